This design comes from an exercise in tuning for small area, a short achievable clock period and few clock cycles per item on the open sky130 flow, not from production work. In this exercise RTL edits were held to simulation tests only and were not proved equivalent to the original. The runs stand in the order in which they began. Some may have run side by side, so a run need not build on the results above it, and the first need not be the original design. Not every run is shown, and edits may drop behaviour that the tests do not exercise.

## flow/run.sh

```bash
#!/bin/bash
# synth_recipe.tcl (not shown) runs the flow's synth.tcl, then flattens the netlist and writes it again
# the make line also repeats each setting of config.mk as NAME=value (left out here)
make -C /OpenROAD-flow-scripts/flow DESIGN_CONFIG=/design/flow/config.mk WORK_HOME=/design/flow/orfs CLKGATE_MAP_FILE= SYNTH_SCRIPT=/design/flow/synth_recipe.tcl finish
```

## flow/config.mk

```make
export PLATFORM = sky130hd
export DESIGN_NAME = dot_product_accel
export DESIGN_NICKNAME = dot_product_accel
export VERILOG_FILES = /design/flow/design.v
export SDC_FILE = /design/flow/constraint.sdc
export NUM_CORES = 4
export LEC_CHECK = 0
export CAP_MARGIN = 20
export CORE_MARGIN = 2
export CORE_UTILIZATION = 40
export SLEW_MARGIN = 20
```

## flow/constraint.sdc

```tcl
create_clock -name core_clock -period 10.5 [get_ports {clk}]
set_input_delay 2.1000 -clock core_clock [delete_from_list [all_inputs] [get_ports {clk}]]
set_output_delay 2.1000 -clock core_clock [all_outputs]
set_load 0.01 [all_outputs]
```

## flow/design.v

```verilog
`timescale 1ns/1ps
module dot_product_accel (
    input  logic                 clk,
    input  logic                 rst,           
    input  logic                 start,         
    output logic                 done,          
    input  logic signed [31:0]   a0,
    input  logic signed [31:0]   a1,
    input  logic signed [31:0]   a2,
    input  logic signed [31:0]   a3,
    input  logic signed [31:0]   a4,
    input  logic signed [31:0]   a5,
    input  logic signed [31:0]   a6,
    input  logic signed [31:0]   a7,
    input  logic signed [31:0]   b0,
    input  logic signed [31:0]   b1,
    input  logic signed [31:0]   b2,
    input  logic signed [31:0]   b3,
    input  logic signed [31:0]   b4,
    input  logic signed [31:0]   b5,
    input  logic signed [31:0]   b6,
    input  logic signed [31:0]   b7,
    output logic signed [63:0]   result
);
    typedef enum logic [1:0] {
        S_IDLE = 2'b00,
        S_RUN  = 2'b01,
        S_DONE = 2'b10
    } state_t;
    state_t state, state_n;
    logic signed [31:0] A [0:7];
    logic signed [31:0] B [0:7];
    logic [3:0]               idx;       
    logic [3:0]               idx_n;
    logic signed [63:0]       acc;       
    logic signed [63:0]       acc_n;
    logic signed [63:0]       prod;      
    always_ff @(posedge clk) begin
        if (rst) begin
            A[0] <= '0; A[1] <= '0; A[2] <= '0; A[3] <= '0;
            A[4] <= '0; A[5] <= '0; A[6] <= '0; A[7] <= '0;
            B[0] <= '0; B[1] <= '0; B[2] <= '0; B[3] <= '0;
            B[4] <= '0; B[5] <= '0; B[6] <= '0; B[7] <= '0;
        end else if (start && (state != S_RUN)) begin
            A[0] <= a0; A[1] <= a1; A[2] <= a2; A[3] <= a3;
            A[4] <= a4; A[5] <= a5; A[6] <= a6; A[7] <= a7;
            B[0] <= b0; B[1] <= b1; B[2] <= b2; B[3] <= b3;
            B[4] <= b4; B[5] <= b5; B[6] <= b6; B[7] <= b7;
        end
    end
    always_comb begin
        prod = $signed(A[idx]) * $signed(B[idx]);
    end
    always_comb begin
        state_n = state;
        idx_n   = idx;
        acc_n   = acc;
    case (state)
            S_IDLE: begin
                if (start) begin
                    idx_n = 4'd0;
                    acc_n = 64'sd0;
                    state_n = S_RUN;
                end
            end
            S_RUN: begin
                acc_n = acc + prod;  
                if (idx == 4'd7) begin
                    state_n = S_DONE;
                end else begin
                    idx_n = idx + 4'd1;
                end
            end
            S_DONE: begin
                if (start) begin
                    idx_n = 4'd0;
                    acc_n = 64'sd0;
                    state_n = S_RUN;
                end
            end
            default: begin
                state_n = S_IDLE;
            end
        endcase
    end
    always_ff @(posedge clk) begin
        if (rst) begin
            state  <= S_IDLE;
            idx    <= '0;
            acc    <= '0;
            result <= '0;
            done   <= 1'b0;
        end else begin
            state <= state_n;
            idx   <= idx_n;
            acc   <= acc_n;
            if (state == S_RUN && state_n == S_DONE) begin
                result <= acc_n;  
            end
            case (state_n)
                S_IDLE: done <= 1'b0;
                S_RUN:  done <= 1'b0;
                S_DONE: done <= 1'b1;
                default: done <= 1'b0;
            endcase
        end
    end
endmodule
```

==> results of run 1 <==
==> what timing repair did <==
| action | 4_1_cts | 5_1_grt |
|---|---|---|
| gates resized for setup | 0 | 24 |
| endpoints found under the setup margin | 0 | 24 |
| setup buffers | 0 | 6 |
==> sequential cells by signal, summed over array words and instances (netlist names) <==
name and count:
A 256, B 256, acc 64, done 1, idx 4, result 64
state 2
==> path summary, 6_finish.rpt <==
path	end	cells after the start
setup / recovery	result[63]	33
hold / removal	acc[49]	2
setup reg to reg	result[63]	33
hold reg to reg	acc[49]	2
==> layout by cell type (no fill, tap or decap), types with 10 or more instances in the layout <==
cell             count
buf_12              23
nand4_1             66
clkbuf_8            15
nand3_1             14
nor2_1             520
xor2_1              25
nand2b_1            29
a211oi_1            27
ha_1               220
dfxtp_1            646
fa_1              1209
diode_2             22
bufinv_16           12
a22oi_1            100
nor3_1              12
a41oi_2             11
o21ai_0             32
a22o_1              22
nor2b_1             17
and2_1              49
a31oi_1             16
o21bai_1            16
inv_1             1321
clkinv_2            10
a21o_1              51
buf_4              208
xnor2_1             54
o21a_1              42
a21oi_1            611
a222oi_1            64
clkdlybuf4s50_1    578
o21ai_2             13
mux2_2              56
clkbuf_16           76
nand2_1           1715
o21ai_1             40
==> final cells by class <==
class	count	area share
Antenna cell	22	0.000715
Clock buffer	100	0.0278
Clock inverter	37	0.00867
Inverter	1323	0.0646
Multi-Input combinational cell	5161	0.592
Sequential cell	647	0.168
Tap cell	2160	0.0351
Timing Repair Buffer	812	0.102
==> worst register-to-register path, delay by kind of cell, from the launching register on <==
family | cells | cell delay (ns)
simple gates | 7 | 1.55
fa+ha+maj | 10 | 5.01
compound gates | 7 | 1.85
xor+xnor | 1 | 0.14
flops | 1 | 0.43
buf+inv | 8 | 1.10
==> cells by family (layout without fill, tap and decap cells) <==
group,after synthesis,in the layout
compound gates,1122,1122
xor+xnor,79,79
fa+ha+maj,1434,1434
buf+inv,1794,2272
flops,647,647
mux,57,57
other cells,0,22
simple gates,2469,2469
==> stage by stage <==
stage,setup WS (ns),instance area [um2],util,std cells
global route,-0.0128,76900,0.478,10261
global placement,0.354,73900,0.459,10096
detailed placement,0.332,73900,0.459,10096
CTS,0.266,76700,0.477,10233
finish,0.276,76900,0.478,10262
floorplan,0.297,65000,-,7602
==> metal layers <==
| metal | up-vias | routed length [um] |
|---|---|---|
| met4 | 14 | 10200 |
| met5 | - | 87 |
| li1 | 24128 | - |
| met1 | 27564 | 104000 |
| met2 | 2367 | 108000 |
| met3 | 405 | 22200 |
==> metrics.md, run 1 <==
| Metric | Value |
|---|---|
| Post-synth top cells | 1,718 x nand2_1, 1,323 x inv_1, 1,210 x fa_1 |
| Main area contributors after synthesis | fa_1 37%, dfxtp_1 20%, nand2_1 9.9%, inv_1 7.6%, a21oi_1 4.7% |
| Post-synth top area share | 0.373 |
| Root buffer cell | clkbuf_16 |
| # IOs | 580 |
| Share of layout cells above drive strength 1 | 0.0630 |
| Worst Path Buf+Inv | 8 |
| H-tree depth | 3 |
| DR iter-0 viols | 5,430 |
| Final #Nets | 9,970 |
| Most numerous cell in the Yosys netlist | nand2_1 |
| Critical setup path kind | reg2reg |
| RR Startpoint | idx[1] |
| Post-synth cell types | 88 |
| Worst hold margin | 0.448 ns |
| Final HPWL DP | 199,000 um |
| Total track usage | 0.297 |
| Grt ovf | 0 |
| Core Area | 161,000 um2 |
| Fraction of the mapped netlist area in compound gates | 0.108 |
| Worst Skew | 0.0717 ns |
| Post-Syn Area | 65,000 um2 |
| Outcome | timing/DRC/antenna clean |
| Die Span X | 407 um |
| CP endpoint kind | flop |
| Crit-path slowest cell | fa_1 |
| Worst EP required | 11.05 ns |
| Type of origin of the critical path | flop |
| Maximum root-to-sink buffer count | 3 |
| Post-synth EDFFs | 0 |
| Slew Viols, Final | 0 |
| CP most frequent cell | fa_1 |
| XOR/XNOR Fraction of Synth Area | 0.0107 |
| Area leader, netlist | fa_1 |
| CP max stage delay | 0.67 ns |
| Register Area | 13,000 um2 |
| Clock Pin Slew Worst Setup and Hold Paths | 0.06 ns |
| Inserted Clock Buffers | 76 |
| Met1 GRT Util | 0.417 |
| Filler cells | 15,639 |
| Worst R2R Setup Slack | 0.28 ns |
| Setup violations, final | 0 |
| Post-Route WL | 244,000 um |
| Via count | 54,478 |
| Fin crit share | 0.974 |
| Die height | 407 um |
| Slew headroom | 0.297 |
| Synth Net Count | 9,551 |
| Final hold viol count | 0 |
| Min Tclk post-route | 10.22 ns |
| Global routing's busiest layer | met2 |
| Fmax | 97.8 MHz |
| CTS tree | built |
| Simple-gate portion of the synthesized area | 0.152 |
| Adder-Cell Fraction of Synth Area | 0.416 |
| Worst-Margin Slew | 1.05 ns |
| Post-Synthesis Cells | 7,602 |
| Syn avg cell area | 8.54 um2 |
| Initial Util | 0.404 |
| DRC Markers | 0 |
| Max-Cap Viols | 0 |
| Multi-input gate area | 45,600 um2 |
| Routed Antenna Nets | 0 |
| Die area | 166,000 um2 |
| Via density | 5.31 |
| First-pass detailed-route iteration total | 9 |
| Clk Latency, worst-skew pair | 0.71 ns |
| Yosys reg bits | 647 |
| First-pass GRT wire length | 363,000 um |
| Vias in the first global route | 55,854 |
| # hold bufs at CTS | 0 |
| Clock Sink Count | 647 |
| Met2 GRT Util | 0.454 |
| Setup TNS | 0 ns |
| Synth Flop Type | dfxtp_1 |
| Crit path DAT | 10.78 ns |
| Sequential-to-total area share from yosys stat | 0.199 |
| Syn. warnings | 3 |
| Initial antenna violation count | 28 |
| RSZ-0062 raised after global routing | yes |
| Cell family with most CP delay | adder cells |
| CP startpoint | idx[1] |
| Layout area overhead | 18.5% |
| Combinational family with the most area after synthesis | adder cells |
| GPL Wtd Cong | 0.969 |
| Met3 usage | 0.0589 |
| Hold Path Class | reg2reg |
| Largest net degree at the start of global routing | 207 |
| Post-DR wirelength/cell | 23.8 um |
| Worst hold path startpoint | acc[49] |
| Max FO, Critical Path | 14 |
| I/O Buffers | 579 |
| Ys async rst share | 0 |
| Mux cell area share after synthesis | 0.00986 |
| Num rows | 147 |
Testbench counts, summed over its fixed seeds: cycles 14,400, items 1,600.
Power of run 1 is not shown: default switching activity piles up to over one toggle a cycle in this logic, so the estimate is an artifact.
==> run 2: too many edits to list; what changed since run 1 <==
flow/design.v: 108 -> 1870 lines; modules unchanged: 0
  dot_product_accel: edited, 107 -> 1869 lines, shown in part
==> module dot_product_accel, changes in run 2, first 48 of 1937 lines <==
@@ -2,5 +2,5 @@
     input  logic                 clk,
-    input  logic                 rst,           
-    input  logic                 start,         
-    output logic                 done,          
+    input  logic                 rst,
+    input  logic                 start,
+    output logic                 done,
     input  logic signed [31:0]   a0,
@@ -23,85 +23,1847 @@
 );
-    typedef enum logic [1:0] {
-        S_IDLE = 2'b00,
-        S_RUN  = 2'b01,
-        S_DONE = 2'b10
-    } state_t;
-    state_t state, state_n;
-    logic signed [31:0] A [0:7];
-    logic signed [31:0] B [0:7];
-    logic [3:0]               idx;       
-    logic [3:0]               idx_n;
-    logic signed [63:0]       acc;       
-    logic signed [63:0]       acc_n;
-    logic signed [63:0]       prod;      
-    always_ff @(posedge clk) begin
-        if (rst) begin
-            A[0] <= '0; A[1] <= '0; A[2] <= '0; A[3] <= '0;
-            A[4] <= '0; A[5] <= '0; A[6] <= '0; A[7] <= '0;
-            B[0] <= '0; B[1] <= '0; B[2] <= '0; B[3] <= '0;
-            B[4] <= '0; B[5] <= '0; B[6] <= '0; B[7] <= '0;
-        end else if (start && (state != S_RUN)) begin
-            A[0] <= a0; A[1] <= a1; A[2] <= a2; A[3] <= a3;
-            A[4] <= a4; A[5] <= a5; A[6] <= a6; A[7] <= a7;
-            B[0] <= b0; B[1] <= b1; B[2] <= b2; B[3] <= b3;
-            B[4] <= b4; B[5] <= b5; B[6] <= b6; B[7] <= b7;
-        end
+  logic [31:0] ra [0:7];
+  logic [31:0] rb [0:7];
+  logic [63:0] acc_s, acc_c;
+  logic [3:0]  cnt;
+  logic        busy;
+  always_ff @(posedge clk) begin
+    if (start) begin
+      ra[0] <= a0; rb[0] <= b0;
+      ra[1] <= a1; rb[1] <= b1;
+      ra[2] <= a2; rb[2] <= b2;
+      ra[3] <= a3; rb[3] <= b3;
+      ra[4] <= a4; rb[4] <= b4;
==> metrics.md, run 2 <==
| Metric | Value |
|---|---|
| Maximum root-to-sink buffer count | 3 (unchanged) |
| Min Tclk post-route | 6.95 ns (-3.27 ns) |
| Main area contributors after synthesis | dfxtp_1 27%, fa_1 23%, mux2_2 11%, a22oi_1 7.4%, xor2_1 6.1% |
| Cell family with most CP delay | compound AO/OA/AOI/OAI gates |
| Share of layout cells above drive strength 1 | 0.142 (+0.0791) |
| Root buffer cell | clkbuf_16 |
| Most frequent cells in the layout | 631 x dfxtp_1, 619 x inv_1, 578 x clkdlybuf4s50_1 |
| Num rows | 126 (-14%) |
| CP endpoint kind | primary output |
| Routed Antenna Nets | 0 (unchanged) |
| Post-synth cell types | 64 (-27%) |
| Post-synth EDFFs | 0 (unchanged) |
| Post-synth top area share | 0.273 (-0.0997) |
| Fin crit share | 0.662 (-0.311) |
| Type of origin of the critical path | flop |
| Final #Nets | 6,139 (-38%) |
| Simple-gate portion of the synthesized area | 0.0595 (-0.0923) |
| Design Area, Final | 57,000 um2 (-26%) |
| Worst Path Buf+Inv | 2 (-6) |
| Post-DR wirelength/cell | 24.4 um (+2.6%) |
| Syn. warnings | 3 (unchanged) |
| Max-Cap Viols | 0 (unchanged) |
| Core Area | 118,000 um2 (-27%) |
| Hold Path End | rb[3][21] |
| GPL Wtd Cong | 0.899 (-7.2%) |
| Clock Sink Count | 645 (-0.31%) |
| Post-cts resize count | 0 (unchanged) |
| Post-CTS setup buffer count | 0 (unchanged) |
| Hold Path Class | reg2reg |
| DRC Markers | 0 (unchanged) |
| First-pass GRT wire length | 238,000 um (-34%) |
| Via density | 5.34 (+0.55%) |
| Post-Route WL | 160,000 um (-35%) |
| Vias in the first global route | 36,532 (-35%) |
| Ys async rst share | 0 (unchanged) |
| Fraction of the mapped netlist area in compound gates | 0.110 (+0.00186) |
| Worst R2R Setup Slack | 4.89 ns (+4.61 ns) |
| First-pass detailed-route iteration total | 6 (-3) |
| Register Area | 12,900 um2 (-0.20%) |
| H-tree depth | 3 (unchanged) |
| Setup violations, final | 0 (unchanged) |
| Synth Net Count | 5,793 (-39%) |
| Clock Pin Slew Worst Setup and Hold Paths | 0.06 ns (about the same) |
| Worst-Margin Slew | 1.11 ns (+0.0600 ns) |
| Final hold viol count | 0 (unchanged) |
| Multi-input gate area | 30,800 um2 (-32%) |
| Layout area overhead | 20.6% |
| Die area | 121,000 um2 (-27%) |
| Die Span X | 348 um (-15%) |
| CTS tree | built |
| CP most frequent cell | o21ai_1 |
| Total track usage | 0.262 (-0.0353) |
| Mux cell area share after synthesis | 0.109 (+0.0995) |
| Inserted Clock Buffers | 73 (-3.9%) |
| Post-Synthesis Cells | 4,605 (-39%) |
| RSZ-0062 raised after global routing | no |
| Yosys reg bits | 645 (-0.31%) |
| Max FO, Critical Path | 4 (-10) |
| Most numerous cell in the Yosys netlist | dfxtp_1 |
| Combinational family with the most area after synthesis | adder cells |
| Final HPWL DP | 115,000 um (-42%) |
| Outcome | timing/DRC/antenna clean |
| Largest net degree at the start of global routing | 154 (-26%) |
| Worst EP required | 8.40 ns (-2.65 ns) |
| CP max stage delay | 0.55 ns (-0.12 ns) |
| Crit path DAT | 4.85 ns (-5.93 ns) |
| Area leader, netlist | dfxtp_1 |
| Syn avg cell area | 10.3 um2 (+20%) |
| Crit-path slowest cell | clkdlybuf4s50_1 |
| Critical setup path kind | reg2out |
| Clk Latency, worst-skew pair | 0.67 ns (-0.04 ns) |
| RR Startpoint | rb[0][3] |
| Final core utilization | 0.484 (+0.00631) |
| DP Area | 54,300 um2 (-27%) |
| # IOs | 580 (unchanged) |
| CP Cell Sequence | ha_1 > inv_1 > fa_1 > nand2b_1 > a21oi_2 > o21ai_1 > a211oi_2 > a31oi_1 > o21ai_1 > nand2_1 > o31ai_1 > xor2_1 > clkdlybuf4s50_1 |
| Die height | 348 um (-15%) |
| Worst hold margin | 0.445 ns (-0.00310 ns) |
| R2r endpoint | acc_c[30] |
| Worst hold path startpoint | rb[4][21] |
| Grt ovf | 0 (unchanged) |
| Slew headroom | 0.262 (-0.0353) |
| Initial antenna violation count | 19 (-32%) |
| Sequential-to-total area share from yosys stat | 0.273 (+0.0739) |
| Filler cells | 10,925 (-30%) |
| Slew Viols, Final | 0 (unchanged) |
| DR iter-0 viols | 2,925 (-46%) |
| Initial Util | 0.402 (-0.00183) |
| Adder-Cell Fraction of Synth Area | 0.264 (-0.152) |
| Post-synth top cells | 645 x dfxtp_1, 619 x inv_1, 542 x fa_1 |
| Fmax | 144 MHz (+47%) |
| # hold bufs at CTS | 0 (unchanged) |
| Most common cell after layout, fill and taps aside | dfxtp_1 |
| XOR/XNOR Fraction of Synth Area | 0.104 (+0.0935) |
| Worst Skew | 0.0380 ns (-0.0337 ns) |
| Worst hold path depth | 1 (-1) |
| I/O Buffers | 579 (unchanged) |
| Synth Flop Type | dfxtp_1 |
| Setup TNS | 0 ns (unchanged) |
| R2R cell count | 15 (-55%) |
| Post-Syn Area | 47,300 um2 (-27%) |
| Via count | 34,947 (-36%) |
| Biggest regs | ra (256), rb (256), acc_s (64) |
==> run 2: worst max path at each step <==
stage / slack, ns / endpoint / cells after the start / startpoint
floorplan: 5.43 / acc_c[29] / 17 / rb[0][3]
global placement: 4.25 / result[63] / 13 / acc_s[1]
detailed placement: 4.26 / result[63] / 13 / acc_s[1]
CTS: 3.53 / result[63] / 13 / acc_c[1]
global route: 3.33 / result[63] / 13 / acc_c[1]
finish: 3.55 / result[61] / 13 / acc_c[1]
==> run 2: area by class of cell <==
class,instances,share of cell area
Antenna cell,2,0.0000878
Timing Repair Buffer,646,0.111
Multi-Input combinational cell,2965,0.541
Inverter,620,0.0408
Clock inverter,39,0.0110
Sequential cell,645,0.227
Clock buffer,94,0.0356
Tap cell,1536,0.0337
==> run 2: stage by stage <==
| stage | setup slack, ns | instances |
|---|---|---|
| final | 3.55 | 6547 |
| after global routing | 3.33 | 6546 |
| after CTS | 3.53 | 6545 |
| after detailed placement | 4.26 | 6412 |
| after global placement | 4.25 | 6412 |
| after floorplan | 5.43 | 4605 |
==> run 2: logic make-up (layout without fill, tap and decap cells) <==
group | Yosys count | in the layout
AOI/OAI and AO/OA | 739 | 739
muxes | 460 | 460
buffers and inverters | 995 | 1399
other | 0 | 2
DFF | 645 | 645
and+or+nand+nor | 531 | 531
adders and majority gates | 673 | 673
xor gates and xnor gates | 562 | 562
==> run 2: per-layer routing <==
layer | GRT usage | wire length (um) | vias to the layer above
met5 | 0 | 114 | -
met4 | 0.0776 | 4730 | 18
met3 | 0.0726 | 15400 | 349
met2 | 0.437 | 76300 | 1772
met1 | 0.329 | 63100 | 17172
li1 | - | - | 15636
Testbench counts for the RTL of run 2, summed over its fixed seeds: cycles 14,400, items 1,600.
Power of run 2 is not shown: the default activity estimate is doubtful for this run.
## Run 3: large edit since run 2, in outline
flow/design.v: 1870 -> 1871 lines; modules unchanged: 0
  dot_product_accel: edited, 1869 -> 1861 lines, shown in part
  dotp_fa: new, 5 lines
  dotp_ha: new, 4 lines
==> module dot_product_accel as of run 3, first 55 of 1861 lines <==
module dot_product_accel (
    input  logic                 clk,
    input  logic                 rst,
    input  logic                 start,
    output logic                 done,
    input  logic signed [31:0]   a0,
    input  logic signed [31:0]   a1,
    input  logic signed [31:0]   a2,
    input  logic signed [31:0]   a3,
    input  logic signed [31:0]   a4,
    input  logic signed [31:0]   a5,
    input  logic signed [31:0]   a6,
    input  logic signed [31:0]   a7,
    input  logic signed [31:0]   b0,
    input  logic signed [31:0]   b1,
    input  logic signed [31:0]   b2,
    input  logic signed [31:0]   b3,
    input  logic signed [31:0]   b4,
    input  logic signed [31:0]   b5,
    input  logic signed [31:0]   b6,
    input  logic signed [31:0]   b7,
    output logic signed [63:0]   result
);
  logic [31:0] ra [0:7];
  logic [31:0] rb [0:7];
  logic [63:0] acc_s, acc_c;
  logic [3:0]  cnt;
  logic        busy;
  logic [63:0] res_q;
  always_ff @(posedge clk) begin
    if (start) begin
      ra[0] <= a0; rb[0] <= b0;
      ra[1] <= a1; rb[1] <= b1;
      ra[2] <= a2; rb[2] <= b2;
      ra[3] <= a3; rb[3] <= b3;
      ra[4] <= a4; rb[4] <= b4;
      ra[5] <= a5; rb[5] <= b5;
      ra[6] <= a6; rb[6] <= b6;
      ra[7] <= a7; rb[7] <= b7;
    end else begin
      ra[0] <= ra[1]; rb[0] <= rb[1];
      ra[1] <= ra[2]; rb[1] <= rb[2];
      ra[2] <= ra[3]; rb[2] <= rb[3];
      ra[3] <= ra[4]; rb[3] <= rb[4];
      ra[4] <= ra[5]; rb[4] <= rb[5];
      ra[5] <= ra[6]; rb[5] <= rb[6];
      ra[6] <= ra[7]; rb[6] <= rb[7];
      ra[7] <= '0; rb[7] <= '0;
    end
  end
  logic [15:0] e_one [0:0];
  logic [15:0] e_two [0:0];
  logic [15:0] e_neg [0:0];
  always_ff @(posedge clk) begin
    if (start) begin
==> module dotp_fa as of run 3 <==
module dotp_fa (input logic a, input logic b, input logic c,
                output logic s, output logic co);
  assign s  = a ^ b ^ c;
  assign co = (a & b) | (a & c) | (b & c);
endmodule
==> module dotp_ha as of run 3 <==
module dotp_ha (input logic a, input logic b, output logic s, output logic co);
  assign s  = a ^ b;
  assign co = a & b;
endmodule
--- a/flow/config.mk
+++ b/flow/config.mk
@@ -11 +11,2 @@
 export SLEW_MARGIN = 20
+export SYNTH_HIERARCHICAL = 1
==> metrics.md, run 3 <==
| Metric | Value |
|---|---|
| GPL Wtd Cong | 0.880 (-2.2%) |
| Post-Route WL | 157,000 um (-1.8%) |
| Inserted Clock Buffers | 79 (+8.2%) |
| Via count | 33,857 (-3.1%) |
| DRC Markers | 0 (unchanged) |
| Setup violations, final | 0 (unchanged) |
| Outcome | timing/DRC/antenna clean |
| Worst hold path depth | 1 (unchanged) |
| Min Tclk post-route | 4.97 ns (-1.98 ns) |
| Clock Sink Count | 725 (+12%) |
| Max-Cap Viols | 0 (unchanged) |
| Final #Nets | 5,700 (-7.2%) |
| Slew headroom | 0.203 (-0.0591) |
| Setup TNS | 0 ns (unchanged) |
| Hold Path Class | reg2reg |
| Maximum root-to-sink buffer count | 3 (unchanged) |
| CP endpoint kind | flop |
| Via density | 5.55 (+4.0%) |
| CTS tree | built |
| Worst hold path startpoint | rb[4][22] |
| Layout area overhead | 20.3% |
| Vias in the first global route | 35,727 (-2.2%) |
| Num rows | 126 (unchanged) |
| CP startpoint | ra[0][14] |
| Most common cell after layout, fill and taps aside | dfxtp_1 |
| Final HPWL DP | 108,000 um (-5.4%) |
| Critical setup path kind | reg2reg |
| Hold Path End | rb[3][22] |
| Most frequent cells in the layout | 613 x dfxtp_1, 578 x clkdlybuf4s50_1, 548 x fa_1 |
| Total track usage | 0.255 (-0.00715) |
| Post-Synthesis Cells | 4,139 (-10%) |
| Final hold viol count | 0 (unchanged) |
| Biggest regs | ra (256), rb (224) |
| Worst Skew | 0.0269 ns (-0.0112 ns) |
| Die Span X | 350 um (+0.54%) |
| Grt ovf | 0 (unchanged) |
| Share of layout cells above drive strength 1 | 0.153 (+0.0110) |
| Synth Flop Type | dfxtp_1 |
| Core Area | 118,000 um2 (+0.54%) |
| Most numerous cell in the Yosys netlist | dfxtp_1 |
| Largest net degree at the start of global routing | 154 (unchanged) |
| Post-synth top cells | 661 x dfxtp_1, 548 x fa_1, 543 x xnor2_1 |
| # IOs | 580 (unchanged) |
| Post-cts resize count | 0 (unchanged) |
| Max FO, Critical Path | 32 (+28) |
| Ys async rst share | 0 (unchanged) |
| Yosys reg bits | 725 (+12%) |
| Routed Antenna Nets | 0 (unchanged) |
| Post-CTS setup buffer count | 0 (unchanged) |
| Post-synth top area share | 0.277 (+0.00376) |
| # hold bufs at CTS | 0 (unchanged) |
| Largest register FFs | 256 |
| Sequential-to-total area share from yosys stat | 0.317 (+0.0440) |
| Worst R2R Setup Slack | 5.53 ns (+0.64 ns) |
| Post-Syn Area | 47,800 um2 (+1.1%) |
| Die height | 350 um (+0.54%) |
| Crit path DAT | 5.49 ns (+0.64 ns) |
| Post-synth EDFFs | 64 (+64) |
| Syn. warnings | 17 (+14) |
| Initial antenna violation count | 33 (+14) |
| Final core utilization | 0.486 (+0.00146) |
| Slew Viols, Final | 0 (unchanged) |
| RR Startpoint | ra[0][14] |
| Post-DR wirelength/cell | 25.7 um (+5.4%) |
| R2r endpoint | acc_c[32] |
| Worst-Margin Slew | 1.20 ns (+0.0886 ns) |
| H-tree depth | 3 (unchanged) |
| Post-synth cell types | 65 (+1.6%) |
| Fin crit share | 0.474 (-0.189) |
| First-pass GRT wire length | 233,000 um (-2.3%) |
| Worst EP required | 11.01 ns (+2.61 ns) |
| Main area contributors after synthesis | dfxtp_1 28%, fa_1 23%, mux2_2 10%, xnor2_1 10%, a22oi_1 7.8% |
| Root buffer cell | clkbuf_16 |
| RSZ-0062 raised after global routing | no |
| Clock Pin Slew Worst Setup and Hold Paths | 0.06 ns (about the same) |
| Syn avg cell area | 11.5 um2 (+12%) |
| Synth Net Count | 5,352 (-7.6%) |
| Largest reg by FF count | ra |
| Fmax | 201 MHz (+40%) |
| Worst hold margin | 0.439 ns (-0.00659 ns) |
| Area leader, netlist | dfxtp_1 |
| Die area | 122,000 um2 (+1.1%) |
| Clk Latency, worst-skew pair | 0.68 ns (about the same) |
| Type of origin of the critical path | flop |
| First-pass detailed-route iteration total | 6 (unchanged) |
| Initial Util | 0.404 (+0.00221) |
| I/O Buffers | 579 (unchanged) |
| R2R cell count | 9 (-6) |
| DR iter-0 viols | 3,234 (+11%) |
[run 3: cell count changes after synthesis, moves of 26 or more]
cell / previous run / this run
inv_1: 619 / 76
xor2_1: 331 / 49
edfxtp_1: 0 / 64
nand2b_1: 44 / 2
xnor2_1: 231 / 543
nand3_1: 36 / 9
a22oi_1: 463 / 496
a21oi_1: 75 / 102
buf_1: 25 / 51
o21ai_0: 72 / 46
[run 3: layer usage]
layer  up-vias  part of all wire  track usage
met5         -            0.0015            0
met1     16784              0.39        0.314
li1      14951                 -            -
met4        38             0.032       0.0874
met2      1719              0.46        0.414
met3       365              0.11       0.0879
[run 3: per-stage QoR]
stage	worst slack, ns	cells	area [um2]
after floorplan	6.17	4139	47800
after global placement	5.63	5942	54600
after detailed placement	5.62	5942	54600
after CTS	5.64	6086	57400
after global routing	5.42	6095	57400
final	5.53	6099	57500
[run 3: cell type report]
class | count | area (um2)
fill | 10725 | 60800
multi-input combinational | 2961 | 30900
sequential | 725 | 15200
timing repair buffer | 644 | 6300
clock buffer | 122 | 2450
tap | 1536 | 1920
clock inverter | 22 | 320
inverter | 76 | 285
antenna | 13 | 32.5
[run 3: worst max path at each step]
stage,to,cells past startpoint
6_report,acc_c[32],9
5_1_grt,acc_c[27],9
4_1_cts,acc_c[32],9
3_5_place_dp,rb[6][26],4
3_3_place_gp,rb[5][13],4
2_1_floorplan,acc_c[25],10
[run 3: worst max-delay path, cell delays in order (launching register included)]
cell and delay [ns]:
dfxtp_2 1.10, a22oi_1 0.25, xnor2_1 0.21, fa_1 0.62, fa_1 0.49, fa_1 0.53
fa_1 0.41, fa_1 0.59, fa_1 0.42, nor2b_1 0.13
[run 3: logic make-up (layout without fill, tap and decap cells)]
family          count (synthesis)  count (layout)  synth area share
compound gates                767             767             0.116
buf+inv                       453             864            0.0356
simple gates                  471             471            0.0516
xor+xnor                      592             592             0.109
flops                         725             725             0.317
mux                           433             433             0.102
fa+ha+maj                     698             698             0.269
other cells                     0              13                 0
[run 3: Yosys stat by module (local to each module, per instance)]
module | copies in the design | cells inside | flip-flops and latches
dot_product_accel | 1 | 3548 | 725
dotp_fa | 547 | 1 | 0
dotp_ha | 44 | 1 | 0
Testbench counts for the RTL of run 3, summed over its fixed seeds: cycles 16,000, items 1,600.
Power of run 3 is not shown: the default activity estimate is doubtful for this run.
==> run 4, diff against run 3 <==
--- a/flow/design.v
+++ b/flow/design.v
@@ -29,3 +29,2 @@
   logic        busy;
-  logic [63:0] res_q;
   always_ff @(posedge clk) begin
@@ -1852,3 +1851,3 @@
       cnt <= cnt + 4'd1;
-      if (cnt == 4'd8) begin
+      if (cnt == 4'd7) begin
         busy <= 1'b0;
@@ -1858,5 +1857,3 @@
   end
-  always_ff @(posedge clk)
-    if (busy && cnt == 4'd8) res_q <= acc_s + acc_c;
-  assign result = res_q;
+  assign result = acc_s + acc_c;
 endmodule
--- a/flow/config.mk
+++ b/flow/config.mk
@@ -10,2 +10,3 @@
 export CORE_UTILIZATION = 40
+export SETUP_SLACK_MARGIN = 5
 export SLEW_MARGIN = 20
==> metrics.md, run 4 <==
| Metric | Value |
|---|---|
| Via density | 5.56 (about the same) |
| Die height | 343 um (-1.9%) |
| Setup violations, final | 0 (unchanged) |
| First-pass GRT wire length | 232,000 um (-0.21%) |
| Worst hold margin | 0.446 ns (+0.00774 ns) |
| Layout area overhead | 23.4% |
| First-pass detailed-route iteration total | 7 (+1) |
| Die area | 118,000 um2 (-3.8%) |
| Slew Viols, Final | 0 (unchanged) |
| Clock Pin Slew Worst Setup and Hold Paths | 0.06 ns (about the same) |
| RSZ-0062 raised after global routing | yes |
| Ys async rst share | 0 (unchanged) |
| Worst EP required | 8.40 ns (-2.61 ns) |
| Worst hold path startpoint | ra[7][23] |
| Inserted Clock Buffers | 76 (-3.8%) |
| Hold Path Class | reg2reg |
| Final hold viol count | 0 (unchanged) |
| Share of layout cells above drive strength 1 | 0.199 (+0.0462) |
| Num rows | 124 (-1.6%) |
| Die Span X | 343 um (-1.9%) |
| CTS tree | built |
| Type of origin of the critical path | flop |
| Most frequent cells in the layout | 584 x dfxtp_1, 547 x fa_1, 530 x clkdlybuf4s50_1 |
| Syn avg cell area | 11.2 um2 (-3.2%) |
| Main area contributors after synthesis | dfxtp_1 29%, fa_1 24%, mux2_2 11%, xnor2_1 10%, a22oi_1 8.1% |
| Post-synth top area share | 0.288 (+0.0111) |
| Max FO, Critical Path | 6 (-81%) |
| RR Startpoint | ra[0][16] |
| DRC Markers | 0 (unchanged) |
| Initial Util | 0.402 (-0.00176) |
| Largest register FFs | 256 (unchanged) |
| Outcome | timing/DRC/antenna clean |
| Final #Nets | 5,723 (+0.40%) |
| Post-Layout Cell Count | 6,085 (-0.23%) |
| Most numerous cell in the Yosys netlist | dfxtp_1 |
| Largest net degree at the start of global routing | 198 (+29%) |
| Post-Synthesis Cells | 4,110 (-0.70%) |
| R2r endpoint | acc_c[26] |
| Post-Route WL | 157,000 um (about the same) |
| Worst hold path depth | 1 (unchanged) |
| Hold Path End | ra[6][23] |
| Syn. warnings | 17 (unchanged) |
| Worst Skew | 0.0338 ns (+0.00689 ns) |
| Post-Syn Area | 45,900 um2 (-3.8%) |
| Post-DR wirelength/cell | 25.8 um (+0.27%) |
| Final HPWL DP | 110,000 um (+1.2%) |
| Sequential-to-total area share from yosys stat | 0.288 (-0.0292) |
| Clk Latency, worst-skew pair | 0.66 ns (-0.02 ns) |
| Yosys reg bits | 661 (-8.8%) |
| Setup TNS | 0 ns (unchanged) |
| Largest reg by FF count | ra |
| Grt ovf | 0 (unchanged) |
| Post-synth cell types | 64 (-1.5%) |
| Initial antenna violation count | 19 (-42%) |
| R2R cell count | 9 (unchanged) |
| Max-Cap Viols | 0 (unchanged) |
| # IOs | 580 (unchanged) |
| Synth Flop Type | dfxtp_1 |
| Post-synth top cells | 661 x dfxtp_1, 548 x fa_1, 541 x xnor2_1 |
| Inst Count DP | 5,886 (-0.94%) |
| Crit path DAT | 3.78 ns (-1.71 ns) |
| GPL Wtd Cong | 0.874 (-0.69%) |
| Synth Net Count | 5,322 (-0.56%) |
| Slew headroom | 0.215 (+0.0119) |
| Area leader, netlist | dfxtp_1 |
| Min Tclk post-route | 5.88 ns (+0.911 ns) |
| Total track usage | 0.263 (+0.00822) |
| Fin crit share | 0.560 (+0.0868) |
| Worst R2R Setup Slack | 5.56 ns (+0.03 ns) |
| Vias in the first global route | 35,456 (-0.76%) |
| Clock Sink Count | 661 (-8.8%) |
| Root buffer cell | clkbuf_16 |
| H-tree depth | 3 (unchanged) |
| Via count | 33,808 (-0.14%) |
| Biggest regs | ra (256), rb (224), acc_s (64) |
| DR iter-0 viols | 3,208 (-0.80%) |
| Maximum root-to-sink buffer count | 3 (unchanged) |
| CP endpoint kind | primary output |
| Fmax | 170 MHz (-15%) |
| Most common cell after layout, fill and taps aside | dfxtp_1 |
| Post-synth EDFFs | 0 (-100%) |
| Core Area | 114,000 um2 (-3.4%) |
| I/O Buffers | 579 (unchanged) |
| Worst-Margin Slew | 1.18 ns (-0.0179 ns) |
| Critical setup path kind | reg2out |
| Routed Antenna Nets | 0 (unchanged) |
[run 4: changes by cell type after synthesis, sizes merged, moves of 9 or more]
cell and delta:
a21o -14, buf +10, clkbuf -11, edfxtp -64, nand2 +14, or3 +9
[run 4: metrics by stage]
step | util | worst slack [ns] | instance area, um2
2_1_floorplan | - | 5.62 | 45900
3_3_place_gp | 0.462 | 3.92 | 52700
3_5_place_dp | 0.462 | 3.89 | 52700
4_1_cts | 0.493 | 4.63 | 56300
5_1_grt | 0.496 | 4.49 | 56700
6_report | 0.496 | 4.62 | 56700
[run 4: cell type report]
class	count	area, um2
Antenna cell	5	12.5
Clock buffer	105	2150
Clock inverter	30	403
Fill cell	10388	57500
Inverter	70	263
Multi-Input combinational cell	3003	31900
Sequential cell	661	13300
Tap cell	1512	1890
Timing Repair Buffer	699	6680
[run 4: timing repair]
action / 4_1_cts / 5_1_grt
gates resized for setup: 290 / 91
pin swaps: 62 / 48
setup endpoints to repair: 53 / 40
buffers inserted: 39 / 20
hold buffers: 0 / 0
[run 4: modules after synthesis (local to each module, per instance)]
| module | flip-flops and latches | times used | cell area, um2 |
|---|---|---|---|
| dotp_ha | 0 | 44 | 12.5 |
| dot_product_accel | 661 | 1 | 34400 |
| dotp_fa | 0 | 547 | 20.0 |
[run 4: worst max-delay path by stage]
stage                     startpoint          to  depth (start not counted)
final                      acc_s[31]  result[52]                         11
after global routing       acc_s[31]  result[54]                         11
after CTS                   acc_c[1]  result[61]                         15
after detailed placement    acc_s[1]  result[57]                         13
after global placement      acc_s[1]  result[57]                         13
after floorplan             acc_s[1]  result[57]                         11
[run 4: critical path, cell delays in order, from the launching register on]
cell,delay [ns]
dfxtp_1,0.33
ha_1,0.49
and3_1,0.30
and2_1,0.22
nand2_1,0.18
nor2_4,0.28
or4b_4,0.59
a21boi_4,0.22
buf_6,0.12
nand2b_4,0.11
xor2_1,0.14
buf_2,0.15
[run 4: kinds of logic (layout without fill, tap and decap cells)]
| logic type | count (synthesis) | count (layout) | share of synthesized area |
|---|---|---|---|
| AO/OA/AOI/OAI | 769 | 769 | 0.118 |
| XOR/XNOR | 589 | 589 | 0.112 |
| adder cells (fa/ha/maj) | 697 | 697 | 0.279 |
| buffers and inverters | 446 | 904 | 0.0370 |
| flip-flops | 661 | 661 | 0.288 |
| multiplexers | 433 | 433 | 0.106 |
| other | 0 | 5 | 0 |
| AND/OR/NAND/NOR | 515 | 515 | 0.0591 |
[run 4: metal layers]
layer  up-vias  wire length [um]  GRT usage
li1      14914                 -          -
met1     16780             62600      0.333
met2      1728             71400      0.416
met3       356             17500     0.0945
met4        30              5070     0.0871
met5         -               175          0
Testbench counts for the RTL of run 4, summed over its fixed seeds: cycles 14,400, items 1,600.
Power of run 4 is not shown: the default activity estimate is doubtful for this run.
==> run 5: too many edits to list; what changed since run 4 <==
flow/design.v: 1868 -> 1867 lines; modules unchanged: 2
  dot_product_accel: edited, 1858 -> 1857 lines, shown in part
==> module dot_product_accel, changes in run 5, first 34 of 1696 lines <==
@@ -24,9 +24,11 @@
   logic [31:0] ra [0:7];
-  logic [31:0] rb [0:7];
+  logic [31:0] rb [1:7];
+  logic [15:0] e_one, e_two, e_neg;
   logic [63:0] acc_s, acc_c;
   logic [3:0]  cnt;
-  logic        busy;
+  logic        busy, first;
+  logic [63:0] res_q;
   always_ff @(posedge clk) begin
     if (start) begin
-      ra[0] <= a0; rb[0] <= b0;
+      ra[0] <= a0;
       ra[1] <= a1; rb[1] <= b1;
@@ -39,3 +41,3 @@
     end else begin
-      ra[0] <= ra[1]; rb[0] <= rb[1];
+      ra[0] <= ra[1];
       ra[1] <= ra[2]; rb[1] <= rb[2];
@@ -49,570 +51,569 @@
   end
-  logic [15:0] e_one [0:0];
-  logic [15:0] e_two [0:0];
-  logic [15:0] e_neg [0:0];
   always_ff @(posedge clk) begin
     if (start) begin
-      e_one[0][0] <= b0[0] ^ 1'b0; e_two[0][0] <= (b0[1] & ~b0[0] & ~1'b0) | (~b0[1] & b0[0] & 1'b0); e_neg[0][0] <= b0[1] & ~(b0[0] & 1'b0);
-      e_one[0][1] <= b0[2] ^ b0[1]; e_two[0][1] <= (b0[3] & ~b0[2] & ~b0[1]) | (~b0[3] & b0[2] & b0[1]); e_neg[0][1] <= b0[3] & ~(b0[2] & b0[1]);
-      e_one[0][2] <= b0[4] ^ b0[3]; e_two[0][2] <= (b0[5] & ~b0[4] & ~b0[3]) | (~b0[5] & b0[4] & b0[3]); e_neg[0][2] <= b0[5] & ~(b0[4] & b0[3]);
-      e_one[0][3] <= b0[6] ^ b0[5]; e_two[0][3] <= (b0[7] & ~b0[6] & ~b0[5]) | (~b0[7] & b0[6] & b0[5]); e_neg[0][3] <= b0[7] & ~(b0[6] & b0[5]);
-      e_one[0][4] <= b0[8] ^ b0[7]; e_two[0][4] <= (b0[9] & ~b0[8] & ~b0[7]) | (~b0[9] & b0[8] & b0[7]); e_neg[0][4] <= b0[9] & ~(b0[8] & b0[7]);
-      e_one[0][5] <= b0[10] ^ b0[9]; e_two[0][5] <= (b0[11] & ~b0[10] & ~b0[9]) | (~b0[11] & b0[10] & b0[9]); e_neg[0][5] <= b0[11] & ~(b0[10] & b0[9]);
-      e_one[0][6] <= b0[12] ^ b0[11]; e_two[0][6] <= (b0[13] & ~b0[12] & ~b0[11]) | (~b0[13] & b0[12] & b0[11]); e_neg[0][6] <= b0[13] & ~(b0[12] & b0[11]);
removed: flow/run.sh
==> flow/flow/run.sh (new file) <==
#!/bin/bash
# Own layout flow: the standard ORFS flow (standard.sh, unchanged
# synthesis), with buf_1 port buffers and timing repair aimed at a tighter
# setup target than the clock period. The constraints are the standard flow's.
# Each tool's output goes to standard_flow.log and ORFS's own logs.
export BUFFER_PORTS_ARGS="-buffer_cell sky130_fd_sc_hd__buf_1"
export SETUP_SLACK_MARGIN=${SETUP_MARGIN_OVERRIDE:-6.5}
bash standard.sh > standard_flow.log 2>&1
==> flow/standard.sh (new file) <==
#!/bin/bash
# synth_recipe.tcl (not shown) runs the flow's synth.tcl, then flattens the netlist and writes it again
# the make line also repeats each setting of config.mk as NAME=value (left out here)
make -C /OpenROAD-flow-scripts/flow DESIGN_CONFIG=/design/flow/config.mk WORK_HOME=/design/flow/orfs CLKGATE_MAP_FILE= SYNTH_SCRIPT=/design/flow/synth_recipe.tcl "${@:-finish}"
--- a/flow/config.mk
+++ b/flow/config.mk
@@ -10,3 +10,2 @@
 export CORE_UTILIZATION = 40
-export SETUP_SLACK_MARGIN = 5
 export SLEW_MARGIN = 20
==> metrics.md, run 5 <==
| Metric | Value |
|---|---|
| Crit path DAT | 4.64 ns (+0.86 ns) |
| Post-Synthesis Cells | 4,171 (+1.5%) |
| Synth Flop Type | dfxtp_1 |
| Final HPWL DP | 108,000 um (-1.4%) |
| Max-Cap Viols | 0 (unchanged) |
| Critical setup path kind | reg2reg |
| Core Area | 118,000 um2 (+3.7%) |
| Worst hold margin | 0.447 ns (+0.000347 ns) |
| R2r endpoint | acc_c[29] |
| Worst-Margin Slew | 1.05 ns (-0.129 ns) |
| Type of origin of the critical path | flop |
| # hold bufs at CTS | 0 (unchanged) |
| Post-Syn Area | 47,900 um2 (+4.3%) |
| Biggest regs | ra (256), rb (224) |
| Most frequent cells in the layout | 586 x dfxtp_1, 578 x buf_1, 512 x xnor2_1 |
| Routed Antenna Nets | 0 (unchanged) |
| Share of layout cells above drive strength 1 | 0.247 (+0.0473) |
| R2R cell count | 9 (unchanged) |
| Worst hold path startpoint | rb[1][0] |
| RSZ-0062 raised after global routing | yes |
| Sequential-to-total area share from yosys stat | 0.317 (+0.0290) |
| Setup ws final | 6.39 ns (+1.78 ns) |
| DRC Markers | 0 (unchanged) |
| Post-synth EDFFs | 64 (+64) |
| H-tree depth | 3 (unchanged) |
| Syn avg cell area | 11.5 um2 (+2.8%) |
| DP Worst Slack | 5.89 ns (+2.00 ns) |
| Min Tclk post-route | 4.11 ns (-1.78 ns) |
| Largest reg by FF count | ra |
| Maximum root-to-sink buffer count | 3 (unchanged) |
| Most numerous cell in the Yosys netlist | dfxtp_1 |
| Via density | 5.72 (+3.0%) |
| Yosys reg bits | 727 (+10%) |
| Die Span X | 350 um (+2.1%) |
| Max FO, Critical Path | 16 (+10) |
| First-pass detailed-route iteration total | 10 (+3) |
| Via count | 36,616 (+8.3%) |
| Ys async rst share | 0 (unchanged) |
| Most common cell after layout, fill and taps aside | dfxtp_1 |
| Root buffer cell | clkbuf_16 |
| Clk Latency, worst-skew pair | 0.69 ns (+0.03 ns) |
| Inserted Clock Buffers | 80 (+5.3%) |
| Post-Route WL | 178,000 um (+13%) |
| First-pass GRT wire length | 255,000 um (+9.7%) |
| CTS tree | built |
| Setup violations, final | 0 (unchanged) |
| GPL Wtd Cong | 0.897 (+2.7%) |
| Worst hold path depth | 1 (unchanged) |
| DR iter-0 viols | 4,406 (+37%) |
| Initial antenna violation count | 10 (-9) |
| Post-DR wirelength/cell | 27.8 um (+7.7%) |
| Largest net degree at the start of global routing | 160 (-19%) |
| Area leader, netlist | dfxtp_1 |
| Final #Nets | 5,937 (+3.7%) |
| Slew headroom | 0.301 (+0.0860) |
| Initial Util | 0.405 (+0.00250) |
| Largest register FFs | 256 (unchanged) |
| Clock Pin Slew Worst Setup and Hold Paths | 0.06 ns (about the same) |
| RR Startpoint | ra[0][14] |
| Layout area overhead | 23.5% (about the same) |
| Final hold viol count | 0 (unchanged) |
| Outcome | timing/DRC/antenna clean |
| Fmax | 244 MHz (+43%) |
| Hold Path End | e_two[0] |
| Num rows | 126 (+1.6%) |
| Main area contributors after synthesis | dfxtp_1 28%, fa_1 23%, mux2_2 10%, xnor2_1 9.9%, a22oi_1 7.8% |
| Synth Net Count | 5,385 (+1.2%) |
| Fin crit share | 0.391 (-0.169) |
| Post-synth top cells | 663 x dfxtp_1, 548 x fa_1, 539 x xnor2_1 |
| # IOs | 580 (unchanged) |
| Clock Sink Count | 727 (+10%) |
| Hold Path Class | reg2reg |
| Worst EP required | 11.03 ns (+2.63 ns) |
| Setup TNS | 0 ns (unchanged) |
| Worst R2R Setup Slack | 6.39 ns (+0.83 ns) |
| Total track usage | 0.283 (+0.0202) |
| Grt ovf | 0 (unchanged) |
| Worst Skew | 0.0465 ns (+0.0128 ns) |
| CP endpoint kind | flop |
| Syn. warnings | 9 (-8) |
| I/O Buffers | 579 (unchanged) |
| Vias in the first global route | 37,850 (+6.8%) |
| Slew Viols, Final | 0 (unchanged) |
| Die area | 123,000 um2 (+4.3%) |
| Post-synth top area share | 0.277 (-0.0111) |
| Final core utilization | 0.500 (+0.00329) |
| Post-synth cell types | 62 (-3.1%) |
| Die height | 350 um (+2.1%) |
[run 5: cell types whose count changed in the layout (fill, tap and decap cells not counted), moves of 87 or more]
cell,before,now
buf_1,0,578
clkdlybuf4s50_1,530,0
fa_1,547,403
fa_2,1,145
buf_12,5,92
[run 5: worst max-delay path by stage]
stage               slack (ns)  depth (start not counted)         to       from
CTS                       6.40                          9  acc_c[41]  ra[0][29]
detailed placement        5.89                          8  acc_c[29]  ra[0][12]
global placement          5.90                          8  acc_c[29]  ra[0][12]
finish                    6.39                          9  acc_c[29]  ra[0][14]
global route              6.34                          9  acc_c[33]  ra[0][28]
floorplan                 6.50                         10  acc_c[25]   e_one[3]
[run 5: kinds of logic after synthesis]
logic type / Yosys count / synth area share
AO/OA/AOI/OAI: 786 / 0.116
multiplexers: 433 / 0.102
adder cells (fa/ha/maj): 699 / 0.268
AND/OR/NAND/NOR: 494 / 0.0537
buffers and inverters: 439 / 0.0344
flip-flops: 727 / 0.317
XOR/XNOR: 593 / 0.108
[run 5: repair_timing]
item,CTS,global route
gates resized for setup,335,166
setup endpoints to repair,82,76
buffers inserted,151,32
gates cloned,29,5
pin swaps,108,133
[run 5: critical path: stages, from the launching register on]
cell     delay, ns
dfxtp_4       0.41
buf_12        0.20
a22oi_1       0.10
xnor2_1       0.26
fa_1          0.52
fa_1          0.50
fa_2          0.53
fa_2          0.44
fa_2          0.56
fa_1          0.40
[run 5: per-layer routing]
| layer | up-vias | part of all wire | global-route usage |
|---|---|---|---|
| met4 | 7 | 0.055 | 0.127 |
| met5 | - | 0.00068 | 0 |
| met2 | 2496 | 0.44 | 0.433 |
| met3 | 636 | 0.14 | 0.120 |
| met1 | 17924 | 0.37 | 0.346 |
| li1 | 15553 | - | - |
[run 5: cell type report]
cell class / instances / area [um2]
clock inverters: 29 / 414
repair buffers: 851 / 6620
inverters: 58 / 218
fillers: 10576 / 59200
well taps: 1600 / 2000
multi-input cells: 3005 / 32100
diodes: 10 / 25.0
clock buffers: 117 / 2350
flip-flops and latches: 727 / 15400
[run 5: per-module statistics from Yosys, one instance, submodules excluded]
module / cells / times used / area, um2 / flip-flops and latches
dot_product_accel: 3580 / 1 / 36400 / 727
dotp_fa: 1 / 547 / 20.0 / 0
dotp_ha: 1 / 44 / 12.5 / 0
[run 5: metrics by stage]
step,instance area [um2],instances
floorplan,48000,4171
global placement,51200,6024
detailed placement,51200,6024
CTS,58000,6350
global route,59200,6393
finish,59200,6397
Testbench counts for the RTL of run 5, summed over its fixed seeds: cycles 16,000, items 1,600.
Power of run 5 is not shown: the default activity estimate is doubtful for this run.
==> run 6, diff against run 5 <==
--- a/flow/design.v
+++ b/flow/design.v
@@ -1855,3 +1855,3 @@
   always_ff @(posedge clk)
-    if (busy && cnt == 4'd8) res_q <= acc_s + acc_c;
+    res_q <= acc_s + acc_c;
   assign result = res_q;
--- a/flow/config.mk
+++ b/flow/config.mk
@@ -9,3 +9,3 @@
 export CORE_MARGIN = 2
-export CORE_UTILIZATION = 40
+export CORE_UTILIZATION = 65
 export SLEW_MARGIN = 20
==> metrics.md, run 6 <==
| Metric | Value |
|---|---|
| Outcome | timing/DRC/antenna clean |
| Synth Flop Type | dfxtp_1 |
| Maximum root-to-sink buffer count | 3 (unchanged) |
| Via count | 37,689 (+2.9%) |
| First-pass GRT wire length | 234,000 um (-8.1%) |
| Worst Skew | 0.0332 ns (-0.0134 ns) |
| Final HPWL DP | 106,000 um (-1.9%) |
| Largest register FFs | 256 (unchanged) |
| Post-synth top area share | 0.309 (+0.0322) |
| Largest reg by FF count | ra |
| Worst hold path depth | 1 (unchanged) |
| Min Tclk post-route | 4.18 ns (+0.0752 ns) |
| Die height | 273 um (-22%) |
| Clock Pin Slew Worst Setup and Hold Paths | 0.06 ns (about the same) |
| Clock Sink Count | 727 (unchanged) |
| Setup ws final | 6.32 ns (-0.0752 ns) |
| Worst R2R Setup Slack | 6.32 ns (-0.08 ns) |
| Setup violations, final | 0 (unchanged) |
| Root buffer cell | clkbuf_16 |
| Slew headroom | 0.397 (+0.0959) |
| Crit path DAT | 4.72 ns (+0.08 ns) |
| CP endpoint kind | flop |
| Design Area, Final | 57,200 um2 (-3.4%) |
| First-pass detailed-route iteration total | 15 (+5) |
| R2r endpoint | acc_c[31] |
| Synth Net Count | 5,332 (-0.98%) |
| Fin crit share | 0.398 (+0.00716) |
| Post-Synthesis Cells | 4,118 (-1.3%) |
| Ys async rst share | 0 (unchanged) |
| Initial antenna violation count | 41 (+31) |
| DP Area | 49,700 um2 (-2.9%) |
| Sequential-to-total area share from yosys stat | 0.309 (-0.00793) |
| Core Area | 71,600 um2 (-40%) |
| Total track usage | 0.421 (+0.138) |
| Die Span X | 273 um (-22%) |
| Max-Cap Viols | 0 (unchanged) |
| Final hold viol count | 0 (unchanged) |
| Die area | 74,600 um2 (-39%) |
| Largest net degree at the start of global routing | 122 (-24%) |
| CTS tree | built |
| Fmax | 239 MHz (-1.8%) |
| CP Cell Sequence | buf_12 > buf_12 > a22oi_2 > xnor2_2 > fa_1 > fa_2 > fa_2 > fa_2 > fa_2 > fa_1 |
| # IOs | 580 (unchanged) |
| I/O Buffers | 579 (unchanged) |
| RR Startpoint | ra[0][13] |
| Post-synth top cells | 727 x dfxtp_1, 548 x fa_1, 541 x xnor2_1 |
| Vias in the first global route | 36,959 (-2.4%) |
| CP max stage delay | 0.59 ns (+0.03 ns) |
| DRC Markers | 0 (unchanged) |
| Setup TNS | 0 ns (unchanged) |
| Crit-path slowest cell | fa_2 |
| Clk Latency, worst-skew pair | 0.69 ns (about the same) |
| DP Worst Slack | 5.89 ns (-0.00251 ns) |
| RSZ-0062 raised after global routing | yes |
| # hold bufs at CTS | 0 (unchanged) |
| Biggest regs | ra (256), rb (224) |
| Worst-Margin Slew | 0.895 ns (-0.153 ns) |
| Yosys reg bits | 727 (unchanged) |
| Post-Layout Cell Count | 5,679 (-11%) |
| Layout area overhead | 21.4% |
| R2R cell count | 10 (+1) |
| GPL Wtd Cong | 0.963 (+7.3%) |
| Post-synth EDFFs | 0 (-100%) |
| Max FO, Critical Path | 14 (-2) |
| Slew Viols, Final | 0 (unchanged) |
| Main area contributors after synthesis | dfxtp_1 31%, fa_1 23%, mux2_2 10%, xnor2_1 10%, a22oi_1 7.9% |
| Num rows | 98 (-22%) |
| DR iter-0 viols | 5,337 (+21%) |
| Inserted Clock Buffers | 76 (-5.0%) |
| Critical setup path kind | reg2reg |
| Post-Route WL | 176,000 um (-0.76%) |
| Post-synth cell types | 67 (+8.1%) |
| Worst hold path startpoint | rb[5][11] |
| Most numerous cell in the Yosys netlist | dfxtp_1 |
| Syn avg cell area | 11.4 um2 (-0.50%) |
| Grt ovf | 0 (unchanged) |
| Hold Path End | rb[4][11] |
| Area leader, netlist | dfxtp_1 |
| Routed Antenna Nets | 0 (unchanged) |
| Final #Nets | 5,855 (-1.4%) |
| CP most frequent cell | fa_2 |
| Most frequent cells in the layout | 652 x dfxtp_1, 578 x buf_1, 508 x xnor2_1 |
| Via density | 6.64 (+16%) |
| Hold Path Class | reg2reg |
| Inst Count DP | 5,360 (-11%) |
| Post-DR wirelength/cell | 31.0 um (+12%) |
| Share of layout cells above drive strength 1 | 0.245 (-0.00219) |
| H-tree depth | 3 (unchanged) |
| Initial Util | 0.657 (+0.253) |
| Post-Syn Area | 47,100 um2 (-1.8%) |
| Worst EP required | 11.04 ns (about the same) |
| Syn. warnings | 9 (unchanged) |
| Type of origin of the critical path | flop |
| Most common cell after layout, fill and taps aside | dfxtp_1 |
run 6: changes by cell type after synthesis, moves of 6 or more:
cell / change
dfxtp_1: +64
nor2_1: -17
nor3_1: -8
clkbuf_1: -12
edfxtp_1: -64
o21ai_0: -7
a21o_1: -7
o21bai_1: -6
run 6: cells by family (layout without fill, tap and decap cells):
logic type / Yosys count / count (layout) / synth area share
AOI/OAI and AO/OA: 766 / 766 / 0.116
xor gates and xnor gates: 594 / 594 / 0.111
adders and majority gates: 699 / 699 / 0.273
buffers and inverters: 423 / 1008 / 0.0337
DFF: 727 / 727 / 0.309
muxes: 433 / 433 / 0.104
other: 0 / 26 / 0
and+or+nand+nor: 476 / 476 / 0.0534
run 6: modules after synthesis, one instance, submodules excluded:
module / flip-flops and latches / cells
dotp_ha: 0 / 1
dotp_fa: 0 / 1
dot_product_accel: 727 / 3527
run 6: how the worst max path moves through the flow:
stage	start	end	slack (ns)	cells past startpoint
after global placement	start	ra[2][10]	5.87	4
after floorplan	e_one[3]	acc_c[25]	6.50	10
final	ra[0][13]	acc_c[31]	6.32	10
after global routing	e_one[3]	acc_c[37]	6.28	9
after detailed placement	start	ra[6][31]	5.89	4
after CTS	ra[0][19]	acc_c[28]	6.46	9
run 6: final cells by class:
| cell class | count | area, um2 |
|---|---|---|
| clock inverter | 33 | 472 |
| fill | 4327 | 14500 |
| inverter | 57 | 214 |
| clock buffer | 107 | 2190 |
| tap | 950 | 1190 |
| sequential | 727 | 14800 |
| antenna | 26 | 65.1 |
| multi-input combinational | 2968 | 32100 |
| timing repair buffer | 811 | 6180 |
run 6: per-layer routing:
layer,global-route usage,routed length [um],vias up
met5,0.00642,529,-
met1,0.516,59700,18143
met3,0.174,26200,1154
li1,-,-,15250
met4,0.188,14500,30
met2,0.652,75300,3112
run 6: critical path: cells and delay by family (launching register included):
family	cells	cell delay, ns
compound gates	1	0.25
fa+ha+maj	6	2.90
flops	1	0.35
buf+inv	2	0.29
xor+xnor	1	0.21
run 6: repair_timing:
| action | CTS | global route |
|---|---|---|
| endpoints found under the setup margin | 68 | 134 |
| endpoints found under the hold margin | 0 | 0 |
| pin swaps | 30 | 191 |
| resized for setup | 249 | 342 |
| cloned | 23 | 33 |
| buffers inserted | 20 | 76 |
run 6: metrics by stage:
stage	util	hold WS, ns
5_1_grt	0.798	0.440
3_3_place_gp	0.694	0.435
4_1_cts	0.758	0.434
2_1_floorplan	-	0.408
3_5_place_dp	0.694	0.440
6_report	0.798	0.436
Testbench counts for the RTL of run 6, summed over its fixed seeds: cycles 16,000, items 1,600.
Power of run 6 is not shown: the default activity estimate is doubtful for this run.
==> run 7, diff against run 6 <==
--- a/flow/config.mk
+++ b/flow/config.mk
@@ -10,2 +10,4 @@
 export CORE_UTILIZATION = 65
+export CTS_BUF_LIST = sky130_fd_sc_hd__clkbuf_4 sky130_fd_sc_hd__clkbuf_8
+export CTS_CLUSTER_SIZE = 24
 export SLEW_MARGIN = 20
==> metrics.md, run 7 <==
| Metric | Value |
|---|---|
| Area leader, netlist | dfxtp_1 |
| Grt ovf | 0 (unchanged) |
| Largest reg by FF count | ra |
| Clock Pin Slew Worst Setup and Hold Paths | 0.07 ns (about the same) |
| DRC Markers | 0 (unchanged) |
| Yosys reg bits | 727 (unchanged) |
| Post-DR wirelength/cell | 29.4 um (-5.2%) |
| Fin crit share | 0.395 (-0.00276) |
| Main area contributors after synthesis | dfxtp_1 31%, fa_1 23%, mux2_2 10%, xnor2_1 10%, a22oi_1 7.9% |
| Worst-Margin Slew | 1.11 ns (+0.220 ns) |
| Post-Layout Cell Count | 5,696 (+0.30%) |
| Synth Flop Type | dfxtp_1 |
| Outcome | timing/DRC/antenna clean |
| Worst hold path depth | 1 (unchanged) |
| CP most frequent cell | fa_1 |
| Post-Route WL | 168,000 um (-4.9%) |
| Post-synth cell types | 67 (unchanged) |
| Hold Path End | rb[4][28] |
| Post-synth top area share | 0.309 (unchanged) |
| Final HPWL DP | 106,000 um (unchanged) |
| Vias in the first global route | 37,093 (+0.36%) |
| First-pass detailed-route iteration total | 13 (-2) |
| Final hold viol count | 0 (unchanged) |
| Worst hold margin | 0.425 ns (-0.0116 ns) |
| Worst R2R Setup Slack | 6.35 ns (+0.03 ns) |
| Post-synth EDFFs | 0 (unchanged) |
| Sequential-to-total area share from yosys stat | 0.309 (unchanged) |
| RSZ-0062 raised after global routing | yes |
| Die area | 74,600 um2 (unchanged) |
| Min Tclk post-route | 4.15 ns (-0.0290 ns) |
| Share of layout cells above drive strength 1 | 0.226 (-0.0181) |
| Worst EP required | 11.14 ns (+0.10 ns) |
| Via count | 36,709 (-2.6%) |
| I/O Buffers | 579 (unchanged) |
| Initial Util | 0.657 (unchanged) |
| CP max stage delay | 0.63 ns (+0.04 ns) |
| # hold bufs at CTS | 0 (unchanged) |
| Crit-path slowest cell | fa_1 |
| Core Area | 71,600 um2 (unchanged) |
| Crit path DAT | 4.80 ns (+0.08 ns) |
| R2r endpoint | acc_c[33] |
| Inst Count DP | 5,360 (unchanged) |
| Largest register FFs | 256 (unchanged) |
| Slew headroom | 0.257 (-0.140) |
| Synth Net Count | 5,332 (unchanged) |
| Post-synth top cells | 727 x dfxtp_1, 548 x fa_1, 541 x xnor2_1 |
| Syn. warnings | 9 (unchanged) |
| Clock Sink Count | 727 (unchanged) |
| Max FO, Critical Path | 16 (+2) |
| Largest net degree at the start of global routing | 122 (unchanged) |
| CTS tree | built |
| Max-Cap Viols | 0 (unchanged) |
| Clk Latency, worst-skew pair | 0.82 ns (+0.13 ns) |
| Most numerous cell in the Yosys netlist | dfxtp_1 |
| R2R cell count | 9 (-1) |
| Routed Antenna Nets | 0 (unchanged) |
| CP endpoint kind | flop |
| GPL Wtd Cong | 0.963 (unchanged) |
| Most frequent cells in the layout | 655 x dfxtp_1, 578 x buf_1, 526 x xnor2_1 |
| Inserted Clock Buffers | 115 (+51%) |
| Via density | 6.44 (-2.9%) |
| Final #Nets | 5,850 (-0.085%) |
| Ys async rst share | 0 (unchanged) |
| Root buffer cell | clkbuf_8 |
| H-tree depth | 3 (unchanged) |
| Setup TNS | 0 ns (unchanged) |
| Worst Skew | 0.0803 ns (+0.0471 ns) |
| Post-Synthesis Cells | 4,118 (unchanged) |
| CP Cell Sequence | buf_12 > a22oi_1 > xnor2_1 > fa_1 > fa_1 > fa_2 > fa_1 > fa_2 > fa_1 |
| First-pass GRT wire length | 236,000 um (+0.93%) |
| Fmax | 241 MHz (+0.70%) |
| Post-Syn Area | 47,100 um2 (unchanged) |
| Biggest regs | ra (256), rb (224) |
| Die Span X | 273 um (unchanged) |
| Filler cells | 4,619 (+6.7%) |
| Maximum root-to-sink buffer count | 3 (unchanged) |
| Final core utilization | 0.783 (-0.0152) |
| Syn avg cell area | 11.4 um2 (unchanged) |
| Critical setup path kind | reg2reg |
| Worst hold path startpoint | rb[5][28] |
| DR iter-0 viols | 4,607 (-14%) |
| Hold Path Class | reg2reg |
| Initial antenna violation count | 37 (-9.8%) |
| Total track usage | 0.425 (+0.00415) |
| Most common cell after layout, fill and taps aside | dfxtp_1 |
| Num rows | 98 (unchanged) |
| # IOs | 580 (unchanged) |
| RR Startpoint | ra[0][15] |
| Die height | 273 um (unchanged) |
| Setup violations, final | 0 (unchanged) |
| Type of origin of the critical path | flop |
| Layout area overhead | 19.1% |
| Slew Viols, Final | 0 (unchanged) |
-- run 7: cell counts after synthesis --
No cell type changed its count.
-- run 7: what timing repair did --
action,4_1_cts,5_1_grt
gates cloned,28,21
gates resized for setup,268,184
buffers inserted,34,26
endpoints found under the setup margin,67,73
pin swaps,46,101
-- run 7: metal layers --
layer	track usage	vias up	part of all wire
li1	-	15246	-
met4	0.190	20	0.071
met1	0.525	17735	0.35
met3	0.175	893	0.15
met5	0	-	0.0013
met2	0.655	2815	0.43
-- run 7: worst max path at each step --
stage / startpoint / to / slack, ns / depth (start not counted)
after global placement: start / ra[2][10] / 5.87 / 4
after CTS: ra[0][19] / acc_c[28] / 6.46 / 9
after global routing: ra[0][25] / acc_c[29] / 6.31 / 9
after floorplan: e_one[3] / acc_c[25] / 6.50 / 10
after detailed placement: start / ra[6][31] / 5.89 / 4
final: ra[0][15] / acc_c[33] / 6.35 / 9
-- run 7: Yosys stat by module, one instance, submodules excluded --
module	cells inside	copies in the design	flops+latches	cell area, um2
dot_product_accel	3527	1	727	35600
dotp_fa	1	547	0	20.0
dotp_ha	1	44	0	12.5
-- run 7: cells by family (layout without fill, tap and decap cells) --
group,count (synthesis),in the layout,share of synthesized area
simple gates,476,476,0.0534
fa+ha+maj,699,699,0.273
compound gates,766,766,0.116
flops,727,727,0.309
other cells,0,25,0
xor+xnor,594,594,0.111
mux,433,433,0.104
buf+inv,423,1026,0.0337
-- run 7: stage by stage --
| step | setup slack [ns] | area (um2) |
|---|---|---|
| 5_1_grt | 6.31 | 56000 |
| 6_report | 6.35 | 56100 |
| 3_3_place_gp | 5.87 | 49700 |
| 4_1_cts | 6.46 | 54500 |
| 2_1_floorplan | 6.50 | 47100 |
| 3_5_place_dp | 5.89 | 49700 |
-- run 7: area by class of cell --
| cell class | count | area [um2] | area share |
|---|---|---|---|
| multi-input combinational | 2968 | 31600 | 0.564 |
| sequential | 727 | 14700 | 0.263 |
| timing repair buffer | 767 | 5670 | 0.101 |
| clock buffer | 176 | 2170 | 0.0387 |
| tap | 950 | 1190 | 0.0212 |
| clock inverter | 26 | 419 | 0.00748 |
| inverter | 57 | 214 | 0.00382 |
| antenna | 25 | 62.6 | 0.00112 |
-- run 7: critical path, delay by kind of cell, from the launching register on --
kind	cells	cell delay, ns
fa+ha+maj	6	2.98
buf+inv	1	0.17
xor+xnor	1	0.16
flops	1	0.38
compound gates	1	0.31
Power of run 7 is not shown: the default activity estimate is doubtful for this run.
--- run 8: outline of the changes from run 7 ---
flow/design.v: 1867 -> 1462 lines; modules unchanged: 2
  dot_product_accel: edited, 1857 -> 1452 lines, shown in part
==> module dot_product_accel, changes in run 8, first 14 of 2786 lines <==
@@ -51,2 +51,24 @@
   end
+  logic [10:0] e_x1, e_x2, e_x3, e_x4, e_ng;
+  logic [33:0] t3;
+  wire  [31:0] nxt_a = start ? a0 : ra[1];
+  wire  [31:0] nxt_b = start ? b0 : rb[1];
+  wire  [33:0] in_ax = {{2{a0[31]}}, a0};
+  wire  [33:0] ch_ax = {{2{ra[1][31]}}, ra[1]};
+  wire  [33:0] in_t3 = in_ax + {in_ax[32:0], 1'b0};
+  wire  [33:0] ch_t3 = ch_ax + {ch_ax[32:0], 1'b0};
+  always_ff @(posedge clk) begin
+    t3 <= start ? in_t3 : ch_t3;
+    e_x1[0] <= ~(nxt_b[1] ^ nxt_b[2]) & ((nxt_b[0] ^ nxt_b[2]) ^ (1'b0 ^ nxt_b[2])); e_x2[0] <= (~(nxt_b[1] ^ nxt_b[2]) & (nxt_b[0] ^ nxt_b[2]) & (1'b0 ^ nxt_b[2])) | ((nxt_b[1] ^ nxt_b[2]) & ~(nxt_b[0] ^ nxt_b[2]) & ~(1'b0 ^ nxt_b[2])); e_x3[0] <= (nxt_b[1] ^ nxt_b[2]) & ((nxt_b[0] ^ nxt_b[2]) ^ (1'b0 ^ nxt_b[2])); e_x4[0] <= (nxt_b[1] ^ nxt_b[2]) & (nxt_b[0] ^ nxt_b[2]) & (1'b0 ^ nxt_b[2]); e_ng[0] <= nxt_b[2] & ((nxt_b[1] ^ nxt_b[2]) | (nxt_b[0] ^ nxt_b[2]) | (1'b0 ^ nxt_b[2]));
+    e_x1[1] <= ~(nxt_b[4] ^ nxt_b[5]) & ((nxt_b[3] ^ nxt_b[5]) ^ (nxt_b[2] ^ nxt_b[5])); e_x2[1] <= (~(nxt_b[4] ^ nxt_b[5]) & (nxt_b[3] ^ nxt_b[5]) & (nxt_b[2] ^ nxt_b[5])) | ((nxt_b[4] ^ nxt_b[5]) & ~(nxt_b[3] ^ nxt_b[5]) & ~(nxt_b[2] ^ nxt_b[5])); e_x3[1] <= (nxt_b[4] ^ nxt_b[5]) & ((nxt_b[3] ^ nxt_b[5]) ^ (nxt_b[2] ^ nxt_b[5])); e_x4[1] <= (nxt_b[4] ^ nxt_b[5]) & (nxt_b[3] ^ nxt_b[5]) & (nxt_b[2] ^ nxt_b[5]); e_ng[1] <= nxt_b[5] & ((nxt_b[4] ^ nxt_b[5]) | (nxt_b[3] ^ nxt_b[5]) | (nxt_b[2] ^ nxt_b[5]));
==> metrics.md, run 8 <==
| Metric | Value |
|---|---|
| DR iter-0 viols | 5,534 (+20%) |
| Yosys reg bits | 764 (+5.1%) |
| CP endpoint kind | flop |
| Fin crit share | 0.385 (-0.0104) |
| First-pass GRT wire length | 238,000 um (+0.64%) |
| Maximum root-to-sink buffer count | 3 (unchanged) |
| R2R cell count | 8 (-1) |
| Main area contributors after synthesis | dfxtp_1 31%, fa_1 17%, mux2_2 9.7%, xnor2_1 7.8%, a221oi_1 5.5% |
| Die area | 77,300 um2 (+3.7%) |
| Clk Latency, worst-skew pair | 0.86 ns (+0.04 ns) |
| Hold Path Class | reg2reg |
| DP Worst Slack | 5.42 ns (-0.466 ns) |
| Biggest regs | ra (255), rb (224) |
| Post-DR wirelength/cell | 26.9 um (-8.4%) |
| Most frequent cells in the layout | 712 x dfxtp_1, 572 x buf_1, 430 x xnor2_1 |
| Syn. warnings | 9 (unchanged) |
| Largest net degree at the start of global routing | 215 (+76%) |
| Post-Synthesis Cells | 4,516 (+9.7%) |
| Post-Route WL | 161,000 um (-4.2%) |
| Initial Util | 0.656 (-0.00156) |
| Slew headroom | 0.248 (-0.00912) |
| Sequential-to-total area share from yosys stat | 0.313 (+0.00410) |
| Area leader, netlist | dfxtp_1 |
| Synth Flop Type | dfxtp_1 |
| # IOs | 580 (unchanged) |
| Max FO, Critical Path | 10 (-6) |
| Core Area | 74,400 um2 (+4.0%) |
| Vias in the first global route | 39,009 (+5.2%) |
| Setup ws final | 6.46 ns (+0.110 ns) |
| DRC Markers | 0 (unchanged) |
| Layout area overhead | 12.7% |
| Via density | 6.58 (+2.0%) |
| Most common cell after layout, fill and taps aside | dfxtp_1 |
| Post-Layout Cell Count | 5,961 (+4.7%) |
| Post-synth top cells | 764 x dfxtp_1, 434 x xnor2_1, 420 x mux2_2 |
| Initial antenna violation count | 23 (-38%) |
| Setup violations, final | 0 (unchanged) |
| Grt ovf | 0 (unchanged) |
| Synth Net Count | 5,623 (+5.5%) |
| CTS tree | built |
| Post-Syn Area | 48,800 um2 (+3.7%) |
| RSZ-0062 raised after global routing | yes |
| Worst hold path startpoint | rb[5][23] |
| RR Startpoint | t3[6] |
| Clock Sink Count | 764 (+5.1%) |
| First-pass detailed-route iteration total | 12 (-1) |
| Worst Skew | 0.0635 ns (-0.0168 ns) |
| Crit path DAT | 4.73 ns (-0.07 ns) |
| Die height | 278 um (+1.8%) |
| Post-synth top area share | 0.313 (+0.00410) |
| Syn avg cell area | 10.8 um2 (-5.4%) |
| Critical setup path kind | reg2reg |
| Die Span X | 278 um (+1.8%) |
| Most numerous cell in the Yosys netlist | dfxtp_1 |
| Setup TNS | 0 ns (unchanged) |
| Worst EP required | 11.19 ns (+0.05 ns) |
| Slew Viols, Final | 0 (unchanged) |
| Final hold viol count | 0 (unchanged) |
| Largest reg by FF count | ra |
| I/O Buffers | 579 (unchanged) |
| H-tree depth | 4 (+1) |
| Worst R2R Setup Slack | 6.46 ns (+0.11 ns) |
| GPL Wtd Cong | 0.983 (+2.1%) |
| Total track usage | 0.402 (-0.0232) |
| Inserted Clock Buffers | 130 (+13%) |
| R2r endpoint | acc_c[34] |
| Filler cells | 5,260 (+14%) |
| Root buffer cell | clkbuf_8 |
| Post-synth cell types | 76 (+13%) |
| Inst Count DP | 5,696 (+6.3%) |
| Share of layout cells above drive strength 1 | 0.176 (-0.0500) |
| Final HPWL DP | 110,000 um (+3.8%) |
| Outcome | timing/DRC/antenna clean |
| Fmax | 247 MHz (+2.7%) |
| Ys async rst share | 0 (unchanged) |
| # hold bufs at CTS | 0 (unchanged) |
| Max-Cap Viols | 0 (unchanged) |
| Min Tclk post-route | 4.04 ns (-0.110 ns) |
| Post-synth EDFFs | 0 (unchanged) |
| Clock Pin Slew Worst Setup and Hold Paths | 0.06 ns (about the same) |
| Type of origin of the critical path | flop |
| Final #Nets | 5,984 (+2.3%) |
| Largest register FFs | 255 (-0.39%) |
| Num rows | 100 (+2.0%) |
| Routed Antenna Nets | 0 (unchanged) |
| Worst-Margin Slew | 1.13 ns (+0.0137 ns) |
| Crit path capture | acc_c[34] |
| CP startpoint | t3[6] |
| Via count | 39,195 (+6.8%) |
[run 8: cell types whose count changed after synthesis, sizes merged, moves of 37 or more]
cell | previous run | this run
a21o | 31 | 80
a221oi | 0 | 304
a22o | 1 | 300
a22oi | 496 | 42
clkbuf | 320 | 376
dfxtp | 727 | 764
fa | 548 | 403
ha | 151 | 189
o21ai | 60 | 114
xnor2 | 541 | 434
[run 8: worst max-delay path, cell delays in order (launching register included)]
cell and delay (ns):
dfxtp_1 0.80, a22o_1 0.22, a221oi_1 0.05, xnor2_1 0.27
fa_2 0.54, fa_1 0.49, fa_1 0.42, fa_2 0.62
fa_1 0.45
[run 8: worst min path at each step]
| stage | endpoint | slack, ns | cells past startpoint |
|---|---|---|---|
| finish | rb[4][23] | 0.43 | 1 |
| global route | ra[4][18] | 0.44 | 1 |
| CTS | ra[1][16] | 0.43 | 1 |
| detailed placement | rb[6][30] | 0.44 | 1 |
| global placement | ra[3][10] | 0.43 | 1 |
| floorplan | ra[1][31] | 0.43 | 1 |
[run 8: logic make-up after synthesis]
| logic type | Yosys count | share of synthesized area |
|---|---|---|
| AOI/OAI and AO/OA | 1106 | 0.177 |
| DFF | 764 | 0.313 |
| adders and majority gates | 592 | 0.214 |
| and+or+nand+nor | 586 | 0.0624 |
| buffers and inverters | 508 | 0.0393 |
| xor gates and xnor gates | 506 | 0.0908 |
| muxes | 454 | 0.104 |
[run 8: through the flow]
step	util	instance area [um2]	hold slack, ns
after floorplan	-	49000	0.434
after global placement	0.689	51300	0.435
after detailed placement	0.689	51300	0.440
after CTS	0.730	54400	0.428
after global routing	0.739	55000	0.437
final	0.739	55000	0.429
[run 8: repair_timing]
item / CTS / global route
pin swaps: 3 / 25
setup buffers: 2 / 16
setup endpoints to repair: 62 / 70
gates resized for setup: 38 / 104
[run 8: routing by layer]
metal	up-vias	share of wire	track usage
li1	17002	-	-
met4	26	0.052	0.158
met3	794	0.14	0.188
met1	18728	0.38	0.505
met2	2645	0.42	0.599
met5	-	0.0040	0.0175
[run 8: final cells by class]
cell class	instances	area (um2)	share of cell area
Clock buffer	205	2510	0.0457
Inverter	74	278	0.00505
Timing Repair Buffer	663	3070	0.0558
Antenna cell	16	40.0	0.000728
Multi-Input combinational cell	3244	32100	0.583
Tap cell	969	1210	0.0220
Sequential cell	764	15400	0.280
Clock inverter	26	425	0.00773
[run 8: per-module statistics from Yosys, one instance, submodules excluded]
module / flops+latches / cells inside / times used
dot_product_accel: 764 / 4069 / 1
dotp_fa: 0 / 1 / 400
dotp_ha: 0 / 1 / 47
Testbench counts for the RTL of run 8, summed over its fixed seeds: cycles 16,000, items 1,600.
Power of run 8 is not shown: the default activity estimate is doubtful for this run.
==> run 9, diff against run 8 <==
--- a/flow/design.v
+++ b/flow/design.v
@@ -54,2 +54,4 @@
   logic [33:0] t3;
+  logic [33:0] t3_n;
+  logic [31:0] ra0_n;
   wire  [31:0] nxt_a = start ? a0 : ra[1];
@@ -62,2 +64,4 @@
     t3 <= start ? in_t3 : ch_t3;
+    t3_n <= ~(start ? in_t3 : ch_t3);
+    ra0_n <= ~(start ? a0 : ra[1]);
     e_x1[0] <= ~(nxt_b[1] ^ nxt_b[2]) & ((nxt_b[0] ^ nxt_b[2]) ^ (1'b0 ^ nxt_b[2])); e_x2[0] <= (~(nxt_b[1] ^ nxt_b[2]) & (nxt_b[0] ^ nxt_b[2]) & (1'b0 ^ nxt_b[2])) | ((nxt_b[1] ^ nxt_b[2]) & ~(nxt_b[0] ^ nxt_b[2]) & ~(1'b0 ^ nxt_b[2])); e_x3[0] <= (nxt_b[1] ^ nxt_b[2]) & ((nxt_b[0] ^ nxt_b[2]) ^ (1'b0 ^ nxt_b[2])); e_x4[0] <= (nxt_b[1] ^ nxt_b[2]) & (nxt_b[0] ^ nxt_b[2]) & (1'b0 ^ nxt_b[2]); e_ng[0] <= nxt_b[2] & ((nxt_b[1] ^ nxt_b[2]) | (nxt_b[0] ^ nxt_b[2]) | (1'b0 ^ nxt_b[2]));
@@ -323,176 +327,176 @@
   wire n210 = ~(((e_x1[5] & ra[0][31]) | (e_x2[5] & ra[0][31]) | (e_x3[5] & t3[33]) | (e_x4[5] & ra[0][31])) ^ e_ng[5]);
-  wire n211 = ((e_x1[6] & ra[0][0]) | (e_x2[6] & 1'b0) | (e_x3[6] & t3[0]) | (e_x4[6] & 1'b0)) ^ e_ng[6];
-  wire n212 = ((e_x1[6] & ra[0][1]) | (e_x2[6] & ra[0][0]) | (e_x3[6] & t3[1]) | (e_x4[6] & 1'b0)) ^ e_ng[6];
-  wire n213 = ((e_x1[6] & ra[0][2]) | (e_x2[6] & ra[0][1]) | (e_x3[6] & t3[2]) | (e_x4[6] & ra[0][0])) ^ e_ng[6];
-  wire n214 = ((e_x1[6] & ra[0][3]) | (e_x2[6] & ra[0][2]) | (e_x3[6] & t3[3]) | (e_x4[6] & ra[0][1])) ^ e_ng[6];
-  wire n215 = ((e_x1[6] & ra[0][4]) | (e_x2[6] & ra[0][3]) | (e_x3[6] & t3[4]) | (e_x4[6] & ra[0][2])) ^ e_ng[6];
-  wire n216 = ((e_x1[6] & ra[0][5]) | (e_x2[6] & ra[0][4]) | (e_x3[6] & t3[5]) | (e_x4[6] & ra[0][3])) ^ e_ng[6];
-  wire n217 = ((e_x1[6] & ra[0][6]) | (e_x2[6] & ra[0][5]) | (e_x3[6] & t3[6]) | (e_x4[6] & ra[0][4])) ^ e_ng[6];
-  wire n218 = ((e_x1[6] & ra[0][7]) | (e_x2[6] & ra[0][6]) | (e_x3[6] & t3[7]) | (e_x4[6] & ra[0][5])) ^ e_ng[6];
-  wire n219 = ((e_x1[6] & ra[0][8]) | (e_x2[6] & ra[0][7]) | (e_x3[6] & t3[8]) | (e_x4[6] & ra[0][6])) ^ e_ng[6];
-  wire n220 = ((e_x1[6] & ra[0][9]) | (e_x2[6] & ra[0][8]) | (e_x3[6] & t3[9]) | (e_x4[6] & ra[0][7])) ^ e_ng[6];
-  wire n221 = ((e_x1[6] & ra[0][10]) | (e_x2[6] & ra[0][9]) | (e_x3[6] & t3[10]) | (e_x4[6] & ra[0][8])) ^ e_ng[6];
-  wire n222 = ((e_x1[6] & ra[0][11]) | (e_x2[6] & ra[0][10]) | (e_x3[6] & t3[11]) | (e_x4[6] & ra[0][9])) ^ e_ng[6];
-  wire n223 = ((e_x1[6] & ra[0][12]) | (e_x2[6] & ra[0][11]) | (e_x3[6] & t3[12]) | (e_x4[6] & ra[0][10])) ^ e_ng[6];
-  wire n224 = ((e_x1[6] & ra[0][13]) | (e_x2[6] & ra[0][12]) | (e_x3[6] & t3[13]) | (e_x4[6] & ra[0][11])) ^ e_ng[6];
-  wire n225 = ((e_x1[6] & ra[0][14]) | (e_x2[6] & ra[0][13]) | (e_x3[6] & t3[14]) | (e_x4[6] & ra[0][12])) ^ e_ng[6];
-  wire n226 = ((e_x1[6] & ra[0][15]) | (e_x2[6] & ra[0][14]) | (e_x3[6] & t3[15]) | (e_x4[6] & ra[0][13])) ^ e_ng[6];
-  wire n227 = ((e_x1[6] & ra[0][16]) | (e_x2[6] & ra[0][15]) | (e_x3[6] & t3[16]) | (e_x4[6] & ra[0][14])) ^ e_ng[6];
-  wire n228 = ((e_x1[6] & ra[0][17]) | (e_x2[6] & ra[0][16]) | (e_x3[6] & t3[17]) | (e_x4[6] & ra[0][15])) ^ e_ng[6];
-  wire n229 = ((e_x1[6] & ra[0][18]) | (e_x2[6] & ra[0][17]) | (e_x3[6] & t3[18]) | (e_x4[6] & ra[0][16])) ^ e_ng[6];
-  wire n230 = ((e_x1[6] & ra[0][19]) | (e_x2[6] & ra[0][18]) | (e_x3[6] & t3[19]) | (e_x4[6] & ra[0][17])) ^ e_ng[6];
-  wire n231 = ((e_x1[6] & ra[0][20]) | (e_x2[6] & ra[0][19]) | (e_x3[6] & t3[20]) | (e_x4[6] & ra[0][18])) ^ e_ng[6];
-  wire n232 = ((e_x1[6] & ra[0][21]) | (e_x2[6] & ra[0][20]) | (e_x3[6] & t3[21]) | (e_x4[6] & ra[0][19])) ^ e_ng[6];
-  wire n233 = ((e_x1[6] & ra[0][22]) | (e_x2[6] & ra[0][21]) | (e_x3[6] & t3[22]) | (e_x4[6] & ra[0][20])) ^ e_ng[6];
-  wire n234 = ((e_x1[6] & ra[0][23]) | (e_x2[6] & ra[0][22]) | (e_x3[6] & t3[23]) | (e_x4[6] & ra[0][21])) ^ e_ng[6];
-  wire n235 = ((e_x1[6] & ra[0][24]) | (e_x2[6] & ra[0][23]) | (e_x3[6] & t3[24]) | (e_x4[6] & ra[0][22])) ^ e_ng[6];
-  wire n236 = ((e_x1[6] & ra[0][25]) | (e_x2[6] & ra[0][24]) | (e_x3[6] & t3[25]) | (e_x4[6] & ra[0][23])) ^ e_ng[6];
-  wire n237 = ((e_x1[6] & ra[0][26]) | (e_x2[6] & ra[0][25]) | (e_x3[6] & t3[26]) | (e_x4[6] & ra[0][24])) ^ e_ng[6];
-  wire n238 = ((e_x1[6] & ra[0][27]) | (e_x2[6] & ra[0][26]) | (e_x3[6] & t3[27]) | (e_x4[6] & ra[0][25])) ^ e_ng[6];
-  wire n239 = ((e_x1[6] & ra[0][28]) | (e_x2[6] & ra[0][27]) | (e_x3[6] & t3[28]) | (e_x4[6] & ra[0][26])) ^ e_ng[6];
-  wire n240 = ((e_x1[6] & ra[0][29]) | (e_x2[6] & ra[0][28]) | (e_x3[6] & t3[29]) | (e_x4[6] & ra[0][27])) ^ e_ng[6];
-  wire n241 = ((e_x1[6] & ra[0][30]) | (e_x2[6] & ra[0][29]) | (e_x3[6] & t3[30]) | (e_x4[6] & ra[0][28])) ^ e_ng[6];
-  wire n242 = ((e_x1[6] & ra[0][31]) | (e_x2[6] & ra[0][30]) | (e_x3[6] & t3[31]) | (e_x4[6] & ra[0][29])) ^ e_ng[6];
-  wire n243 = ((e_x1[6] & ra[0][31]) | (e_x2[6] & ra[0][31]) | (e_x3[6] & t3[32]) | (e_x4[6] & ra[0][30])) ^ e_ng[6];
-  wire n244 = ((e_x1[6] & ra[0][31]) | (e_x2[6] & ra[0][31]) | (e_x3[6] & t3[33]) | (e_x4[6] & ra[0][31])) ^ e_ng[6];
-  wire n245 = ~(((e_x1[6] & ra[0][31]) | (e_x2[6] & ra[0][31]) | (e_x3[6] & t3[33]) | (e_x4[6] & ra[0][31])) ^ e_ng[6]);
-  wire n246 = ((e_x1[7] & ra[0][0]) | (e_x2[7] & 1'b0) | (e_x3[7] & t3[0]) | (e_x4[7] & 1'b0)) ^ e_ng[7];
-  wire n247 = ((e_x1[7] & ra[0][1]) | (e_x2[7] & ra[0][0]) | (e_x3[7] & t3[1]) | (e_x4[7] & 1'b0)) ^ e_ng[7];
-  wire n248 = ((e_x1[7] & ra[0][2]) | (e_x2[7] & ra[0][1]) | (e_x3[7] & t3[2]) | (e_x4[7] & ra[0][0])) ^ e_ng[7];
-  wire n249 = ((e_x1[7] & ra[0][3]) | (e_x2[7] & ra[0][2]) | (e_x3[7] & t3[3]) | (e_x4[7] & ra[0][1])) ^ e_ng[7];
-  wire n250 = ((e_x1[7] & ra[0][4]) | (e_x2[7] & ra[0][3]) | (e_x3[7] & t3[4]) | (e_x4[7] & ra[0][2])) ^ e_ng[7];
-  wire n251 = ((e_x1[7] & ra[0][5]) | (e_x2[7] & ra[0][4]) | (e_x3[7] & t3[5]) | (e_x4[7] & ra[0][3])) ^ e_ng[7];
-  wire n252 = ((e_x1[7] & ra[0][6]) | (e_x2[7] & ra[0][5]) | (e_x3[7] & t3[6]) | (e_x4[7] & ra[0][4])) ^ e_ng[7];
-  wire n253 = ((e_x1[7] & ra[0][7]) | (e_x2[7] & ra[0][6]) | (e_x3[7] & t3[7]) | (e_x4[7] & ra[0][5])) ^ e_ng[7];
-  wire n254 = ((e_x1[7] & ra[0][8]) | (e_x2[7] & ra[0][7]) | (e_x3[7] & t3[8]) | (e_x4[7] & ra[0][6])) ^ e_ng[7];
-  wire n255 = ((e_x1[7] & ra[0][9]) | (e_x2[7] & ra[0][8]) | (e_x3[7] & t3[9]) | (e_x4[7] & ra[0][7])) ^ e_ng[7];
-  wire n256 = ((e_x1[7] & ra[0][10]) | (e_x2[7] & ra[0][9]) | (e_x3[7] & t3[10]) | (e_x4[7] & ra[0][8])) ^ e_ng[7];
-  wire n257 = ((e_x1[7] & ra[0][11]) | (e_x2[7] & ra[0][10]) | (e_x3[7] & t3[11]) | (e_x4[7] & ra[0][9])) ^ e_ng[7];
-  wire n258 = ((e_x1[7] & ra[0][12]) | (e_x2[7] & ra[0][11]) | (e_x3[7] & t3[12]) | (e_x4[7] & ra[0][10])) ^ e_ng[7];
-  wire n259 = ((e_x1[7] & ra[0][13]) | (e_x2[7] & ra[0][12]) | (e_x3[7] & t3[13]) | (e_x4[7] & ra[0][11])) ^ e_ng[7];
-  wire n260 = ((e_x1[7] & ra[0][14]) | (e_x2[7] & ra[0][13]) | (e_x3[7] & t3[14]) | (e_x4[7] & ra[0][12])) ^ e_ng[7];
-  wire n261 = ((e_x1[7] & ra[0][15]) | (e_x2[7] & ra[0][14]) | (e_x3[7] & t3[15]) | (e_x4[7] & ra[0][13])) ^ e_ng[7];
-  wire n262 = ((e_x1[7] & ra[0][16]) | (e_x2[7] & ra[0][15]) | (e_x3[7] & t3[16]) | (e_x4[7] & ra[0][14])) ^ e_ng[7];
-  wire n263 = ((e_x1[7] & ra[0][17]) | (e_x2[7] & ra[0][16]) | (e_x3[7] & t3[17]) | (e_x4[7] & ra[0][15])) ^ e_ng[7];
-  wire n264 = ((e_x1[7] & ra[0][18]) | (e_x2[7] & ra[0][17]) | (e_x3[7] & t3[18]) | (e_x4[7] & ra[0][16])) ^ e_ng[7];
-  wire n265 = ((e_x1[7] & ra[0][19]) | (e_x2[7] & ra[0][18]) | (e_x3[7] & t3[19]) | (e_x4[7] & ra[0][17])) ^ e_ng[7];
-  wire n266 = ((e_x1[7] & ra[0][20]) | (e_x2[7] & ra[0][19]) | (e_x3[7] & t3[20]) | (e_x4[7] & ra[0][18])) ^ e_ng[7];
-  wire n267 = ((e_x1[7] & ra[0][21]) | (e_x2[7] & ra[0][20]) | (e_x3[7] & t3[21]) | (e_x4[7] & ra[0][19])) ^ e_ng[7];
-  wire n268 = ((e_x1[7] & ra[0][22]) | (e_x2[7] & ra[0][21]) | (e_x3[7] & t3[22]) | (e_x4[7] & ra[0][20])) ^ e_ng[7];
-  wire n269 = ((e_x1[7] & ra[0][23]) | (e_x2[7] & ra[0][22]) | (e_x3[7] & t3[23]) | (e_x4[7] & ra[0][21])) ^ e_ng[7];
-  wire n270 = ((e_x1[7] & ra[0][24]) | (e_x2[7] & ra[0][23]) | (e_x3[7] & t3[24]) | (e_x4[7] & ra[0][22])) ^ e_ng[7];
-  wire n271 = ((e_x1[7] & ra[0][25]) | (e_x2[7] & ra[0][24]) | (e_x3[7] & t3[25]) | (e_x4[7] & ra[0][23])) ^ e_ng[7];
-  wire n272 = ((e_x1[7] & ra[0][26]) | (e_x2[7] & ra[0][25]) | (e_x3[7] & t3[26]) | (e_x4[7] & ra[0][24])) ^ e_ng[7];
-  wire n273 = ((e_x1[7] & ra[0][27]) | (e_x2[7] & ra[0][26]) | (e_x3[7] & t3[27]) | (e_x4[7] & ra[0][25])) ^ e_ng[7];
-  wire n274 = ((e_x1[7] & ra[0][28]) | (e_x2[7] & ra[0][27]) | (e_x3[7] & t3[28]) | (e_x4[7] & ra[0][26])) ^ e_ng[7];
-  wire n275 = ((e_x1[7] & ra[0][29]) | (e_x2[7] & ra[0][28]) | (e_x3[7] & t3[29]) | (e_x4[7] & ra[0][27])) ^ e_ng[7];
-  wire n276 = ((e_x1[7] & ra[0][30]) | (e_x2[7] & ra[0][29]) | (e_x3[7] & t3[30]) | (e_x4[7] & ra[0][28])) ^ e_ng[7];
-  wire n277 = ((e_x1[7] & ra[0][31]) | (e_x2[7] & ra[0][30]) | (e_x3[7] & t3[31]) | (e_x4[7] & ra[0][29])) ^ e_ng[7];
-  wire n278 = ((e_x1[7] & ra[0][31]) | (e_x2[7] & ra[0][31]) | (e_x3[7] & t3[32]) | (e_x4[7] & ra[0][30])) ^ e_ng[7];
-  wire n279 = ((e_x1[7] & ra[0][31]) | (e_x2[7] & ra[0][31]) | (e_x3[7] & t3[33]) | (e_x4[7] & ra[0][31])) ^ e_ng[7];
-  wire n280 = ~(((e_x1[7] & ra[0][31]) | (e_x2[7] & ra[0][31]) | (e_x3[7] & t3[33]) | (e_x4[7] & ra[0][31])) ^ e_ng[7]);
-  wire n281 = ((e_x1[8] & ra[0][0]) | (e_x2[8] & 1'b0) | (e_x3[8] & t3[0]) | (e_x4[8] & 1'b0)) ^ e_ng[8];
-  wire n282 = ((e_x1[8] & ra[0][1]) | (e_x2[8] & ra[0][0]) | (e_x3[8] & t3[1]) | (e_x4[8] & 1'b0)) ^ e_ng[8];
-  wire n283 = ((e_x1[8] & ra[0][2]) | (e_x2[8] & ra[0][1]) | (e_x3[8] & t3[2]) | (e_x4[8] & ra[0][0])) ^ e_ng[8];
-  wire n284 = ((e_x1[8] & ra[0][3]) | (e_x2[8] & ra[0][2]) | (e_x3[8] & t3[3]) | (e_x4[8] & ra[0][1])) ^ e_ng[8];
-  wire n285 = ((e_x1[8] & ra[0][4]) | (e_x2[8] & ra[0][3]) | (e_x3[8] & t3[4]) | (e_x4[8] & ra[0][2])) ^ e_ng[8];
-  wire n286 = ((e_x1[8] & ra[0][5]) | (e_x2[8] & ra[0][4]) | (e_x3[8] & t3[5]) | (e_x4[8] & ra[0][3])) ^ e_ng[8];
-  wire n287 = ((e_x1[8] & ra[0][6]) | (e_x2[8] & ra[0][5]) | (e_x3[8] & t3[6]) | (e_x4[8] & ra[0][4])) ^ e_ng[8];
-  wire n288 = ((e_x1[8] & ra[0][7]) | (e_x2[8] & ra[0][6]) | (e_x3[8] & t3[7]) | (e_x4[8] & ra[0][5])) ^ e_ng[8];
-  wire n289 = ((e_x1[8] & ra[0][8]) | (e_x2[8] & ra[0][7]) | (e_x3[8] & t3[8]) | (e_x4[8] & ra[0][6])) ^ e_ng[8];
-  wire n290 = ((e_x1[8] & ra[0][9]) | (e_x2[8] & ra[0][8]) | (e_x3[8] & t3[9]) | (e_x4[8] & ra[0][7])) ^ e_ng[8];
-  wire n291 = ((e_x1[8] & ra[0][10]) | (e_x2[8] & ra[0][9]) | (e_x3[8] & t3[10]) | (e_x4[8] & ra[0][8])) ^ e_ng[8];
-  wire n292 = ((e_x1[8] & ra[0][11]) | (e_x2[8] & ra[0][10]) | (e_x3[8] & t3[11]) | (e_x4[8] & ra[0][9])) ^ e_ng[8];
-  wire n293 = ((e_x1[8] & ra[0][12]) | (e_x2[8] & ra[0][11]) | (e_x3[8] & t3[12]) | (e_x4[8] & ra[0][10])) ^ e_ng[8];
-  wire n294 = ((e_x1[8] & ra[0][13]) | (e_x2[8] & ra[0][12]) | (e_x3[8] & t3[13]) | (e_x4[8] & ra[0][11])) ^ e_ng[8];
-  wire n295 = ((e_x1[8] & ra[0][14]) | (e_x2[8] & ra[0][13]) | (e_x3[8] & t3[14]) | (e_x4[8] & ra[0][12])) ^ e_ng[8];
-  wire n296 = ((e_x1[8] & ra[0][15]) | (e_x2[8] & ra[0][14]) | (e_x3[8] & t3[15]) | (e_x4[8] & ra[0][13])) ^ e_ng[8];
-  wire n297 = ((e_x1[8] & ra[0][16]) | (e_x2[8] & ra[0][15]) | (e_x3[8] & t3[16]) | (e_x4[8] & ra[0][14])) ^ e_ng[8];
-  wire n298 = ((e_x1[8] & ra[0][17]) | (e_x2[8] & ra[0][16]) | (e_x3[8] & t3[17]) | (e_x4[8] & ra[0][15])) ^ e_ng[8];
-  wire n299 = ((e_x1[8] & ra[0][18]) | (e_x2[8] & ra[0][17]) | (e_x3[8] & t3[18]) | (e_x4[8] & ra[0][16])) ^ e_ng[8];
-  wire n300 = ((e_x1[8] & ra[0][19]) | (e_x2[8] & ra[0][18]) | (e_x3[8] & t3[19]) | (e_x4[8] & ra[0][17])) ^ e_ng[8];
-  wire n301 = ((e_x1[8] & ra[0][20]) | (e_x2[8] & ra[0][19]) | (e_x3[8] & t3[20]) | (e_x4[8] & ra[0][18])) ^ e_ng[8];
-  wire n302 = ((e_x1[8] & ra[0][21]) | (e_x2[8] & ra[0][20]) | (e_x3[8] & t3[21]) | (e_x4[8] & ra[0][19])) ^ e_ng[8];
-  wire n303 = ((e_x1[8] & ra[0][22]) | (e_x2[8] & ra[0][21]) | (e_x3[8] & t3[22]) | (e_x4[8] & ra[0][20])) ^ e_ng[8];
-  wire n304 = ((e_x1[8] & ra[0][23]) | (e_x2[8] & ra[0][22]) | (e_x3[8] & t3[23]) | (e_x4[8] & ra[0][21])) ^ e_ng[8];
-  wire n305 = ((e_x1[8] & ra[0][24]) | (e_x2[8] & ra[0][23]) | (e_x3[8] & t3[24]) | (e_x4[8] & ra[0][22])) ^ e_ng[8];
-  wire n306 = ((e_x1[8] & ra[0][25]) | (e_x2[8] & ra[0][24]) | (e_x3[8] & t3[25]) | (e_x4[8] & ra[0][23])) ^ e_ng[8];
-  wire n307 = ((e_x1[8] & ra[0][26]) | (e_x2[8] & ra[0][25]) | (e_x3[8] & t3[26]) | (e_x4[8] & ra[0][24])) ^ e_ng[8];
-  wire n308 = ((e_x1[8] & ra[0][27]) | (e_x2[8] & ra[0][26]) | (e_x3[8] & t3[27]) | (e_x4[8] & ra[0][25])) ^ e_ng[8];
-  wire n309 = ((e_x1[8] & ra[0][28]) | (e_x2[8] & ra[0][27]) | (e_x3[8] & t3[28]) | (e_x4[8] & ra[0][26])) ^ e_ng[8];
-  wire n310 = ((e_x1[8] & ra[0][29]) | (e_x2[8] & ra[0][28]) | (e_x3[8] & t3[29]) | (e_x4[8] & ra[0][27])) ^ e_ng[8];
-  wire n311 = ((e_x1[8] & ra[0][30]) | (e_x2[8] & ra[0][29]) | (e_x3[8] & t3[30]) | (e_x4[8] & ra[0][28])) ^ e_ng[8];
-  wire n312 = ((e_x1[8] & ra[0][31]) | (e_x2[8] & ra[0][30]) | (e_x3[8] & t3[31]) | (e_x4[8] & ra[0][29])) ^ e_ng[8];
-  wire n313 = ((e_x1[8] & ra[0][31]) | (e_x2[8] & ra[0][31]) | (e_x3[8] & t3[32]) | (e_x4[8] & ra[0][30])) ^ e_ng[8];
-  wire n314 = ((e_x1[8] & ra[0][31]) | (e_x2[8] & ra[0][31]) | (e_x3[8] & t3[33]) | (e_x4[8] & ra[0][31])) ^ e_ng[8];
-  wire n315 = ~(((e_x1[8] & ra[0][31]) | (e_x2[8] & ra[0][31]) | (e_x3[8] & t3[33]) | (e_x4[8] & ra[0][31])) ^ e_ng[8]);
-  wire n316 = ((e_x1[9] & ra[0][0]) | (e_x2[9] & 1'b0) | (e_x3[9] & t3[0]) | (e_x4[9] & 1'b0)) ^ e_ng[9];
-  wire n317 = ((e_x1[9] & ra[0][1]) | (e_x2[9] & ra[0][0]) | (e_x3[9] & t3[1]) | (e_x4[9] & 1'b0)) ^ e_ng[9];
-  wire n318 = ((e_x1[9] & ra[0][2]) | (e_x2[9] & ra[0][1]) | (e_x3[9] & t3[2]) | (e_x4[9] & ra[0][0])) ^ e_ng[9];
-  wire n319 = ((e_x1[9] & ra[0][3]) | (e_x2[9] & ra[0][2]) | (e_x3[9] & t3[3]) | (e_x4[9] & ra[0][1])) ^ e_ng[9];
-  wire n320 = ((e_x1[9] & ra[0][4]) | (e_x2[9] & ra[0][3]) | (e_x3[9] & t3[4]) | (e_x4[9] & ra[0][2])) ^ e_ng[9];
-  wire n321 = ((e_x1[9] & ra[0][5]) | (e_x2[9] & ra[0][4]) | (e_x3[9] & t3[5]) | (e_x4[9] & ra[0][3])) ^ e_ng[9];
-  wire n322 = ((e_x1[9] & ra[0][6]) | (e_x2[9] & ra[0][5]) | (e_x3[9] & t3[6]) | (e_x4[9] & ra[0][4])) ^ e_ng[9];
-  wire n323 = ((e_x1[9] & ra[0][7]) | (e_x2[9] & ra[0][6]) | (e_x3[9] & t3[7]) | (e_x4[9] & ra[0][5])) ^ e_ng[9];
-  wire n324 = ((e_x1[9] & ra[0][8]) | (e_x2[9] & ra[0][7]) | (e_x3[9] & t3[8]) | (e_x4[9] & ra[0][6])) ^ e_ng[9];
-  wire n325 = ((e_x1[9] & ra[0][9]) | (e_x2[9] & ra[0][8]) | (e_x3[9] & t3[9]) | (e_x4[9] & ra[0][7])) ^ e_ng[9];
-  wire n326 = ((e_x1[9] & ra[0][10]) | (e_x2[9] & ra[0][9]) | (e_x3[9] & t3[10]) | (e_x4[9] & ra[0][8])) ^ e_ng[9];
-  wire n327 = ((e_x1[9] & ra[0][11]) | (e_x2[9] & ra[0][10]) | (e_x3[9] & t3[11]) | (e_x4[9] & ra[0][9])) ^ e_ng[9];
-  wire n328 = ((e_x1[9] & ra[0][12]) | (e_x2[9] & ra[0][11]) | (e_x3[9] & t3[12]) | (e_x4[9] & ra[0][10])) ^ e_ng[9];
-  wire n329 = ((e_x1[9] & ra[0][13]) | (e_x2[9] & ra[0][12]) | (e_x3[9] & t3[13]) | (e_x4[9] & ra[0][11])) ^ e_ng[9];
-  wire n330 = ((e_x1[9] & ra[0][14]) | (e_x2[9] & ra[0][13]) | (e_x3[9] & t3[14]) | (e_x4[9] & ra[0][12])) ^ e_ng[9];
-  wire n331 = ((e_x1[9] & ra[0][15]) | (e_x2[9] & ra[0][14]) | (e_x3[9] & t3[15]) | (e_x4[9] & ra[0][13])) ^ e_ng[9];
-  wire n332 = ((e_x1[9] & ra[0][16]) | (e_x2[9] & ra[0][15]) | (e_x3[9] & t3[16]) | (e_x4[9] & ra[0][14])) ^ e_ng[9];
-  wire n333 = ((e_x1[9] & ra[0][17]) | (e_x2[9] & ra[0][16]) | (e_x3[9] & t3[17]) | (e_x4[9] & ra[0][15])) ^ e_ng[9];
-  wire n334 = ((e_x1[9] & ra[0][18]) | (e_x2[9] & ra[0][17]) | (e_x3[9] & t3[18]) | (e_x4[9] & ra[0][16])) ^ e_ng[9];
-  wire n335 = ((e_x1[9] & ra[0][19]) | (e_x2[9] & ra[0][18]) | (e_x3[9] & t3[19]) | (e_x4[9] & ra[0][17])) ^ e_ng[9];
-  wire n336 = ((e_x1[9] & ra[0][20]) | (e_x2[9] & ra[0][19]) | (e_x3[9] & t3[20]) | (e_x4[9] & ra[0][18])) ^ e_ng[9];
-  wire n337 = ((e_x1[9] & ra[0][21]) | (e_x2[9] & ra[0][20]) | (e_x3[9] & t3[21]) | (e_x4[9] & ra[0][19])) ^ e_ng[9];
-  wire n338 = ((e_x1[9] & ra[0][22]) | (e_x2[9] & ra[0][21]) | (e_x3[9] & t3[22]) | (e_x4[9] & ra[0][20])) ^ e_ng[9];
-  wire n339 = ((e_x1[9] & ra[0][23]) | (e_x2[9] & ra[0][22]) | (e_x3[9] & t3[23]) | (e_x4[9] & ra[0][21])) ^ e_ng[9];
-  wire n340 = ((e_x1[9] & ra[0][24]) | (e_x2[9] & ra[0][23]) | (e_x3[9] & t3[24]) | (e_x4[9] & ra[0][22])) ^ e_ng[9];
-  wire n341 = ((e_x1[9] & ra[0][25]) | (e_x2[9] & ra[0][24]) | (e_x3[9] & t3[25]) | (e_x4[9] & ra[0][23])) ^ e_ng[9];
-  wire n342 = ((e_x1[9] & ra[0][26]) | (e_x2[9] & ra[0][25]) | (e_x3[9] & t3[26]) | (e_x4[9] & ra[0][24])) ^ e_ng[9];
-  wire n343 = ((e_x1[9] & ra[0][27]) | (e_x2[9] & ra[0][26]) | (e_x3[9] & t3[27]) | (e_x4[9] & ra[0][25])) ^ e_ng[9];
-  wire n344 = ((e_x1[9] & ra[0][28]) | (e_x2[9] & ra[0][27]) | (e_x3[9] & t3[28]) | (e_x4[9] & ra[0][26])) ^ e_ng[9];
-  wire n345 = ((e_x1[9] & ra[0][29]) | (e_x2[9] & ra[0][28]) | (e_x3[9] & t3[29]) | (e_x4[9] & ra[0][27])) ^ e_ng[9];
-  wire n346 = ((e_x1[9] & ra[0][30]) | (e_x2[9] & ra[0][29]) | (e_x3[9] & t3[30]) | (e_x4[9] & ra[0][28])) ^ e_ng[9];
-  wire n347 = ((e_x1[9] & ra[0][31]) | (e_x2[9] & ra[0][30]) | (e_x3[9] & t3[31]) | (e_x4[9] & ra[0][29])) ^ e_ng[9];
-  wire n348 = ((e_x1[9] & ra[0][31]) | (e_x2[9] & ra[0][31]) | (e_x3[9] & t3[32]) | (e_x4[9] & ra[0][30])) ^ e_ng[9];
-  wire n349 = ((e_x1[9] & ra[0][31]) | (e_x2[9] & ra[0][31]) | (e_x3[9] & t3[33]) | (e_x4[9] & ra[0][31])) ^ e_ng[9];
-  wire n350 = ~(((e_x1[9] & ra[0][31]) | (e_x2[9] & ra[0][31]) | (e_x3[9] & t3[33]) | (e_x4[9] & ra[0][31])) ^ e_ng[9]);
-  wire n351 = ((e_x1[10] & ra[0][0]) | (e_x2[10] & 1'b0) | (e_x3[10] & t3[0]) | (e_x4[10] & 1'b0)) ^ e_ng[10];
-  wire n352 = ((e_x1[10] & ra[0][1]) | (e_x2[10] & ra[0][0]) | (e_x3[10] & t3[1]) | (e_x4[10] & 1'b0)) ^ e_ng[10];
-  wire n353 = ((e_x1[10] & ra[0][2]) | (e_x2[10] & ra[0][1]) | (e_x3[10] & t3[2]) | (e_x4[10] & ra[0][0])) ^ e_ng[10];
-  wire n354 = ((e_x1[10] & ra[0][3]) | (e_x2[10] & ra[0][2]) | (e_x3[10] & t3[3]) | (e_x4[10] & ra[0][1])) ^ e_ng[10];
-  wire n355 = ((e_x1[10] & ra[0][4]) | (e_x2[10] & ra[0][3]) | (e_x3[10] & t3[4]) | (e_x4[10] & ra[0][2])) ^ e_ng[10];
-  wire n356 = ((e_x1[10] & ra[0][5]) | (e_x2[10] & ra[0][4]) | (e_x3[10] & t3[5]) | (e_x4[10] & ra[0][3])) ^ e_ng[10];
-  wire n357 = ((e_x1[10] & ra[0][6]) | (e_x2[10] & ra[0][5]) | (e_x3[10] & t3[6]) | (e_x4[10] & ra[0][4])) ^ e_ng[10];
-  wire n358 = ((e_x1[10] & ra[0][7]) | (e_x2[10] & ra[0][6]) | (e_x3[10] & t3[7]) | (e_x4[10] & ra[0][5])) ^ e_ng[10];
-  wire n359 = ((e_x1[10] & ra[0][8]) | (e_x2[10] & ra[0][7]) | (e_x3[10] & t3[8]) | (e_x4[10] & ra[0][6])) ^ e_ng[10];
-  wire n360 = ((e_x1[10] & ra[0][9]) | (e_x2[10] & ra[0][8]) | (e_x3[10] & t3[9]) | (e_x4[10] & ra[0][7])) ^ e_ng[10];
-  wire n361 = ((e_x1[10] & ra[0][10]) | (e_x2[10] & ra[0][9]) | (e_x3[10] & t3[10]) | (e_x4[10] & ra[0][8])) ^ e_ng[10];
-  wire n362 = ((e_x1[10] & ra[0][11]) | (e_x2[10] & ra[0][10]) | (e_x3[10] & t3[11]) | (e_x4[10] & ra[0][9])) ^ e_ng[10];
-  wire n363 = ((e_x1[10] & ra[0][12]) | (e_x2[10] & ra[0][11]) | (e_x3[10] & t3[12]) | (e_x4[10] & ra[0][10])) ^ e_ng[10];
-  wire n364 = ((e_x1[10] & ra[0][13]) | (e_x2[10] & ra[0][12]) | (e_x3[10] & t3[13]) | (e_x4[10] & ra[0][11])) ^ e_ng[10];
-  wire n365 = ((e_x1[10] & ra[0][14]) | (e_x2[10] & ra[0][13]) | (e_x3[10] & t3[14]) | (e_x4[10] & ra[0][12])) ^ e_ng[10];
-  wire n366 = ((e_x1[10] & ra[0][15]) | (e_x2[10] & ra[0][14]) | (e_x3[10] & t3[15]) | (e_x4[10] & ra[0][13])) ^ e_ng[10];
-  wire n367 = ((e_x1[10] & ra[0][16]) | (e_x2[10] & ra[0][15]) | (e_x3[10] & t3[16]) | (e_x4[10] & ra[0][14])) ^ e_ng[10];
-  wire n368 = ((e_x1[10] & ra[0][17]) | (e_x2[10] & ra[0][16]) | (e_x3[10] & t3[17]) | (e_x4[10] & ra[0][15])) ^ e_ng[10];
-  wire n369 = ((e_x1[10] & ra[0][18]) | (e_x2[10] & ra[0][17]) | (e_x3[10] & t3[18]) | (e_x4[10] & ra[0][16])) ^ e_ng[10];
-  wire n370 = ((e_x1[10] & ra[0][19]) | (e_x2[10] & ra[0][18]) | (e_x3[10] & t3[19]) | (e_x4[10] & ra[0][17])) ^ e_ng[10];
-  wire n371 = ((e_x1[10] & ra[0][20]) | (e_x2[10] & ra[0][19]) | (e_x3[10] & t3[20]) | (e_x4[10] & ra[0][18])) ^ e_ng[10];
-  wire n372 = ((e_x1[10] & ra[0][21]) | (e_x2[10] & ra[0][20]) | (e_x3[10] & t3[21]) | (e_x4[10] & ra[0][19])) ^ e_ng[10];
-  wire n373 = ((e_x1[10] & ra[0][22]) | (e_x2[10] & ra[0][21]) | (e_x3[10] & t3[22]) | (e_x4[10] & ra[0][20])) ^ e_ng[10];
-  wire n374 = ((e_x1[10] & ra[0][23]) | (e_x2[10] & ra[0][22]) | (e_x3[10] & t3[23]) | (e_x4[10] & ra[0][21])) ^ e_ng[10];
-  wire n375 = ((e_x1[10] & ra[0][24]) | (e_x2[10] & ra[0][23]) | (e_x3[10] & t3[24]) | (e_x4[10] & ra[0][22])) ^ e_ng[10];
-  wire n376 = ((e_x1[10] & ra[0][25]) | (e_x2[10] & ra[0][24]) | (e_x3[10] & t3[25]) | (e_x4[10] & ra[0][23])) ^ e_ng[10];
-  wire n377 = ((e_x1[10] & ra[0][26]) | (e_x2[10] & ra[0][25]) | (e_x3[10] & t3[26]) | (e_x4[10] & ra[0][24])) ^ e_ng[10];
-  wire n378 = ((e_x1[10] & ra[0][27]) | (e_x2[10] & ra[0][26]) | (e_x3[10] & t3[27]) | (e_x4[10] & ra[0][25])) ^ e_ng[10];
-  wire n379 = ((e_x1[10] & ra[0][28]) | (e_x2[10] & ra[0][27]) | (e_x3[10] & t3[28]) | (e_x4[10] & ra[0][26])) ^ e_ng[10];
-  wire n380 = ((e_x1[10] & ra[0][29]) | (e_x2[10] & ra[0][28]) | (e_x3[10] & t3[29]) | (e_x4[10] & ra[0][27])) ^ e_ng[10];
-  wire n381 = ((e_x1[10] & ra[0][30]) | (e_x2[10] & ra[0][29]) | (e_x3[10] & t3[30]) | (e_x4[10] & ra[0][28])) ^ e_ng[10];
-  wire n382 = ((e_x1[10] & ra[0][31]) | (e_x2[10] & ra[0][30]) | (e_x3[10] & t3[31]) | (e_x4[10] & ra[0][29])) ^ e_ng[10];
-  wire n383 = ((e_x1[10] & ra[0][31]) | (e_x2[10] & ra[0][31]) | (e_x3[10] & t3[32]) | (e_x4[10] & ra[0][30])) ^ e_ng[10];
-  wire n384 = ((e_x1[10] & ra[0][31]) | (e_x2[10] & ra[0][31]) | (e_x3[10] & t3[33]) | (e_x4[10] & ra[0][31])) ^ e_ng[10];
+  wire n211 = ((e_x1[6] & ~ra0_n[0]) | (e_x2[6] & 1'b0) | (e_x3[6] & ~t3_n[0]) | (e_x4[6] & 1'b0)) ^ e_ng[6];
+  wire n212 = ((e_x1[6] & ~ra0_n[1]) | (e_x2[6] & ~ra0_n[0]) | (e_x3[6] & ~t3_n[1]) | (e_x4[6] & 1'b0)) ^ e_ng[6];
+  wire n213 = ((e_x1[6] & ~ra0_n[2]) | (e_x2[6] & ~ra0_n[1]) | (e_x3[6] & ~t3_n[2]) | (e_x4[6] & ~ra0_n[0])) ^ e_ng[6];
+  wire n214 = ((e_x1[6] & ~ra0_n[3]) | (e_x2[6] & ~ra0_n[2]) | (e_x3[6] & ~t3_n[3]) | (e_x4[6] & ~ra0_n[1])) ^ e_ng[6];
+  wire n215 = ((e_x1[6] & ~ra0_n[4]) | (e_x2[6] & ~ra0_n[3]) | (e_x3[6] & ~t3_n[4]) | (e_x4[6] & ~ra0_n[2])) ^ e_ng[6];
+  wire n216 = ((e_x1[6] & ~ra0_n[5]) | (e_x2[6] & ~ra0_n[4]) | (e_x3[6] & ~t3_n[5]) | (e_x4[6] & ~ra0_n[3])) ^ e_ng[6];
+  wire n217 = ((e_x1[6] & ~ra0_n[6]) | (e_x2[6] & ~ra0_n[5]) | (e_x3[6] & ~t3_n[6]) | (e_x4[6] & ~ra0_n[4])) ^ e_ng[6];
+  wire n218 = ((e_x1[6] & ~ra0_n[7]) | (e_x2[6] & ~ra0_n[6]) | (e_x3[6] & ~t3_n[7]) | (e_x4[6] & ~ra0_n[5])) ^ e_ng[6];
+  wire n219 = ((e_x1[6] & ~ra0_n[8]) | (e_x2[6] & ~ra0_n[7]) | (e_x3[6] & ~t3_n[8]) | (e_x4[6] & ~ra0_n[6])) ^ e_ng[6];
+  wire n220 = ((e_x1[6] & ~ra0_n[9]) | (e_x2[6] & ~ra0_n[8]) | (e_x3[6] & ~t3_n[9]) | (e_x4[6] & ~ra0_n[7])) ^ e_ng[6];
+  wire n221 = ((e_x1[6] & ~ra0_n[10]) | (e_x2[6] & ~ra0_n[9]) | (e_x3[6] & ~t3_n[10]) | (e_x4[6] & ~ra0_n[8])) ^ e_ng[6];
+  wire n222 = ((e_x1[6] & ~ra0_n[11]) | (e_x2[6] & ~ra0_n[10]) | (e_x3[6] & ~t3_n[11]) | (e_x4[6] & ~ra0_n[9])) ^ e_ng[6];
+  wire n223 = ((e_x1[6] & ~ra0_n[12]) | (e_x2[6] & ~ra0_n[11]) | (e_x3[6] & ~t3_n[12]) | (e_x4[6] & ~ra0_n[10])) ^ e_ng[6];
+  wire n224 = ((e_x1[6] & ~ra0_n[13]) | (e_x2[6] & ~ra0_n[12]) | (e_x3[6] & ~t3_n[13]) | (e_x4[6] & ~ra0_n[11])) ^ e_ng[6];
+  wire n225 = ((e_x1[6] & ~ra0_n[14]) | (e_x2[6] & ~ra0_n[13]) | (e_x3[6] & ~t3_n[14]) | (e_x4[6] & ~ra0_n[12])) ^ e_ng[6];
+  wire n226 = ((e_x1[6] & ~ra0_n[15]) | (e_x2[6] & ~ra0_n[14]) | (e_x3[6] & ~t3_n[15]) | (e_x4[6] & ~ra0_n[13])) ^ e_ng[6];
+  wire n227 = ((e_x1[6] & ~ra0_n[16]) | (e_x2[6] & ~ra0_n[15]) | (e_x3[6] & ~t3_n[16]) | (e_x4[6] & ~ra0_n[14])) ^ e_ng[6];
+  wire n228 = ((e_x1[6] & ~ra0_n[17]) | (e_x2[6] & ~ra0_n[16]) | (e_x3[6] & ~t3_n[17]) | (e_x4[6] & ~ra0_n[15])) ^ e_ng[6];
+  wire n229 = ((e_x1[6] & ~ra0_n[18]) | (e_x2[6] & ~ra0_n[17]) | (e_x3[6] & ~t3_n[18]) | (e_x4[6] & ~ra0_n[16])) ^ e_ng[6];
+  wire n230 = ((e_x1[6] & ~ra0_n[19]) | (e_x2[6] & ~ra0_n[18]) | (e_x3[6] & ~t3_n[19]) | (e_x4[6] & ~ra0_n[17])) ^ e_ng[6];
+  wire n231 = ((e_x1[6] & ~ra0_n[20]) | (e_x2[6] & ~ra0_n[19]) | (e_x3[6] & ~t3_n[20]) | (e_x4[6] & ~ra0_n[18])) ^ e_ng[6];
+  wire n232 = ((e_x1[6] & ~ra0_n[21]) | (e_x2[6] & ~ra0_n[20]) | (e_x3[6] & ~t3_n[21]) | (e_x4[6] & ~ra0_n[19])) ^ e_ng[6];
+  wire n233 = ((e_x1[6] & ~ra0_n[22]) | (e_x2[6] & ~ra0_n[21]) | (e_x3[6] & ~t3_n[22]) | (e_x4[6] & ~ra0_n[20])) ^ e_ng[6];
+  wire n234 = ((e_x1[6] & ~ra0_n[23]) | (e_x2[6] & ~ra0_n[22]) | (e_x3[6] & ~t3_n[23]) | (e_x4[6] & ~ra0_n[21])) ^ e_ng[6];
+  wire n235 = ((e_x1[6] & ~ra0_n[24]) | (e_x2[6] & ~ra0_n[23]) | (e_x3[6] & ~t3_n[24]) | (e_x4[6] & ~ra0_n[22])) ^ e_ng[6];
+  wire n236 = ((e_x1[6] & ~ra0_n[25]) | (e_x2[6] & ~ra0_n[24]) | (e_x3[6] & ~t3_n[25]) | (e_x4[6] & ~ra0_n[23])) ^ e_ng[6];
+  wire n237 = ((e_x1[6] & ~ra0_n[26]) | (e_x2[6] & ~ra0_n[25]) | (e_x3[6] & ~t3_n[26]) | (e_x4[6] & ~ra0_n[24])) ^ e_ng[6];
+  wire n238 = ((e_x1[6] & ~ra0_n[27]) | (e_x2[6] & ~ra0_n[26]) | (e_x3[6] & ~t3_n[27]) | (e_x4[6] & ~ra0_n[25])) ^ e_ng[6];
+  wire n239 = ((e_x1[6] & ~ra0_n[28]) | (e_x2[6] & ~ra0_n[27]) | (e_x3[6] & ~t3_n[28]) | (e_x4[6] & ~ra0_n[26])) ^ e_ng[6];
+  wire n240 = ((e_x1[6] & ~ra0_n[29]) | (e_x2[6] & ~ra0_n[28]) | (e_x3[6] & ~t3_n[29]) | (e_x4[6] & ~ra0_n[27])) ^ e_ng[6];
+  wire n241 = ((e_x1[6] & ~ra0_n[30]) | (e_x2[6] & ~ra0_n[29]) | (e_x3[6] & ~t3_n[30]) | (e_x4[6] & ~ra0_n[28])) ^ e_ng[6];
+  wire n242 = ((e_x1[6] & ~ra0_n[31]) | (e_x2[6] & ~ra0_n[30]) | (e_x3[6] & ~t3_n[31]) | (e_x4[6] & ~ra0_n[29])) ^ e_ng[6];
+  wire n243 = ((e_x1[6] & ~ra0_n[31]) | (e_x2[6] & ~ra0_n[31]) | (e_x3[6] & ~t3_n[32]) | (e_x4[6] & ~ra0_n[30])) ^ e_ng[6];
+  wire n244 = ((e_x1[6] & ~ra0_n[31]) | (e_x2[6] & ~ra0_n[31]) | (e_x3[6] & ~t3_n[33]) | (e_x4[6] & ~ra0_n[31])) ^ e_ng[6];
+  wire n245 = ~(((e_x1[6] & ~ra0_n[31]) | (e_x2[6] & ~ra0_n[31]) | (e_x3[6] & ~t3_n[33]) | (e_x4[6] & ~ra0_n[31])) ^ e_ng[6]);
+  wire n246 = ((e_x1[7] & ~ra0_n[0]) | (e_x2[7] & 1'b0) | (e_x3[7] & ~t3_n[0]) | (e_x4[7] & 1'b0)) ^ e_ng[7];
+  wire n247 = ((e_x1[7] & ~ra0_n[1]) | (e_x2[7] & ~ra0_n[0]) | (e_x3[7] & ~t3_n[1]) | (e_x4[7] & 1'b0)) ^ e_ng[7];
+  wire n248 = ((e_x1[7] & ~ra0_n[2]) | (e_x2[7] & ~ra0_n[1]) | (e_x3[7] & ~t3_n[2]) | (e_x4[7] & ~ra0_n[0])) ^ e_ng[7];
+  wire n249 = ((e_x1[7] & ~ra0_n[3]) | (e_x2[7] & ~ra0_n[2]) | (e_x3[7] & ~t3_n[3]) | (e_x4[7] & ~ra0_n[1])) ^ e_ng[7];
+  wire n250 = ((e_x1[7] & ~ra0_n[4]) | (e_x2[7] & ~ra0_n[3]) | (e_x3[7] & ~t3_n[4]) | (e_x4[7] & ~ra0_n[2])) ^ e_ng[7];
+  wire n251 = ((e_x1[7] & ~ra0_n[5]) | (e_x2[7] & ~ra0_n[4]) | (e_x3[7] & ~t3_n[5]) | (e_x4[7] & ~ra0_n[3])) ^ e_ng[7];
+  wire n252 = ((e_x1[7] & ~ra0_n[6]) | (e_x2[7] & ~ra0_n[5]) | (e_x3[7] & ~t3_n[6]) | (e_x4[7] & ~ra0_n[4])) ^ e_ng[7];
+  wire n253 = ((e_x1[7] & ~ra0_n[7]) | (e_x2[7] & ~ra0_n[6]) | (e_x3[7] & ~t3_n[7]) | (e_x4[7] & ~ra0_n[5])) ^ e_ng[7];
+  wire n254 = ((e_x1[7] & ~ra0_n[8]) | (e_x2[7] & ~ra0_n[7]) | (e_x3[7] & ~t3_n[8]) | (e_x4[7] & ~ra0_n[6])) ^ e_ng[7];
+  wire n255 = ((e_x1[7] & ~ra0_n[9]) | (e_x2[7] & ~ra0_n[8]) | (e_x3[7] & ~t3_n[9]) | (e_x4[7] & ~ra0_n[7])) ^ e_ng[7];
+  wire n256 = ((e_x1[7] & ~ra0_n[10]) | (e_x2[7] & ~ra0_n[9]) | (e_x3[7] & ~t3_n[10]) | (e_x4[7] & ~ra0_n[8])) ^ e_ng[7];
+  wire n257 = ((e_x1[7] & ~ra0_n[11]) | (e_x2[7] & ~ra0_n[10]) | (e_x3[7] & ~t3_n[11]) | (e_x4[7] & ~ra0_n[9])) ^ e_ng[7];
+  wire n258 = ((e_x1[7] & ~ra0_n[12]) | (e_x2[7] & ~ra0_n[11]) | (e_x3[7] & ~t3_n[12]) | (e_x4[7] & ~ra0_n[10])) ^ e_ng[7];
+  wire n259 = ((e_x1[7] & ~ra0_n[13]) | (e_x2[7] & ~ra0_n[12]) | (e_x3[7] & ~t3_n[13]) | (e_x4[7] & ~ra0_n[11])) ^ e_ng[7];
+  wire n260 = ((e_x1[7] & ~ra0_n[14]) | (e_x2[7] & ~ra0_n[13]) | (e_x3[7] & ~t3_n[14]) | (e_x4[7] & ~ra0_n[12])) ^ e_ng[7];
+  wire n261 = ((e_x1[7] & ~ra0_n[15]) | (e_x2[7] & ~ra0_n[14]) | (e_x3[7] & ~t3_n[15]) | (e_x4[7] & ~ra0_n[13])) ^ e_ng[7];
+  wire n262 = ((e_x1[7] & ~ra0_n[16]) | (e_x2[7] & ~ra0_n[15]) | (e_x3[7] & ~t3_n[16]) | (e_x4[7] & ~ra0_n[14])) ^ e_ng[7];
+  wire n263 = ((e_x1[7] & ~ra0_n[17]) | (e_x2[7] & ~ra0_n[16]) | (e_x3[7] & ~t3_n[17]) | (e_x4[7] & ~ra0_n[15])) ^ e_ng[7];
+  wire n264 = ((e_x1[7] & ~ra0_n[18]) | (e_x2[7] & ~ra0_n[17]) | (e_x3[7] & ~t3_n[18]) | (e_x4[7] & ~ra0_n[16])) ^ e_ng[7];
+  wire n265 = ((e_x1[7] & ~ra0_n[19]) | (e_x2[7] & ~ra0_n[18]) | (e_x3[7] & ~t3_n[19]) | (e_x4[7] & ~ra0_n[17])) ^ e_ng[7];
+  wire n266 = ((e_x1[7] & ~ra0_n[20]) | (e_x2[7] & ~ra0_n[19]) | (e_x3[7] & ~t3_n[20]) | (e_x4[7] & ~ra0_n[18])) ^ e_ng[7];
+  wire n267 = ((e_x1[7] & ~ra0_n[21]) | (e_x2[7] & ~ra0_n[20]) | (e_x3[7] & ~t3_n[21]) | (e_x4[7] & ~ra0_n[19])) ^ e_ng[7];
+  wire n268 = ((e_x1[7] & ~ra0_n[22]) | (e_x2[7] & ~ra0_n[21]) | (e_x3[7] & ~t3_n[22]) | (e_x4[7] & ~ra0_n[20])) ^ e_ng[7];
+  wire n269 = ((e_x1[7] & ~ra0_n[23]) | (e_x2[7] & ~ra0_n[22]) | (e_x3[7] & ~t3_n[23]) | (e_x4[7] & ~ra0_n[21])) ^ e_ng[7];
+  wire n270 = ((e_x1[7] & ~ra0_n[24]) | (e_x2[7] & ~ra0_n[23]) | (e_x3[7] & ~t3_n[24]) | (e_x4[7] & ~ra0_n[22])) ^ e_ng[7];
+  wire n271 = ((e_x1[7] & ~ra0_n[25]) | (e_x2[7] & ~ra0_n[24]) | (e_x3[7] & ~t3_n[25]) | (e_x4[7] & ~ra0_n[23])) ^ e_ng[7];
+  wire n272 = ((e_x1[7] & ~ra0_n[26]) | (e_x2[7] & ~ra0_n[25]) | (e_x3[7] & ~t3_n[26]) | (e_x4[7] & ~ra0_n[24])) ^ e_ng[7];
+  wire n273 = ((e_x1[7] & ~ra0_n[27]) | (e_x2[7] & ~ra0_n[26]) | (e_x3[7] & ~t3_n[27]) | (e_x4[7] & ~ra0_n[25])) ^ e_ng[7];
+  wire n274 = ((e_x1[7] & ~ra0_n[28]) | (e_x2[7] & ~ra0_n[27]) | (e_x3[7] & ~t3_n[28]) | (e_x4[7] & ~ra0_n[26])) ^ e_ng[7];
+  wire n275 = ((e_x1[7] & ~ra0_n[29]) | (e_x2[7] & ~ra0_n[28]) | (e_x3[7] & ~t3_n[29]) | (e_x4[7] & ~ra0_n[27])) ^ e_ng[7];
+  wire n276 = ((e_x1[7] & ~ra0_n[30]) | (e_x2[7] & ~ra0_n[29]) | (e_x3[7] & ~t3_n[30]) | (e_x4[7] & ~ra0_n[28])) ^ e_ng[7];
+  wire n277 = ((e_x1[7] & ~ra0_n[31]) | (e_x2[7] & ~ra0_n[30]) | (e_x3[7] & ~t3_n[31]) | (e_x4[7] & ~ra0_n[29])) ^ e_ng[7];
+  wire n278 = ((e_x1[7] & ~ra0_n[31]) | (e_x2[7] & ~ra0_n[31]) | (e_x3[7] & ~t3_n[32]) | (e_x4[7] & ~ra0_n[30])) ^ e_ng[7];
+  wire n279 = ((e_x1[7] & ~ra0_n[31]) | (e_x2[7] & ~ra0_n[31]) | (e_x3[7] & ~t3_n[33]) | (e_x4[7] & ~ra0_n[31])) ^ e_ng[7];
+  wire n280 = ~(((e_x1[7] & ~ra0_n[31]) | (e_x2[7] & ~ra0_n[31]) | (e_x3[7] & ~t3_n[33]) | (e_x4[7] & ~ra0_n[31])) ^ e_ng[7]);
+  wire n281 = ((e_x1[8] & ~ra0_n[0]) | (e_x2[8] & 1'b0) | (e_x3[8] & ~t3_n[0]) | (e_x4[8] & 1'b0)) ^ e_ng[8];
+  wire n282 = ((e_x1[8] & ~ra0_n[1]) | (e_x2[8] & ~ra0_n[0]) | (e_x3[8] & ~t3_n[1]) | (e_x4[8] & 1'b0)) ^ e_ng[8];
+  wire n283 = ((e_x1[8] & ~ra0_n[2]) | (e_x2[8] & ~ra0_n[1]) | (e_x3[8] & ~t3_n[2]) | (e_x4[8] & ~ra0_n[0])) ^ e_ng[8];
+  wire n284 = ((e_x1[8] & ~ra0_n[3]) | (e_x2[8] & ~ra0_n[2]) | (e_x3[8] & ~t3_n[3]) | (e_x4[8] & ~ra0_n[1])) ^ e_ng[8];
+  wire n285 = ((e_x1[8] & ~ra0_n[4]) | (e_x2[8] & ~ra0_n[3]) | (e_x3[8] & ~t3_n[4]) | (e_x4[8] & ~ra0_n[2])) ^ e_ng[8];
+  wire n286 = ((e_x1[8] & ~ra0_n[5]) | (e_x2[8] & ~ra0_n[4]) | (e_x3[8] & ~t3_n[5]) | (e_x4[8] & ~ra0_n[3])) ^ e_ng[8];
+  wire n287 = ((e_x1[8] & ~ra0_n[6]) | (e_x2[8] & ~ra0_n[5]) | (e_x3[8] & ~t3_n[6]) | (e_x4[8] & ~ra0_n[4])) ^ e_ng[8];
+  wire n288 = ((e_x1[8] & ~ra0_n[7]) | (e_x2[8] & ~ra0_n[6]) | (e_x3[8] & ~t3_n[7]) | (e_x4[8] & ~ra0_n[5])) ^ e_ng[8];
+  wire n289 = ((e_x1[8] & ~ra0_n[8]) | (e_x2[8] & ~ra0_n[7]) | (e_x3[8] & ~t3_n[8]) | (e_x4[8] & ~ra0_n[6])) ^ e_ng[8];
+  wire n290 = ((e_x1[8] & ~ra0_n[9]) | (e_x2[8] & ~ra0_n[8]) | (e_x3[8] & ~t3_n[9]) | (e_x4[8] & ~ra0_n[7])) ^ e_ng[8];
+  wire n291 = ((e_x1[8] & ~ra0_n[10]) | (e_x2[8] & ~ra0_n[9]) | (e_x3[8] & ~t3_n[10]) | (e_x4[8] & ~ra0_n[8])) ^ e_ng[8];
+  wire n292 = ((e_x1[8] & ~ra0_n[11]) | (e_x2[8] & ~ra0_n[10]) | (e_x3[8] & ~t3_n[11]) | (e_x4[8] & ~ra0_n[9])) ^ e_ng[8];
+  wire n293 = ((e_x1[8] & ~ra0_n[12]) | (e_x2[8] & ~ra0_n[11]) | (e_x3[8] & ~t3_n[12]) | (e_x4[8] & ~ra0_n[10])) ^ e_ng[8];
+  wire n294 = ((e_x1[8] & ~ra0_n[13]) | (e_x2[8] & ~ra0_n[12]) | (e_x3[8] & ~t3_n[13]) | (e_x4[8] & ~ra0_n[11])) ^ e_ng[8];
+  wire n295 = ((e_x1[8] & ~ra0_n[14]) | (e_x2[8] & ~ra0_n[13]) | (e_x3[8] & ~t3_n[14]) | (e_x4[8] & ~ra0_n[12])) ^ e_ng[8];
+  wire n296 = ((e_x1[8] & ~ra0_n[15]) | (e_x2[8] & ~ra0_n[14]) | (e_x3[8] & ~t3_n[15]) | (e_x4[8] & ~ra0_n[13])) ^ e_ng[8];
+  wire n297 = ((e_x1[8] & ~ra0_n[16]) | (e_x2[8] & ~ra0_n[15]) | (e_x3[8] & ~t3_n[16]) | (e_x4[8] & ~ra0_n[14])) ^ e_ng[8];
+  wire n298 = ((e_x1[8] & ~ra0_n[17]) | (e_x2[8] & ~ra0_n[16]) | (e_x3[8] & ~t3_n[17]) | (e_x4[8] & ~ra0_n[15])) ^ e_ng[8];
+  wire n299 = ((e_x1[8] & ~ra0_n[18]) | (e_x2[8] & ~ra0_n[17]) | (e_x3[8] & ~t3_n[18]) | (e_x4[8] & ~ra0_n[16])) ^ e_ng[8];
+  wire n300 = ((e_x1[8] & ~ra0_n[19]) | (e_x2[8] & ~ra0_n[18]) | (e_x3[8] & ~t3_n[19]) | (e_x4[8] & ~ra0_n[17])) ^ e_ng[8];
+  wire n301 = ((e_x1[8] & ~ra0_n[20]) | (e_x2[8] & ~ra0_n[19]) | (e_x3[8] & ~t3_n[20]) | (e_x4[8] & ~ra0_n[18])) ^ e_ng[8];
+  wire n302 = ((e_x1[8] & ~ra0_n[21]) | (e_x2[8] & ~ra0_n[20]) | (e_x3[8] & ~t3_n[21]) | (e_x4[8] & ~ra0_n[19])) ^ e_ng[8];
+  wire n303 = ((e_x1[8] & ~ra0_n[22]) | (e_x2[8] & ~ra0_n[21]) | (e_x3[8] & ~t3_n[22]) | (e_x4[8] & ~ra0_n[20])) ^ e_ng[8];
+  wire n304 = ((e_x1[8] & ~ra0_n[23]) | (e_x2[8] & ~ra0_n[22]) | (e_x3[8] & ~t3_n[23]) | (e_x4[8] & ~ra0_n[21])) ^ e_ng[8];
+  wire n305 = ((e_x1[8] & ~ra0_n[24]) | (e_x2[8] & ~ra0_n[23]) | (e_x3[8] & ~t3_n[24]) | (e_x4[8] & ~ra0_n[22])) ^ e_ng[8];
+  wire n306 = ((e_x1[8] & ~ra0_n[25]) | (e_x2[8] & ~ra0_n[24]) | (e_x3[8] & ~t3_n[25]) | (e_x4[8] & ~ra0_n[23])) ^ e_ng[8];
+  wire n307 = ((e_x1[8] & ~ra0_n[26]) | (e_x2[8] & ~ra0_n[25]) | (e_x3[8] & ~t3_n[26]) | (e_x4[8] & ~ra0_n[24])) ^ e_ng[8];
+  wire n308 = ((e_x1[8] & ~ra0_n[27]) | (e_x2[8] & ~ra0_n[26]) | (e_x3[8] & ~t3_n[27]) | (e_x4[8] & ~ra0_n[25])) ^ e_ng[8];
+  wire n309 = ((e_x1[8] & ~ra0_n[28]) | (e_x2[8] & ~ra0_n[27]) | (e_x3[8] & ~t3_n[28]) | (e_x4[8] & ~ra0_n[26])) ^ e_ng[8];
+  wire n310 = ((e_x1[8] & ~ra0_n[29]) | (e_x2[8] & ~ra0_n[28]) | (e_x3[8] & ~t3_n[29]) | (e_x4[8] & ~ra0_n[27])) ^ e_ng[8];
+  wire n311 = ((e_x1[8] & ~ra0_n[30]) | (e_x2[8] & ~ra0_n[29]) | (e_x3[8] & ~t3_n[30]) | (e_x4[8] & ~ra0_n[28])) ^ e_ng[8];
+  wire n312 = ((e_x1[8] & ~ra0_n[31]) | (e_x2[8] & ~ra0_n[30]) | (e_x3[8] & ~t3_n[31]) | (e_x4[8] & ~ra0_n[29])) ^ e_ng[8];
+  wire n313 = ((e_x1[8] & ~ra0_n[31]) | (e_x2[8] & ~ra0_n[31]) | (e_x3[8] & ~t3_n[32]) | (e_x4[8] & ~ra0_n[30])) ^ e_ng[8];
+  wire n314 = ((e_x1[8] & ~ra0_n[31]) | (e_x2[8] & ~ra0_n[31]) | (e_x3[8] & ~t3_n[33]) | (e_x4[8] & ~ra0_n[31])) ^ e_ng[8];
+  wire n315 = ~(((e_x1[8] & ~ra0_n[31]) | (e_x2[8] & ~ra0_n[31]) | (e_x3[8] & ~t3_n[33]) | (e_x4[8] & ~ra0_n[31])) ^ e_ng[8]);
+  wire n316 = ((e_x1[9] & ~ra0_n[0]) | (e_x2[9] & 1'b0) | (e_x3[9] & ~t3_n[0]) | (e_x4[9] & 1'b0)) ^ e_ng[9];
+  wire n317 = ((e_x1[9] & ~ra0_n[1]) | (e_x2[9] & ~ra0_n[0]) | (e_x3[9] & ~t3_n[1]) | (e_x4[9] & 1'b0)) ^ e_ng[9];
+  wire n318 = ((e_x1[9] & ~ra0_n[2]) | (e_x2[9] & ~ra0_n[1]) | (e_x3[9] & ~t3_n[2]) | (e_x4[9] & ~ra0_n[0])) ^ e_ng[9];
+  wire n319 = ((e_x1[9] & ~ra0_n[3]) | (e_x2[9] & ~ra0_n[2]) | (e_x3[9] & ~t3_n[3]) | (e_x4[9] & ~ra0_n[1])) ^ e_ng[9];
+  wire n320 = ((e_x1[9] & ~ra0_n[4]) | (e_x2[9] & ~ra0_n[3]) | (e_x3[9] & ~t3_n[4]) | (e_x4[9] & ~ra0_n[2])) ^ e_ng[9];
+  wire n321 = ((e_x1[9] & ~ra0_n[5]) | (e_x2[9] & ~ra0_n[4]) | (e_x3[9] & ~t3_n[5]) | (e_x4[9] & ~ra0_n[3])) ^ e_ng[9];
+  wire n322 = ((e_x1[9] & ~ra0_n[6]) | (e_x2[9] & ~ra0_n[5]) | (e_x3[9] & ~t3_n[6]) | (e_x4[9] & ~ra0_n[4])) ^ e_ng[9];
+  wire n323 = ((e_x1[9] & ~ra0_n[7]) | (e_x2[9] & ~ra0_n[6]) | (e_x3[9] & ~t3_n[7]) | (e_x4[9] & ~ra0_n[5])) ^ e_ng[9];
+  wire n324 = ((e_x1[9] & ~ra0_n[8]) | (e_x2[9] & ~ra0_n[7]) | (e_x3[9] & ~t3_n[8]) | (e_x4[9] & ~ra0_n[6])) ^ e_ng[9];
+  wire n325 = ((e_x1[9] & ~ra0_n[9]) | (e_x2[9] & ~ra0_n[8]) | (e_x3[9] & ~t3_n[9]) | (e_x4[9] & ~ra0_n[7])) ^ e_ng[9];
+  wire n326 = ((e_x1[9] & ~ra0_n[10]) | (e_x2[9] & ~ra0_n[9]) | (e_x3[9] & ~t3_n[10]) | (e_x4[9] & ~ra0_n[8])) ^ e_ng[9];
+  wire n327 = ((e_x1[9] & ~ra0_n[11]) | (e_x2[9] & ~ra0_n[10]) | (e_x3[9] & ~t3_n[11]) | (e_x4[9] & ~ra0_n[9])) ^ e_ng[9];
+  wire n328 = ((e_x1[9] & ~ra0_n[12]) | (e_x2[9] & ~ra0_n[11]) | (e_x3[9] & ~t3_n[12]) | (e_x4[9] & ~ra0_n[10])) ^ e_ng[9];
+  wire n329 = ((e_x1[9] & ~ra0_n[13]) | (e_x2[9] & ~ra0_n[12]) | (e_x3[9] & ~t3_n[13]) | (e_x4[9] & ~ra0_n[11])) ^ e_ng[9];
+  wire n330 = ((e_x1[9] & ~ra0_n[14]) | (e_x2[9] & ~ra0_n[13]) | (e_x3[9] & ~t3_n[14]) | (e_x4[9] & ~ra0_n[12])) ^ e_ng[9];
+  wire n331 = ((e_x1[9] & ~ra0_n[15]) | (e_x2[9] & ~ra0_n[14]) | (e_x3[9] & ~t3_n[15]) | (e_x4[9] & ~ra0_n[13])) ^ e_ng[9];
+  wire n332 = ((e_x1[9] & ~ra0_n[16]) | (e_x2[9] & ~ra0_n[15]) | (e_x3[9] & ~t3_n[16]) | (e_x4[9] & ~ra0_n[14])) ^ e_ng[9];
+  wire n333 = ((e_x1[9] & ~ra0_n[17]) | (e_x2[9] & ~ra0_n[16]) | (e_x3[9] & ~t3_n[17]) | (e_x4[9] & ~ra0_n[15])) ^ e_ng[9];
+  wire n334 = ((e_x1[9] & ~ra0_n[18]) | (e_x2[9] & ~ra0_n[17]) | (e_x3[9] & ~t3_n[18]) | (e_x4[9] & ~ra0_n[16])) ^ e_ng[9];
+  wire n335 = ((e_x1[9] & ~ra0_n[19]) | (e_x2[9] & ~ra0_n[18]) | (e_x3[9] & ~t3_n[19]) | (e_x4[9] & ~ra0_n[17])) ^ e_ng[9];
+  wire n336 = ((e_x1[9] & ~ra0_n[20]) | (e_x2[9] & ~ra0_n[19]) | (e_x3[9] & ~t3_n[20]) | (e_x4[9] & ~ra0_n[18])) ^ e_ng[9];
+  wire n337 = ((e_x1[9] & ~ra0_n[21]) | (e_x2[9] & ~ra0_n[20]) | (e_x3[9] & ~t3_n[21]) | (e_x4[9] & ~ra0_n[19])) ^ e_ng[9];
+  wire n338 = ((e_x1[9] & ~ra0_n[22]) | (e_x2[9] & ~ra0_n[21]) | (e_x3[9] & ~t3_n[22]) | (e_x4[9] & ~ra0_n[20])) ^ e_ng[9];
+  wire n339 = ((e_x1[9] & ~ra0_n[23]) | (e_x2[9] & ~ra0_n[22]) | (e_x3[9] & ~t3_n[23]) | (e_x4[9] & ~ra0_n[21])) ^ e_ng[9];
+  wire n340 = ((e_x1[9] & ~ra0_n[24]) | (e_x2[9] & ~ra0_n[23]) | (e_x3[9] & ~t3_n[24]) | (e_x4[9] & ~ra0_n[22])) ^ e_ng[9];
+  wire n341 = ((e_x1[9] & ~ra0_n[25]) | (e_x2[9] & ~ra0_n[24]) | (e_x3[9] & ~t3_n[25]) | (e_x4[9] & ~ra0_n[23])) ^ e_ng[9];
+  wire n342 = ((e_x1[9] & ~ra0_n[26]) | (e_x2[9] & ~ra0_n[25]) | (e_x3[9] & ~t3_n[26]) | (e_x4[9] & ~ra0_n[24])) ^ e_ng[9];
+  wire n343 = ((e_x1[9] & ~ra0_n[27]) | (e_x2[9] & ~ra0_n[26]) | (e_x3[9] & ~t3_n[27]) | (e_x4[9] & ~ra0_n[25])) ^ e_ng[9];
+  wire n344 = ((e_x1[9] & ~ra0_n[28]) | (e_x2[9] & ~ra0_n[27]) | (e_x3[9] & ~t3_n[28]) | (e_x4[9] & ~ra0_n[26])) ^ e_ng[9];
+  wire n345 = ((e_x1[9] & ~ra0_n[29]) | (e_x2[9] & ~ra0_n[28]) | (e_x3[9] & ~t3_n[29]) | (e_x4[9] & ~ra0_n[27])) ^ e_ng[9];
+  wire n346 = ((e_x1[9] & ~ra0_n[30]) | (e_x2[9] & ~ra0_n[29]) | (e_x3[9] & ~t3_n[30]) | (e_x4[9] & ~ra0_n[28])) ^ e_ng[9];
+  wire n347 = ((e_x1[9] & ~ra0_n[31]) | (e_x2[9] & ~ra0_n[30]) | (e_x3[9] & ~t3_n[31]) | (e_x4[9] & ~ra0_n[29])) ^ e_ng[9];
+  wire n348 = ((e_x1[9] & ~ra0_n[31]) | (e_x2[9] & ~ra0_n[31]) | (e_x3[9] & ~t3_n[32]) | (e_x4[9] & ~ra0_n[30])) ^ e_ng[9];
+  wire n349 = ((e_x1[9] & ~ra0_n[31]) | (e_x2[9] & ~ra0_n[31]) | (e_x3[9] & ~t3_n[33]) | (e_x4[9] & ~ra0_n[31])) ^ e_ng[9];
+  wire n350 = ~(((e_x1[9] & ~ra0_n[31]) | (e_x2[9] & ~ra0_n[31]) | (e_x3[9] & ~t3_n[33]) | (e_x4[9] & ~ra0_n[31])) ^ e_ng[9]);
+  wire n351 = ((e_x1[10] & ~ra0_n[0]) | (e_x2[10] & 1'b0) | (e_x3[10] & ~t3_n[0]) | (e_x4[10] & 1'b0)) ^ e_ng[10];
+  wire n352 = ((e_x1[10] & ~ra0_n[1]) | (e_x2[10] & ~ra0_n[0]) | (e_x3[10] & ~t3_n[1]) | (e_x4[10] & 1'b0)) ^ e_ng[10];
+  wire n353 = ((e_x1[10] & ~ra0_n[2]) | (e_x2[10] & ~ra0_n[1]) | (e_x3[10] & ~t3_n[2]) | (e_x4[10] & ~ra0_n[0])) ^ e_ng[10];
+  wire n354 = ((e_x1[10] & ~ra0_n[3]) | (e_x2[10] & ~ra0_n[2]) | (e_x3[10] & ~t3_n[3]) | (e_x4[10] & ~ra0_n[1])) ^ e_ng[10];
+  wire n355 = ((e_x1[10] & ~ra0_n[4]) | (e_x2[10] & ~ra0_n[3]) | (e_x3[10] & ~t3_n[4]) | (e_x4[10] & ~ra0_n[2])) ^ e_ng[10];
+  wire n356 = ((e_x1[10] & ~ra0_n[5]) | (e_x2[10] & ~ra0_n[4]) | (e_x3[10] & ~t3_n[5]) | (e_x4[10] & ~ra0_n[3])) ^ e_ng[10];
+  wire n357 = ((e_x1[10] & ~ra0_n[6]) | (e_x2[10] & ~ra0_n[5]) | (e_x3[10] & ~t3_n[6]) | (e_x4[10] & ~ra0_n[4])) ^ e_ng[10];
+  wire n358 = ((e_x1[10] & ~ra0_n[7]) | (e_x2[10] & ~ra0_n[6]) | (e_x3[10] & ~t3_n[7]) | (e_x4[10] & ~ra0_n[5])) ^ e_ng[10];
+  wire n359 = ((e_x1[10] & ~ra0_n[8]) | (e_x2[10] & ~ra0_n[7]) | (e_x3[10] & ~t3_n[8]) | (e_x4[10] & ~ra0_n[6])) ^ e_ng[10];
+  wire n360 = ((e_x1[10] & ~ra0_n[9]) | (e_x2[10] & ~ra0_n[8]) | (e_x3[10] & ~t3_n[9]) | (e_x4[10] & ~ra0_n[7])) ^ e_ng[10];
+  wire n361 = ((e_x1[10] & ~ra0_n[10]) | (e_x2[10] & ~ra0_n[9]) | (e_x3[10] & ~t3_n[10]) | (e_x4[10] & ~ra0_n[8])) ^ e_ng[10];
+  wire n362 = ((e_x1[10] & ~ra0_n[11]) | (e_x2[10] & ~ra0_n[10]) | (e_x3[10] & ~t3_n[11]) | (e_x4[10] & ~ra0_n[9])) ^ e_ng[10];
+  wire n363 = ((e_x1[10] & ~ra0_n[12]) | (e_x2[10] & ~ra0_n[11]) | (e_x3[10] & ~t3_n[12]) | (e_x4[10] & ~ra0_n[10])) ^ e_ng[10];
+  wire n364 = ((e_x1[10] & ~ra0_n[13]) | (e_x2[10] & ~ra0_n[12]) | (e_x3[10] & ~t3_n[13]) | (e_x4[10] & ~ra0_n[11])) ^ e_ng[10];
+  wire n365 = ((e_x1[10] & ~ra0_n[14]) | (e_x2[10] & ~ra0_n[13]) | (e_x3[10] & ~t3_n[14]) | (e_x4[10] & ~ra0_n[12])) ^ e_ng[10];
+  wire n366 = ((e_x1[10] & ~ra0_n[15]) | (e_x2[10] & ~ra0_n[14]) | (e_x3[10] & ~t3_n[15]) | (e_x4[10] & ~ra0_n[13])) ^ e_ng[10];
+  wire n367 = ((e_x1[10] & ~ra0_n[16]) | (e_x2[10] & ~ra0_n[15]) | (e_x3[10] & ~t3_n[16]) | (e_x4[10] & ~ra0_n[14])) ^ e_ng[10];
+  wire n368 = ((e_x1[10] & ~ra0_n[17]) | (e_x2[10] & ~ra0_n[16]) | (e_x3[10] & ~t3_n[17]) | (e_x4[10] & ~ra0_n[15])) ^ e_ng[10];
+  wire n369 = ((e_x1[10] & ~ra0_n[18]) | (e_x2[10] & ~ra0_n[17]) | (e_x3[10] & ~t3_n[18]) | (e_x4[10] & ~ra0_n[16])) ^ e_ng[10];
+  wire n370 = ((e_x1[10] & ~ra0_n[19]) | (e_x2[10] & ~ra0_n[18]) | (e_x3[10] & ~t3_n[19]) | (e_x4[10] & ~ra0_n[17])) ^ e_ng[10];
+  wire n371 = ((e_x1[10] & ~ra0_n[20]) | (e_x2[10] & ~ra0_n[19]) | (e_x3[10] & ~t3_n[20]) | (e_x4[10] & ~ra0_n[18])) ^ e_ng[10];
+  wire n372 = ((e_x1[10] & ~ra0_n[21]) | (e_x2[10] & ~ra0_n[20]) | (e_x3[10] & ~t3_n[21]) | (e_x4[10] & ~ra0_n[19])) ^ e_ng[10];
+  wire n373 = ((e_x1[10] & ~ra0_n[22]) | (e_x2[10] & ~ra0_n[21]) | (e_x3[10] & ~t3_n[22]) | (e_x4[10] & ~ra0_n[20])) ^ e_ng[10];
+  wire n374 = ((e_x1[10] & ~ra0_n[23]) | (e_x2[10] & ~ra0_n[22]) | (e_x3[10] & ~t3_n[23]) | (e_x4[10] & ~ra0_n[21])) ^ e_ng[10];
+  wire n375 = ((e_x1[10] & ~ra0_n[24]) | (e_x2[10] & ~ra0_n[23]) | (e_x3[10] & ~t3_n[24]) | (e_x4[10] & ~ra0_n[22])) ^ e_ng[10];
+  wire n376 = ((e_x1[10] & ~ra0_n[25]) | (e_x2[10] & ~ra0_n[24]) | (e_x3[10] & ~t3_n[25]) | (e_x4[10] & ~ra0_n[23])) ^ e_ng[10];
+  wire n377 = ((e_x1[10] & ~ra0_n[26]) | (e_x2[10] & ~ra0_n[25]) | (e_x3[10] & ~t3_n[26]) | (e_x4[10] & ~ra0_n[24])) ^ e_ng[10];
+  wire n378 = ((e_x1[10] & ~ra0_n[27]) | (e_x2[10] & ~ra0_n[26]) | (e_x3[10] & ~t3_n[27]) | (e_x4[10] & ~ra0_n[25])) ^ e_ng[10];
+  wire n379 = ((e_x1[10] & ~ra0_n[28]) | (e_x2[10] & ~ra0_n[27]) | (e_x3[10] & ~t3_n[28]) | (e_x4[10] & ~ra0_n[26])) ^ e_ng[10];
+  wire n380 = ((e_x1[10] & ~ra0_n[29]) | (e_x2[10] & ~ra0_n[28]) | (e_x3[10] & ~t3_n[29]) | (e_x4[10] & ~ra0_n[27])) ^ e_ng[10];
+  wire n381 = ((e_x1[10] & ~ra0_n[30]) | (e_x2[10] & ~ra0_n[29]) | (e_x3[10] & ~t3_n[30]) | (e_x4[10] & ~ra0_n[28])) ^ e_ng[10];
+  wire n382 = ((e_x1[10] & ~ra0_n[31]) | (e_x2[10] & ~ra0_n[30]) | (e_x3[10] & ~t3_n[31]) | (e_x4[10] & ~ra0_n[29])) ^ e_ng[10];
+  wire n383 = ((e_x1[10] & ~ra0_n[31]) | (e_x2[10] & ~ra0_n[31]) | (e_x3[10] & ~t3_n[32]) | (e_x4[10] & ~ra0_n[30])) ^ e_ng[10];
+  wire n384 = ((e_x1[10] & ~ra0_n[31]) | (e_x2[10] & ~ra0_n[31]) | (e_x3[10] & ~t3_n[33]) | (e_x4[10] & ~ra0_n[31])) ^ e_ng[10];
   wire n385_s, n385_c;
==> flow/flow/run.sh (replaced) <==
#!/bin/bash
# Own layout flow: the standard ORFS flow (standard.sh, unchanged
# synthesis), with buf_1 port buffers and timing repair aimed at a tighter
# setup target than the clock period (the margin in flow/setup_margin).
# The constraints are the standard flow's. Each tool's output goes to standard_flow.log
# and ORFS's own logs.
export BUFFER_PORTS_ARGS="-buffer_cell sky130_fd_sc_hd__buf_1"
export SETUP_SLACK_MARGIN=$(cat flow/setup_margin 2>/dev/null || echo 6.5)
bash standard.sh > standard_flow.log 2>&1
--- a/flow/config.mk
+++ b/flow/config.mk
@@ -9,3 +9,3 @@
 export CORE_MARGIN = 2
-export CORE_UTILIZATION = 65
+export CORE_UTILIZATION = 55
 export CTS_BUF_LIST = sky130_fd_sc_hd__clkbuf_4 sky130_fd_sc_hd__clkbuf_8
==> metrics.md, run 9 <==
| Metric | Value |
|---|---|
| Most numerous cell in the Yosys netlist | dfxtp_1 |
| Synth Net Count | 5,787 (+2.9%) |
| Clk Latency, worst-skew pair | 0.85 ns (about the same) |
| Syn. warnings | 9 (unchanged) |
| Largest net degree at the start of global routing | 186 (-13%) |
| Slew Viols, Final | 0 (unchanged) |
| Root buffer cell | clkbuf_8 |
| Fin crit share | 0.378 (-0.00704) |
| Worst Skew | 0.0502 ns (-0.0133 ns) |
| CP endpoint kind | flop |
| Slew headroom | 0.302 (+0.0541) |
| Final #Nets | 6,221 (+4.0%) |
| Yosys reg bits | 828 (+8.4%) |
| CTS tree | built |
| Post-Syn Area | 50,400 um2 (+3.2%) |
| Syn avg cell area | 10.8 um2 (-0.39%) |
| Inserted Clock Buffers | 141 (+8.5%) |
| Post-synth top area share | 0.329 (+0.0156) |
| Worst EP required | 11.20 ns (about the same) |
| Post-Route WL | 162,000 um (+0.79%) |
| Post-synth EDFFs | 0 (unchanged) |
| Num rows | 111 (+11%) |
| Fmax | 252 MHz (+1.9%) |
| Worst-Margin Slew | 1.05 ns (-0.0826 ns) |
| Grt ovf | 0 (unchanged) |
| Die area | 94,100 um2 (+22%) |
| Filler cells | 7,653 (+45%) |
| Type of origin of the critical path | flop |
| Core Area | 91,200 um2 (+23%) |
| H-tree depth | 4 (unchanged) |
| Max FO, Critical Path | 8 (-2) |
| DR iter-0 viols | 4,546 (-18%) |
| Ys async rst share | 0 (unchanged) |
| Die height | 307 um (+10%) |
| Main area contributors after synthesis | dfxtp_1 33%, fa_1 16%, mux2_2 8.9%, xnor2_1 7.2%, a221oi_1 5.3% |
| Post-synth cell types | 87 (+14%) |
| Total track usage | 0.339 (-0.0631) |
| Initial antenna violation count | 32 (+39%) |
| Setup TNS | 0 ns (unchanged) |
| First-pass detailed-route iteration total | 10 (-2) |
| Final hold viol count | 0 (unchanged) |
| Die Span X | 307 um (+10%) |
| Synth Flop Type | dfxtp_1 |
| GPL Wtd Cong | 0.951 (-3.3%) |
| Most common cell after layout, fill and taps aside | dfxtp_1 |
| # IOs | 580 (unchanged) |
| Critical setup path kind | reg2reg |
| # hold bufs at CTS | 0 (unchanged) |
| Post-DR wirelength/cell | 25.2 um (-6.4%) |
| Routed Antenna Nets | 0 (unchanged) |
| Clock Sink Count | 828 (+8.4%) |
| Outcome | timing/DRC/antenna clean |
| First-pass GRT wire length | 243,000 um (+2.4%) |
| DRC Markers | 0 (unchanged) |
| Final HPWL DP | 122,000 um (+10%) |
| Crit path DAT | 4.67 ns (-0.06 ns) |
| Hold Path Class | reg2reg |
| Layout area overhead | 13.5% |
| Post-Layout Cell Count | 6,416 (+7.6%) |
| Inst Count DP | 6,130 (+7.6%) |
| Setup violations, final | 0 (unchanged) |
| Min Tclk post-route | 3.97 ns (-0.0739 ns) |
| Max-Cap Viols | 0 (unchanged) |
| Maximum root-to-sink buffer count | 3 (unchanged) |
| Most frequent cells in the layout | 768 x dfxtp_1, 576 x buf_1, 410 x xnor2_1 |
| Clock Pin Slew Worst Setup and Hold Paths | 0.06 ns (about the same) |
| Vias in the first global route | 38,985 (-0.062%) |
| Via count | 39,119 (-0.19%) |
| Sequential-to-total area share from yosys stat | 0.329 (+0.0156) |
| Via density | 6.10 (-7.3%) |
| RSZ-0062 raised after global routing | yes |
| Largest reg by FF count | ra |
| I/O Buffers | 579 (unchanged) |
| Biggest regs | ra (255), rb (224) |
| Post-Synthesis Cells | 4,680 (+3.6%) |
| Area leader, netlist | dfxtp_1 |
| Initial Util | 0.552 (-0.104) |
| Share of layout cells above drive strength 1 | 0.173 (-0.00383) |
| Post-synth top cells | 828 x dfxtp_1, 413 x xnor2_1, 403 x fa_1 |
| Largest register FFs | 255 (unchanged) |
run 9: cell types whose count changed after synthesis, sizes merged, moves of 41 or more:
cell,delta
o22ai,+148
mux2i,+41
inv,+99
a22o,-120
clkbuf,-75
dfxtp,+64
run 9: cell families after synthesis:
group	count (synthesis)	synth area share
multiplexers	473	0.104
buffers and inverters	543	0.0406
AND/OR/NAND/NOR	622	0.0638
adder cells (fa/ha/maj)	592	0.207
flip-flops	828	0.329
AO/OA/AOI/OAI	1110	0.167
XOR/XNOR	512	0.0890
run 9: final timing paths:
| kind | from | endpoint | slack [ns] | depth (start not counted) |
|---|---|---|---|---|
| max reg2reg | ra0_n[6] | acc_c[35] | 6.53 | 8 |
| min reg2reg | rb[4][3] | rb[3][3] | 0.42 | 1 |
| min | rb[4][3] | rb[3][3] | 0.42 | 1 |
| max | ra0_n[6] | acc_c[35] | 6.53 | 8 |
run 9: per-module statistics from Yosys (local to each module, per instance):
module,cells inside,flip-flops and latches,copies in the design
dot_product_accel,4233,828,1
dotp_fa,1,0,400
dotp_ha,1,0,47
run 9: critical path, stage by stage, from the launching register on:
cell	delay (ns)
dfxtp_1	0.51
inv_2	0.18
a221oi_1	0.36
xnor2_1	0.20
fa_1	0.68
fa_2	0.53
fa_1	0.42
fa_1	0.55
fa_1	0.42
run 9: per-stage QoR:
stage          area, um2  setup WS [ns]   util  hold slack (ns)
2_1_floorplan      50600           6.26      -            0.434
3_3_place_gp       53300           5.31  0.584            0.436
3_5_place_dp       53300           5.31  0.584            0.440
4_1_cts            56600           6.49  0.620            0.422
5_1_grt            57200           6.45  0.627            0.426
6_report           57200           6.53  0.627            0.422
run 9: final cells by class:
class	count	area, um2	area share
repair inverters	4	27.5	0.000481
flip-flops and latches	828	16700	0.291
well taps	1186	1480	0.0259
diodes	16	40.0	0.000700
clock buffers	205	2600	0.0455
inverters	173	679	0.0119
repair buffers	657	2950	0.0515
clock inverters	38	382	0.00667
multi-input cells	3309	32400	0.566
run 9: routing by layer:
| metal | wire length (um) | share of wire | GRT usage | up-vias |
|---|---|---|---|---|
| met5 | 121 | 0.00075 | 0 | - |
| met4 | 5870 | 0.036 | 0.117 | 18 |
| met3 | 18900 | 0.12 | 0.124 | 476 |
| met2 | 71200 | 0.44 | 0.520 | 2167 |
| met1 | 65800 | 0.41 | 0.442 | 18773 |
| li1 | - | - | - | 17685 |
run 9: timing repair:
| item | 4_1_cts | 5_1_grt |
|---|---|---|
| buffers inserted | 17 | 6 |
| pin swaps | 1 | 8 |
| gates resized for setup | 39 | 125 |
| cloned | 4 | 0 |
| setup endpoints to repair | 71 | 189 |
Testbench counts for the RTL of run 9, summed over its fixed seeds: cycles 16,000, items 1,600.
Power of run 9 is not shown: the default activity estimate is doubtful for this run.
==> run 10, diff against run 9 <==
==> flow/flow/setup_margin (new file) <==
7.0
==> metrics.md, run 10 <==
| Metric | Value |
|---|---|
| Outcome | timing/DRC/antenna clean |
| Most numerous cell in the Yosys netlist | dfxtp_1 |
| Main area contributors after synthesis | dfxtp_1 33%, fa_1 16%, mux2_2 8.9%, xnor2_1 7.2%, a221oi_1 5.3% |
| Die area | 94,100 um2 (unchanged) |
| DP Area | 54,400 um2 (+2.0%) |
| Area leader, netlist | dfxtp_1 |
| First-pass GRT wire length | 253,000 um (+4.1%) |
| Initial Util | 0.552 (unchanged) |
| Min Tclk post-route | 3.96 ns (-0.0102 ns) |
| Met3 usage | 0.118 (-0.00579) |
| Grt ovf | 0 (unchanged) |
| Post-Synthesis Cells | 4,680 (unchanged) |
| Post-synth EDFFs | 0 (unchanged) |
| Via density | 6.19 (+1.6%) |
| R2r endpoint | acc_c[33] |
| Critical setup path kind | reg2reg |
| Crit path capture | acc_c[33] |
| Worst R2R Setup Slack | 6.54 ns (about the same) |
| Most frequent cells in the layout | 733 x dfxtp_1, 559 x buf_1, 394 x mux2_2 |
| Routed Antenna Nets | 0 (unchanged) |
| Filler cells | 6,936 (-9.4%) |
| DRC Markers | 0 (unchanged) |
| R2R cell count | 10 (+2) |
| # IOs | 580 (unchanged) |
| Worst-Margin Slew | 0.996 ns (-0.0499 ns) |
| DR iter-0 viols | 4,568 (+0.48%) |
| Total track usage | 0.355 (+0.0156) |
| Syn. warnings | 9 (unchanged) |
| Root buffer cell | clkbuf_8 |
| Biggest regs | ra (255), rb (224) |
| Type of origin of the critical path | flop |
| Vias in the first global route | 40,387 (+3.6%) |
| Num rows | 111 (unchanged) |
| Final hold viol count | 0 (unchanged) |
| Die height | 307 um (unchanged) |
| Setup TNS | 0 ns (unchanged) |
| Slew Viols, Final | 0 (unchanged) |
| Ys async rst share | 0 (unchanged) |
| Clk Latency, worst-skew pair | 0.84 ns (about the same) |
| Crit path DAT | 4.65 ns (-0.02 ns) |
| Max FO, Critical Path | 6 (-2) |
| Clock Pin Slew Worst Setup and Hold Paths | 0.06 ns (about the same) |
| Fmax | 253 MHz (+0.26%) |
| Synth Net Count | 5,787 (unchanged) |
| Post-synth top cells | 828 x dfxtp_1, 413 x xnor2_1, 403 x fa_1 |
| Share of layout cells above drive strength 1 | 0.303 (+0.130) |
| Met1 GRT Util | 0.459 (+0.0165) |
| Via count | 40,636 (+3.9%) |
| Worst EP required | 11.19 ns (about the same) |
| Synth Flop Type | dfxtp_1 |
| Largest reg by FF count | ra |
| Met2 GRT Util | 0.550 (+0.0296) |
| Worst Skew | 0.0594 ns (+0.00925 ns) |
| Post-DR wirelength/cell | 26.4 um (+4.7%) |
| Die Span X | 307 um (unchanged) |
| Fin crit share | 0.377 (-0.000974) |
| Clock Sink Count | 828 (unchanged) |
| Global routing's busiest layer | met2 |
| Post-Route WL | 173,000 um (+7.1%) |
| Maximum root-to-sink buffer count | 3 (unchanged) |
| Hold Path Class | reg2reg |
| RR Startpoint | e_x4[8] |
| Design Area, Final | 62,300 um2 (+8.9%) |
| Sequential-to-total area share from yosys stat | 0.329 (unchanged) |
| Post-synth top area share | 0.329 (unchanged) |
| H-tree depth | 4 (unchanged) |
| GPL Wtd Cong | 0.967 (+1.6%) |
| CP startpoint | e_x4[8] |
| Setup violations, final | 0 (unchanged) |
| Syn avg cell area | 10.8 um2 (unchanged) |
| I/O Buffers | 579 (unchanged) |
| First-pass detailed-route iteration total | 9 (-1) |
| Largest net degree at the start of global routing | 169 (-9.1%) |
| Yosys reg bits | 828 (unchanged) |
| Max-Cap Viols | 0 (unchanged) |
| Core Area | 91,200 um2 (unchanged) |
| Final #Nets | 6,376 (+2.5%) |
| Post-synth cell types | 87 (unchanged) |
| Largest register FFs | 255 (unchanged) |
| Final HPWL DP | 123,000 um (+1.0%) |
| Initial antenna violation count | 21 (-34%) |
| RSZ-0062 raised after global routing | yes |
| Post-Syn Area | 50,400 um2 (unchanged) |
| Layout area overhead | 23.6% |
| CTS tree | built |
| Most common cell after layout, fill and taps aside | dfxtp_1 |
| Inserted Clock Buffers | 139 (-1.4%) |
| CP endpoint kind | flop |
| Slew headroom | 0.317 (+0.0152) |
[run 10: cell types whose count changed in the layout (fill, tap and decap cells not counted), moves of 24 or more]
cell	previous run	this run
xnor2_2	3	33
fa_2	15	216
dfxtp_1	768	733
a221oi_1	269	101
dfxtp_4	2	56
o22ai_1	153	107
fa_1	388	187
o22ai_2	0	33
xnor2_1	410	379
buf_6	9	47
inv_1	162	138
buf_4	58	126
a221oi_2	34	184
[run 10: what timing repair did]
item                                    CTS  global route
buffers inserted                         87            71
gates cloned                             20             3
pin swaps                               243           178
hold buffers                              0             0
endpoints found under the setup margin  458           316
gates resized for setup                 521           241
[run 10: area by class of cell]
cell class	instances	area, um2	area share
multi-input cells	3309	35100	0.564
flip-flops and latches	828	16800	0.270
repair buffers	814	5100	0.0819
clock buffers	206	2610	0.0419
well taps	1186	1480	0.0238
inverters	173	771	0.0124
clock inverters	32	299	0.00480
repair inverters	4	30.0	0.000482
diodes	11	27.5	0.000442
[run 10: per-layer routing]
layer | wire (um) | vias up
met5 | 100 | -
met1 | 69600 | 19539
li1 | - | 18034
met3 | 19200 | 679
met2 | 75400 | 2370
met4 | 9020 | 14
[run 10: per-module statistics from Yosys (local to each module, per instance)]
| module | cells | flip-flops and latches |
|---|---|---|
| dot_product_accel | 4233 | 828 |
| dotp_ha | 1 | 0 |
| dotp_fa | 1 | 0 |
[run 10: critical path, cell delays in order, from the launching register on]
cell	delay (ns)
dfxtp_4	0.43
inv_8	0.07
clkbuf_16	0.17
o22ai_2	0.31
a221oi_2	0.09
xnor2_1	0.30
fa_2	0.53
fa_2	0.46
fa_1	0.47
fa_1	0.54
fa_1	0.41
[run 10: cells by family (layout without fill, tap and decap cells)]
logic type,Yosys count,after routing,share of synthesized area
compound gates,1110,1110,0.167
buf+inv,543,1229,0.0406
fa+ha+maj,592,592,0.207
flops,828,828,0.329
simple gates,622,622,0.0638
other cells,0,11,0
mux,473,473,0.104
xor+xnor,512,512,0.0890
[run 10: worst min path at each step]
stage               from         to  slack (ns)  cells past startpoint
2_1_floorplan   ra[3][0]   ra[2][0]        0.43                      1
6_report       rb[2][18]  rb[1][18]        0.43                      1
3_5_place_dp   ra[5][27]  ra[4][27]        0.44                      1
3_3_place_gp   ra[6][31]  ra[5][31]        0.44                      1
5_1_grt        rb[2][17]  rb[1][17]        0.43                      1
4_1_cts        rb[2][18]  rb[1][18]        0.42                      1
[run 10: through the flow]
stage | instances | util | setup WS [ns] | hold slack (ns)
after CTS | 6478 | 0.662 | 6.72 | 0.420
after floorplan | 4680 | - | 6.26 | 0.434
after detailed placement | 6133 | 0.596 | 5.24 | 0.440
final | 6563 | 0.683 | 6.54 | 0.430
after global routing | 6559 | 0.683 | 6.52 | 0.430
after global placement | 6129 | 0.595 | 5.25 | 0.436
Power of run 10 is not shown: the default activity estimate is doubtful for this run.
==> run 11, diff against run 10 <==
==> flow/design.v: back to that of run 8 <==
==> flow/flow/setup_margin (replaced) <==
6.5
==> metrics.md, run 11 <==
| Metric | Value |
|---|---|
| Die height | 302 um (-1.6%) |
| First-pass detailed-route iteration total | 9 (unchanged) |
| # IOs | 580 (unchanged) |
| Yosys reg bits | 764 (-7.7%) |
| Die area | 91,200 um2 (-3.1%) |
| Die Span X | 302 um (-1.6%) |
| Largest reg by FF count | ra |
| Post-Syn Area | 48,800 um2 (-3.1%) |
| Post-synth top cells | 764 x dfxtp_1, 434 x xnor2_1, 420 x mux2_2 |
| Type of origin of the critical path | input port |
| Via density | 6.21 (+0.29%) |
| R2r endpoint | acc_c[25] |
| Clock Pin Slew Worst Setup and Hold Paths | 0.06 ns (about the same) |
| Synth Net Count | 5,623 (-2.8%) |
| Root buffer cell | clkbuf_8 |
| R2R cell count | 8 (-2) |
| I/O Buffers | 579 (unchanged) |
| Routed Antenna Nets | 0 (unchanged) |
| RR Startpoint | t3[18] |
| Maximum root-to-sink buffer count | 3 (unchanged) |
| Share of layout cells above drive strength 1 | 0.178 (-0.124) |
| CTS tree | built |
| Post-Synthesis Cells | 4,516 (-3.5%) |
| Syn. warnings | 9 (unchanged) |
| Core Area | 88,200 um2 (-3.3%) |
| Sequential-to-total area share from yosys stat | 0.313 (-0.0156) |
| Post-synth top area share | 0.313 (-0.0156) |
| Main area contributors after synthesis | dfxtp_1 31%, fa_1 17%, mux2_2 9.7%, xnor2_1 7.8%, a221oi_1 5.5% |
| DRC Markers | 0 (unchanged) |
| Grt ovf | 0 (unchanged) |
| Critical setup path kind | in2reg |
| Post-Route WL | 161,000 um (-7.1%) |
| Worst-Margin Slew | 1.00 ns (+0.00573 ns) |
| Largest register FFs | 255 (unchanged) |
| Syn avg cell area | 10.8 um2 (+0.40%) |
| Inserted Clock Buffers | 132 (-5.0%) |
| DR iter-0 viols | 3,899 (-15%) |
| GPL Wtd Cong | 0.922 (-4.7%) |
| Post-synth EDFFs | 0 (unchanged) |
| Vias in the first global route | 37,810 (-6.4%) |
| Max FO, Critical Path | 4 (-2) |
| Most common cell after layout, fill and taps aside | dfxtp_1 |
| H-tree depth | 4 (unchanged) |
| Ys async rst share | 0 (unchanged) |
| Slew Viols, Final | 0 (unchanged) |
| Worst R2R Setup Slack | 6.52 ns (-0.02 ns) |
| Fin crit share | 0.390 (+0.0130) |
| RSZ-0062 raised after global routing | yes |
| Biggest regs | ra (255), rb (224) |
| Worst Skew | 0.0469 ns (-0.0125 ns) |
| Final hold viol count | 0 (unchanged) |
| Clk Latency, worst-skew pair | 0.84 ns (about the same) |
| Most frequent cells in the layout | 710 x dfxtp_1, 573 x buf_1, 428 x xnor2_1 |
| Worst hold path depth | 1 (unchanged) |
| Initial antenna violation count | 23 (+9.5%) |
| Hold Path Class | reg2reg |
| Post-synth cell types | 76 (-13%) |
| Most numerous cell in the Yosys netlist | dfxtp_1 |
| Max-Cap Viols | 0 (unchanged) |
| # hold bufs at CTS | 0 (unchanged) |
| Fmax | 244 MHz (-3.3%) |
| Post-DR wirelength/cell | 26.2 um (-0.87%) |
| Slew headroom | 0.332 (+0.0152) |
| First-pass GRT wire length | 239,000 um (-5.5%) |
| Synth Flop Type | dfxtp_1 |
| Crit path DAT | 4.74 ns (+0.09 ns) |
| Via count | 38,206 (-6.0%) |
| Worst EP required | 11.15 ns (-0.04 ns) |
| Final HPWL DP | 113,000 um (-7.7%) |
| Largest net degree at the start of global routing | 189 (+12%) |
| Min Tclk post-route | 4.09 ns (+0.136 ns) |
| CP endpoint kind | flop |
| Total track usage | 0.347 (-0.00779) |
| Clock Sink Count | 764 (-7.7%) |
| Hold Path End | ra[6][4] |
| Outcome | timing/DRC/antenna clean |
| Worst hold path startpoint | ra[7][4] |
| Final #Nets | 5,983 (-6.2%) |
| Setup violations, final | 0 (unchanged) |
| Setup TNS | 0 ns (unchanged) |
| Initial Util | 0.553 (+0.000991) |
| Num rows | 109 (-1.8%) |
| Layout area overhead | 12.8% |
| Area leader, netlist | dfxtp_1 |
==> run 11: stage by stage <==
| step | cells | cell area, um2 | hold slack, ns | util | worst slack [ns] |
|---|---|---|---|---|---|
| 3_5_place_dp | 5894 | 51500 | 0.440 | 0.584 | 5.52 |
| 2_1_floorplan | 4516 | 49000 | 0.434 | - | 6.10 |
| 5_1_grt | 6142 | 55000 | 0.452 | 0.624 | 6.37 |
| 3_3_place_gp | 5894 | 51500 | 0.435 | 0.584 | 5.52 |
| 4_1_cts | 6124 | 54400 | 0.450 | 0.617 | 6.49 |
| 6_report | 6153 | 55100 | 0.447 | 0.624 | 6.41 |
==> run 11: how the worst max path moves through the flow <==
| stage | start | to | slack, ns | cells past startpoint |
|---|---|---|---|---|
| after global routing | a0[0] | t3[29] | 6.37 | 13 |
| after CTS | a0[1] | t3[29] | 6.49 | 13 |
| after detailed placement | a0[0] | t3[29] | 5.52 | 13 |
| after floorplan | a0[0] | t3[27] | 6.10 | 12 |
| after global placement | a0[0] | t3[31] | 5.52 | 13 |
| final | a0[0] | t3[29] | 6.41 | 13 |
==> run 11: repair_timing <==
item	in CTS	in global routing
gates resized for setup	35	121
buffers inserted	2	11
pin swaps	4	26
endpoints found under the setup margin	38	165
gates cloned	0	0
==> run 11: cell type report <==
class                           count  area [um2]
Inverter                           74         278
Clock buffer                      199        2460
Tap cell                         1165        1460
Fill cell                        7467       33200
Timing Repair Buffer              660        3020
Clock inverter                     29         297
Sequential cell                   764       15400
Antenna cell                       18        45.0
Multi-Input combinational cell   3244       32100
==> run 11: Yosys stat by module, one instance, submodules excluded <==
| module | flip-flops and latches | cells inside | area [um2] | times used |
|---|---|---|---|---|
| dotp_ha | 0 | 1 | 12.5 | 47 |
| dot_product_accel | 764 | 4069 | 40200 | 1 |
| dotp_fa | 0 | 1 | 20.0 | 400 |
==> run 11: kinds of logic (layout without fill, tap and decap cells) <==
| family | after synthesis | after routing | share of synthesized area |
|---|---|---|---|
| compound gates | 1106 | 1106 | 0.177 |
| mux | 454 | 454 | 0.104 |
| simple gates | 586 | 586 | 0.0624 |
| buf+inv | 508 | 962 | 0.0393 |
| flops | 764 | 764 | 0.313 |
| fa+ha+maj | 592 | 592 | 0.214 |
| xor+xnor | 506 | 506 | 0.0908 |
| other cells | 0 | 18 | 0 |
==> run 11: worst max-delay path, cell delays in order <==
cell      delay, ns
buf_12         0.11
ha_4           0.16
fa_2           0.42
a211oi_4       0.29
o211a_1        0.25
o31ai_4        0.09
o21ai_2        0.20
o211a_1        0.19
o41a_1         0.24
o21bai_1       0.09
a21o_1         0.20
o41ai_2        0.28
o22ai_1        0.10
==> run 11: layer usage <==
layer	global-route usage	share of wire
met1	0.453	0.41
met4	0.102	0.033
met2	0.526	0.43
met3	0.145	0.12
met5	0.00259	0.0010
Testbench counts for the RTL of run 11, summed over its fixed seeds: cycles 16,000, items 1,600.
Power of run 11 is not shown: the default activity estimate is doubtful for this run.
==> run 12, diff against run 11 <==
==> flow/flow/setup_margin (replaced) <==
6.0
--- a/flow/config.mk
+++ b/flow/config.mk
@@ -9,3 +9,3 @@
 export CORE_MARGIN = 2
-export CORE_UTILIZATION = 55
+export CORE_UTILIZATION = 65
 export CTS_BUF_LIST = sky130_fd_sc_hd__clkbuf_4 sky130_fd_sc_hd__clkbuf_8
==> metrics.md, run 12 <==
| Metric | Value |
|---|---|
| Outcome | timing/DRC/antenna clean |
| Worst hold path startpoint | rb[3][27] |
| Area leader, netlist | dfxtp_1 |
| RSZ-0062 raised after global routing | no |
| Type of origin of the critical path | flop |
| Max FO, Critical Path | 21 (+17) |
| First-pass GRT wire length | 235,000 um (-1.7%) |
| # IOs | 580 (unchanged) |
| Worst hold path depth | 1 (unchanged) |
| Die height | 278 um (-7.9%) |
| Biggest regs | ra (255), rb (224) |
| I/O Buffers | 579 (unchanged) |
| Layout area overhead | 10.5% |
| Final hold viol count | 0 (unchanged) |
| DR iter-0 viols | 5,809 (+49%) |
| Largest reg by FF count | ra |
| Grt ovf | 0 (unchanged) |
| Yosys reg bits | 764 (unchanged) |
| Setup TNS | 0 ns (unchanged) |
| Die area | 77,300 um2 (-15%) |
| CP startpoint | e_x1[1] |
| Clk Latency, worst-skew pair | 0.81 ns (-0.03 ns) |
| Syn. warnings | 9 (unchanged) |
| # hold bufs at CTS | 0 (unchanged) |
| Share of layout cells above drive strength 1 | 0.154 (-0.0240) |
| RR Startpoint | e_x1[1] |
| Final core utilization | 0.725 (+0.101) |
| Post-Route WL | 158,000 um (-2.1%) |
| Main area contributors after synthesis | dfxtp_1 31%, fa_1 17%, mux2_2 9.7%, xnor2_1 7.8%, a221oi_1 5.5% |
| Max-Cap Viols | 0 (unchanged) |
| Slew Viols, Final | 0 (unchanged) |
| Worst R2R Setup Slack | 6.13 ns (-0.39 ns) |
| R2R cell count | 9 (+1) |
| Post-DR wirelength/cell | 26.6 um (+1.6%) |
| DRC Markers | 0 (unchanged) |
| Ys async rst share | 0 (unchanged) |
| Final #Nets | 5,957 (-0.43%) |
| Synth Flop Type | dfxtp_1 |
| Die Span X | 278 um (-7.9%) |
| Min Tclk post-route | 4.37 ns (+0.276 ns) |
| Fmax | 229 MHz (-6.3%) |
| Clock Pin Slew Worst Setup and Hold Paths | 0.06 ns (about the same) |
| Fin crit share | 0.416 (+0.0263) |
| Root buffer cell | clkbuf_8 |
| Syn avg cell area | 10.8 um2 (unchanged) |
| Largest register FFs | 255 (unchanged) |
| Num rows | 100 (-8.3%) |
| Worst-Margin Slew | 1.10 ns (+0.0959 ns) |
| Initial antenna violation count | 20 (-13%) |
| Most numerous cell in the Yosys netlist | dfxtp_1 |
| Via density | 6.60 (+6.4%) |
| Slew headroom | 0.268 (-0.0639) |
| Sequential-to-total area share from yosys stat | 0.313 (unchanged) |
| First-pass detailed-route iteration total | 14 (+5) |
| Post-synth EDFFs | 0 (unchanged) |
| Total track usage | 0.396 (+0.0487) |
| Setup violations, final | 0 (unchanged) |
| Post-synth top area share | 0.313 (unchanged) |
| Routed Antenna Nets | 0 (unchanged) |
| Synth Net Count | 5,623 (unchanged) |
| Via count | 39,158 (+2.5%) |
| Hold Path Class | reg2reg |
| CP endpoint kind | flop |
| H-tree depth | 3 (-1) |
| Most common cell after layout, fill and taps aside | dfxtp_1 |
| Clock Sink Count | 764 (unchanged) |
| Worst EP required | 11.16 ns (about the same) |
| Maximum root-to-sink buffer count | 3 (unchanged) |
| Most frequent cells in the layout | 727 x dfxtp_1, 578 x buf_1, 434 x xnor2_1 |
| Initial Util | 0.656 (+0.103) |
| Post-synth cell types | 76 (unchanged) |
| Inserted Clock Buffers | 119 (-9.8%) |
| Post-synth top cells | 764 x dfxtp_1, 434 x xnor2_1, 420 x mux2_2 |
| Post-Synthesis Cells | 4,516 (unchanged) |
| Final HPWL DP | 110,000 um (-2.8%) |
| Core Area | 74,400 um2 (-16%) |
| GPL Wtd Cong | 0.963 (+4.5%) |
| Vias in the first global route | 38,602 (+2.1%) |
| Critical setup path kind | reg2reg |
| Post-Syn Area | 48,800 um2 (unchanged) |
| Worst Skew | 0.0525 ns (+0.00555 ns) |
| Largest net degree at the start of global routing | 182 (-3.7%) |
| CTS tree | built |
| Crit path DAT | 5.03 ns (+0.29 ns) |
==> run 12: cell count changes in the layout (fill, tap and decap cells not counted), moves of 9 or more <==
| cell | change |
|---|---|
| dfxtp_4 | -23 |
| a221oi_1 | +21 |
| buf_4 | +20 |
| fa_2 | -30 |
| fa_1 | +30 |
| dfxtp_1 | +17 |
| a221oi_2 | -21 |
| clkbuf_4 | -10 |
| ha_1 | +9 |
| buf_6 | -30 |
==> run 12: cells by family after synthesis <==
family / synth area share
compound gates: 0.177
flops: 0.313
fa+ha+maj: 0.214
simple gates: 0.0624
buf+inv: 0.0393
xor+xnor: 0.0908
mux: 0.104
==> run 12: per-layer routing <==
metal  wire, um  vias up  GRT usage
met1      62000    18886      0.509
met4       6620       30      0.128
li1           -    16945          -
met3      21200      698      0.175
met2      67400     2599      0.594
met5        551        -     0.0319
==> run 12: repair_timing <==
action                                  in CTS  in global routing
endpoints found under the hold margin        0                  0
endpoints found under the setup margin       0                 22
resized for setup                            0                  4
buffers inserted                             0                  1
==> run 12: cell type report <==
cell class                 count  area [um2]
multi-input combinational   3244       31600
fill                        5470       20500
sequential                   764       15300
timing repair buffer         647        2740
clock buffer                 187        2350
tap                          969        1210
clock inverter                29         382
inverter                      74         278
antenna                       15        37.5
==> run 12: worst paths after layout <==
kind,end
setup / recovery,acc_c[38]
hold / removal,rb[2][27]
hold reg to reg,rb[2][27]
setup reg to reg,acc_c[38]
==> run 12: metrics by stage <==
step	cell area, um2	worst slack, ns	hold WS, ns	std cells
final	54000	6.13	0.425	5929
after floorplan	48800	6.03	0.434	4516
after global placement	51200	5.31	0.435	5697
after global routing	54000	6.00	0.436	5925
after CTS	53900	6.00	0.418	5913
after detailed placement	51200	5.22	0.440	5697
==> run 12: critical path, stage by stage (launching register included) <==
cell and delay [ns]:
dfxtp_1 0.77, buf_4 0.44, o41ai_1 0.17, xnor2_1 0.34, inv_1 0.11, fa_1 0.50, fa_1 0.47, fa_1 0.55
fa_1 0.44, fa_1 0.45
==> run 12: Yosys stat by module (local to each module, per instance) <==
module	area [um2]	cells	times used	flip-flops and latches
dot_product_accel	40200	4069	1	764
dotp_fa	20.0	1	400	0
dotp_ha	12.5	1	47	0
Power of run 12 is not shown: the default activity estimate is doubtful for this run.

-- re-timing with driven ports --
The flow's constraints put no driver on any port. The routed layouts listed below were extracted and timed again, unchanged, in two steps.
Step 1 (the two cells are an assumption about what drives the block):
set clk [get_ports {clk}]
set_driving_cell -lib_cell sky130_fd_sc_hd__clkbuf_16 $clk
set_driving_cell -lib_cell sky130_fd_sc_hd__buf_2 [delete_from_list [all_inputs] $clk]
Step 2, shift: input delay + t, output delay - t, t = (earliest + latest rising clock arrival at the registers) / 2. This alone moves slack from input paths to output paths.
Three values: ideal, step 1, step 2; two values: the first two.
| run | t, ns | setup slack, ns | worst setup path at the end |
|---|---|---|---|
| run 1 | 0.754 | 0.276 / 0.276 / 0.276 | register to register |
| run 2 | 0.724 | 3.547 / 3.476 / 4.200 | register to output |
| run 3 | 0.734 | 5.527 / 5.527 / 5.502 | input to register |
| run 4 | 0.722 | 4.616 / 4.538 / 5.261 | register to output |
| run 5 | 0.748 | 6.394 / 6.394 / 5.909 | input to register |
| run 6 | 0.736 | 6.319 / 6.319 / 6.006 | input to register |
| run 7 | 0.836 | 6.348 / 6.348 / 5.793 | input to register |
| run 8 | 0.891 | 6.457 / 6.457 / 5.653 | input to register |
| run 9 | 0.904 | 6.531 / 6.531 / 5.679 | input to register |
| run 10 | 0.887 | 6.542 / 6.542 / 5.720 | input to register |
| run 11 | 0.879 | 6.405 / 6.365 / 5.486 | input to register |
| run 12 | 0.845 | 6.129 / 6.129 / 5.436 | input to register |
After both steps setup and hold are still met in every run listed. The setup slack of run 11, which loses most, moves by -0.040 ns with the drivers and by -0.919 ns with both steps.
